Background: an optimization exercise with open tools, aiming at small area and a short achievable clock period. Do not read the settings as production practice. RTL that was checked went through simulation tests only; none was proved equivalent to the original. Order is by start time. A run may have started before the one above it ended, and the first run may already hold edits. Some runs may be left out. An edit can pass the tests and still lose a function that they never use. Only the layout flow was run in runs 2 to 7 and 12; the RTL was not checked for function there. The flow treats the clock pin as an ideal source, which a real chip does not have.

==> design/flow/design.v <==
`timescale 1ns / 1ps
 `timescale 1ns / 1ps
module request_update (
	input	[31:0] di,
	input	re,	
	input	we,
	input	clk,
	input   rst,
	output	we_n,
	output	re_n,
	output	[8'd5-1:0]	r_adr,
	output	[8'd5-1:0]	w_adr,
	output  r_err,
	output  w_err,
	output  [31:0] data_out
);  
	wire full,empty;
	assign  we_n  = (we & (~full) & (~rst)) | (we & re & full);
	assign  re_n  = re & (~empty)& (~rst);
	assign  w_err  = we & (full);
	assign  r_err  = re & (empty);
	address_update  lut1(
	.clk	(clk),
	.rst	(rst),
	.re		(re),	
	.we		(we),
	.empty	(empty),
	.full	(full),
	.r_adr	(r_adr),
	.w_adr	(w_adr)
	);
	assign data_out  = di;
endmodule
module address_update (
	input   clk,
	input   rst,
	input	re,	
	input	we,
	output  empty,
	output	full,
	output	[8'd5-1:0] r_adr,
	output	[8'd5-1:0] w_adr
);
	reg  [8'd5:0] rd_addr;
	reg  [8'd5:0] wr_addr;
	reg  [3:0] count;
	assign  full  = (rd_addr[8'd5] ^ wr_addr[8'd5]) & (rd_addr[8'd5-1:0]==wr_addr[8'd5-1:0]);
	assign	empty = (rd_addr == wr_addr);
	always @(posedge clk ) begin
		if(rst) begin
			rd_addr <= 4'b0;
		end
		else if(re & ~empty ) begin
			rd_addr <= rd_addr +1'b1;
		end
	end
	always @(posedge clk ) begin
		if(rst) begin
			wr_addr <= 4'b0;
		end
		else if((we & ~full)|(we & re & full)) begin
			wr_addr <= wr_addr +1'b1;
		end
	end
	assign r_adr = rd_addr[8'd5-1:0];
	assign w_adr = wr_addr[8'd5-1:0];
endmodule
 `timescale 1ns / 1ps
module mem_ctr    (
	input	clk,
	input	rst,
	input	WE_N,
	input	RE_N,
	input	[8'd5-1:0] R_ADR,
	input	[8'd5-1:0] W_ADR,
	input	[31:0] DI,
 	output 	ENABLE_0,
	output	WE_0,
	output	[8'd5-2:0] A_0,
	output	[31:0] DI_0,
 	output 	ENABLE_1,
	output	WE_1,
	output	[8'd5-2:0] A_1,
	output	[31:0] DI_1
);
	wire	R_bit, W_bit;
	wire	[8'd5-2:0] R_A;
	wire	[8'd5-2:0] W_A;
	wire	CONFLICT;
	reg		W_bit_D;
	reg		[8'd5-2:0] W_A_D;
	reg		[31:0] DI_D; 	
	reg		flag;
	assign  {R_A,R_bit} = R_ADR;
	assign  {W_A,W_bit} = W_ADR;
	assign	CONFLICT = (RE_N & WE_N )&&(R_bit ^~ W_bit ) ? 1'b1 : 1'b0;
	always @(posedge clk ) begin
		if(rst) begin
			W_bit_D <= 1'b0 ;
			W_A_D	<= 31'b0 ;
			DI_D	<= 31'b0	;
			flag	<= 1'b0 ;
		end
		else if (CONFLICT) begin
			W_bit_D <= W_bit ;
			W_A_D	<= W_A   ;
			DI_D	<= DI	 ;
			flag	<= 1'b1 ;
		end
		else begin
			flag <= 1'b0;
		end
	end
	assign  ENABLE_0 = (RE_N & ~R_bit) | (WE_N & ~W_bit) | (flag & ~W_bit_D) ;
	assign  ENABLE_1 = (RE_N &  R_bit) | (WE_N &  W_bit) | (flag &  W_bit_D) ;
	assign	WE_0 = (~ (RE_N & ~R_bit) ) & ( WE_N & ~W_bit) | (flag & ~W_bit_D) ;
	assign	WE_1 = (~ (RE_N &  R_bit) ) & ( WE_N &  W_bit) | (flag &  W_bit_D) ;
	assign	A_0  = (RE_N & ~R_bit)   ? R_A   :
				   (flag & ~W_bit_D) ? W_A_D :
				   (WE_N & ~W_bit) 	 ? W_A   :
				   					   R_A   ;
	assign	A_1  = (RE_N & R_bit)   ? R_A   :
				   (flag & W_bit_D) ? W_A_D :
				   (WE_N & W_bit)   ? W_A   :
				   					  R_A   ;
	assign  DI_0 = (flag & ~W_bit_D ) ? DI_D:
				   (WE_N & ~W_bit)    ? DI  : 
									    DI_D;
	assign  DI_1 = (flag & W_bit_D )  ? DI_D:
				   (WE_N & W_bit)     ? DI  :
									    DI_D;
endmodule
 `timescale 1ns / 1ps
module single_port_ram (
	input clk,
	input rst,
	input ena,
	input wea,
	input	[31:0]	din,
	input	[8'd5-2:0] addr,
	output reg [31:0]	dout,
	output reg read_valid
);
	parameter  num = 32'b1<<8'd5;
	reg [31:0] ram[num-1:0];
	integer i;
	always @(posedge clk ) begin
		if(rst) begin
			for (i = 0;i<num ;i=i+1 ) begin
				ram[i] <= 32'b0;
			end
			dout <= 32'b0;			
			read_valid <=1'b0;
		end
		else if (ena && wea) begin
			ram[addr] <= din;
			read_valid <= 1'b0;
		end 
		else if (ena && ~wea) begin
			dout <= ram[addr];
			read_valid <=1'b1;
		end
		else
			read_valid <=1'b0;
	end
endmodule
 `timescale 1ns / 1ps
module fifo (
	input [31:0] DI,
	input	RE,
	input	WE,
	input   clk,
	input	rst,
	output	[31:0] res,
	output	read_valid,
	output	r_err,
	output	w_err
);
	wire	we_n;
	wire	re_n;
	wire	[8'd5-1:0]  r_adr;
	wire	[8'd5-1:0]  w_adr;	
	wire	[31:0] d_out;
	wire	read_valid_0,read_valid_1;
	request_update update_addr (
		.di		(DI),
		.re		(RE),	
		.we		(WE),
		.clk	(clk),
		.rst	(rst),
		.we_n	(we_n),
		.re_n	(re_n),
		.r_adr	(r_adr),
		.w_adr	(w_adr),
		.r_err	(r_err),
		.w_err	(w_err),
		.data_out (d_out)
	);
	wire	ENABLE_0,ENABLE_1;
	wire	WE_0,WE_1;
	wire	[8'd5-2:0] A_0;
	wire    [31:0] DI_0;
	wire	[8'd5-2:0] A_1;
	wire    [31:0] DI_1;
	wire    [31:0] RAM_0_out,RAM_1_out;
	mem_ctr mem_ctr_1(
		.clk	(clk),
		.rst	(rst),
		.WE_N	(we_n),
		.RE_N	(re_n),
		.R_ADR	(r_adr),
		.W_ADR	(w_adr),
		.DI		(d_out),
 		.ENABLE_0 (ENABLE_0),
		.WE_0	  (WE_0),
		.A_0	  (A_0)	,
		.DI_0	  (DI_0),
 		.ENABLE_1 (ENABLE_1),
		.WE_1	  (WE_1),
		.A_1	  (A_1),
		.DI_1	  (DI_1)
	);
	single_port_ram RAM_0(
		.clk	(clk),
		.rst	(rst),
		.ena	(ENABLE_0),
		.wea	(WE_0),
		.din	(DI_0),
		.addr	(A_0),
		.dout	(RAM_0_out),
		.read_valid (read_valid_0)
	);
	single_port_ram RAM_1(
		.clk	(clk),
		.rst	(rst),
		.ena	(ENABLE_1),
		.wea	(WE_1),
		.din	(DI_1),
		.addr	(A_1),
		.dout	(RAM_1_out),
		.read_valid (read_valid_1)
	);
	res_mux r(
		.clk	(clk),
		.rd_en	(RE),
		.en0	(read_valid_0),
		.en1	(read_valid_1),
		.data0	(RAM_0_out),
		.data1	(RAM_1_out),
		.out	(res),
		.read_valid (read_valid)
	);
endmodule
module res_mux (
	input	clk,
	input	rd_en,
	input 	en0,
	input 	en1,
	input [31:0] data0,
	input [31:0] data1,
	output [31:0] out,
	output read_valid
);
	reg en0_r;
	reg en1_r;
	assign out = (en0 ) ? data0 :
				 (en1 ) ? data1 :
				 	      32'hffffffff;
	assign read_valid = (en0 | en1);
endmodule
==> design/flow/run.sh <==
#!/bin/bash
# synth_recipe.tcl (not shown) runs the flow's synth.tcl, then flattens the netlist and writes it again
# the make line also repeats each setting of config.mk as NAME=value (left out here)
make -C /OpenROAD-flow-scripts/flow DESIGN_CONFIG=/design/flow/config.mk WORK_HOME=/design/flow/orfs CLKGATE_MAP_FILE= SYNTH_SCRIPT=/design/flow/synth_recipe.tcl finish
==> design/flow/config.mk <==
export PLATFORM = sky130hd
export DESIGN_NAME = fifo
export DESIGN_NICKNAME = fifo
export VERILOG_FILES = /design/flow/design.v
export SDC_FILE = /design/flow/constraint.sdc
export NUM_CORES = 4
export LEC_CHECK = 0
export CAP_MARGIN = 20
export CORE_MARGIN = 2
export CORE_UTILIZATION = 40
export SLEW_MARGIN = 20
==> design/flow/constraint.sdc <==
create_clock -name core_clock -period 5.0 [get_ports {clk}]
set_input_delay 1.0000 -clock core_clock [delete_from_list [all_inputs] [get_ports {clk}]]
set_output_delay 1.0000 -clock core_clock [all_outputs]
set_load 0.01 [all_outputs]
==> flow_results.org, run 1 <==
** Logic synthesis
- Counting flops with a built-in enable in the synthesized netlist gives 1024.
- After Yosys synthesis, and, or, nand and nor cells account for 12.1% of the synthesized area.
- Synth Area in Compound Gates :: 13.4%
- After synthesis, the mean cell area works out to 11.9 um2.
- After synthesis the netlist holds a flip-flop and latch count of 1140.
- Library cells used by synthesis :: 75
- Post-Synth Adder-Cell Area :: 0.0514%
- Largest family of logic cells by synthesized area :: compound AO/OA/AOI/OAI gates
- Summing the sequential cell areas from Yosys gives about 68% of the chip area.
- The cell area that synthesis handed to floorplanning was 48700 um2.
- Ys Warns :: 3
- The number of nets handed over by synthesis was 4120.
- In the synthesized netlist the dominant register cell turns out to be edfxtp_1.
- After technology mapping, the gate count stands at about 4100.
- Fraction of synthesized cell area in xor and xnor cells :: 0.306%
- After synthesis, the share of cell area in mux cells is under 10%.
- Async set-or-reset flop fraction in the synthesized netlist :: 0%

** Routing
- The detail route stage leaves a number of antenna-violating nets equal to 0.
- Total wirelength of the detailed-routed design :: 150000 um
- The routed layout has 34400 vias.
- The first TritonRoute pass finished after 6 iterations.
- Post-route DRC :: 0
- The first routing iteration left 4395 violations.
- Using the TritonRoute via totals, the vias-per-cell ratio works out to roughly 6.
- Dividing the detail-routed wire length by the instance count gives 25.5 um.

** Timing
- Worst clock skew :: 34.1 ps
- Setup repair after global routing missed its margin :: no
- At the pin with the least slew margin, the transition time is 934 ps.
- Once routing completed, OpenROAD measured the worst setup slack at 557 ps.
- Derived from the worst setup path, the maximum achievable clock frequency is 225 MHz.
- Setup Viol. Count Final :: 0
- Final Critical Period :: 4440 ps
- The hold violation total from the final report is 0.
- Worst slew slack as a fraction of its limit :: between 30% and 40%
- Period utilisation layout :: 88.9%
- Setup tns final :: 0 ps
- The number of pins with negative max-slew slack in the final report was 0.

** Global routing
- Total global routing track utilization :: 23.6%
- The number of global-route vias before repair came to ~33000.
- The first global-routing pass estimated 221000 um of wire.
- The number of antenna violations at the first check in global routing is 0.
- Overflow left after global routing :: 0
- Maximum number of pins on one net before global-route repair :: 67

** Setup path
- For the worst flop-to-flop path, the logic depth is 11.
- Classification of the worst setup path :: in2reg
- CP arrival :: 4990 ps
- Across all register-to-register paths, the minimum setup slack is 570 ps.
- Sort of element at the end of the critical path :: flip-flop
- Startpoint of the worst register-to-register path :: update_addr.lut1.rd_addr[3]
- Critical path endpoint :: RAM_0.dout[26]
- Capture point of the worst reg-to-reg path :: RAM_0.dout[26]
- Along the worst path, the maximum fanout reaches 30.
- Element type at the critical path start :: input pin
- STA puts the critical path data required time at 5550 ps.
- Launching instance or port of the critical path :: rst

** Min path
- The path class of the tightest hold or removal check is reg2reg.
- Worst Hold Path Cells :: 2

** CTS
- After clock tree synthesis, the clock-pin slew on the worst setup and hold paths is 60 ps.
- At the later pin of the worst-skew pair, clock insertion delay measures 720 ps.
- In this run, post-CTS hold repair placed 0 buffers.
- Post-cts resize count :: 0
- CTS built an H-tree with a depth of 3.
- TritonCTS built the clock tree.
- CTS placed an instance of clkbuf_16 at the clock tree root.
- Bufs on Longest Clock Path :: 3
- Post-CTS setup buffers :: 0
- For this design, the sink count on the clock tree is 1140.
- Buffers inserted during clock tree synthesis total 117.

** Placed design
- Post-detailed-placement half-perimeter wirelength :: 94300 um
- OpenSTA, run right after detailed placement, puts the worst setup slack at -177 ps.
- Gp weighted congestion :: 0.892
- Buffers placed on the I/O ports in this run total 70.

** Die
- The initialized floorplan defines 128 standard-cell rows.
- The die covers 125000 um2.
- I/O Pins :: 71
- The initial utilization of the core area, before any placement, comes to 40.2%.
- X dimension of the die :: 353 um
- Chip height :: between 300 and 400 um
- In this run the standard cell core region covers roughly 120000 um2.

** Layout
- Final nets :: around 4200
- Relative area change from synthesis to final layout :: 15.0%
- Fill cell count :: 10900
- The number of antenna diodes in the final layout is 0.
- Cells with a size suffix above 1 make up 11.6% of the layout.

** Outcome
- The flow ran to the end and the layout has no timing, DRC or antenna violations.

** Run
- Max capacitance violation total :: 0
[state kept, by name, indices dropped and copies added (netlist names)]
signal                    cells
mem_ctr_1.flag                1
RAM_0.read_valid              1
update_addr.lut1.rd_addr      6
RAM_0.ram                   512
RAM_0.dout                   32
update_addr.lut1.wr_addr      6
mem_ctr_1.DI_D               32
mem_ctr_1.W_bit_D             1
mem_ctr_1.W_A_D               4
RAM_1.ram                   512
RAM_1.dout                   32
RAM_1.read_valid              1
[metal layers]
layer / up-vias / track usage [%] / share of wire, %
met5: - / 0 / 0
met4: 0 / 6.68 / 2.5
met3: 227 / 3.66 / 9.4
met2: 1778 / 36.7 / 46
met1: 17300 / 34.2 / 42
li1: 15200 / - / -
[layout make-up]
cell class | count | area [um2] | share of cell area, %
clock inverters | 43 | 319 | 0.570
flip-flops and latches | 1140 | 33100 | 59.1
repair buffers | 318 | 2890 | 5.16
inverters | 49 | 189 | 0.337
multi-input cells | 2519 | 14100 | 25.2
clock buffers | 170 | 3350 | 5.98
well taps | 1625 | 2030 | 3.63
[layout by cell type, fill, tap and decap left out, drive strengths merged, types with 16 or more instances in the layout]
master | netlist | layout
nor4 | 20 | 20
buf | 89 | 248
clkbuf | 285 | 170
clkinv | 0 | 35
dfxtp | 116 | 116
edfxtp | 1024 | 1024
a211oi | 22 | 22
a2111oi | 33 | 33
a22o | 39 | 39
nand2 | 256 | 256
or2 | 16 | 16
o22a | 31 | 31
nor2 | 1059 | 1059
inv | 49 | 52
a31oi | 52 | 52
a222oi | 33 | 33
mux2i | 128 | 128
a21oi | 159 | 159
a22oi | 306 | 306
o22ai | 64 | 64
o21ai | 73 | 73
clkdlybuf4s50 | 0 | 70
nor3b | 41 | 41
[synthesized netlist by cell type, drive strengths merged (16+ instances only)]
master      n  area, um2
a2111oi    33        297
a211oi     22        178
a21oi     159        807
a222oi     33        330
a22o       39        342
a22oi     306       2300
a31oi      52        340
buf        89        463
clkbuf    285       1070
dfxtp     116       2320
edfxtp   1024      30700
inv        49        184
mux2i     128       1280
nand2     256        961
nor2     1059       3980
nor3b      41        313
nor4       20        125
o21ai      73        380
o22a       31        272
o22ai      64        400
or2        16        100
[per-stage QoR]
| stage | hold slack, ps | util, % | std cells | cell area (um2) |
|---|---|---|---|---|
| 3_5_place_dp | 464 | 43.2 | 5651 | 52300 |
| 5_1_grt | 491 | 46.2 | 5864 | 56000 |
| 3_3_place_gp | 457 | 43.2 | 5651 | 52300 |
| 2_1_floorplan | 448 | - | 4082 | 48700 |
| 4_1_cts | 475 | 46.2 | 5864 | 56000 |
| 6_report | 472 | 46.2 | 5864 | 56000 |
[logic make-up after synthesis]
kind of cell | Yosys count
AO/OA/AOI/OAI | 909
XOR/XNOR | 17
adder cells (fa/ha/maj) | 2
buffers and inverters | 423
flip-flops | 1140
multiplexers | 133
AND/OR/NAND/NOR | 1458
[worst max-delay path: stages]
cell             delay (ps)
clkdlybuf4s50_1         660
nor3_1                  310
a21boi_0                560
o31ai_2                 340
a221o_4                 620
nand2_1                 150
buf_12                  210
o22ai_1                 150
a2111oi_0               820
a31oi_1                 140
[worst min path at each step]
stage / startpoint / to / slack [ps]
2_1_floorplan: mem_ctr_1.DI_D[0] / mem_ctr_1.DI_D[0] / 450
3_3_place_gp: mem_ctr_1.DI_D[12] / mem_ctr_1.DI_D[12] / 460
3_5_place_dp: mem_ctr_1.DI_D[5] / mem_ctr_1.DI_D[5] / 460
4_1_cts: mem_ctr_1.DI_D[5] / mem_ctr_1.DI_D[5] / 480
5_1_grt: mem_ctr_1.DI_D[3] / mem_ctr_1.DI_D[3] / 490
6_report: mem_ctr_1.DI_D[11] / mem_ctr_1.DI_D[11] / 470
Power of run 1 is not shown: the default activity estimate is doubtful for this run.
==> run 2: changes to the inputs <==
==> design/flow/design.v (replaced) <==
`timescale 1ns / 1ps
module fifo (
	input  [31:0] DI,
	input         RE,
	input         WE,
	input         clk,
	input         rst,
	output [31:0] res,
	output        read_valid,
	output        r_err,
	output        w_err
);
	reg  [4:0]  rd_ptr, wr_ptr;
	reg         empty, full;
	reg         rv;
	reg  [31:0] dout;
	wire rd = RE & ~empty;
	wire wr = WE & (~full | RE);
	assign r_err      = RE & empty;
	assign w_err      = WE & full;
	assign read_valid = rv;
	assign res        = dout;
	wire [31:0] wsel = 32'd1 << wr_ptr;
	wire [31:0] rsel = 32'd1 << rd_ptr;
	wire [31:0] mem_q [0:31];
	genvar k;
	generate
		for (k = 0; k < 32; k = k + 1) begin : g_word
			reg  [31:0] q;
			wire        en = wr & wsel[k];
			always @(posedge clk)
				q <= ({32{en}} & DI) | ({32{~en}} & q);
			assign mem_q[k] = q;
		end
	endgenerate
	reg [31:0] rdata;
	integer j;
	always @(*) begin
		rdata = 32'd0;
		for (j = 0; j < 32; j = j + 1)
			rdata = rdata | ({32{rsel[j]}} & mem_q[j]);
	end
	wire [4:0] rd_inc = rd_ptr + 5'd1;
	wire [4:0] wr_inc = wr_ptr + 5'd1;
	always @(posedge clk) begin
		dout <= rdata;
		if (rst) begin
			rd_ptr <= 5'd0;
			wr_ptr <= 5'd0;
			empty  <= 1'b1;
			full   <= 1'b0;
			rv     <= 1'b0;
		end else begin
			rv <= rd;
			if (rd) rd_ptr <= rd_inc;
			if (wr) wr_ptr <= wr_inc;
			empty <= ~wr & (empty | (rd & (rd_inc == wr_ptr)));
			full  <= (full & ~(rd & ~wr)) | (wr & ~rd & (wr_inc == rd_ptr));
		end
	end
endmodule
==> run 2 against run 1 <==
Net effect: synthesized area shrank 19%; sequential cell count shrank 71; non-clock buffer count shrank 123; final cell count shrank 37%; sequential share of layout area grew 9.6 points; synthesized cell count shrank 47%; fmax grew 26%; die area shrank 19%; hold slack gained 67 ps; critical path depth shrank 5; clock skew shrank 4.9 ps; critical path type is now reg2reg.
==> flow_results.org, run 2 <==
** Global routing
- Number of global-route vias before repair :: 23300 (-29%)
- The global-route wire length before repair came to 180000 um (-19%).
- Overflow left after global routing :: 0 (unchanged)
- The maximum number of pins on one net before global-route repair was 46 (-31%).
- Total global routing track utilization :: 25.1% (+1.6 points)
- Antenna violations before repair :: 5 (+5)

** Logic synthesis
- The number of synthesized register bits was 1069 (-6.2%).
- The net count after synthesis was 2218 (-46%).
- The number of distinct library cell variants in the gate-level netlist after synthesis was 64 (-15%).
- Portion of synthesized cell area occupied by the leading cell type :: 77.9% (+15 points)
- Synth Cell Area :: 39500 um2 (-19%)
- The synthesized design spends more area on one cell type than any other, namely edfxtp_1.
- Sorting the synthesized cells by how often they occur yields edfxtp_1 (1024), a22oi_1 (214), a22o_1 (71).
- Sequential element share of the synthesized area :: 80.2% (+12 points)
- Leading register cell type out of synthesis :: edfxtp_1
- The share of async-settable or async-resettable flops after synthesis came to 0% (unchanged).
- Post-synthesis average cell area :: 18.2 um2 (+52%)
- The number of standard cells after synthesis is 2170 (-47%).
- The number of warnings printed during yosys synthesis was 1 (-2).
- Most common cell in the synthesized netlist :: edfxtp_1
- Number of enable flip-flop cells after synthesis :: 1024 (unchanged)
- Yosys attributes the largest share of cell area to edfxtp_1 (78%), a22oi_1 (4.1%), dfxtp_1 (2.3%), a22o_1 (1.6%), a221oi_1 (1.4%).

** Placed design
- Post-detailed-placement half-perimeter wirelength :: 75800 um (-20%)
- The final estimated routing congestion in global placement was 0.885 (-0.76%).
- Number of buffer cells added on primary ports :: 70 (unchanged)
- Placed cell areas :: 42600 um2 (-19%)

** Setup path
- In this run the critical register-to-register path is launched from rd_ptr[3].
- The worst register-to-register path ends at dout[20].
- The worst setup path is captured at a flip-flop.
- Classification of the worst setup path :: reg2reg
- CP arrival :: 4090 ps (-900 ps)
- The top fanout value on the critical path came to 45 (+50%).
- Worst-case register-to-register setup slack :: 1460 ps (+890 ps)
- The worst setup path is launched from a flip-flop.
- Cell depth of the worst flop-to-flop path :: 5 (-6)
- The required time of the critical path came to 5550 ps (about the same).

** Die
- Number of core rows :: 115 (-10%)
- Effective utilization at floorplan :: 40.2% (+0.062 points)
- X dimension of the die :: 318 um (-9.8%)
- Area of the die :: 101000 um2 (-19%)
- The number of top-level pins came to 71 (unchanged).
- The die boundary height came to 318 um (-9.8%).
- The core region area came to 98100 um2 (-19%).

** Layout
- The total of fill cells in the finished design is 8203 (-25%).
- In the layout the commonest cells are edfxtp_1 (1024), a22oi_1 (214), buf_4 (113).
- Combined flip-flop and latch cell area :: 31700 um2 (-4.3%)
- The area used by multi-input combinational logic is 7520 um2 (-47%).
- Fraction of final layout cells sized beyond drive strength 1 :: 16.6% (+5.0 points)
- The post-route cell area is 46100 um2 (-18%).
- Final nets :: 2388 (-43%)
- Antenna Cells :: 0 (unchanged)
- Relative area change from synthesis to final layout :: 16.8%
- Most common cell after layout, fill and taps aside :: edfxtp_1

** Routing
- Post-route DRC :: 0 (unchanged)
- The mean routed wirelength per cell came to 34.8 um (+36%).
- After detailed routing, no signal wire sits above met5.
- The met1 layer wirelength in the final routing is 48400 um (-24%).
- The remaining number of nets flagged by the antenna check after routing was 0 (unchanged).
- The mean number of vias per cell is 6.36 (+8.3%).
- The final routed wirelength across all metal layers is 129000 um (-14%).
- Vias after detailed routing :: 23700 (-31%)
- The detailed route wirelength on metal2 came to 59700 um (-13%).
- The violation count after the first detailed-route iteration came to 3428 (-22%).
- First drt pass iteration count :: 6 (unchanged)
- Wire length on met3 :: 15100 um (+7.0%)

** CTS
- The clock edge transition at the registers on the reported setup and hold paths came to 70 ps (about the same).
- The clock sink count was 1069 (-6.2%).
- Worst-skew pair later-pin latency :: 700 ps (-20 ps)
- The H-tree depth is 3 (unchanged).
- Post-cts resize count :: 0 (unchanged)
- The post-CTS setup buffer count is 0 (unchanged).
- Clock tree synthesis selected as its root buffer the cell clkbuf_16.
- The number of hold buffers added after CTS came to 0 (unchanged).
- Bufs on Longest Clock Path :: 3 (unchanged)
- The TritonCTS buffer count was 108 (-7.7%).
- TritonCTS built the clock tree.

** Run
- Max capacitance violation total :: 0 (unchanged)

** Timing
- Worst clock skew :: 29.3 ps (-4.85 ps)
- The highest achievable clock rate is 283 MHz (+26%).
- The number of pins with negative max-slew slack in the final report is 0 (unchanged).
- Setup repair after global routing left no endpoint under its margin.
- Worst hold slack :: 539 ps (+67.5 ps)
- Setup tns final :: 0 ps (unchanged)
- Transition time at the pin with the least slew margin :: 1270 ps (+338 ps)
- The minimum period implied by the final worst setup slack was 3540 ps (-908 ps).
- The relative max-transition margin was 15.2% (-21 points).
- Setup Viol. Count Final :: 0 (unchanged)
- Final Hold Vio Count :: 0 (unchanged)
- The portion of the clock cycle consumed by the worst path in the final layout is 70.7% (-18 points).

** Min path
- For hold timing, the worst endpoint is dout[10].
- The depth of the worst hold-timing path came to 2 (unchanged).
- In this run the worst hold path is classified as reg2reg.

** Outcome
- Outcome :: complete, no violations
## run 2: kinds of logic after synthesis
kind of cell / synth area share, %
AOI/OAI and AO/OA: 10.5
xor gates and xnor gates: 0.333
and+or+nand+nor: 4.37
adders and majority gates: 0.380
muxes: 2.48
buffers and inverters: 1.74
DFF: 80.2
## run 2: how the worst max path moves through the flow
| stage | endpoint | slack [ps] | cells after the start | startpoint |
|---|---|---|---|---|
| 6_report | dout[20] | 1460 | 5 | rd_ptr[3] |
| 2_1_floorplan | flip-flop | 990 | 3 | RE |
| 3_5_place_dp | flip-flop | 1200 | 7 | RE |
| 5_1_grt | dout[5] | 1470 | 5 | rd_ptr[3] |
| 4_1_cts | dout[20] | 1590 | 5 | rd_ptr[3] |
| 3_3_place_gp | flip-flop | 1210 | 7 | RE |
## run 2: critical path, cell delays in order (launching register included)
cell and delay [ps]:
dfxtp_4 900, and4b_1 630, buf_4 410, a222oi_1 480, o221ai_1 360, or4_1 560
## run 2: area by class of cell
class	count	share of cell area, %
flip-flops and latches	1069	68.6
clock inverters	67	1.45
clock buffers	138	6.23
multi-input cells	953	16.3
inverters	13	0.106
well taps	1287	3.49
repair buffers	195	3.77
## run 2: metal layers
layer  GRT usage (%)  vias to the layer above
met3            5.70                      349
li1                -                     9426
met4            10.6                        8
met5               0                        -
met2            39.7                     1737
met1            33.7                    12100
## run 2: per-stage QoR
stage | util (%) | std cells | setup WS (ps)
after detailed placement | 43.4 | 3517 | 1200
after global routing | 47.0 | 3722 | 1470
after CTS | 47.0 | 3722 | 1590
final | 47.0 | 3722 | 1460
after floorplan | - | 2170 | 993
after global placement | 43.4 | 3517 | 1210
Power of run 2 is not shown: the default activity estimate is doubtful for this run.
==> run 3: changes to the inputs <==
--- a/design/flow/design.v
+++ b/design/flow/design.v
@@ -23,3 +23,3 @@
 	wire [31:0] wsel = 32'd1 << wr_ptr;
-	wire [31:0] rsel = 32'd1 << rd_ptr;
+	reg  [31:0] rsel;	 
 	wire [31:0] mem_q [0:31];
@@ -44,4 +44,6 @@
 	wire [4:0] wr_inc = wr_ptr + 5'd1;
+	wire [4:0] rd_next = rst ? 5'd0 : rd ? rd_inc : rd_ptr;
 	always @(posedge clk) begin
 		dout <= rdata;
+		rsel <= 32'd1 << rd_next;
 		if (rst) begin
--- a/design/flow/config.mk
+++ b/design/flow/config.mk
@@ -10,2 +10,3 @@
 export CORE_UTILIZATION = 40
+export SETUP_SLACK_MARGIN = 2.5
 export SLEW_MARGIN = 20
==> run 3 against run 2 <==
Net effect: sequential share of layout area grew 2.4 points; synthesized area shrank 1.6%; first-iteration DRC count grew 17%; utilization grew 0.20 points; cell area shrank 1.3%; count of clock-buffer cells in the layout shrank 5; register-to-register slack gained 1100 ps; setup slack gained 1100 ps; critical path depth shrank 1; global-route usage shrank 0.44 points; still clean on timing, DRC and antenna; fmax grew 43%; final cell count shrank 2.8%; critical path type unchanged.
==> flow_results.org, run 3 <==
** Outcome
- The run finished with no timing, DRC or antenna violations.

** Logic synthesis
- For this run, the leading register cell type out of synthesis is edfxtp_1.
- After synthesis, the most frequently instantiated cells are edfxtp_1 (1024), a22oi_1 (512), nand4_1 (130).
- Number of enable flip-flop cells after synthesis :: 1024 (unchanged)
- Mux contribution to synthesized area :: 0% (-2.5 points)
- Of all cell types, the one taking the most synthesized area is edfxtp_1.
- The number of distinct library cell variants in the gate-level netlist after synthesis was 50 (-22%).
- The share of async-settable or async-resettable flops after synthesis came to 0% (unchanged).
- Post-Syn Instances :: 2071 (-4.6%)
- The xor and xnor fraction of the mapped netlist area is 0.428% (+0.096 points).
- Synth Cell Area :: 38800 um2 (-1.6%)
- The proportion of netlist area held by the largest area contributor was 79.2% (+1.3 points).
- The part of the Yosys area used for sequential elements came to 83.1% (+3.0 points).
- Area share of and/or/nand/nor cells after synthesis :: 4.72% (+0.35 points)
- Post-Synth Adder-Cell Area :: 0.225% (-0.15 points)
- After synthesis, the largest family of logic cells by area is compound AO/OA/AOI/OAI gates.
- The net count after synthesis is 2114 (-4.7%).
- The number of synthesized register bits was 1101 (+3.0%).
- The post-synthesis compound-gate area fraction is 10.2% (-0.34 points).
- The number of warnings printed during yosys synthesis was 1 (unchanged).
- Yosys instantiated no cell more often than edfxtp_1.
- Main area contributors after synthesis :: edfxtp_1 (79%), a22oi_1 (9.9%), dfxtp_1 (4.0%), nand4_1 (2.1%), clkbuf_1 (1.0%)
- Post-synthesis average cell area :: 18.8 um2 (+3.1%)

** Layout
- The footprint of the flip-flops and latches came to 32300 um2 (+2.1%).
- Fill cell count :: 7989 (-2.6%)
- Highest-count cells in the layout ignoring fill and taps :: edfxtp_1 (1024), a22oi_1 (512), nand4_1 (130)
- The post-route core utilization was 47.2% (+0.20 points).
- From synthesis to final layout, the design area changed by 17.2%.
- The total number of nets in the final design came to 2288 (-4.2%).
- The library cell used most frequently in the layout, excluding fill and tap cells, is edfxtp_1.
- The post-route cell area is 45500 um2 (-1.3%).
- The area used by multi-input combinational logic is 6380 um2 (-15%).
- The ratio of cells with drive above 1 in the final layout came to 16.5% (-0.12 points).

** Timing
- The relative max-transition margin was 14.2% (-0.97 points).
- The setup TNS after final layout is 0 ps (unchanged).
- Period utilisation layout :: 49.3% (-21 points)
- Setup repair after global routing left no endpoint under its margin.
- The hold violation total from the final report was 0 (unchanged).
- Worst hold slack :: 558 ps (+18.7 ps)
- The transition time of the tightest slew-check pin is 1290 ps (+15.4 ps).
- The total setup violations reported at the end of the flow is 0 (unchanged).
- The highest achievable clock rate is 406 MHz (+43%).
- The minimum period implied by the final worst setup slack was 2460 ps (-1070 ps).
- Max Slew Vio Count :: 0 (unchanged)
- Worst clock skew :: 29.1 ps (-0.144 ps)

** Die
- Core area :: 96400 um2 (-1.7%)
- Effective utilization at floorplan :: 40.3% (+0.055 points)
- The die boundary height came to 316 um (-0.80%).
- The site row count was 114 (-0.87%).
- The die footprint came to 99600 um2 (-1.6%).
- X dimension of the die :: 316 um (-0.80%)
- The number of top-level pins was 71 (unchanged).

** Placed design
- Post-detailed-placement half-perimeter wirelength :: 68100 um (-10%)
- Number of buffer cells added on primary ports :: 70 (unchanged)
- The area of placed instances is 41700 um2 (-2.0%).
- Gp weighted congestion :: 0.845 (-4.5%)

** Routing
- Via density per instance :: 6.32 (-0.52%)
- The final routed DRC violation total was 0 (unchanged).
- Wire per inst :: 34.3 um (-1.4%)
- Number of DRC violations after detailed-routing iteration 0 :: 4008 (+17%)
- The remaining number of nets flagged by the antenna check after routing was 0 (unchanged).
- The total via count after detailed routing was 22900 (-3.4%).
- The final routed wirelength across all metal layers was 124000 um (-4.2%).
- First drt pass iteration count :: 6 (unchanged)

** CTS
- The number of hold buffers added after CTS is 0 (unchanged).
- Htree depth :: 3 (unchanged)
- The clock sink count came to 1101 (+3.0%).
- The clock edge transition at the registers on the reported setup and hold paths came to 60 ps (about the same).
- The TritonCTS buffer count was 107 (-0.93%).
- The worst-case clock buffer depth came to 3 (unchanged).
- The tree is rooted in a clkbuf_16.
- Worst-skew pair later-pin latency :: 700 ps (about the same)
- Clock tree from TritonCTS :: built

** Global routing
- The global-route congestion overflow total came to 0 (unchanged).
- The global-route wire length before repair came to 173000 um (-3.9%).
- Antenna violations before repair :: 7 (+2)
- Maximum number of pins on one net before global-route repair :: 33 (-28%)
- The number of global-route vias before repair is 22200 (-4.5%).
- The global router's overall resource usage came to 24.7% (-0.44 points).

** Setup path
- The arrival time of data at the critical path endpoint was 2940 ps (-1150 ps).
- Capture point of the worst reg-to-reg path :: dout[5]
- Stages on worst setup path :: 4 (-1)
- The top fanout value on the critical path is 32 (-29%).
- Required @ worst endpoint :: 5470 ps (-80 ps)
- The stage delay of the slowest cell on the critical path is 780 ps (-120 ps).
- The critical path starts at rsel[7].
- The worst setup path is launched from a flip-flop.
- The worst-case reg-to-reg path depth is 4 (-1).
- Startpoint of the worst register-to-register path :: rsel[7]
- Sort of element at the end of the critical path :: flip-flop
- The critical path is of the reg2reg type.
- For this design, the slowest cell found on the critical path is or4_1.
- Worst-case register-to-register setup slack :: 2540 ps (+1070 ps)
- The critical path goes through buf_4, a22oi_1, nand4_1, or4_1.
- Critical path endpoint :: dout[5]
- On the critical path the largest part of the delay comes from simple AND/OR/NAND/NOR gates.
- The number of buffers and inverters on the critical path was 1 (unchanged).

** Min path
- Path category of the worst min-delay check :: reg2reg

** Run
- Max capacitance violation total :: 0 (unchanged)
## run 3: how the worst min path moves through the flow
stage | depth (start not counted) | slack, ps | startpoint | endpoint
after global routing | 2 | 570 | wr_ptr[1] | wr_ptr[1]
after global placement | 2 | 540 | wr_ptr[1] | wr_ptr[1]
after detailed placement | 2 | 550 | wr_ptr[1] | wr_ptr[1]
after CTS | 2 | 540 | full | full
final | 2 | 560 | full | full
after floorplan | 2 | 500 | full | full
## run 3: worst min-delay path: stages (launching register included)
cell and delay (ps):
dfxtp_2 340, nand2b_1 100, o32ai_1 70
## run 3: stage by stage
step	cells	worst slack, ps
2_1_floorplan	2071	2490
3_3_place_gp	3387	1240
3_5_place_dp	3389	1180
4_1_cts	3611	2270
5_1_grt	3613	2500
6_report	3616	2540
## run 3: cells by family after synthesis
logic type               count (synthesis)
XOR/XNOR                                16
buffers and inverters                  124
adder cells (fa/ha/maj)                  7
flip-flops                            1101
AND/OR/NAND/NOR                        293
AO/OA/AOI/OAI                          530
## run 3: routing by layer
layer,routed length (um),share of wire (%),GRT usage [%]
met5,0,0,0
met2,55800,45,37.6
met4,3820,3.1,7.72
met1,48400,39,36.1
met3,15800,13,4.75
## run 3: timing repair
action                     CTS  global route
gates cloned                 1             0
setup endpoints to repair  896           178
buffers inserted            20             2
pin swaps                   13             1
resized for setup           49             6
## run 3: cell type report
cell class                 instances  share of cell area [%]
inverter                           7                  0.0577
multi-input combinational        847                    14.0
clock buffer                     133                    6.19
timing repair buffer             181                    3.43
antenna                            3                  0.0165
sequential                      1101                    71.0
clock inverter                    68                    1.73
tap                             1276                    3.51
Power of run 3 is not shown: the default activity estimate is doubtful for this run.
==> run 4: changes to the inputs <==
--- a/design/flow/config.mk
+++ b/design/flow/config.mk
@@ -10,3 +10,6 @@
 export CORE_UTILIZATION = 40
-export SETUP_SLACK_MARGIN = 2.5
+export CTS_BUF_LIST = sky130_fd_sc_hd__clkbuf_16
+export CTS_CLUSTER_DIAMETER = 100
+export CTS_CLUSTER_SIZE = 25
+export SETUP_SLACK_MARGIN = 2.7
 export SLEW_MARGIN = 20
==> run 4 against run 3 <==
Net effect: count of clock-buffer cells in the layout shrank 82; cell area shrank 3.7%; via count shrank 0.39%; global-route usage grew 0.27 points.
==> flow_results.org, run 4 <==
** Timing
- Maximum operating frequency :: 420 MHz (+3.4%)
- Transition time at the pin with the least slew margin :: 1050 ps (-234 ps)
- Final Hold Vio Count :: 0 (unchanged)
- Max Slew Vio Count :: 0 (unchanged)
- Period utilisation layout :: 47.7% (-1.6 points)
- The setup TNS after final layout came to 0 ps (unchanged).
- The minimum period implied by the final worst setup slack is 2380 ps (-80.9 ps).
- The final worst hold slack came to 547 ps (-10.8 ps).
- The total setup violations reported at the end of the flow was 0 (unchanged).
- The clock tree skew after final layout came to 22.1 ps (-7.00 ps).
- Setup repair after global routing missed its margin :: yes
- Worst slew slack as a fraction of its limit :: 29.8% (+16 points)

** Routing
- Wire per inst :: 35.4 um (+3.4%)
- Via density per instance :: 6.43 (+1.6%)
- The remaining number of nets flagged by the antenna check after routing came to 0 (unchanged).
- First drt pass iteration count :: 5 (-1)
- Number of DRC violations after detailed-routing iteration 0 :: 3971 (-0.92%)
- The final routed wirelength across all metal layers was 126000 um (+1.3%).
- Post-route DRC :: 0 (unchanged)
- The total via count after detailed routing was 22800 (-0.39%).

** Logic synthesis
- In the post-synthesis netlist, the cell with the most instances is edfxtp_1.
- The part of the Yosys area used for sequential elements came to 83.1% (unchanged).
- The number of enable-type register cells in the synthesized netlist came to 1024 (unchanged).
- Library cells used by synthesis :: 50 (unchanged)
- Portion of synthesized cell area occupied by the leading cell type :: 79.2% (unchanged)
- The net count after synthesis came to 2114 (unchanged).
- Synth top cells by count :: edfxtp_1 (1024), a22oi_1 (512), nand4_1 (130)
- Leading register cell type out of synthesis :: edfxtp_1
- Flip-flop and latch count after synthesis :: 1101 (unchanged)
- The number of warnings printed during yosys synthesis came to 1 (unchanged).
- edfxtp_1 takes more of the synthesized area than any other cell.
- Synth Cell Area :: 38800 um2 (unchanged)
- Post-synthesis average cell area :: 18.8 um2 (unchanged)
- Async set-or-reset flop fraction in the synthesized netlist :: 0% (unchanged)
- The number of standard cells after synthesis was 2071 (unchanged).
- Main area contributors after synthesis :: edfxtp_1 (79%), a22oi_1 (9.9%), dfxtp_1 (4.0%), nand4_1 (2.1%), clkbuf_1 (1.0%)

** Setup path
- Total buffers and inverters traversed by the critical path :: 2 (+1)
- Sort of element at the end of the critical path :: primary output
- The required time of the critical path came to 4000 ps (-1470 ps).
- The cell that appears most often on the critical path is buf_6.
- Walking the worst path, the cells encountered are buf_6, and2_4, buf_6.
- Classification of the worst setup path :: in2out
- The worst setup path is launched from an input pin.
- The stage delay of the slowest cell on the critical path was 150 ps (-630 ps).
- Slowest library cell on the worst path :: and2_4
- Broken down by cell family, the worst path's largest delay share belongs to buffers and inverters.
- The top fanout value on the critical path was 9 (-72%).
- The arrival time of data at the critical path endpoint came to 1380 ps (-1560 ps).

** Global routing
- Total global routing track utilization :: 25.0% (+0.27 points)
- Wire length of the first global-routing pass :: 174000 um (+0.82%)
- Maximum number of pins on one net before global-route repair :: 33 (unchanged)
- The global-route congestion overflow total was 0 (unchanged).
- The number of antenna violations at the first check in global routing is 6 (-1).
- The number of global-route vias before repair is 21900 (-1.4%).

** CTS
- Number of buffers created by CTS :: 50 (-53%)
- Worst-skew pair later-pin latency :: 650 ps (-50 ps)
- The cell sitting at the root of the clock tree is a clkbuf_16.
- TritonCTS built the clock tree.
- The clock edge transition at the registers on the reported setup and hold paths came to 100 ps (+40 ps).
- The worst-case clock buffer depth was 3 (unchanged).
- Hold buffer count at CTS :: 0 (unchanged)
- The H-tree depth is 2 (-1).
- Number of sinks driven by the clock tree :: 1101 (unchanged)

** Placed design
- Count of placed standard cells including taps :: 3395 (+0.18%)
- The total of buffers placed on input and output ports is 70 (unchanged).
- The sum of net half-perimeters after detailed placement came to 69100 um (+1.4%).
- Placed cell areas :: 41800 um2 (+0.12%)
- Gp weighted congestion :: 0.885 (+4.7%)

** Layout
- Fraction of final layout cells sized beyond drive strength 1 :: 14.6% (-1.9 points)
- The area growth from synthesis to layout is 12.9%.
- Final nets :: 2269 (-0.83%)
- Non-Filler Cell Area, Final :: 43800 um2 (-3.7%)
- Number of standard cells in the layout, taps in and fillers out :: 3544 (-2.0%)
- Highest-count cells in the layout ignoring fill and taps :: edfxtp_1 (1024), a22oi_1 (510), nand4_1 (130)
- Most common cell after layout, fill and taps aside :: edfxtp_1

** Die
- The site row count is 114 (unchanged).
- Core area :: 96400 um2 (unchanged)
- The chip width is 316 um (unchanged).
- The starting utilization of the core area is 40.3% (unchanged).
- Area of the die :: 99600 um2 (unchanged)
- The number of top-level pins was 71 (unchanged).
- Chip height :: 316 um (unchanged)

** Outcome
- Outcome :: complete, no violations

** Min path
- Path category of the worst min-delay check :: reg2reg

** Run
- The max-capacitance violation count was 0 (unchanged).
## run 4: tightest hold or removal path: stages (launching register included)
cell and delay [ps]:
dfxtp_2 370, nand2b_1 70, o32ai_1 70
## run 4: area by class of cell
| type | instances | area (um2) |
|---|---|---|
| fill | 8174 | 52600 |
| sequential | 1101 | 32300 |
| multi-input combinational | 848 | 6410 |
| timing repair buffer | 218 | 2010 |
| tap | 1276 | 1600 |
| clock buffer | 51 | 1280 |
| clock inverter | 41 | 175 |
| inverter | 7 | 26.3 |
| antenna | 2 | 5.00 |
## run 4: kinds of logic (layout without fill, tap and decap cells)
logic type | Yosys count | in the layout | synth area share (%)
xor gates and xnor gates | 16 | 16 | 0.428
buffers and inverters | 124 | 317 | 1.30
and+or+nand+nor | 293 | 295 | 4.72
adders and majority gates | 7 | 7 | 0.225
other | 0 | 2 | 0
DFF | 1101 | 1101 | 83.1
AOI/OAI and AO/OA | 530 | 530 | 10.2
## run 4: final timing paths
check / startpoint / slack (ps) / endpoint / cells after the start
setup / recovery: RE / 2620 / r_err / 3
hold / removal: full / 550 / full / 2
setup reg to reg: rsel[15] / 2740 / dout[22] / 4
hold reg to reg: full / 550 / full / 2
## run 4: layer usage
metal | vias up | wire, um | global-route usage (%)
met5 | - | 13 | 0
met4 | 2 | 4050 | 7.24
met3 | 231 | 16600 | 5.58
met2 | 1852 | 56100 | 37.6
met1 | 11700 | 48700 | 36.5
li1 | 8977 | - | -
## run 4: repair_timing
item,CTS,global route
setup endpoints to repair,1072,186
cloned,2,0
setup buffers,47,6
gates resized for setup,65,16
pin swaps,25,4
## run 4: stage by stage
step	worst slack (ps)	utilization (%)
CTS	2260	45.4
finish	2620	45.5
detailed placement	1080	43.3
floorplan	2490	-
global route	2600	45.5
global placement	1090	43.4
Power of run 4 is not shown: the default activity estimate is doubtful for this run.
==> run 5: changes to the inputs <==
--- a/design/flow/config.mk
+++ b/design/flow/config.mk
@@ -9,3 +9,3 @@
 export CORE_MARGIN = 2
-export CORE_UTILIZATION = 40
+export CORE_UTILIZATION = 60
 export CTS_BUF_LIST = sky130_fd_sc_hd__clkbuf_16
@@ -13,3 +13,3 @@
 export CTS_CLUSTER_SIZE = 25
-export SETUP_SLACK_MARGIN = 2.7
+export SETUP_SLACK_MARGIN = 2.5
 export SLEW_MARGIN = 20
==> run 5 against run 4 <==
Net effect: hold slack improved by 29 ps; setup slack got worse by 140 ps; first-iteration DRC count grew 0.58%; non-clock buffer count decreased by 18; critical path depth rose by 1; still clean on timing, DRC and antenna; final cell count down 12%; sequential cell count stayed put; die area decreased by 33%.
==> flow_results.org, run 5 <==
** Outcome
- Outcome :: complete, no violations

** CTS
- Number of sinks driven by the clock tree :: 1101 (unchanged)
- Htree depth :: 2 (unchanged)
- The clock latency of the later-clocked register in the worst-skew pair was 660 ps (about the same).
- The worst-case clock buffer depth is 3 (unchanged).
- The TritonCTS buffer count is 50 (unchanged).
- CTS clk-pin slew, worst paths :: 100 ps (about the same)
- The tree is rooted in a clkbuf_16.
- TritonCTS built the clock tree.

** Layout
- Number of standard cells in the layout, taps in and fillers out :: 3106 (-12%)
- Most common cell after layout, fill and taps aside :: edfxtp_1
- Combined flip-flop and latch cell area :: 32300 um2 (about the same)
- Highest-count cells in the layout ignoring fill and taps :: edfxtp_1 (1024), a22oi_1 (512), nand4_1 (130)
- The area used by multi-input combinational logic came to 6380 um2 (-0.41%).
- Relative area change from synthesis to final layout :: 10.9%
- The post-route cell area came to 43100 um2 (-1.7%).
- The ratio of cells with drive above 1 in the final layout was 13.3% (-1.3 points).
- The total of fill cells in the finished design is 4358 (-47%).
- The total number of nets in the final design was 2250 (-0.84%).

** Logic synthesis
- Synth top cells by count :: edfxtp_1 (1024), a22oi_1 (512), nand4_1 (130)
- Yosys instantiated no cell more often than edfxtp_1.
- Post-synthesis average cell area :: 18.8 um2 (unchanged)
- The number of distinct library cell variants in the gate-level netlist after synthesis was 50 (unchanged).
- The biggest area contributor in the post-synthesis netlist is edfxtp_1.
- Async set-or-reset flop fraction in the synthesized netlist :: 0% (unchanged)
- The proportion of netlist area held by the largest area contributor is 79.2% (unchanged).
- Syn_nets :: 2114 (unchanged)
- The number of warnings printed during yosys synthesis came to 1 (unchanged).
- The total standard cell area after synthesis is 38800 um2 (unchanged).
- By area the synthesized netlist is led by edfxtp_1 (79%), a22oi_1 (9.9%), dfxtp_1 (4.0%), nand4_1 (2.1%), clkbuf_1 (1.0%).
- Post-Syn Instances :: 2071 (unchanged)
- The number of enable-type register cells in the synthesized netlist came to 1024 (unchanged).
- The part of the Yosys area used for sequential elements is 83.1% (unchanged).
- Flip-flop and latch count after synthesis :: 1101 (unchanged)
- Leading register cell type out of synthesis :: edfxtp_1

** Die
- The chip width is 258 um (-18%).
- The die footprint is 66800 um2 (-33%).
- Chip height :: 258 um (-18%)
- Effective utilization at floorplan :: 60.5% (+20 points)
- Number of core rows :: 93 (-18%)
- The number of top-level pins is 71 (unchanged).
- The core region area came to 64200 um2 (-33%).

** Timing
- Worst slew slack as a fraction of its limit :: 27.0% (-2.7 points)
- Transition time at the pin with the least slew margin :: 1090 ps (+37.8 ps)
- The minimum period implied by the final worst setup slack came to 2520 ps (+138 ps).
- Setup repair after global routing left no endpoint under its margin.
- Maximum operating frequency :: 397 MHz (-5.5%)
- Worst hold slack :: 576 ps (+28.6 ps)
- The total setup violations reported at the end of the flow was 0 (unchanged).
- The setup TNS after final layout came to 0 ps (unchanged).
- Worst clock skew :: 27.2 ps (+5.04 ps)
- The hold violation total from the final report is 0 (unchanged).
- Period utilisation layout :: 50.4% (+2.8 points)
- The number of pins with negative max-slew slack in the final report is 0 (unchanged).

** Min path
- WHS Endpoint :: dout[7]
- Worst Hold Path Cells :: 3 (+1)
- The tightest min-delay check is of the reg2reg type.

** Run
- The max-capacitance violation count came to 0 (unchanged).

** Setup path
- The endpoint identified for the worst register-to-register timing path is dout[20].
- Worst-case register-to-register setup slack :: 2480 ps (-260 ps)
- The stage delay of the slowest cell on the critical path is 740 ps (+590 ps).
- Cell depth of the worst flop-to-flop path :: 4 (unchanged)
- The required time of the critical path came to 5470 ps (+1470 ps).
- The number of buffers and inverters on the critical path came to 1 (-1).
- The arrival time of data at the critical path endpoint came to 2990 ps (+1610 ps).
- STA classifies the critical path endpoint as a flip-flop.
- Largest delay contributor family on the critical path :: simple AND/OR/NAND/NOR gates
- Startpoint of the worst register-to-register path :: rsel[8]
- STA classifies the critical path startpoint as a flip-flop.
- The largest individual stage delay along the critical path comes from the cell or4_1.
- The most critical setup path has its startpoint at rsel[8].
- Stages on worst setup path :: 4 (+1)
- The critical path is of the reg2reg type.
- The top fanout value on the critical path came to 20 (+11).
- CP Cell Sequence :: buf_4, a22oi_1, nand4_1, or4_1

** Routing
- Number of DRC violations after detailed-routing iteration 0 :: 3994 (+0.58%)
- Via density per instance :: 7.31 (+14%)
- The remaining number of nets flagged by the antenna check after routing came to 0 (unchanged).
- The mean routed wirelength per cell was 39.7 um (+12%).
- The final routed wirelength across all metal layers came to 123000 um (-1.7%).
- First drt pass iteration count :: 6 (+1)
- The total via count after detailed routing was 22700 (-0.36%).
- Post-route DRC :: 0 (unchanged)

** Placed design
- The area of placed instances came to 41400 um2 (-0.95%).
- Post-detailed-placement half-perimeter wirelength :: 67200 um (-2.7%)
- Count of placed standard cells including taps :: 2984 (-12%)
- Number of buffer cells added on primary ports :: 70 (unchanged)
- Gp weighted congestion :: 0.865 (-2.3%)

** Global routing
- Total global routing track utilization :: 37.1% (+12 points)
- Wire length of the first global-routing pass :: 170000 um (-2.3%)
- The number of antenna violations at the first check in global routing was 0 (-6).
- Number of global-route vias before repair :: 21800 (-0.61%)
- Maximum number of pins on one net before global-route repair :: 33 (unchanged)
- The global-route congestion overflow total was 0 (unchanged).
-- run 5: worst max-delay path by stage --
| stage | to | slack (ps) |
|---|---|---|
| 6_report | dout[20] | 2480 |
| 5_1_grt | flip-flop | 2510 |
| 4_1_cts | r_err | 2400 |
| 3_5_place_dp | flip-flop | 1080 |
| 3_3_place_gp | flip-flop | 1080 |
| 2_1_floorplan | flip-flop | 2490 |
-- run 5: logic make-up after synthesis --
kind of cell | count (synthesis) | synth area share, %
DFF | 1101 | 83.1
AOI/OAI and AO/OA | 530 | 10.2
and+or+nand+nor | 293 | 4.72
buffers and inverters | 124 | 1.30
xor gates and xnor gates | 16 | 0.428
adders and majority gates | 7 | 0.225
-- run 5: per-stage QoR --
| stage | setup WS [ps] | util, % |
|---|---|---|
| 3_5_place_dp | 1080 | 64.5 |
| 2_1_floorplan | 2490 | - |
| 3_3_place_gp | 1080 | 64.5 |
| 4_1_cts | 2400 | 67.0 |
| 6_report | 2480 | 67.1 |
| 5_1_grt | 2510 | 67.1 |
-- run 5: area by class of cell --
cell class,instances,area share (%)
tap,855,2.48
timing repair buffer,200,4.20
inverter,7,0.0610
clock buffer,50,2.90
sequential,1101,75.0
clock inverter,44,0.496
multi-input combinational,847,14.8
antenna,2,0.0116
-- run 5: worst reg2reg max path, cell delays in order, from the launching register on --
cell and delay (ps):
dfxtp_2 640, buf_4 400, a22oi_1 240, nand4_1 310, or4_1 740
-- run 5: routing by layer --
metal,share of wire (%),GRT usage (%),wire length [um],up-vias
met5,0,0,0,-
met4,4.1,13.6,5110,0
met3,12,6.69,14500,254
met2,47,57.4,57700,1754
met1,37,53.9,46100,11800
li1,-,-,-,8937
-- run 5: timing repair --
| action | 4_1_cts | 5_1_grt |
|---|---|---|
| setup endpoints to repair | 1008 | 146 |
| buffers inserted | 18 | 7 |
| gates cloned | 1 | 0 |
| pin swaps | 8 | 4 |
| gates resized for setup | 52 | 6 |
| hold buffers | 0 | 0 |
Power of run 5 is not shown: the default activity estimate is doubtful for this run.
==> run 6: changes to the inputs <==
--- a/design/flow/config.mk
+++ b/design/flow/config.mk
@@ -13,3 +13,3 @@
 export CTS_CLUSTER_SIZE = 25
-export SETUP_SLACK_MARGIN = 2.5
+export SETUP_SLACK_MARGIN = 2.9
 export SLEW_MARGIN = 20
==> run 6 against run 5 <==
Net effect: hold slack worse by 34 ps; global-route usage down 1.0 points; via count down 1.6%; still clean; utilization up 0.52 points.
==> flow_results.org, run 6 <==
** Setup path
- Critical Path Fanout Max :: 3 (-85%)
- Sort of element at the end of the critical path :: primary output
- The arrival time of data at the critical path endpoint was 1350 ps (-1640 ps).
- The required time of the critical path is 4000 ps (-1470 ps).
- The stage delay of the slowest cell on the critical path came to 140 ps (-600 ps).
- Element type at the critical path start :: input pin
- CP Cell Sequence :: buf_12, and2_4, buf_6
- Classification of the worst setup path :: in2out
- Slowest library cell on the worst path :: and2_4

** Layout
- Relative area change from synthesis to final layout :: 11.8%
- Most common cell after layout, fill and taps aside :: edfxtp_1
- Number of standard cells in the layout, taps in and fillers out :: 3104 (-0.064%)
- The total number of nets in the final design was 2251 (+0.044%).
- The footprint of the flip-flops and latches is 32400 um2 (+0.13%).
- Area used by multi-input combinational logic :: 6450 um2 (+0.98%)
- In the layout the commonest cells are edfxtp_1 (1024), a22oi_1 (506), nand4_1 (130).
- Fill cell count :: 4320 (-0.87%)
- The ratio of cells with drive above 1 in the final layout came to 16.7% (+3.4 points).

** CTS
- Root Driver :: clkbuf_16
- Htree depth :: 2 (unchanged)
- The worst-case clock buffer depth is 3 (unchanged).
- The TritonCTS buffer count came to 50 (unchanged).
- Worst-skew pair later-pin latency :: 650 ps (about the same)
- Clock tree from TritonCTS :: built
- The clock edge transition at the registers on the reported setup and hold paths is 90 ps (about the same).
- Number of sinks driven by the clock tree :: 1101 (unchanged)
- The number of hold buffers added after CTS is 0 (unchanged).

** Timing
- Worst clock skew :: 25.6 ps (-1.55 ps)
- Setup repair after global routing missed its margin :: yes
- The setup TNS after final layout came to 0 ps (unchanged).
- The hold violation total from the final report came to 0 (unchanged).
- Period utilisation layout :: 47.0% (-3.4 points)
- Final Critical Period :: 2350 ps (-169 ps)
- Maximum operating frequency :: 425 MHz (+7.2%)
- The worst-case setup margin in the final layout is 2650 ps (+169 ps).
- The total setup violations reported at the end of the flow came to 0 (unchanged).
- Max Slew Vio Count :: 0 (unchanged)
- Transition time at the pin with the least slew margin :: 1100 ps (+9.65 ps)
- Worst slew slack as a fraction of its limit :: 26.4% (-0.65 points)

** Logic synthesis
- Post-Syn Instances :: 2071 (unchanged)
- Main area contributors after synthesis :: edfxtp_1 (79%), a22oi_1 (9.9%), dfxtp_1 (4.0%), nand4_1 (2.1%), clkbuf_1 (1.0%)
- Syn_nets :: 2114 (unchanged)
- Most common cell in the synthesized netlist :: edfxtp_1
- Library cells used by synthesis :: 50 (unchanged)
- The post-synthesis average cell area is 18.8 um2 (unchanged).
- The commonest cells after synthesis are edfxtp_1 (1024), a22oi_1 (512), nand4_1 (130).
- The largest total area in the synthesized netlist belongs to edfxtp_1.
- For this run, the leading register cell type out of synthesis is edfxtp_1.
- The part of the Yosys area used for sequential elements is 83.1% (unchanged).
- Synth Cell Area :: 38800 um2 (unchanged)
- Number of enable flip-flop cells after synthesis :: 1024 (unchanged)
- The proportion of netlist area held by the largest area contributor is 79.2% (unchanged).
- Async set-or-reset flop fraction in the synthesized netlist :: 0% (unchanged)
- Flip-flop and latch count after synthesis :: 1101 (unchanged)
- The number of warnings printed during yosys synthesis is 1 (unchanged).

** Routing
- Via density per instance :: 7.20 (-1.5%)
- First drt pass iteration count :: 8 (+2)
- The final routed DRC violation total is 0 (unchanged).
- Antenna Violating Nets Remaining :: 0 (unchanged)
- The total via count after detailed routing came to 22300 (-1.6%).
- Number of DRC violations after detailed-routing iteration 0 :: 3649 (-8.6%)
- Wire per inst :: 38.6 um (-2.9%)
- Total wirelength of the detailed-routed design :: 120000 um (-2.9%)

** Die
- X dimension of the die :: 258 um (unchanged)
- The site row count came to 93 (unchanged).
- The core region area was 64200 um2 (unchanged).
- The starting utilization of the core area is 60.5% (unchanged).
- The number of top-level pins was 71 (unchanged).
- Area of the die :: 66800 um2 (unchanged)
- The die boundary height came to 258 um (unchanged).

** Placed design
- Count of placed standard cells including taps :: 2961 (-0.77%)
- Worst setup slack before clock tree synthesis :: 1110 ps (+25.1 ps)
- Post-detailed-placement half-perimeter wirelength :: 62200 um (-7.4%)
- The total of buffers placed on input and output ports is 70 (unchanged).
- Gp weighted congestion :: 0.842 (-2.6%)

** Run
- The max-capacitance violation count came to 0 (unchanged).

** Global routing
- The number of global-route vias before repair is 21600 (-0.97%).
- Antenna violations before repair :: 4 (+4)
- The global-route congestion overflow total was 0 (unchanged).
- Total global routing track utilization :: 36.1% (-1.0 points)
- The maximum number of pins on one net before global-route repair was 33 (unchanged).
- Wire length of the first global-routing pass :: 165000 um (-3.0%)

** Min path
- Path category of the worst min-delay check :: reg2reg

** Outcome
- The flow ran to the end and the layout has no timing, DRC or antenna violations.
==> run 6: cell counts after synthesis <==
No cell type changed its count.
==> run 6: path summary, 6_finish.rpt <==
check                  from   endpoint  slack [ps]  depth (start not counted)
hold / removal    rd_ptr[1]  rd_ptr[1]         540                          2
setup reg to reg    rsel[2]   dout[10]        2880                          4
setup / recovery         RE      r_err        2650                          3
hold reg to reg   rd_ptr[1]  rd_ptr[1]         540                          2
==> run 6: cell type report <==
| class | count | area share (%) |
|---|---|---|
| multi-input cells | 846 | 14.8 |
| clock inverters | 41 | 0.464 |
| flip-flops and latches | 1101 | 74.5 |
| well taps | 855 | 2.46 |
| repair buffers | 202 | 4.68 |
| clock buffers | 51 | 2.94 |
| diodes | 1 | 0.00576 |
| inverters | 7 | 0.0605 |
==> run 6: timing repair <==
action | CTS | global route
endpoints found under the setup margin | 1101 | 472
gates cloned | 1 | 0
pin swaps | 21 | 3
resized for setup | 203 | 63
setup buffers | 44 | 5
==> run 6: layer usage <==
metal	vias to the layer above	GRT usage (%)	wire length (um)
li1	8948	-	-
met1	11500	51.6	44400
met2	1642	56.0	55900
met3	252	7.94	14900
met4	6	12.4	4550
met5	-	0	40
==> run 6: cells by family (layout without fill, tap and decap cells) <==
family / Yosys count / count (layout) / share of synthesized area [%]
xor gates and xnor gates: 16 / 16 / 0.428
buffers and inverters: 124 / 301 / 1.30
AOI/OAI and AO/OA: 530 / 530 / 10.2
adders and majority gates: 7 / 7 / 0.225
and+or+nand+nor: 293 / 293 / 4.72
other: 0 / 1 / 0
DFF: 1101 / 1101 / 83.1
==> run 6: metrics by stage <==
| stage | hold WS, ps | util, % | cell area, um2 |
|---|---|---|---|
| after detailed placement | 554 | 64.2 | 41200 |
| after CTS | 543 | 67.3 | 43200 |
| after floorplan | 496 | - | 39200 |
| final | 542 | 67.6 | 43400 |
| after global placement | 565 | 64.2 | 41300 |
| after global routing | 566 | 67.6 | 43400 |
==> run 6: worst max-delay path, delay by kind of cell <==
kind | cells | cell delay [ps]
buffers and inverters | 2 | 210
and+or+nand+nor | 1 | 140
Power of run 6 is not shown: the default activity estimate is doubtful for this run.
==> run 7: changes to the inputs <==
==> design/flow/design.v (replaced) <==
`timescale 1ns / 1ps
module fifo (
	input  [31:0] DI,
	input         RE,
	input         WE,
	input         clk,
	input         rst,
	output [31:0] res,
	output        read_valid,
	output        r_err,
	output        w_err
);
	reg  [5:0]  count;
	reg         empty, full;
	reg  [31:0] rsel;	 
	reg         rv;
	reg  [31:0] dout;
	wire rd = RE & ~empty;
	wire wr = WE & (~full | RE);
	assign r_err      = RE & empty;
	assign w_err      = WE & full;
	assign read_valid = rv;
	assign res        = dout;
	reg [31:0] stage [0:31];
	integer k;
	always @(posedge clk)
		if (wr) begin
			stage[0] <= DI;
			for (k = 1; k < 32; k = k + 1)
				stage[k] <= stage[k-1];
		end
	reg [31:0] rdata;
	integer j;
	always @(*) begin
		rdata = 32'd0;
		for (j = 0; j < 32; j = j + 1)
			rdata = rdata | ({32{rsel[j]}} & stage[j]);
	end
	wire [5:0] count_next = rst ? 6'd0 : count + {5'd0, wr & ~rd} - {5'd0, rd & ~wr};
	wire [4:0] head_next  = count_next[4:0] - 5'd1;
	always @(posedge clk) begin
		dout  <= rdata;
		rv    <= ~rst & rd;
		count <= count_next;
		empty <= count_next == 6'd0;
		full  <= count_next[5];
		rsel  <= 32'd1 << head_next;
	end
endmodule
==> run 7 against run 6 <==
Net effect: sequential share of layout area increased by 2.2 points; hold slack got worse by 91 ps; first-iteration DRC count decreased by 13%; critical path type is now in2reg; utilization decreased by 0.84 points; routed wire length decreased by 16%; cell area decreased by 3.2%; synthesized area decreased by 1.9%; still clean; global-route usage decreased by 5.7 points; sequential cell count decreased by 5; critical endpoint is now rsel[16]; setup slack got worse by 130 ps; via count decreased by 6.5%; clock skew decreased by 4.0 ps.
==> flow_results.org, run 7 <==
** Layout
- The post-layout instance count excluding filler cells was 2934 (-5.5%).
- In the final layout, the registers with the most flip-flops are stage x1024, dout x32, rsel x32.
- The total number of nets in the final design came to 2091 (-7.1%).
- In the layout the commonest cells are edfxtp_1 (1024), a22oi_1 (512), nand4_1 (128).
- The ratio of cells with drive above 1 in the final layout came to 12.5% (-4.2 points).
- Number of flip-flops under the largest register name :: around 1000
- Relative area change from synthesis to final layout :: 10.4%
- Fill cell count :: 4249 (-1.6%)
- The number of antenna repair diodes is 0 (-1).
- Leaving out fill and tap cells, the most frequent cell in the layout is edfxtp_1.
- More flip-flops sit in one register than any other, and that register is stage.

** Logic synthesis
- The number of enable-type register cells in the synthesized netlist was 1024 (unchanged).
- Ys Warns :: 2 (+1)
- Among all cell types in the netlist, the one instantiated most often is edfxtp_1.
- Area share of and/or/nand/nor cells after synthesis :: 3.44% (-1.3 points)
- Largest family of logic cells by synthesized area :: compound AO/OA/AOI/OAI gates
- After synthesis, the cell types taking the most area are edfxtp_1 (81%), a22oi_1 (10%), dfxtp_1 (3.8%), nand4_1 (2.1%), clkbuf_1 (0.97%).
- The net count after synthesis came to 2002 (-5.3%).
- Post-Synth Adder-Cell Area :: 0.250% (+0.024 points)
- The proportion of netlist area held by the largest area contributor came to 80.7% (+1.6 points).
- Flip-flop and latch count after synthesis :: 1096 (-0.45%)
- Leading register cell type out of synthesis :: edfxtp_1
- The number of distinct library cell variants in the gate-level netlist after synthesis was 34 (-32%).
- The post-synthesis compound-gate area fraction is 10.4% (+0.18 points).
- edfxtp_1 takes more of the synthesized area than any other cell.
- Fraction of synthesized cell area in xor and xnor cells :: 0.282% (-0.15 points)
- The number of standard cells after synthesis came to 1959 (-5.4%).
- The portion of netlist area occupied by mux cells was 0.0591% (+0.059 points).
- The post-synthesis average cell area was 19.4 um2 (+3.7%).
- Sequential element share of the synthesized area :: 84.5% (+1.4 points)
- Synth Cell Area :: 38100 um2 (-1.9%)
- Async set-or-reset flop fraction in the synthesized netlist :: 0% (unchanged)
- Ranked by instance count, the synthesized netlist is headed by edfxtp_1 (1024), a22oi_1 (512), nand4_1 (128).

** Setup path
- The required time of the critical path is 5550 ps (+1550 ps).
- Classification of the worst setup path :: in2reg
- The register-to-register path setup slack is 2580 ps (-300 ps).
- Element type at the critical path start :: input pin
- CP arrival :: 3030 ps (+1680 ps)
- The worst register-to-register path begins at count[5].
- STA classifies the critical path endpoint as a flip-flop.
- Critical Path Fanout Max :: 5 (+2)
- Capture point of the worst reg-to-reg path :: rsel[16]
- The worst-case reg-to-reg path depth came to 13 (+9).

** CTS
- The clock sink count came to 1096 (-0.45%).
- Htree depth :: 2 (unchanged)
- The clock latency of the later-clocked register in the worst-skew pair is 640 ps (about the same).
- Root Driver :: clkbuf_16
- TritonCTS built the clock tree.
- The worst-case clock buffer depth was 3 (unchanged).
- The TritonCTS buffer count was 49 (-2.0%).
- The clock edge transition at the registers on the reported setup and hold paths was 100 ps (about the same).
- Hold buffer count at CTS :: 0 (unchanged)

** Timing
- The highest achievable clock rate was 404 MHz (-5.1%).
- Max Slew Vio Count :: 0 (unchanged)
- The portion of the clock cycle consumed by the worst path in the final layout was 49.5% (+2.5 points).
- Transition time at the pin with the least slew margin :: 897 ps (-203 ps)
- Setup Viol. Count Final :: 0 (unchanged)
- Final Hold Vio Count :: 0 (unchanged)
- The clock tree skew after final layout was 21.6 ps (-4.04 ps).
- Final Critical Period :: 2480 ps (+125 ps)
- The relative max-transition margin was 40.2% (+14 points).
- Setup repair after global routing could not meet its margin everywhere.
- PnR worst setup slack :: 2520 ps (-125 ps)
- The setup TNS after final layout came to 0 ps (unchanged).

** Routing
- Post-route DRC :: 0 (unchanged)
- The met1 layer wirelength in the final routing was 40700 um (-8.4%).
- The remaining number of nets flagged by the antenna check after routing came to 0 (unchanged).
- Met2 Routed Length :: 47100 um (-16%)
- The final routed wirelength across all metal layers was 101000 um (-16%).
- First drt pass iteration count :: 5 (-3)
- Number of DRC violations after detailed-routing iteration 0 :: 3168 (-13%)
- Vias after detailed routing :: 20900 (-6.5%)
- Wire per inst :: 34.4 um (-11%)
- The highest metal layer carrying signal wires in the routed design is met4.
- The routed length on met3 came to 10300 um (-31%).
- The mean number of vias per cell was 7.12 (-1.1%).

** Die
- The core region area is 63000 um2 (-2.0%).
- Number of core rows :: 92 (-1.1%)
- Area of the die :: 65500 um2 (-1.9%)
- The chip width is 256 um (-0.96%).
- The starting utilization of the core area was 60.5% (about the same).
- Chip height :: 256 um (-0.96%)
- The number of top-level pins came to 71 (unchanged).

** Placed design
- The final estimated routing congestion in global placement came to 0.812 (-3.6%).
- Count of placed standard cells including taps :: 2817 (-4.9%)
- Number of buffer cells added on primary ports :: 70 (unchanged)
- Post-detailed-placement half-perimeter wirelength :: 51000 um (-18%)
- Worst setup slack before clock tree synthesis :: 838 ps (-270 ps)

** Global routing
- Overflow left after global routing :: 0 (unchanged)
- The global-route wire length before repair was 142000 um (-14%).
- The global router's overall resource usage was 30.4% (-5.7 points).
- Number of global-route vias before repair :: 20200 (-6.5%)
- The maximum number of pins on one net before global-route repair came to 107 (+220%).
- The number of antenna violations at the first check in global routing was 0 (-4).

** Min path
- The worst hold path begins at stage[17][9].
- Path category of the worst min-delay check :: reg2reg
- WHS Endpoint :: stage[18][9]
- The depth of the worst hold-timing path was 0 (-2).

** Run
- The max-capacitance violation count is 0 (unchanged).

** Outcome
- The run finished with no timing, DRC or antenna violations.
## run 7: cell count changes in the layout (fill, tap and decap cells not counted), moves of 8 or more
cell,before,now
buf_2,31,17
buf_4,86,34
xnor2_1,10,2
buf_16,0,8
nor2_4,28,1
clkdlybuf4s50_1,18,33
buf_12,30,4
## run 7: cell families after synthesis
logic type	after synthesis
AO/OA/AOI/OAI	525
buffers and inverters	110
multiplexers	1
flip-flops	1096
adder cells (fa/ha/maj)	7
XOR/XNOR	8
AND/OR/NAND/NOR	212
## run 7: routing by layer
layer	GRT usage (%)	vias up
met5	0	-
met4	8.72	0
met3	4.59	165
met2	47.1	1284
met1	45.8	11000
li1	-	8458
## run 7: how the worst max path moves through the flow
stage               from       endpoint  slack (ps)  cells after the start
floorplan             RE    stage[0][0]      -11940                      2
global placement      RE  stage[28][18]         910                      5
detailed placement    RE  stage[18][18]         840                      5
CTS                   RE       rsel[12]        2510                     14
global route          RE       rsel[16]        2490                     14
finish                RE       rsel[16]        2520                     14
## run 7: per-stage QoR
stage                     hold slack (ps)  utilization [%]  cell area, um2
after floorplan                       427                -           38200
after global placement                429             63.5           40000
after detailed placement              433             63.5           40000
after CTS                             451             66.5           41900
after global routing                  458             66.8           42000
final                                 451             66.8           42000
## run 7: final cells by class
class                      count  area [um2]  area share [%]
timing repair buffer         137        1520            3.61
clock buffer                  52        1300            3.09
multi-input combinational    753        5700            13.6
tap                          846        1060            2.52
inverter                      11        60.1           0.143
sequential                  1096       32300            76.7
clock inverter                39         151           0.360
## run 7: what timing repair did
action | 4_1_cts | 5_1_grt
endpoints found under the setup margin | 1100 | 572
pin swaps | 10 | 13
resized for setup | 233 | 26
gates cloned | 6 | 1
buffers inserted | 13 | 6
## run 7: critical path: stages
cell	delay, ps
buf_12	120
inv_12	40
nor2_4	30
ha_4	260
inv_2	40
ha_4	150
fa_2	350
a21o_1	190
a21oi_4	150
buf_6	130
xor2_4	170
buf_6	140
nand2b_4	80
a211oi_2	170
Power of run 7 is not shown: the default activity estimate is doubtful for this run.
==> run 8: changes to the inputs <==
--- a/design/flow/design.v
+++ b/design/flow/design.v
@@ -12,3 +12,3 @@
 );
-	reg  [5:0]  count;
+	reg  [4:0]  head;	 
 	reg         empty, full;
@@ -38,4 +38,7 @@
 	end
-	wire [5:0] count_next = rst ? 6'd0 : count + {5'd0, wr & ~rd} - {5'd0, rd & ~wr};
-	wire [4:0] head_next  = count_next[4:0] - 5'd1;
+	wire up = wr & ~rd;
+	wire dn = rd & ~wr;
+	wire [4:0] head_p1 = head + 5'd1;
+	wire [4:0] head_m1 = head - 5'd1;
+	wire [4:0] head_next = rst ? 5'd31 : up ? head_p1 : dn ? head_m1 : head;
 	always @(posedge clk) begin
@@ -43,5 +46,5 @@
 		rv    <= ~rst & rd;
-		count <= count_next;
-		empty <= count_next == 6'd0;
-		full  <= count_next[5];
+		head  <= head_next;
+		empty <= rst | (empty & ~up) | (dn & (head == 5'd0));
+		full  <= ~rst & ((full & ~dn) | (up & (head == 5'd30)));
 		rsel  <= 32'd1 << head_next;
==> design/flow/flow/run.sh (new file) <==
#!/bin/bash
# The standard layout with two changes: small port buffers (the flow's
# timing repair upsizes those on critical paths) and a clock tree without
# dummy loads.  Each tool's output goes to the ORFS logs under orfs/logs;
# make's own output goes to standard.log here.
set -euo pipefail
bash standard.sh \
  "BUFFER_PORTS_ARGS=-buffer_cell sky130_fd_sc_hd__buf_2" \
  "CTS_ARGS=-sink_clustering_enable -repair_clock_nets -sink_clustering_size 25 -sink_clustering_max_diameter 100 -buf_list sky130_fd_sc_hd__clkbuf_16 -dont_use_dummy_load" \
  finish > standard.log 2>&1
==> design/flow/standard.sh (new file) <==
#!/bin/bash
# synth_recipe.tcl (not shown) runs the flow's synth.tcl, then flattens the netlist and writes it again
# the make line also repeats each setting of config.mk as NAME=value (left out here)
make -C /OpenROAD-flow-scripts/flow DESIGN_CONFIG=/design/flow/config.mk WORK_HOME=/design/flow/orfs CLKGATE_MAP_FILE= SYNTH_SCRIPT=/design/flow/synth_recipe.tcl "${@:-finish}"
removed: design/flow/run.sh
==> run 8 against run 7 <==
Net effect: first-iteration DRC count rose by 4.0%; setup slack better by 140 ps; clock skew grew 17 ps; utilization is 0.24 points lower; largest cell class unchanged; routed wire length barely moved; still clean on timing, DRC and antenna.
==> flow_results.org, run 8 <==
** Layout
- Core occupancy in the finished layout :: 66.5% (-0.24 points)
- The total number of nets in the final design was 2125 (+1.6%).
- Top flop regs :: stage x1024, dout x32, rsel x32
- Highest-count cells in the layout ignoring fill and taps :: edfxtp_1 (1024), a22oi_1 (512), nand4_1 (129)
- The post-layout instance count excluding filler cells is 2931 (-0.10%).
- Non-Filler Cell Area, Final :: 41900 um2 (-0.36%)
- Leaving out fill and tap cells, the most frequent cell in the layout is edfxtp_1.
- Compared with the post-synthesis result, the final layout area differs by 9.64%.
- Fraction of final layout cells sized beyond drive strength 1 :: 15.7% (+3.2 points)
- Number of flip-flops under the largest register name :: 1024 (unchanged)
- Largest reg by FF count :: stage

** Routing
- The violation count after the first detailed-route iteration was 3295 (+4.0%).
- First drt pass iteration count :: 6 (+1)
- The mean number of vias per cell was 7.26 (+2.0%).
- Vias after detailed routing :: 21300 (+1.9%)
- The mean routed wirelength per cell is 34.4 um (about the same).
- Antenna Violating Nets Remaining :: 0 (unchanged)
- Total wirelength of the detailed-routed design :: 101000 um (about the same)
- The final routed DRC violation total was 0 (unchanged).

** Logic synthesis
- The number of standard cells after synthesis was 1975 (+0.82%).
- The share of async-settable or async-resettable flops after synthesis came to 0% (unchanged).
- The total standard cell area after synthesis came to 38200 um2 (+0.33%).
- Flip-flop and latch count after synthesis :: 1096 (unchanged)
- Sequential element share of the synthesized area :: 84.2% (-0.28 points)
- The proportion of netlist area held by the largest area contributor was 80.5% (-0.27 points).
- Leading register cell type out of synthesis :: edfxtp_1
- The number of warnings printed during yosys synthesis was 2 (unchanged).
- Cell type with the highest aggregate area in the netlist :: edfxtp_1
- The number of distinct library cell variants in the gate-level netlist after synthesis came to 44 (+29%).
- In the post-synthesis netlist, the biggest area contributors are edfxtp_1 (80%), a22oi_1 (10%), dfxtp_1 (3.8%), nand4_1 (2.1%), clkbuf_1 (0.96%).
- Syn_nets :: 2015 (+0.65%)
- The post-synthesis average cell area is 19.4 um2 (-0.48%).
- Number of enable flip-flop cells after synthesis :: 1024 (unchanged)
- Most common cell in the synthesized netlist :: edfxtp_1
- Synth top cells by count :: edfxtp_1 (1024), a22oi_1 (512), nand4_1 (129)

** Setup path
- Sort of element at the end of the critical path :: primary output
- Highest cell delay on the worst timing path :: 130 ps (-220 ps)
- Startpoint of the worst register-to-register path :: rsel[13]
- Element type at the critical path start :: input pin
- In this design, the largest share of critical-path delay is due to buffers and inverters.
- The critical path goes through buf_8, and2_4, buf_6.
- CP arrival :: 1330 ps (-1700 ps)
- Slowest library cell on the worst path :: and2_4
- Required @ worst endpoint :: 4000 ps (-1550 ps)
- The worst setup path is of the in2out kind.
- The top fanout value on the critical path is 2 (-3).
- The number of buffers and inverters on the critical path came to 2 (-3).
- Launching instance or port of the critical path :: RE

** Global routing
- Overflow left after global routing :: 0 (unchanged)
- Maximum number of pins on one net before global-route repair :: 92 (-14%)
- The number of global-route vias before repair came to 20500 (+1.7%).
- Wire length of the first global-routing pass :: 143000 um (+0.37%)
- The global router's overall resource usage came to 30.2% (-0.18 points).
- Antenna violations before repair :: 1 (+1)

** Timing
- Transition time at the pin with the least slew margin :: 913 ps (+15.8 ps)
- Setup repair after global routing could not meet its margin everywhere.
- Max Slew Vio Count :: 0 (unchanged)
- Worst slew slack as a fraction of its limit :: 39.1% (-1.1 points)
- Maximum operating frequency :: 428 MHz (+6.1%)
- Setup tns final :: 0 ps (unchanged)
- Final Hold Vio Count :: 0 (unchanged)
- Worst clock skew :: 38.6 ps (+17.0 ps)
- The portion of the clock cycle consumed by the worst path in the final layout came to 46.7% (-2.9 points).
- The minimum period implied by the final worst setup slack is 2330 ps (-143 ps).
- Setup Viol. Count Final :: 0 (unchanged)

** Die
- Core area :: 63000 um2 (unchanged)
- I/O Pins :: 71 (unchanged)
- The die boundary height is 256 um (+0.16%).
- The die footprint was 65700 um2 (+0.32%).
- The site row count was 92 (unchanged).
- Effective utilization at floorplan :: 60.7% (+0.20 points)
- The chip width was 256 um (+0.16%).

** Min path
- Path category of the worst min-delay check :: reg2reg
- The startpoint identified for the worst hold timing path is stage[25][9].

** CTS
- TritonCTS built the clock tree.
- Root Driver :: clkbuf_16
- The clock latency of the later-clocked register in the worst-skew pair was 650 ps (about the same).
- The number of hold buffers added after CTS is 0 (unchanged).
- The H-tree depth was 2 (unchanged).
- The clock sink count came to 1096 (unchanged).
- The worst-case clock buffer depth is 3 (unchanged).
- The clock edge transition at the registers on the reported setup and hold paths is 90 ps (about the same).
- The TritonCTS buffer count came to 49 (unchanged).

** Placed design
- Post-detailed-placement half-perimeter wirelength :: 51700 um (+1.3%)
- Number of buffer cells added on primary ports :: 70 (unchanged)
- The final estimated routing congestion in global placement was 0.810 (-0.25%).
- Placed cell areas :: 40000 um2 (+0.20%)
- The total placed cells including tap cells is 2855 (+1.3%).

** Run
- The max-capacitance violation count was 0 (unchanged).

** Outcome
- Outcome :: complete, no violations
==> run 8: cell type report <==
cell class	count	area, um2
fillers	4261	21100
inverters	8	46.3
clock buffers	49	1230
flip-flops and latches	1096	32300
multi-input cells	767	5840
repair buffers	163	1460
well taps	846	1060
diodes	2	5.00
==> run 8: what timing repair did <==
action	in CTS	in global routing
pin swaps	9	10
buffers inserted	13	12
endpoints found under the setup margin	324	62
resized for setup	58	36
==> run 8: worst paths after layout <==
check	endpoint	slack [ps]	cells past startpoint
setup / recovery	r_err	2670	3
hold / removal	stage[26][9]	450	0
setup reg to reg	dout[17]	2890	4
hold reg to reg	stage[26][9]	450	0
==> run 8: cell families after synthesis <==
family / count (synthesis) / share of synthesized area, %
DFF: 1096 / 84.2
muxes: 2 / 0.0786
buffers and inverters: 112 / 1.21
adders and majority gates: 4 / 0.131
AOI/OAI and AO/OA: 537 / 10.5
and+or+nand+nor: 224 / 3.80
==> run 8: metal layers <==
| layer | global-route usage, % | share of wire (%) |
|---|---|---|
| met1 | 43.8 | 39 |
| met2 | 46.7 | 47 |
| met3 | 5.96 | 11 |
| met4 | 10.4 | 3.5 |
| met5 | 0 | 0 |
==> run 8: per-stage QoR <==
step	worst slack, ps	hold slack, ps
after floorplan	-13430	427
after global placement	1830	429
after detailed placement	2100	433
after CTS	2670	433
after global routing	2660	436
final	2670	445
Power of run 8 is not shown: the default activity estimate is doubtful for this run.
==> run 9: changes to the inputs <==
==> design/flow/run.sh (new file) <==
#!/bin/bash
# synth_recipe.tcl (not shown) runs the flow's synth.tcl, then flattens the netlist and writes it again
# the make line also repeats each setting of config.mk as NAME=value (left out here)
make -C /OpenROAD-flow-scripts/flow DESIGN_CONFIG=/design/flow/config.mk WORK_HOME=/design/flow/orfs CLKGATE_MAP_FILE= SYNTH_SCRIPT=/design/flow/synth_recipe.tcl finish
removed: design/flow/flow/run.sh
removed: design/flow/standard.sh
==> run 9 against run 8 <==
Net effect: still clean on timing, DRC and antenna; hold slack better by 3.1 ps; register-to-register slack about the same; die area unchanged; sequential share of layout area down 0.81 points; routed wire length up 0.74%; sequential cell count unchanged; final cell count up 1.2%; cell area up 1.1%; fmax down 0.65%; critical path depth unchanged; highest routed layer unchanged.
==> flow_results.org, run 9 <==
** Timing
- The highest achievable clock rate came to 426 MHz (-0.65%).
- Final Hold Vio Count :: 0 (unchanged)
- The transition time of the tightest slew-check pin was 928 ps (+15.1 ps).
- The minimum period implied by the final worst setup slack is 2350 ps (+15.2 ps).
- Setup tns final :: 0 ps (unchanged)
- The portion of the clock cycle consumed by the worst path in the final layout was 47.0% (+0.30 points).
- Worst clock skew :: 23.8 ps (-14.8 ps)
- Worst slew slack as a fraction of its limit :: 38.1% (-1.0 points)
- The number of pins with negative max-slew slack in the final report was 0 (unchanged).
- Setup repair after global routing could not meet its margin everywhere.
- The total setup violations reported at the end of the flow came to 0 (unchanged).

** Logic synthesis
- The number of distinct library cell variants in the gate-level netlist after synthesis was 44 (unchanged).
- Flip-flop and latch count after synthesis :: 1096 (unchanged)
- Ys Warns :: 2 (unchanged)
- Number of enable flip-flop cells after synthesis :: 1024 (unchanged)
- Post-synthesis average cell area :: 19.4 um2 (unchanged)
- The share of async-settable or async-resettable flops after synthesis is 0% (unchanged).
- By count the netlist is led by edfxtp_1 (1024), a22oi_1 (512), nand4_1 (129).
- Cell type with the highest aggregate area in the netlist :: edfxtp_1
- Post-Syn Instances :: 1975 (unchanged)
- The net count after synthesis is 2015 (unchanged).
- Sequential element share of the synthesized area :: 84.2% (unchanged)
- The most used flip-flop cell after synthesis is edfxtp_1.
- Main area contributors after synthesis :: edfxtp_1 (80%), a22oi_1 (10%), dfxtp_1 (3.8%), nand4_1 (2.1%), clkbuf_1 (0.96%)
- Most common cell in the synthesized netlist :: edfxtp_1
- Synth Cell Area :: 38200 um2 (unchanged)
- The proportion of netlist area held by the largest area contributor is 80.5% (unchanged).

** Global routing
- Global-route track usage on met1 :: 45.4% (+1.6 points)
- Antenna violations before repair :: 1 (unchanged)
- Met2 routing resource usage after global routing :: 47.6% (+0.84 points)
- Most heavily used metal layer in global routing :: met2
- The global router's overall resource usage came to 30.3% (+0.060 points).
- The global-route congestion overflow total was 0 (unchanged).
- The maximum number of pins on one net before global-route repair is 99 (+7.6%).
- Wire length of the first global-routing pass :: 144000 um (+0.45%)
- The number of global-route vias before repair is 20300 (-0.99%).
- GR Layer Usage met3 :: 4.40% (-1.6 points)

** Layout
- The post-layout instance count excluding filler cells was 2967 (+1.2%).
- Antenna Cells :: 0 (-2)
- Number of flip-flops under the largest register name :: 1024 (unchanged)
- Fraction of final layout cells sized beyond drive strength 1 :: 13.9% (-1.8 points)
- Relative to the synthesized area, the layout overhead comes to 10.8%.
- Top flop regs :: stage x1024, dout x32, rsel x32
- The register with the most flip-flops in the final layout is stage.
- In the layout the commonest cells are edfxtp_1 (1024), a22oi_1 (512), nand4_1 (129).
- Core occupancy in the finished layout :: 67.3% (+0.73 points)
- The library cell used most frequently in the layout, excluding fill and tap cells, is edfxtp_1.
- Final nets :: 2123 (-0.094%)

** CTS
- The TritonCTS buffer count is 49 (unchanged).
- Hold buffer count at CTS :: 0 (unchanged)
- The clock sink count came to 1096 (unchanged).
- The clock latency of the later-clocked register in the worst-skew pair came to 630 ps (-20 ps).
- Clock tree from TritonCTS :: built
- CTS clk-pin slew, worst paths :: 100 ps (about the same)
- The root buffer cell chosen for the clock tree is clkbuf_16.
- The H-tree depth was 2 (unchanged).
- Bufs on Longest Clock Path :: 3 (unchanged)

** Routing
- The violation count after the first detailed-route iteration was 3229 (-2.0%).
- Vias after detailed routing :: 21400 (+0.30%)
- The remaining number of nets flagged by the antenna check after routing was 0 (unchanged).
- The mean routed wirelength per cell is 34.2 um (-0.48%).
- Post-route DRC :: 0 (unchanged)
- Total wirelength of the detailed-routed design :: 102000 um (+0.74%)
- First drt pass iteration count :: 6 (unchanged)
- Via density per instance :: 7.20 (-0.92%)

** Setup path
- Sort of element at the end of the critical path :: primary output
- Element type at the critical path start :: input pin
- The required time of the critical path was 4000 ps (about the same).
- Classification of the worst setup path :: in2out
- The top fanout value on the critical path was 2 (unchanged).
- The arrival time of data at the critical path endpoint was 1350 ps (+20 ps).

** Die
- Number of core rows :: 92 (unchanged)
- Area of the die :: 65700 um2 (unchanged)
- The number of top-level pins came to 71 (unchanged).
- The chip width was 256 um (unchanged).
- Chip height :: 256 um (unchanged)
- The core region area came to 63000 um2 (unchanged).
- The starting utilization of the core area was 60.7% (unchanged).

** Min path
- Path category of the worst min-delay check :: reg2reg

** Placed design
- The final estimated routing congestion in global placement is 0.835 (+3.1%).
- The total placed cells including tap cells is 2854 (-0.035%).
- The sum of net half-perimeters after detailed placement was 52400 um (+1.4%).
- Number of buffer cells added on primary ports :: 70 (unchanged)

** Run
- Max capacitance violation total :: 0 (unchanged)

** Outcome
- The flow ran to the end and the layout has no timing, DRC or antenna violations.
run 9: cell type report:
type                       instances  area, um2
clock buffer                      50       1250
tap                              846       1060
timing repair buffer             160       1710
fill                            4208      20600
clock inverter                    39        146
sequential                      1096      32300
multi-input combinational        767       5860
inverter                           8       45.0
timing repair inverter             1       8.76
run 9: worst paths after layout:
path / from / endpoint / slack (ps) / depth (start not counted)
setup reg to reg: rsel[27] / dout[0] / 2880 / 4
hold reg to reg: stage[22][7] / stage[23][7] / 450 / 0
hold / removal: stage[22][7] / stage[23][7] / 450 / 0
setup / recovery: WE / w_err / 2650 / 3
run 9: kinds of logic after synthesis:
family	count (synthesis)	synth area share [%]
AND/OR/NAND/NOR	224	3.80
buffers and inverters	112	1.21
multiplexers	2	0.0786
AO/OA/AOI/OAI	537	10.5
flip-flops	1096	84.2
adder cells (fa/ha/maj)	4	0.131
run 9: critical path, cell delays in order:
cell and delay [ps]:
buf_8 90, and2_4 140, buf_6 110
run 9: routing by layer:
metal / wire, um / vias up / share of wire [%]
li1: - / 8602 / -
met2: 47800 / 1418 / 47
met5: 0 / - / 0
met4: 2820 / 0 / 2.8
met3: 10400 / 178 / 10
met1: 40600 / 11200 / 40
run 9: timing repair:
item                                    in CTS  in global routing
endpoints found under the setup margin    1099                 55
endpoints found under the hold margin        0                  0
cloned                                       0                  2
buffers inserted                             9                 13
pin swaps                                    3                 12
gates resized for setup                    200                 59
run 9: per-stage QoR:
step / setup slack [ps] / hold WS (ps) / cell area, um2
after global routing: 2640 / 463 / 42400
after global placement: 1410 / 428 / 40400
after detailed placement: 1600 / 433 / 40400
after floorplan: -13430 / 427 / 38300
final: 2650 / 448 / 42400
after CTS: 2640 / 452 / 41900
Power of run 9 is not shown: the default activity estimate is doubtful for this run.
==> run 10: changes to the inputs <==
==> design/flow/flow/run.sh (new file) <==
#!/bin/bash
# The standard layout with two changes: small port buffers (the flow's
# timing repair upsizes those on critical paths) and a clock tree without
# dummy loads.  Each tool's output goes to the ORFS logs under orfs/logs;
# make's own output goes to standard.log here.
set -euo pipefail
bash standard.sh \
  "BUFFER_PORTS_ARGS=-buffer_cell sky130_fd_sc_hd__buf_1" \
  "CTS_ARGS=-sink_clustering_enable -repair_clock_nets -sink_clustering_size 25 -sink_clustering_max_diameter 100 -buf_list sky130_fd_sc_hd__clkbuf_16 -dont_use_dummy_load" \
  finish > standard.log 2>&1
==> design/flow/standard.sh (new file) <==
#!/bin/bash
# synth_recipe.tcl (not shown) runs the flow's synth.tcl, then flattens the netlist and writes it again
# the make line also repeats each setting of config.mk as NAME=value (left out here)
make -C /OpenROAD-flow-scripts/flow DESIGN_CONFIG=/design/flow/config.mk WORK_HOME=/design/flow/orfs CLKGATE_MAP_FILE= SYNTH_SCRIPT=/design/flow/synth_recipe.tcl "${@:-finish}"
--- a/design/flow/config.mk
+++ b/design/flow/config.mk
@@ -13,3 +13,3 @@
 export CTS_CLUSTER_SIZE = 25
-export SETUP_SLACK_MARGIN = 2.9
+export SETUP_SLACK_MARGIN = 2.7
 export SLEW_MARGIN = 20
removed: design/flow/run.sh
==> run 10 against run 9 <==
Net effect: sequential cell count stayed put; hold slack got worse by 2.8 ps; critical path depth unchanged; cell area decreased by 2.4%; die area is the same; final cell count fell by 1.8%; fmax rose by 0.42%.
==> flow_results.org, run 10 <==
** CTS
- TritonCTS built the clock tree.
- The clock edge transition at the registers on the reported setup and hold paths is 90 ps (about the same).
- The number of hold buffers added after CTS came to 0 (unchanged).
- Htree depth :: 2 (unchanged)
- Worst-skew pair later-pin latency :: 640 ps (about the same)
- The clock sink count came to 1096 (unchanged).
- Number of buffers created by CTS :: 49 (unchanged)
- Root Driver :: clkbuf_16
- The worst-case clock buffer depth came to 3 (unchanged).

** Routing
- Number of DRC violations after detailed-routing iteration 0 :: 3190 (-1.2%)
- The number of search-and-repair iterations in the first detailed-routing pass was 6 (unchanged).
- The final routed DRC violation total was 0 (unchanged).
- Wire per inst :: 34.8 um (+1.6%)
- The final routed wirelength across all metal layers is 101000 um (-0.15%).
- Via density per instance :: 7.23 (+0.47%)
- The total via count after detailed routing came to 21100 (-1.3%).
- Antenna Violating Nets Remaining :: 0 (unchanged)

** Logic synthesis
- Synth Cell Area :: 38200 um2 (unchanged)
- Mux contribution to synthesized area :: 0.0786% (unchanged)
- Syn_nets :: 2015 (unchanged)
- By instance count, the leading cell after synthesis is edfxtp_1.
- The number of enable-type register cells in the synthesized netlist came to 1024 (unchanged).
- Post-Syn Instances :: 1975 (unchanged)
- Cell type with the highest aggregate area in the netlist :: edfxtp_1
- Fraction of synthesized cell area in xor and xnor cells :: 0% (unchanged)
- By count the netlist is led by edfxtp_1 (1024), a22oi_1 (512), nand4_1 (129).
- The post-synthesis compound-gate area fraction was 10.5% (unchanged).
- The post-synthesis average cell area was 19.4 um2 (unchanged).
- The share of async-settable or async-resettable flops after synthesis is 0% (unchanged).
- Largest family of logic cells by synthesized area :: compound AO/OA/AOI/OAI gates
- Ys Warns :: 2 (unchanged)
- Area share of and/or/nand/nor cells after synthesis :: 3.80% (unchanged)
- The number of distinct library cell variants in the gate-level netlist after synthesis was 44 (unchanged).
- The post-synthesis share of cell area spent on full adders, half adders and majority gates was 0.131% (unchanged).
- Main area contributors after synthesis :: edfxtp_1 (80%), a22oi_1 (10%), dfxtp_1 (3.8%), nand4_1 (2.1%), clkbuf_1 (0.96%)
- The number of synthesized register bits came to 1096 (unchanged).
- Sequential element share of the synthesized area :: 84.2% (unchanged)
- Leading register cell type out of synthesis :: edfxtp_1
- The proportion of netlist area held by the largest area contributor was 80.5% (unchanged).

** Die
- Chip height :: 256 um (unchanged)
- I/O Pins :: 71 (unchanged)
- The core region area is 63000 um2 (unchanged).
- X dimension of the die :: 256 um (unchanged)
- Area of the die :: 65700 um2 (unchanged)
- Effective utilization at floorplan :: 60.7% (unchanged)
- Number of core rows :: 92 (unchanged)

** Setup path
- The worst setup path is launched from an input pin.
- Following the worst setup path forward leads to its endpoint at w_err.
- Sort of element at the end of the critical path :: primary output
- Launching instance or port of the critical path :: WE
- The worst register-to-register path begins at rsel[9].
- The critical path is of the in2out type.
- The register-to-register path setup slack was 2850 ps (-30 ps).
- The stage delay of the slowest cell on the critical path came to 130 ps (about the same).
- For this design, the slowest cell found on the critical path is and2_4.
- CP Cell Sequence :: buf_12, and2_4, buf_6
- Capture point of the worst reg-to-reg path :: dout[30]
- Cell depth of the worst flop-to-flop path :: 4 (unchanged)
- Critical Path Fanout Max :: 4 (+2)
- The arrival time of data at the critical path endpoint is 1340 ps (about the same).
- Required @ worst endpoint :: 4000 ps (about the same)

** Global routing
- The global-route wire length before repair came to 145000 um (+0.68%).
- The number of antenna violations at the first check in global routing was 0 (-1).
- Overflow left after global routing :: 0 (unchanged)
- Number of global-route vias before repair :: 20500 (+1.2%)
- The global router's overall resource usage is 30.6% (+0.32 points).
- Maximum number of pins on one net before global-route repair :: 89 (-10%)

** Min path
- Path category of the worst min-delay check :: reg2reg
- The startpoint identified for the worst hold timing path is stage[6][11].

** Run
- Max capacitance violation total :: 0 (unchanged)

** Timing
- Setup Viol. Count Final :: 0 (unchanged)
- The portion of the clock cycle consumed by the worst path in the final layout is 46.8% (-0.20 points).
- The minimum period implied by the final worst setup slack is 2340 ps (-9.80 ps).
- The setup TNS after final layout was 0 ps (unchanged).
- The highest achievable clock rate is 427 MHz (+0.42%).
- Worst clock skew :: 25.2 ps (+1.37 ps)
- Setup repair after global routing could not meet its margin everywhere.
- The number of pins with negative max-slew slack in the final report was 0 (unchanged).
- The relative max-transition margin came to 39.5% (+1.4 points).
- The hold violation total from the final report is 0 (unchanged).
- The transition time of the tightest slew-check pin was 907 ps (-20.7 ps).

** Layout
- The flip-flop count of the largest register, all copies and words added came to 1024 (unchanged).
- Leaving out fill and tap cells, the most frequent cell in the layout is edfxtp_1.
- Largest reg by FF count :: stage
- Antenna Cells :: 0 (unchanged)
- Highest-count cells in the layout ignoring fill and taps :: edfxtp_1 (1024), a22oi_1 (512), nand4_1 (129)
- Fraction of final layout cells sized beyond drive strength 1 :: 9.91% (-4.0 points)
- Relative area change from synthesis to final layout :: 8.18%
- The largest registers in the layout are stage x1024, dout x32, rsel x32.
- The total number of nets in the final design was 2111 (-0.57%).

** Outcome
- Outcome :: complete, no violations

** Placed design
- Post-detailed-placement half-perimeter wirelength :: 51500 um (-1.7%)
- The total of buffers placed on input and output ports was 70 (unchanged).
- The final estimated routing congestion in global placement was 0.819 (-1.8%).
-- run 10: cell counts after synthesis --
No cell type changed its count.
-- run 10: cell type report --
cell class                 count  area [um2]
clock buffer                  49        1230
fill                        4240       21600
inverter                       8        35.0
multi-input combinational    767        5660
sequential                  1096       32200
tap                          846        1060
timing repair buffer         149        1120
-- run 10: metal layers --
metal	wire, um	vias up	track usage (%)	share of wire, %
met3	11700	169	6.90	12
met1	40400	11000	45.5	40
li1	-	8520	-	-
met2	46300	1375	46.3	46
met4	3030	0	8.72	3.0
met5	0	-	0	0
-- run 10: repair_timing --
action | 4_1_cts | 5_1_grt
buffers inserted | 5 | 6
pin swaps | 1 | 0
endpoints found under the setup margin | 922 | 33
hold endpoints to repair | 0 | 0
gates resized for setup | 9 | 11
-- run 10: critical path: cells and delay by family --
family,cells,cell delay [ps]
and+or+nand+nor,1,130
buffers and inverters,2,210
-- run 10: cell families (layout without fill, tap and decap cells) --
group,Yosys count,after routing
compound gates,537,537
fa+ha+maj,4,4
buf+inv,112,206
flops,1096,1096
mux,2,2
simple gates,224,224
-- run 10: how the worst min path moves through the flow --
stage	slack, ps	end	cells past startpoint
after floorplan	430	stage[10][30]	0
after global placement	430	stage[29][21]	0
after detailed placement	430	stage[1][4]	0
after CTS	440	stage[7][11]	0
after global routing	460	stage[26][11]	0
final	450	stage[7][11]	0
-- run 10: metrics by stage --
stage | cell area, um2 | setup slack (ps) | hold WS [ps] | instances | util (%)
after floorplan | 38300 | -13430 | 427 | 1975 | -
after global placement | 40000 | 1810 | 429 | 2855 | 63.5
after detailed placement | 40000 | 1720 | 433 | 2855 | 63.5
after CTS | 41300 | 2540 | 440 | 2909 | 65.5
after global routing | 41300 | 2650 | 455 | 2915 | 65.7
final | 41300 | 2660 | 446 | 2915 | 65.7
Power of run 10 is not shown: the default activity estimate is doubtful for this run.
==> run 11: changes to the inputs <==
==> design/flow/flow/run.sh (replaced) <==
#!/bin/bash
# The standard layout with three changes:
#  - the read multiplexer of the standard synthesis is re-mapped with larger
#    AND-OR cells (flow/remap_readmux.py; registers are untouched),
#  - small port buffers (timing repair upsizes those on critical paths),
#  - a clock tree without dummy loads.
# make's output goes to standard_synth.log and standard.log here, each
# tool's own log to orfs/logs/.
set -euo pipefail
ARGS=(
  "BUFFER_PORTS_ARGS=-buffer_cell sky130_fd_sc_hd__buf_1"
  "CTS_ARGS=-sink_clustering_enable -repair_clock_nets -sink_clustering_size 25 -sink_clustering_max_diameter 100 -buf_list sky130_fd_sc_hd__clkbuf_16 -dont_use_dummy_load"
)
bash standard.sh "${ARGS[@]}" synth > standard_synth.log 2>&1
R=orfs/results/sky130hd/fifo/base
cp $R/1_2_yosys.v $R/1_2_yosys_standard.v
python3 flow/remap_readmux.py $R/1_2_yosys_standard.v $R/1_2_yosys.v > remap.log 2>&1
# rebuild the synthesis database from the re-mapped netlist
rm -f $R/1_synth.odb $R/1_synth.sdc
bash standard.sh "${ARGS[@]}" finish > standard.log 2>&1
==> design/flow/flow/remap_readmux.py (new file) <==
#!/usr/bin/env python3
"""Re-map the read multiplexer of a Yosys netlist with fewer, larger cells.

Finds every or4 whose four inputs come from nand4 cells whose inputs all come
from a22oi cells (an AND-OR of 32 two-input terms), and rebuilds it as ten
a222oi plus one a22oi, two nand4 and a nand3, and an or3.  The function is
unchanged; only combinational cells are touched.

usage: remap_readmux.py IN.v OUT.v
"""
import re
import sys
from collections import Counter

P = 'sky130_fd_sc_hd__'
src = open(sys.argv[1]).read()

inst_re = re.compile(r'^\s*(' + P + r'\w+)\s+(\S+)\s*\((.*?)\);\n', re.M | re.S)
pin_re = re.compile(r'\.(\w+)\(([^()]*)\)')
cells = {}
for m in inst_re.finditer(src):
    pins = {k: v.strip() for k, v in pin_re.findall(m.group(3))}
    cells[m.group(2)] = dict(type=m.group(1), pins=pins, span=m.span())

use = Counter()
drv = {}
for n, c in cells.items():
    for k, v in c['pins'].items():
        if k in ('X', 'Y'):
            drv[v] = n
        else:
            use[v] += 1
# nets also used by assign statements or ports count as extra uses
for v in re.findall(r'assign\s+\S+\s*=\s*(\S+?)\s*;', src):
    use[v] += 1


def is_type(n, base):
    return n is not None and re.fullmatch(P + base + r'_\d+', cells[n]['type'])


def net_name(s):
    return s if s.startswith('\\') else s


remove = set()
groups = []
for n, c in cells.items():
    if not is_type(n, 'or4'):
        continue
    terms = []
    inner = []
    ok = True
    for k in ('A', 'B', 'C', 'D'):
        nd = drv.get(c['pins'][k])
        if not is_type(nd, 'nand4') or use[c['pins'][k]] != 1:
            ok = False
            break
        inner.append(nd)
        for kk in ('A', 'B', 'C', 'D'):
            net = cells[nd]['pins'][kk]
            a = drv.get(net)
            if not is_type(a, 'a22oi') or use[net] != 1:
                ok = False
                break
            inner.append(a)
            p = cells[a]['pins']
            terms.append((p['A1'], p['A2']))
            terms.append((p['B1'], p['B2']))
        if not ok:
            break
    if not ok or len(terms) != 32:
        continue
    remove.add(n)
    remove.update(inner)
    groups.append((c['pins']['X'], terms))

# drop the old cells
spans = sorted(cells[n]['span'] for n in remove)
out = []
pos = 0
for a, b in spans:
    out.append(src[pos:a])
    pos = b
out.append(src[pos:])
body = ''.join(out)

wires = []
new = []
k = 0


def cell(t, pins):
    global k
    k += 1
    conn = ',\n'.join('    .%s(%s)' % (p, v if not v.startswith('\\') else v + ' ') for p, v in pins)
    new.append('  %s%s rmx_c%d (\n%s\n  );\n' % (P, t, k, conn))


def wire():
    global k
    k += 1
    w = 'rmx_n%d' % k
    wires.append('  wire %s;\n' % w)
    return w


for out_net, terms in groups:
    g = []
    for i in range(0, 30, 3):
        w = wire()
        t = terms[i:i + 3]
        cell('a222oi_1', [('A1', t[0][0]), ('A2', t[0][1]), ('B1', t[1][0]), ('B2', t[1][1]),
                          ('C1', t[2][0]), ('C2', t[2][1]), ('Y', w)])
        g.append(w)
    w = wire()
    t = terms[30:32]
    cell('a22oi_1', [('A1', t[0][0]), ('A2', t[0][1]), ('B1', t[1][0]), ('B2', t[1][1]), ('Y', w)])
    g.append(w)
    h = [wire(), wire(), wire()]
    cell('nand4_1', [('A', g[0]), ('B', g[1]), ('C', g[2]), ('D', g[3]), ('Y', h[0])])
    cell('nand4_1', [('A', g[4]), ('B', g[5]), ('C', g[6]), ('D', g[7]), ('Y', h[1])])
    cell('nand3_1', [('A', g[8]), ('B', g[9]), ('C', g[10]), ('Y', h[2])])
    cell('or3_1', [('A', h[0]), ('B', h[1]), ('C', h[2]), ('X', out_net)])

i = body.rindex('endmodule')
body = body[:i] + ''.join(wires) + ''.join(new) + body[i:]
open(sys.argv[2], 'w').write(body)
sys.stderr.write('remap_readmux: rebuilt %d multiplexer bits, removed %d cells, added %d\n'
                 % (len(groups), len(remove), len(new)))
==> run 11 against run 10 <==
Net effect: still clean; cell area fell by 2.0%; synthesized area is 1.8% lower; register-to-register slack hardly changed; setup slack worse by 8.2 ps; routed wire length decreased by 3.5%; die area is 1.8% lower; fmax is 0.35% lower; synthesized cell count fell by 9.7%; non-clock buffer count fell by 14; final cell count fell by 7.3%; critical endpoint unchanged.
==> flow_results.org, run 11 <==
** CTS
- Number of buffers created by CTS :: 49 (unchanged)
- Root Driver :: clkbuf_16
- The clock sink count came to 1096 (unchanged).
- The H-tree depth was 2 (unchanged).
- The worst-case clock buffer depth is 3 (unchanged).
- The clock edge transition at the registers on the reported setup and hold paths was 100 ps (about the same).
- Worst-skew pair later-pin latency :: 640 ps (about the same)
- The number of hold buffers added after CTS came to 0 (unchanged).
- TritonCTS built the clock tree.

** Layout
- More flip-flops sit in one register than any other, and that register is stage.
- The post-route core utilization is 65.5% (-0.15 points).
- The total number of nets in the final design is 1905 (-9.8%).
- Fraction of final layout cells sized beyond drive strength 1 :: 10.2% (+0.29 points)
- Non-Filler Cell Area, Final :: 40500 um2 (-2.0%)
- Most common cell after layout, fill and taps aside :: edfxtp_1
- In the layout the commonest cells are edfxtp_1 (1024), a222oi_1 (320), buf_1 (66).
- Top flop regs :: stage x1024, dout x32, rsel x32
- From synthesis to final layout, the design area changed by 7.91%.
- Number of flip-flops under the largest register name :: 1024 (unchanged)

** Die
- The core region area came to 61800 um2 (-1.8%).
- Effective utilization at floorplan :: 60.7% (about the same)
- The die footprint came to 64600 um2 (-1.8%).
- The chip width is 254 um (-0.88%).
- The site row count was 91 (-1.1%).
- Chip height :: 254 um (-0.88%)
- I/O Pins :: 71 (unchanged)

** Logic synthesis
- Syn_nets :: 1823 (-9.5%)
- The number of standard cells after synthesis was 1783 (-9.7%).
- The post-synthesis average cell area is 21.1 um2 (+8.8%).
- Ys Warns :: 2 (unchanged)
- Synth Cell Area :: 37500 um2 (-1.8%)

** Timing
- The highest achievable clock rate came to 426 MHz (-0.35%).
- Setup repair after global routing could not meet its margin everywhere.
- PnR worst setup slack :: 2650 ps (-8.20 ps)
- The setup TNS after final layout is 0 ps (unchanged).
- Final Hold Vio Count :: 0 (unchanged)
- The minimum period implied by the final worst setup slack is 2350 ps (+8.20 ps).
- Max Slew Vio Count :: 0 (unchanged)
- Period utilisation layout :: 47.0% (+0.16 points)
- Setup Viol. Count Final :: 0 (unchanged)
- Transition time at the pin with the least slew margin :: 903 ps (-4.07 ps)
- The clock tree skew after final layout is 31.6 ps (+6.39 ps).
- Worst slew slack as a fraction of its limit :: 39.8% (+0.27 points)

** Setup path
- STA classifies the critical path startpoint as an input pin.
- Startpoint of the worst register-to-register path :: head[0]
- Required @ worst endpoint :: 4000 ps (about the same)
- The critical path is of the in2out type.
- STA classifies the critical path endpoint as a primary output.
- The top fanout value on the critical path was 4 (unchanged).
- Tracing the worst setup path back leads to its startpoint at WE.
- CP arrival :: 1350 ps (about the same)

** Min path
- In this run the worst hold path is classified as reg2reg.
- Startpoint of the lowest-slack hold path :: stage[16][6]

** Routing
- Wire per inst :: 36.2 um (+4.1%)
- Via density per instance :: 7.49 (+3.6%)
- The total via count after detailed routing came to 20200 (-4.0%).
- Number of DRC violations after detailed-routing iteration 0 :: 4965 (+56%)
- Post-route DRC :: 0 (unchanged)
- The final routed wirelength across all metal layers was 97800 um (-3.5%).
- The remaining number of nets flagged by the antenna check after routing was 0 (unchanged).
- First drt pass iteration count :: 10 (+4)

** Global routing
- The number of global-route vias before repair came to 19400 (-5.7%).
- Maximum number of pins on one net before global-route repair :: 118 (+33%)
- The number of antenna violations at the first check in global routing is 2 (+2).
- The global-route wire length before repair is 137000 um (-5.5%).
- The global router's overall resource usage came to 30.1% (-0.48 points).
- The global-route congestion overflow total was 0 (unchanged).

** Placed design
- Post-detailed-placement half-perimeter wirelength :: 48700 um (-5.4%)
- Gp weighted congestion :: 0.812 (-0.94%)
- Number of buffer cells added on primary ports :: 70 (unchanged)
- Worst setup slack before clock tree synthesis :: 1810 ps (+91.9 ps)
- The area of placed instances came to 39100 um2 (-2.1%).

** Run
- The max-capacitance violation count was 0 (unchanged).

** Outcome
- Outcome :: complete, no violations
run 11: through the flow:
step | hold slack, ps | std cells
2_1_floorplan | 425 | 1783
3_3_place_gp | 427 | 2641
3_5_place_dp | 433 | 2641
4_1_cts | 447 | 2695
5_1_grt | 449 | 2701
6_report | 451 | 2702
run 11: path summary, 6_finish.rpt:
check	slack [ps]	cells after the start	endpoint
min	450	0	stage[17][6]
min reg2reg	450	0	stage[17][6]
max reg2reg	2860	6	rsel[19]
max	2650	3	w_err
run 11: repair_timing:
item | 4_1_cts | 5_1_grt
setup buffers | 5 | 5
setup endpoints to repair | 746 | 398
pin swaps | 0 | 1
gates resized for setup | 15 | 2
run 11: routing by layer:
layer / vias to the layer above / routed length, um / GRT usage (%)
met3: 202 / 13200 / 6.87
li1: 8111 / - / -
met5: - / 0 / 0
met2: 1545 / 44800 / 45.6
met1: 10400 / 36300 / 43.9
met4: 0 / 3580 / 10.3
run 11: final cells by class:
type	count	area, um2
Antenna cell	2	5.00
Multi-Input combinational cell	575	4980
Clock buffer	49	1230
Inverter	8	35.0
Fill cell	4143	21300
Sequential cell	1096	32200
Timing Repair Buffer	135	980
Tap cell	837	1050
run 11: critical path, cell delays in order:
cell	delay [ps]
buf_8	100
and2_4	130
buf_6	110
Power of run 11 is not shown: the default activity estimate is doubtful for this run.
==> run 12: changes to the inputs <==
--- a/design/flow/design.v
+++ b/design/flow/design.v
@@ -14,3 +14,2 @@
 	reg         empty, full;
-	reg  [31:0] rsel;	 
 	reg         rv;
@@ -31,9 +30,3 @@
 		end
-	reg [31:0] rdata;
-	integer j;
-	always @(*) begin
-		rdata = 32'd0;
-		for (j = 0; j < 32; j = j + 1)
-			rdata = rdata | ({32{rsel[j]}} & stage[j]);
-	end
+	wire [31:0] rdata = stage[head];
 	wire up = wr & ~rd;
@@ -49,3 +42,2 @@
 		full  <= ~rst & ((full & ~dn) | (up & (head == 5'd30)));
-		rsel  <= 32'd1 << head_next;
 	end
==> design/flow/flow/run.sh (replaced) <==
#!/bin/bash
# The standard layout with three changes:
#  - the read multiplexer of the standard synthesis is rebuilt as a one-hot
#    decoder of head feeding AND-OR cells (flow/remap_readcone.py;
#    registers are untouched),
#  - small port buffers (timing repair upsizes those on critical paths),
#  - a clock tree without dummy loads.
# make's output goes to standard_synth.log and standard.log here, each
# tool's own log to orfs/logs/.
set -euo pipefail
ARGS=(
  "BUFFER_PORTS_ARGS=-buffer_cell sky130_fd_sc_hd__buf_1"
  "CTS_ARGS=-sink_clustering_enable -repair_clock_nets -sink_clustering_size 30 -sink_clustering_max_diameter 100 -buf_list sky130_fd_sc_hd__clkbuf_16 -dont_use_dummy_load"
)
bash standard.sh "${ARGS[@]}" synth > standard_synth.log 2>&1
R=orfs/results/sky130hd/fifo/base
cp $R/1_2_yosys.v $R/1_2_yosys_standard.v
python3 flow/remap_readcone.py $R/1_2_yosys_standard.v $R/1_2_yosys.v > remap.log 2>&1
# rebuild the synthesis database from the re-mapped netlist
rm -f $R/1_synth.odb $R/1_synth.sdc
bash standard.sh "${ARGS[@]}" finish > standard.log 2>&1
==> design/flow/flow/remap_readcone.py (new file) <==
#!/usr/bin/env python3
"""Rebuild the read multiplexer of the synthesized netlist.

The read port of the FIFO is dout[b] <= stage[head][b].  This script removes
the combinational cells that Yosys/ABC made for that multiplexer (the cells
whose outputs reach only the D pins of the dout registers) and builds it
again as a one-hot decoder of head (predecoded, 32 select lines) followed by
an AND-OR per bit made of a222oi/a22oi, nand4/nand3 and or3 cells.
Registers are untouched; the function is unchanged.

usage: remap_readcone.py IN.v OUT.v
"""
import re
import sys
from collections import defaultdict

P = 'sky130_fd_sc_hd__'
src = open(sys.argv[1]).read()

inst_re = re.compile(r'^\s*(' + P + r'\w+)\s+(\S+)\s*\((.*?)\);\n', re.M | re.S)
pin_re = re.compile(r'\.(\w+)\(([^()]*)\)')
OUTS = {'X', 'Y', 'Q', 'Q_N', 'SUM', 'COUT', 'HI', 'LO'}
cells = {}
for m in inst_re.finditer(src):
    pins = {k: v.strip() for k, v in pin_re.findall(m.group(3))}
    cells[m.group(2)] = dict(type=m.group(1), pins=pins, span=m.span())


def is_seq(n):
    return re.search(r'__(s?e?df|dl)', cells[n]['type']) is not None


drv = {}
loads = defaultdict(list)
for n, c in cells.items():
    for k, v in c['pins'].items():
        if k in OUTS:
            drv[v] = n
        else:
            loads[v].append((n, k))
# nets read by assign statements (e.g. ports) count as outside loads
for a, b in re.findall(r'assign\s+(\S+)\s*=\s*(\S+?)\s*;', src):
    loads[b].append(('<assign>', a))


def flop(name_re):
    r = {}
    for n in cells:
        m = re.fullmatch(name_re, n)
        if m and is_seq(n):
            r[tuple(int(g) for g in m.groups())] = n
    return r


dout = flop(r'\\dout\[(\d+)\]\$\S*')
head = flop(r'\\head\[(\d+)\]\$\S*')
stage = flop(r'\\stage\[(\d+)\]\[(\d+)\]\$\S*')
assert len(dout) == 32 and len(head) == 5 and len(stage) == 1024, (len(dout), len(head), len(stage))
head_q = [cells[head[(i,)]]['pins']['Q'] for i in range(5)]
stage_q = {k: cells[n]['pins']['Q'] for k, n in stage.items()}
d_nets = {cells[dout[(b,)]]['pins']['D']: b for b in range(32)}

# the fan-in cone of the dout D pins, up to registers and ports
cone = set()
stack = list(d_nets)
while stack:
    net = stack.pop()
    n = drv.get(net)
    if n is None or n in cone or is_seq(n):
        continue
    cone.add(n)
    for k, v in cells[n]['pins'].items():
        if k not in OUTS:
            stack.append(v)

# cells of the cone whose outputs feed only the cone or the dout D pins
dpins = set((dout[(b,)], 'D') for b in range(32))
removable = set(cone)
changed = True
while changed:
    changed = False
    for n in list(removable):
        for k, v in cells[n]['pins'].items():
            if k in OUTS:
                for ld in loads[v]:
                    if ld[0] not in removable and ld not in dpins:
                        removable.discard(n)
                        changed = True
                        break
            if n not in removable:
                break
# every D net must now be driven by a removable cell
for net in d_nets:
    assert drv.get(net) in removable, net

spans = sorted(cells[n]['span'] for n in removable)
out = []
pos = 0
for a, b in spans:
    out.append(src[pos:a])
    pos = b
out.append(src[pos:])
body = ''.join(out)

wires = []
new = []
cnt = [0]


def ref(v):
    return v + ' ' if v.startswith('\\') else v


def cell(t, pins):
    cnt[0] += 1
    conn = ',\n'.join('    .%s(%s)' % (p, ref(v)) for p, v in pins)
    new.append('  %s%s rdm_c%d (\n%s\n  );\n' % (P, t, cnt[0], conn))


def wire():
    cnt[0] += 1
    w = 'rdm_n%d' % cnt[0]
    wires.append('  wire %s;\n' % w)
    return w


# head decoder: inverted bits, active-low predecodes, one-hot selects
hn = []
for i in range(5):
    w = wire()
    cell('inv_1', [('A', head_q[i]), ('Y', w)])
    hn.append(w)


def lit(i, v):
    return head_q[i] if v else hn[i]


lo_n = []
for j in range(4):
    w = wire()
    cell('nand2_1', [('A', lit(0, j & 1)), ('B', lit(1, (j >> 1) & 1)), ('Y', w)])
    lo_n.append(w)
hi_n = []
for j in range(8):
    w = wire()
    cell('nand3_1', [('A', lit(2, j & 1)), ('B', lit(3, (j >> 1) & 1)), ('C', lit(4, (j >> 2) & 1)), ('Y', w)])
    hi_n.append(w)
sel = []
for j in range(32):
    w = wire()
    cell('nor2_1', [('A', lo_n[j & 3]), ('B', hi_n[j >> 2]), ('Y', w)])
    sel.append(w)

d_of = {b: cells[dout[(b,)]]['pins']['D'] for b in range(32)}
for b in range(32):
    terms = [(sel[j], stage_q[(j, b)]) for j in range(32)]
    g = []
    for i in range(0, 30, 3):
        w = wire()
        t = terms[i:i + 3]
        cell('a222oi_1', [('A1', t[0][0]), ('A2', t[0][1]), ('B1', t[1][0]), ('B2', t[1][1]),
                          ('C1', t[2][0]), ('C2', t[2][1]), ('Y', w)])
        g.append(w)
    w = wire()
    t = terms[30:32]
    cell('a22oi_1', [('A1', t[0][0]), ('A2', t[0][1]), ('B1', t[1][0]), ('B2', t[1][1]), ('Y', w)])
    g.append(w)
    h = [wire(), wire(), wire()]
    cell('nand4_1', [('A', g[0]), ('B', g[1]), ('C', g[2]), ('D', g[3]), ('Y', h[0])])
    cell('nand4_1', [('A', g[4]), ('B', g[5]), ('C', g[6]), ('D', g[7]), ('Y', h[1])])
    cell('nand3_1', [('A', g[8]), ('B', g[9]), ('C', g[10]), ('Y', h[2])])
    cell('or3_1', [('A', h[0]), ('B', h[1]), ('C', h[2]), ('X', d_of[b])])

i = body.rindex('endmodule')
body = body[:i] + ''.join(wires) + ''.join(new) + body[i:]
open(sys.argv[2], 'w').write(body)
sys.stderr.write('remap_readcone: cone %d cells, removed %d, added %d\n'
                 % (len(cone), len(removable), len(new)))
--- a/design/flow/config.mk
+++ b/design/flow/config.mk
@@ -9,6 +9,6 @@
 export CORE_MARGIN = 2
-export CORE_UTILIZATION = 60
+export CORE_UTILIZATION = 70
 export CTS_BUF_LIST = sky130_fd_sc_hd__clkbuf_16
 export CTS_CLUSTER_DIAMETER = 100
-export CTS_CLUSTER_SIZE = 25
+export CTS_CLUSTER_SIZE = 30
 export SETUP_SLACK_MARGIN = 2.7
removed: design/flow/flow/remap_readmux.py
==> run 12 against run 11 <==
Net effect: hold slack lost 41 ps; fmax shrank 7.7%; non-clock buffer count grew 63; final cell count shrank 4.4%; die area shrank 17%; utilization grew 13 points; setup slack lost 190 ps; critical path depth grew 7; first-iteration DRC count shrank 11%; synthesized area shrank 3.0%; sequential cell count shrank 32; count of clock-buffer cells in the layout shrank 8; critical endpoint is now dout[15]; highest routed layer is now met5.
==> flow_results.org, run 12 <==
** Outcome
- The flow ran to the end and the layout has no timing, DRC or antenna violations.

** CTS
- The clock edge transition at the registers on the reported setup and hold paths came to 120 ps (+20 ps).
- The H-tree depth was 2 (unchanged).
- Root Driver :: clkbuf_16
- Bufs on Longest Clock Path :: 3 (unchanged)
- Clock tree from TritonCTS :: built
- Number of sinks driven by the clock tree :: 1064 (-2.9%)
- Worst-skew pair later-pin latency :: 610 ps (-30 ps)
- Number of buffers created by CTS :: 41 (-16%)

** Setup path
- Critical path endpoint :: dout[15]
- Capture point of the worst reg-to-reg path :: dout[15]
- Cell depth of the worst flop-to-flop path :: 10 (+4)
- STA classifies the critical path endpoint as a flip-flop.
- The setup path with the least slack is of type reg2reg.
- Worst-case register-to-register setup slack :: 2460 ps (-400 ps)
- Slowest library cell on the worst path :: or3_1
- The critical path starts at head[2].
- CP arrival :: 3040 ps (+1690 ps)
- The top fanout value on the critical path was 8 (+4).
- Startpoint of the worst register-to-register path :: head[2]
- CP Cell Sequence :: clkinvlp_4, buf_6, buf_6, nand3_4, buf_12, buf_12, nor2_4, a222oi_1, nand4_1, or3_1
- Element type at the critical path start :: flip-flop
- The required time of the critical path came to 5490 ps (+1490 ps).
- The stage delay of the slowest cell on the critical path came to 420 ps (+290 ps).

** Layout
- Most common cell after layout, fill and taps aside :: edfxtp_1
- Fraction of final layout cells sized beyond drive strength 1 :: 13.3% (+3.1 points)
- Highest-count cells in the layout ignoring fill and taps :: edfxtp_1 (1024), a222oi_1 (320), buf_4 (68)
- Relative to the synthesized area, the layout overhead comes to 11.4%.
- Number of flip-flops under the largest register name :: 1024 (unchanged)
- Top flop regs :: stage x1024, dout x32, head x5
- Largest reg by FF count :: stage
- The number of antenna repair diodes is 0 (-2).
- Fill cell count :: 2564 (-38%)
- Final nets :: 1949 (+2.3%)

** Timing
- The minimum period implied by the final worst setup slack is 2540 ps (+195 ps).
- The setup TNS after final layout is 0 ps (unchanged).
- Setup Viol. Count Final :: 0 (unchanged)
- The relative max-transition margin is 20.8% (-19 points).
- Transition time at the pin with the least slew margin :: 1190 ps (+285 ps)
- Maximum operating frequency :: 393 MHz (-7.7%)
- Worst hold slack :: 410 ps (-41.3 ps)
- Worst clock skew :: 46.9 ps (+15.3 ps)
- The worst-case setup margin in the final layout is 2460 ps (-195 ps).
- Setup repair after global routing missed its margin :: yes
- The portion of the clock cycle consumed by the worst path in the final layout was 50.9% (+3.9 points).
- The hold violation total from the final report came to 0 (unchanged).
- The number of pins with negative max-slew slack in the final report is 0 (unchanged).

** Global routing
- The maximum number of pins on one net before global-route repair is 212 (+80%).
- Wire length of the first global-routing pass :: 122000 um (-11%)
- Overflow left after global routing :: 0 (unchanged)
- Total global routing track utilization :: 31.3% (+1.2 points)
- The number of antenna violations at the first check in global routing is 6 (+4).
- The number of global-route vias before repair came to 18500 (-4.4%).

** Placed design
- The sum of net half-perimeters after detailed placement is 40500 um (-17%).
- The total of buffers placed on input and output ports was 70 (unchanged).
- The final estimated routing congestion in global placement is 0.772 (-4.9%).
- Worst setup slack before clock tree synthesis :: 1650 ps (-161 ps)

** Routing
- The remaining number of nets flagged by the antenna check after routing came to 0 (unchanged).
- First drt pass iteration count :: 10 (unchanged)
- The total via count after detailed routing is 20000 (-1.0%).
- The final routed wirelength across all metal layers is 86200 um (-12%).
- Via density per instance :: 7.75 (+3.5%)
- Post-route DRC :: 0 (unchanged)
- Wire per inst :: 33.4 um (-7.9%)
- Number of DRC violations after detailed-routing iteration 0 :: 4417 (-11%)

** Die
- The chip width was 232 um (-8.7%).
- The die boundary height was 232 um (-8.7%).
- Core area :: 51400 um2 (-17%)
- I/O Pins :: 71 (unchanged)
- The starting utilization of the core area was 70.9% (+10 points).
- The site row count came to 83 (-8.8%).
- Area of the die :: 53900 um2 (-17%)

** Logic synthesis
- The net count after synthesis came to 1711 (-6.1%).
- The number of warnings printed during yosys synthesis is 2 (unchanged).
- Post-Syn Instances :: 1668 (-6.4%)
- The post-synthesis average cell area is 21.8 um2 (+3.7%).
- The total standard cell area after synthesis came to 36400 um2 (-3.0%).

** Min path
- Path category of the worst min-delay check :: reg2reg
- The startpoint identified for the worst hold timing path is stage[10][29].

** Run
- The max-capacitance violation count came to 0 (unchanged).
## run 12: area by class of cell
class | count | area [um2] | share of cell area, %
multi-input cells | 586 | 5240 | 12.9
clock buffers | 41 | 1030 | 2.53
repair inverters | 1 | 5.00 | 0.0123
inverters | 14 | 75.1 | 0.185
well taps | 680 | 851 | 2.10
flip-flops and latches | 1064 | 31600 | 77.8
repair buffers | 198 | 1820 | 4.49
## run 12: critical path: cells and delay by family, from the launching register on
family | cells | cell delay [ps]
simple gates | 4 | 930
buf+inv | 5 | 670
compound gates | 1 | 410
flops | 1 | 390
## run 12: how the worst min path moves through the flow
stage,to,slack [ps],cells past startpoint
6_report,stage[11][29],410,0
5_1_grt,stage[6][4],420,0
4_1_cts,stage[11][29],410,0
3_5_place_dp,stage[10][25],430,0
3_3_place_gp,stage[10][15],430,0
2_1_floorplan,stage[10][0],430,0
## run 12: through the flow
stage	util, %	std cells	cell area (um2)
final	79.0	2584	40600
after global routing	79.0	2584	40600
after CTS	78.0	2550	40100
after detailed placement	73.7	2424	37900
after global placement	73.7	2423	37900
after floorplan	-	1668	36400
## run 12: per-layer routing
metal / share of wire [%] / track usage [%]
met1: 38 / 46.7
met4: 2.4 / 8.59
met2: 48 / 49.2
met5: 0.010 / 0
met3: 11 / 5.35
## run 12: what timing repair did
item                                    4_1_cts  5_1_grt
setup buffers                                64       32
hold buffers                                  0        0
resized for setup                            91       37
endpoints found under the setup margin      747       36
pin swaps                                    74       91
cloned                                       21        2
Power of run 12 is not shown: the default activity estimate is doubtful for this run.
==> run 13: changes to the inputs <==
--- a/design/flow/design.v
+++ b/design/flow/design.v
@@ -14,2 +14,3 @@
 	reg         empty, full;
+	reg  [31:0] rsel;	 
 	reg         rv;
@@ -30,3 +31,9 @@
 		end
-	wire [31:0] rdata = stage[head];
+	reg [31:0] rdata;
+	integer j;
+	always @(*) begin
+		rdata = 32'd0;
+		for (j = 0; j < 32; j = j + 1)
+			rdata = rdata | ({32{rsel[j]}} & stage[j]);
+	end
 	wire up = wr & ~rd;
@@ -42,2 +49,3 @@
 		full  <= ~rst & ((full & ~dn) | (up & (head == 5'd30)));
+		rsel  <= 32'd1 << head_next;
 	end
--- a/design/flow/flow/run.sh
+++ b/design/flow/flow/run.sh
@@ -2,5 +2,4 @@
 # The standard layout with three changes:
-#  - the read multiplexer of the standard synthesis is rebuilt as a one-hot
-#    decoder of head feeding AND-OR cells (flow/remap_readcone.py;
-#    registers are untouched),
+#  - the read multiplexer of the standard synthesis is re-mapped with larger
+#    AND-OR cells (flow/remap_readmux.py; registers are untouched),
 #  - small port buffers (timing repair upsizes those on critical paths),
@@ -17,3 +16,3 @@
 cp $R/1_2_yosys.v $R/1_2_yosys_standard.v
-python3 flow/remap_readcone.py $R/1_2_yosys_standard.v $R/1_2_yosys.v > remap.log 2>&1
+python3 flow/remap_readmux.py $R/1_2_yosys_standard.v $R/1_2_yosys.v > remap.log 2>&1
 # rebuild the synthesis database from the re-mapped netlist
==> design/flow/flow/remap_readmux.py: back to that of run 11 <==
removed: design/flow/flow/remap_readcone.py
==> run 13 against run 12 <==
Net effect: critical path depth shrank 7; synthesized cell count grew 6.9%; still clean on timing, DRC and antenna; sequential cell count grew 32; synthesized area grew 3.1%.
==> flow_results.org, run 13 <==
** CTS
- Number of buffers created by CTS :: 42 (+2.4%)
- The number of hold buffers added after CTS came to 0 (unchanged).
- The worst-case clock buffer depth was 3 (unchanged).
- The clock sink count was 1096 (+3.0%).
- The clock latency of the later-clocked register in the worst-skew pair was 630 ps (+20 ps).
- Root Driver :: clkbuf_16
- Clock tree from TritonCTS :: built
- Htree depth :: 2 (unchanged)
- The clock edge transition at the registers on the reported setup and hold paths came to 110 ps (about the same).

** Setup path
- CP Cell Sequence :: buf_6, and2_4, buf_6
- Crit-path most repeated cell :: buf_6
- The arrival time of data at the critical path endpoint was 1350 ps (-1690 ps).
- Broken down by cell family, the worst path's largest delay share belongs to buffers and inverters.
- Stages on worst setup path :: 3 (-7)
- Critical Path Fanout Max :: 5 (-3)
- Required @ worst endpoint :: 4000 ps (-1490 ps)
- The worst-case reg-to-reg path depth came to 4 (-6).
- Element type at the critical path start :: input pin
- The largest individual stage delay along the critical path comes from the cell and2_4.
- The number of buffers and inverters on the critical path was 2 (-3).
- The stage delay of the slowest cell on the critical path was 130 ps (-290 ps).
- By startpoint and endpoint, the worst setup path is classified as in2out.
- STA classifies the critical path endpoint as a primary output.

** Placed design
- The total of buffers placed on input and output ports was 70 (unchanged).
- The sum of net half-perimeters after detailed placement is 46700 um (+15%).
- Gp weighted congestion :: 0.827 (+7.2%)

** Outcome
- The flow ran to the end and the layout has no timing, DRC or antenna violations.

** Layout
- Largest reg by FF count :: stage
- The flip-flop count of the largest register, all copies and words added came to 1024 (unchanged).
- In the layout the commonest cells are edfxtp_1 (1024), a222oi_1 (320), buf_1 (66).
- The largest registers in the layout are stage x1024, dout x32, rsel x32.
- Most common cell after layout, fill and taps aside :: edfxtp_1
- Relative area change from synthesis to final layout :: 6.75%
- Fraction of final layout cells sized beyond drive strength 1 :: 9.62% (-3.7 points)
- Final nets :: 1892 (-2.9%)

** Routing
- The violation count after the first detailed-route iteration came to 5038 (+14%).
- The remaining number of nets flagged by the antenna check after routing came to 0 (unchanged).
- Vias after detailed routing :: 20600 (+2.7%)
- Post-route DRC :: 0 (unchanged)
- Wire per inst :: 37.3 um (+12%)
- Via density per instance :: 8.10 (+4.4%)
- Total wirelength of the detailed-routed design :: 94800 um (+10%)
- First drt pass iteration count :: 7 (-3)

** Timing
- The number of pins with negative max-slew slack in the final report came to 0 (unchanged).
- The minimum period implied by the final worst setup slack came to 2350 ps (-193 ps).
- Setup Viol. Count Final :: 0 (unchanged)
- Worst clock skew :: 36.8 ps (-10.1 ps)
- The highest achievable clock rate was 425 MHz (+8.2%).
- The portion of the clock cycle consumed by the worst path in the final layout is 47.0% (-3.9 points).
- The final worst hold slack was 443 ps (+33.0 ps).
- Setup repair after global routing could not meet its margin everywhere.
- The hold violation total from the final report was 0 (unchanged).
- The transition time of the tightest slew-check pin was 898 ps (-290 ps).
- The setup TNS after final layout came to 0 ps (unchanged).
- The relative max-transition margin was 40.1% (+19 points).

** Die
- The die boundary height was 236 um (+1.5%).
- The starting utilization of the core area was 71.1% (+0.29 points).
- The chip width is 236 um (+1.5%).
- Core area :: 52800 um2 (+2.6%)
- The site row count is 84 (+1.2%).
- Area of the die :: 55500 um2 (+3.0%)
- I/O Pins :: 71 (unchanged)

** Global routing
- Maximum number of pins on one net before global-route repair :: 171 (-19%)
- Number of global-route vias before repair :: 19600 (+6.1%)
- The global router's overall resource usage came to 33.7% (+2.4 points).
- The global-route congestion overflow total was 0 (unchanged).
- Antenna violations before repair :: 1 (-5)
- The global-route wire length before repair is 134000 um (+9.7%).

** Min path
- The depth of the worst hold-timing path came to 0 (unchanged).
- The path class of the tightest hold or removal check is reg2reg.

** Logic synthesis
- Ys Warns :: 2 (unchanged)
- The number of standard cells after synthesis came to 1783 (+6.9%).
- The total standard cell area after synthesis came to 37500 um2 (+3.1%).
- Post-synthesis average cell area :: 21.1 um2 (-3.6%)
- Syn_nets :: 1823 (+6.5%)

** Run
- Max capacitance violation total :: 0 (unchanged)
[run 13: worst register-to-register path, delay by kind of cell (launching register included)]
family | cells | cell delay [ps]
AOI/OAI and AO/OA | 1 | 500
and+or+nand+nor | 2 | 530
DFF | 1 | 590
buffers and inverters | 1 | 430
[run 13: path summary, 6_finish.rpt]
path,start,to,slack [ps]
setup / recovery,RE,r_err,2650
hold / removal,stage[5][0],stage[6][0],440
setup reg to reg,rsel[16],dout[31],2840
hold reg to reg,stage[5][0],stage[6][0],440
[run 13: stage by stage]
stage | util (%) | instances | setup slack (ps) | instance area [um2]
3_5_place_dp | 73.7 | 2488 | 1790 | 38900
6_report | 75.9 | 2540 | 2650 | 40100
4_1_cts | 75.8 | 2533 | 2660 | 40000
3_3_place_gp | 73.7 | 2488 | 1830 | 38900
2_1_floorplan | - | 1783 | -13430 | 37600
5_1_grt | 75.9 | 2538 | 2640 | 40100
[run 13: layout make-up]
class | instances | area (um2)
sequential | 1096 | 32200
fill | 2926 | 12700
multi-input combinational | 575 | 4980
clock buffer | 42 | 1050
timing repair buffer | 129 | 902
tap | 688 | 861
inverter | 8 | 35.0
antenna | 2 | 5.00
[run 13: layer usage]
metal	vias up	global-route usage (%)	wire, um	part of all wire [%]
met5	-	0	0	0
met4	0	13.4	3760	4.0
met3	224	6.64	13700	14
met2	1891	51.8	44400	47
met1	10400	49.1	33000	35
li1	8094	-	-	-
[run 13: repair_timing]
action	CTS	global route
resized for setup	14	6
buffers inserted	3	4
pin swaps	0	1
gates cloned	0	1
endpoints found under the setup margin	749	638
Power of run 13 is not shown: the default activity estimate is doubtful for this run.
==> run 14: changes to the inputs <==
--- a/design/flow/design.v
+++ b/design/flow/design.v
@@ -14,3 +14,4 @@
 	reg         empty, full;
-	reg  [31:0] rsel;	 
+	reg  [3:0]  lo_n;	 
+	reg  [7:0]  hi_n;	 
 	reg         rv;
@@ -36,3 +37,3 @@
 		for (j = 0; j < 32; j = j + 1)
-			rdata = rdata | ({32{rsel[j]}} & stage[j]);
+			rdata = rdata | ({32{~lo_n[j%4] & ~hi_n[j/4]}} & stage[j]);
 	end
@@ -49,3 +50,4 @@
 		full  <= ~rst & ((full & ~dn) | (up & (head == 5'd30)));
-		rsel  <= 32'd1 << head_next;
+		lo_n  <= ~(4'd1 << head_next[1:0]);
+		hi_n  <= ~(8'd1 << head_next[4:2]);
 	end
--- a/design/flow/flow/run.sh
+++ b/design/flow/flow/run.sh
@@ -3,3 +3,3 @@
 #  - the read multiplexer of the standard synthesis is re-mapped with larger
-#    AND-OR cells (flow/remap_readmux.py; registers are untouched),
+#    AND-OR cells (flow/remap_readsel.py; registers are untouched),
 #  - small port buffers (timing repair upsizes those on critical paths),
@@ -16,3 +16,3 @@
 cp $R/1_2_yosys.v $R/1_2_yosys_standard.v
-python3 flow/remap_readmux.py $R/1_2_yosys_standard.v $R/1_2_yosys.v > remap.log 2>&1
+python3 flow/remap_readsel.py $R/1_2_yosys_standard.v $R/1_2_yosys.v > remap.log 2>&1
 # rebuild the synthesis database from the re-mapped netlist
==> design/flow/flow/remap_readsel.py (new file) <==
#!/usr/bin/env python3
"""Rebuild the read multiplexer of the synthesized netlist.

The read port of the FIFO is dout[b] <= stage[j][b] for the one j whose
active-low predecode registers lo_n[j%4] and hi_n[j/4] are both low.  This
script removes the combinational cells that Yosys/ABC made for that
multiplexer (the cells whose outputs reach only the D pins of the dout
registers) and builds it again as 32 select lines, nor2(lo_n, hi_n), feeding
an AND-OR per bit made of a222oi/a22oi, nand4/nand3 and or3 cells.
Registers are untouched; the function is unchanged.

usage: remap_readcone.py IN.v OUT.v
"""
import re
import sys
from collections import defaultdict

P = 'sky130_fd_sc_hd__'
src = open(sys.argv[1]).read()

inst_re = re.compile(r'^\s*(' + P + r'\w+)\s+(\S+)\s*\((.*?)\);\n', re.M | re.S)
pin_re = re.compile(r'\.(\w+)\(([^()]*)\)')
OUTS = {'X', 'Y', 'Q', 'Q_N', 'SUM', 'COUT', 'HI', 'LO'}
cells = {}
for m in inst_re.finditer(src):
    pins = {k: v.strip() for k, v in pin_re.findall(m.group(3))}
    cells[m.group(2)] = dict(type=m.group(1), pins=pins, span=m.span())


def is_seq(n):
    return re.search(r'__(s?e?df|dl)', cells[n]['type']) is not None


drv = {}
loads = defaultdict(list)
for n, c in cells.items():
    for k, v in c['pins'].items():
        if k in OUTS:
            drv[v] = n
        else:
            loads[v].append((n, k))
# nets read by assign statements (e.g. ports) count as outside loads
for a, b in re.findall(r'assign\s+(\S+)\s*=\s*(\S+?)\s*;', src):
    loads[b].append(('<assign>', a))


def flop(name_re):
    r = {}
    for n in cells:
        m = re.fullmatch(name_re, n)
        if m and is_seq(n):
            r[tuple(int(g) for g in m.groups())] = n
    return r


dout = flop(r'\\dout\[(\d+)\]\$\S*')
lo_n = flop(r'\\lo_n\[(\d+)\]\$\S*')
hi_n = flop(r'\\hi_n\[(\d+)\]\$\S*')
stage = flop(r'\\stage\[(\d+)\]\[(\d+)\]\$\S*')
assert len(dout) == 32 and len(lo_n) == 4 and len(hi_n) == 8 and len(stage) == 1024
lo_q = [cells[lo_n[(i,)]]['pins']['Q'] for i in range(4)]
hi_q = [cells[hi_n[(i,)]]['pins']['Q'] for i in range(8)]
stage_q = {k: cells[n]['pins']['Q'] for k, n in stage.items()}
d_nets = {cells[dout[(b,)]]['pins']['D']: b for b in range(32)}

# the fan-in cone of the dout D pins, up to registers and ports
cone = set()
stack = list(d_nets)
while stack:
    net = stack.pop()
    n = drv.get(net)
    if n is None or n in cone or is_seq(n):
        continue
    cone.add(n)
    for k, v in cells[n]['pins'].items():
        if k not in OUTS:
            stack.append(v)

# cells of the cone whose outputs feed only the cone or the dout D pins
dpins = set((dout[(b,)], 'D') for b in range(32))
removable = set(cone)
changed = True
while changed:
    changed = False
    for n in list(removable):
        for k, v in cells[n]['pins'].items():
            if k in OUTS:
                for ld in loads[v]:
                    if ld[0] not in removable and ld not in dpins:
                        removable.discard(n)
                        changed = True
                        break
            if n not in removable:
                break
# every D net must now be driven by a removable cell
for net in d_nets:
    assert drv.get(net) in removable, net

spans = sorted(cells[n]['span'] for n in removable)
out = []
pos = 0
for a, b in spans:
    out.append(src[pos:a])
    pos = b
out.append(src[pos:])
body = ''.join(out)

wires = []
new = []
cnt = [0]


def ref(v):
    return v + ' ' if v.startswith('\\') else v


def cell(t, pins):
    cnt[0] += 1
    conn = ',\n'.join('    .%s(%s)' % (p, ref(v)) for p, v in pins)
    new.append('  %s%s rdm_c%d (\n%s\n  );\n' % (P, t, cnt[0], conn))


def wire():
    cnt[0] += 1
    w = 'rdm_n%d' % cnt[0]
    wires.append('  wire %s;\n' % w)
    return w


# one-hot select lines from the predecode registers
sel = []
for j in range(32):
    w = wire()
    cell('nor2_1', [('A', lo_q[j & 3]), ('B', hi_q[j >> 2]), ('Y', w)])
    sel.append(w)

d_of = {b: cells[dout[(b,)]]['pins']['D'] for b in range(32)}
for b in range(32):
    terms = [(sel[j], stage_q[(j, b)]) for j in range(32)]
    g = []
    for i in range(0, 30, 3):
        w = wire()
        t = terms[i:i + 3]
        cell('a222oi_1', [('A1', t[0][0]), ('A2', t[0][1]), ('B1', t[1][0]), ('B2', t[1][1]),
                          ('C1', t[2][0]), ('C2', t[2][1]), ('Y', w)])
        g.append(w)
    w = wire()
    t = terms[30:32]
    cell('a22oi_1', [('A1', t[0][0]), ('A2', t[0][1]), ('B1', t[1][0]), ('B2', t[1][1]), ('Y', w)])
    g.append(w)
    h = [wire(), wire(), wire()]
    cell('nand4_1', [('A', g[0]), ('B', g[1]), ('C', g[2]), ('D', g[3]), ('Y', h[0])])
    cell('nand4_1', [('A', g[4]), ('B', g[5]), ('C', g[6]), ('D', g[7]), ('Y', h[1])])
    cell('nand3_1', [('A', g[8]), ('B', g[9]), ('C', g[10]), ('Y', h[2])])
    cell('or3_1', [('A', h[0]), ('B', h[1]), ('C', h[2]), ('X', d_of[b])])

i = body.rindex('endmodule')
body = body[:i] + ''.join(wires) + ''.join(new) + body[i:]
open(sys.argv[2], 'w').write(body)
sys.stderr.write('remap_readsel: cone %d cells, removed %d, added %d\n'
                 % (len(cone), len(removable), len(new)))
removed: design/flow/flow/remap_readmux.py
==> run 14 against run 13 <==
Net effect: still clean; utilization up 1.0 points; cell area down 1.2%; critical path depth unchanged; final cell count down 1.3%; sequential cell count down 20; highest routed layer is now met5.
==> flow_results.org, run 14 <==
** Placed design
- Number of buffer cells added on primary ports :: 70 (unchanged)
- Worst setup slack before clock tree synthesis :: 2010 ps (+221 ps)
- Gp weighted congestion :: 0.771 (-6.8%)
- Post-detailed-placement half-perimeter wirelength :: 44000 um (-5.8%)

** Setup path
- Required @ worst endpoint :: 4000 ps (about the same)
- The setup path with the least slack is of type in2out.
- Element type at the critical path start :: input pin
- CP arrival :: 1340 ps (about the same)
- Cell depth of the worst flop-to-flop path :: 5 (+1)
- Worst-case register-to-register setup slack :: 2760 ps (-80 ps)
- In this design, the largest share of critical-path delay is due to buffers and inverters.
- STA classifies the critical path endpoint as a primary output.
- The slowest stage of the critical path belongs to the cell and2_4.
- Startpoint of the worst register-to-register path :: lo_n[2]
- Critical Path Fanout Max :: 3 (-2)
- The critical path goes through buf_8, and2_4, buf_6.
- Total buffers and inverters traversed by the critical path :: 2 (unchanged)
- In this run the critical register-to-register path is captured at dout[8].
- The stage delay of the slowest cell on the critical path is 130 ps (about the same).

** Timing
- Setup tns final :: 0 ps (unchanged)
- The transition time of the tightest slew-check pin came to 1160 ps (+261 ps).
- The minimum period implied by the final worst setup slack was 2340 ps (-9.94 ps).
- The highest achievable clock rate is 427 MHz (+0.42%).
- Setup repair after global routing could not meet its margin everywhere.
- Setup Viol. Count Final :: 0 (unchanged)
- Worst slew slack as a fraction of its limit :: 22.5% (-18 points)
- The clock tree skew after final layout was 37.3 ps (+0.503 ps).
- The number of pins with negative max-slew slack in the final report was 0 (unchanged).
- Worst hold slack :: 439 ps (-4.08 ps)
- The hold violation total from the final report was 0 (unchanged).
- PnR worst setup slack :: 2660 ps (+9.94 ps)
- Period utilisation layout :: 46.8% (-0.20 points)

** CTS
- Number of buffers created by CTS :: 41 (-2.4%)
- Worst-skew pair later-pin latency :: 620 ps (about the same)
- TritonCTS built the clock tree.
- The number of hold buffers added after CTS was 0 (unchanged).
- Root Driver :: clkbuf_16
- CTS clk-pin slew, worst paths :: 110 ps (about the same)
- Bufs on Longest Clock Path :: 3 (unchanged)
- The clock sink count came to 1076 (-1.8%).
- Htree depth :: 2 (unchanged)

** Die
- The number of top-level pins was 71 (unchanged).
- X dimension of the die :: 232 um (-1.3%)
- Area of the die :: 54000 um2 (-2.6%)
- Chip height :: 232 um (-1.3%)
- The core region area came to 51400 um2 (-2.6%).
- The site row count came to 83 (-1.2%).
- Effective utilization at floorplan :: 71.1% (-0.091 points)

** Run
- Max capacitance violation total :: 0 (unchanged)

** Layout
- Final nets :: 1870 (-1.2%)
- The area growth from synthesis to layout is 8.37%.
- Largest reg by FF count :: stage
- Most common cell after layout, fill and taps aside :: edfxtp_1
- Core occupancy in the finished layout :: 77.0% (+1.0 points)
- Fraction of final layout cells sized beyond drive strength 1 :: 8.97% (-0.65 points)
- Highest-count cells in the layout ignoring fill and taps :: edfxtp_1 (1024), a222oi_1 (320), buf_1 (66)
- Antenna Cells :: 0 (-2)
- Number of flip-flops under the largest register name :: 1024 (unchanged)
- Top flop regs :: stage x1024, dout x32, hi_n x8

** Min path
- Startpoint of the lowest-slack hold path :: stage[22][2]
- Worst Hold Path Cells :: 0 (unchanged)
- WHS Endpoint :: stage[23][2]
- The path class of the tightest hold or removal check is reg2reg.

** Routing
- Post-route DRC :: 0 (unchanged)
- Vias after detailed routing :: 19100 (-6.9%)
- Via density per instance :: 7.63 (-5.7%)
- The remaining number of nets flagged by the antenna check after routing came to 0 (unchanged).
- Number of DRC violations after detailed-routing iteration 0 :: 4118 (-18%)
- First drt pass iteration count :: 14 (+7)
- The mean routed wirelength per cell was 30.2 um (-19%).
- Total wirelength of the detailed-routed design :: 75800 um (-20%)

** Global routing
- Number of global-route vias before repair :: 18300 (-6.8%)
- Total global routing track utilization :: 28.1% (-5.6 points)
- The global-route congestion overflow total is 0 (unchanged).
- The number of antenna violations at the first check in global routing is 8 (+7).
- The maximum number of pins on one net before global-route repair came to 70 (-59%).
- Wire length of the first global-routing pass :: 113000 um (-16%)

** Logic synthesis
- The net count after synthesis came to 1691 (-7.2%).
- The total standard cell area after synthesis came to 36500 um2 (-2.7%).
- The post-synthesis average cell area is 22.1 um2 (+5.1%).
- The number of warnings printed during yosys synthesis is 2 (unchanged).
- Post-Syn Instances :: 1651 (-7.4%)

** Outcome
- Outcome :: complete, no violations
run 14: how the worst max path moves through the flow:
stage	from	endpoint	cells past startpoint
after floorplan	full	empty	2
after global placement	RE	stage[23][20]	5
after detailed placement	RE	stage[23][20]	6
after CTS	WE	w_err	3
after global routing	WE	w_err	3
final	WE	w_err	3
run 14: final cells by class:
| cell class | instances | area [um2] |
|---|---|---|
| fill | 2760 | 11800 |
| tap | 680 | 851 |
| sequential | 1076 | 31800 |
| clock buffer | 41 | 1030 |
| inverter | 6 | 22.5 |
| timing repair buffer | 138 | 996 |
| multi-input combinational | 567 | 4870 |
run 14: worst register-to-register path, cell delays in order (launching register included):
cell,delay [ps]
dfxtp_4,470
nor2_2,70
buf_4,270
a222oi_1,420
nand4_1,390
or3_1,490
run 14: per-layer routing:
| layer | global-route usage (%) | vias up | wire length, um |
|---|---|---|---|
| met1 | 43.3 | 9863 | 30800 |
| li1 | - | 7961 | - |
| met3 | 6.38 | 98 | 8720 |
| met5 | 0 | - | 13 |
| met2 | 42.2 | 1220 | 34900 |
| met4 | 6.67 | 2 | 1340 |
run 14: timing repair:
| action | in CTS | in global routing |
|---|---|---|
| pin swaps | 4 | 11 |
| resized for setup | 23 | 3 |
| buffers inserted | 1 | 7 |
| endpoints found under the hold margin | 0 | 0 |
| setup endpoints to repair | 98 | 78 |
run 14: per-stage QoR:
| stage | instance area, um2 | std cells |
|---|---|---|
| global route | 39600 | 2508 |
| global placement | 38400 | 2457 |
| CTS | 39500 | 2501 |
| floorplan | 36600 | 1651 |
| finish | 39600 | 2508 |
| detailed placement | 38400 | 2459 |
Power of run 14 is not shown: the default activity estimate is doubtful for this run.
==> run 15: changes to the inputs <==
--- a/design/flow/flow/run.sh
+++ b/design/flow/flow/run.sh
@@ -2,4 +2,5 @@
 # The standard layout with three changes:
-#  - the read multiplexer of the standard synthesis is re-mapped with larger
-#    AND-OR cells (flow/remap_readsel.py; registers are untouched),
+#  - the read multiplexer of the standard synthesis is rebuilt as 32 select
+#    lines, nor2 of the predecode registers lo_n/hi_n, feeding AND-OR cells
+#    (flow/remap_readsel.py; registers are untouched),
 #  - small port buffers (timing repair upsizes those on critical paths),
==> run 15 against run 14 <==
Net effect: still clean; final cell count unchanged; clock skew unchanged; synthesized cell count unchanged; global-route usage unchanged; cell area unchanged; setup slack unchanged; non-clock buffer count unchanged; utilization unchanged; hold slack unchanged; die area unchanged; fmax unchanged; register-to-register slack about the same; largest cell class unchanged.
==> flow_results.org, run 15 <==
** Outcome
- The run finished with no timing, DRC or antenna violations.

** Setup path
- The stage delay of the slowest cell on the critical path came to 130 ps (about the same).
- The arrival time of data at the critical path endpoint is 1340 ps (about the same).
- Total buffers and inverters traversed by the critical path :: 2 (unchanged)
- Classification of the worst setup path :: in2out
- Cell depth of the worst flop-to-flop path :: 5 (unchanged)
- STA classifies the critical path startpoint as an input pin.
- In this run the critical register-to-register path is launched from lo_n[2].
- Traced cell by cell, the critical path runs through buf_8, and2_4, buf_6.
- The register-to-register path setup slack is 2760 ps (about the same).
- Tracing the worst setup path back leads to its startpoint at WE.
- Sort of element at the end of the critical path :: primary output
- The endpoint identified for the worst register-to-register timing path is dout[8].
- The required time of the critical path was 4000 ps (about the same).
- Slowest library cell on the worst path :: and2_4
- Largest delay contributor family on the critical path :: buffers and inverters
- Critical Path Fanout Max :: 3 (unchanged)

** Global routing
- The global router's overall resource usage is 28.1% (unchanged).
- The global-route congestion overflow total is 0 (unchanged).
- Number of global-route vias before repair :: 18300 (unchanged)
- The global-route wire length before repair came to 113000 um (unchanged).
- The number of antenna violations at the first check in global routing came to 8 (unchanged).
- The maximum number of pins on one net before global-route repair is 70 (unchanged).

** Timing
- Maximum operating frequency :: 427 MHz (unchanged)
- Worst slew slack as a fraction of its limit :: 22.5% (unchanged)
- The clock tree skew after final layout is 37.3 ps (unchanged).
- The total setup violations reported at the end of the flow is 0 (unchanged).
- Setup repair after global routing missed its margin :: yes
- Worst hold slack :: 439 ps (unchanged)
- Max Slew Vio Count :: 0 (unchanged)
- The transition time of the tightest slew-check pin came to 1160 ps (unchanged).
- The minimum period implied by the final worst setup slack is 2340 ps (unchanged).
- Final Hold Vio Count :: 0 (unchanged)
- The portion of the clock cycle consumed by the worst path in the final layout is 46.8% (unchanged).
- Setup tns final :: 0 ps (unchanged)

** Routing
- Total wirelength of the detailed-routed design :: 75800 um (unchanged)
- Top routing layer used :: met5
- Wire length on met3 :: 8720 um (unchanged)
- Met2 Routed Length :: 34900 um (unchanged)
- The number of search-and-repair iterations in the first detailed-routing pass is 14 (unchanged).
- Post-route DRC :: 0 (unchanged)
- Number of DRC violations after detailed-routing iteration 0 :: 4118 (unchanged)
- The met1 layer wirelength in the final routing was 30800 um (unchanged).
- The mean number of vias per cell was 7.63 (unchanged).
- The remaining number of nets flagged by the antenna check after routing came to 0 (unchanged).
- Wire per inst :: 30.2 um (unchanged)
- Vias after detailed routing :: 19100 (unchanged)

** Layout
- Number of standard cells in the layout, taps in and fillers out :: 2508 (unchanged)
- Highest-count cells in the layout ignoring fill and taps :: edfxtp_1 (1024), a222oi_1 (320), buf_1 (66)
- The post-route core utilization came to 77.0% (unchanged).
- Fraction of final layout cells sized beyond drive strength 1 :: 8.97% (unchanged)
- The library cell used most frequently in the layout, excluding fill and tap cells, is edfxtp_1.
- Antenna Cells :: 0 (unchanged)
- The growth of design area from synthesis to finish was 8.37% (unchanged).
- Top flop regs :: stage x1024, dout x32, hi_n x8
- The total number of nets in the final design is 1870 (unchanged).
- The flip-flop count of the largest register, all copies and words added was 1024 (unchanged).
- Counting flops per register, the top entry is stage.

** Die
- Effective utilization at floorplan :: 71.1% (unchanged)
- The die footprint is 54000 um2 (unchanged).
- The number of top-level pins is 71 (unchanged).
- The die boundary height is 232 um (unchanged).
- X dimension of the die :: 232 um (unchanged)
- Number of core rows :: 83 (unchanged)
- Core area :: 51400 um2 (unchanged)

** Logic synthesis
- The number of standard cells after synthesis is 1651 (unchanged).
- The post-synthesis average cell area was 22.1 um2 (unchanged).
- The total standard cell area after synthesis was 36500 um2 (unchanged).
- The number of warnings printed during yosys synthesis is 2 (unchanged).
- Syn_nets :: 1691 (unchanged)

** CTS
- The clock sink count is 1076 (unchanged).
- The clock latency of the later-clocked register in the worst-skew pair was 620 ps (about the same).
- The clock edge transition at the registers on the reported setup and hold paths was 110 ps (about the same).
- Number of buffers created by CTS :: 41 (unchanged)
- The worst-case clock buffer depth was 3 (unchanged).
- The root buffer cell chosen for the clock tree is clkbuf_16.
- TritonCTS built the clock tree.
- The H-tree depth was 2 (unchanged).
- Hold buffer count at CTS :: 0 (unchanged)

** Placed design
- The sum of net half-perimeters after detailed placement was 44000 um (unchanged).
- Gp weighted congestion :: 0.771 (unchanged)
- Count of placed standard cells including taps :: 2459 (unchanged)
- The total of buffers placed on input and output ports was 70 (unchanged).

** Min path
- Worst Hold Path Cells :: 0 (unchanged)
- For hold timing, the worst endpoint is stage[23][2].
- The tightest min-delay check is of the reg2reg type.
- Startpoint of the lowest-slack hold path :: stage[22][2]

** Run
- Max capacitance violation total :: 0 (unchanged)
==> run 15: cell counts in the layout (fill, tap and decap cells not counted) <==
Identical to the previous run, type by type.
==> run 15: worst max-delay path by stage <==
stage | to | slack (ps) | cells past startpoint
after floorplan | empty | -13430 | 2
after global placement | stage[23][20] | 1750 | 5
after detailed placement | stage[23][20] | 2010 | 6
after CTS | w_err | 2660 | 3
after global routing | w_err | 2650 | 3
final | w_err | 2660 | 3
==> run 15: stage by stage <==
step | instance area, um2 | worst slack [ps]
final | 39600 | 2660
after global routing | 39600 | 2650
after CTS | 39500 | 2660
after detailed placement | 38400 | 2010
after global placement | 38400 | 1750
after floorplan | 36600 | -13430
==> run 15: metal layers <==
layer | up-vias | track usage (%)
met3 | 98 | 6.38
li1 | 7961 | -
met4 | 2 | 6.67
met5 | - | 0
met2 | 1220 | 42.2
met1 | 9863 | 43.3
==> run 15: what timing repair did <==
action	in CTS	in global routing
resized for setup	23	3
setup endpoints to repair	98	78
pin swaps	4	11
buffers inserted	1	7
hold endpoints to repair	0	0
==> run 15: worst register-to-register path, stage by stage (launching register included) <==
cell      delay [ps]
dfxtp_4          470
nor2_2            70
buf_4            270
a222oi_1         420
nand4_1          390
or3_1            490
==> run 15: layout make-up <==
type | instances | area [um2]
multi-input cells | 567 | 4870
fillers | 2760 | 11800
inverters | 6 | 22.5
clock buffers | 41 | 1030
flip-flops and latches | 1076 | 31800
repair buffers | 138 | 996
well taps | 680 | 851
Power of run 15 is not shown: the default activity estimate is doubtful for this run.
==> run 16: changes to the inputs <==
--- a/design/flow/config.mk
+++ b/design/flow/config.mk
@@ -7,3 +7,3 @@
 export LEC_CHECK = 0
-export CAP_MARGIN = 20
+export CAP_MARGIN = 10
 export CORE_MARGIN = 2
@@ -13,3 +13,3 @@
 export CTS_CLUSTER_SIZE = 30
-export SETUP_SLACK_MARGIN = 2.7
-export SLEW_MARGIN = 20
+export SETUP_SLACK_MARGIN = 2.68
+export SLEW_MARGIN = 10
==> run 16 against run 15 <==
Net effect: still clean; count of clock-buffer cells in the layout stayed put; hold slack improved by 4.5 ps; routed wire length shrank 1.1%; synthesized area did not move; fmax is 0.28% lower; sequential share of layout area up 0.51 points; clock skew shrank 10 ps; synthesized cell count is the same; die area unchanged; final cell count is 1.0% lower; non-clock buffer count shrank 26; cell area is 0.63% lower; critical path type unchanged; critical endpoint is now r_err.
==> flow_results.org, run 16 <==
** Outcome
- Outcome :: complete, no violations

** Die
- Area of the die :: 54000 um2 (unchanged)
- Chip height :: 232 um (unchanged)
- The chip width is 232 um (unchanged).
- Core area :: 51400 um2 (unchanged)
- The number of top-level pins is 71 (unchanged).
- Effective utilization at floorplan :: 71.1% (unchanged)
- Number of core rows :: 83 (unchanged)

** Min path
- The min-delay analysis places its worst path in the category reg2reg.
- WHS Endpoint :: stage[9][16]
- The depth of the worst hold-timing path is 0 (unchanged).
- The startpoint identified for the worst hold timing path is stage[8][16].

** Timing
- Setup repair after global routing could not meet its margin everywhere.
- Maximum operating frequency :: 426 MHz (-0.28%)
- The clock tree skew after final layout was 26.9 ps (-10.4 ps).
- Final Hold Vio Count :: 0 (unchanged)
- The final worst hold slack came to 443 ps (+4.45 ps).
- Worst slew slack as a fraction of its limit :: 26.1% (+3.6 points)
- The total setup violations reported at the end of the flow is 0 (unchanged).
- Transition time at the pin with the least slew margin :: 1110 ps (-53.4 ps)
- The number of pins with negative max-slew slack in the final report is 0 (unchanged).
- The portion of the clock cycle consumed by the worst path in the final layout is 46.9% (+0.13 points).
- Setup tns final :: 0 ps (unchanged)
- The minimum period implied by the final worst setup slack was 2350 ps (+6.67 ps).

** Layout
- Non-Filler Cell Area, Final :: 39300 um2 (-0.63%)
- The ratio of cells with drive above 1 in the final layout is 7.66% (-1.3 points).
- The total of fill cells in the finished design is 2756 (-0.14%).
- Highest-count cells in the layout ignoring fill and taps :: edfxtp_1 (1024), a222oi_1 (320), buf_1 (66)
- The flip-flop count of the largest register, all copies and words added came to 1024 (unchanged).
- Largest reg by FF count :: stage
- The total number of nets in the final design was 1844 (-1.4%).
- The post-route core utilization came to 76.5% (-0.48 points).
- The largest registers in the layout are stage x1024, dout x32, hi_n x8.
- Most common cell after layout, fill and taps aside :: edfxtp_1
- Relative area change from synthesis to final layout :: 7.68%

** Placed design
- Gp weighted congestion :: 0.793 (+2.9%)
- The area of placed instances was 38200 um2 (-0.66%).
- Post-detailed-placement half-perimeter wirelength :: 41900 um (-4.8%)
- The total of buffers placed on input and output ports is 70 (unchanged).

** Setup path
- The worst-case reg-to-reg path depth was 5 (unchanged).
- STA classifies the critical path endpoint as a primary output.
- The worst register-to-register path begins at lo_n[1].
- The endpoint identified for the worst register-to-register timing path is dout[20].
- The arrival time of data at the critical path endpoint came to 1350 ps (about the same).
- Worst-case register-to-register setup slack :: 2740 ps (-20 ps)
- Classification of the worst setup path :: in2out
- Critical Path Fanout Max :: 2 (-1)
- The worst setup path is launched from an input pin.
- Required @ worst endpoint :: 4000 ps (about the same)

** Global routing
- The global-route congestion overflow total was 0 (unchanged).
- Total global routing track utilization :: 27.6% (-0.52 points)
- Maximum number of pins on one net before global-route repair :: 147 (+110%)
- Antenna violations before repair :: 4 (-4)
- The global-route wire length before repair came to 110000 um (-2.2%).
- The number of global-route vias before repair came to 17700 (-3.1%).

** Run
- Max capacitance violation total :: 0 (unchanged)

** Routing
- The final routed DRC violation total came to 0 (unchanged).
- Antenna Violating Nets Remaining :: 0 (unchanged)
- Vias after detailed routing :: 18900 (-1.1%)
- Met2 Routed Length :: 33700 um (-3.4%)
- Wire per inst :: 30.2 um (-0.15%)
- First drt pass iteration count :: 11 (-3)
- The routed length on met3 is 9640 um (+11%).
- Top routing layer used :: met4
- Number of DRC violations after detailed-routing iteration 0 :: 4233 (+2.8%)
- The met1 layer wirelength in the final routing came to 30500 um (-0.99%).
- Total wirelength of the detailed-routed design :: 74900 um (-1.1%)
- Via density per instance :: 7.63 (about the same)

** CTS
- Number of buffers created by CTS :: 41 (unchanged)
- The clock sink count was 1076 (unchanged).
- The H-tree depth is 2 (unchanged).
- Clock tree from TritonCTS :: built
- Hold buffer count at CTS :: 0 (unchanged)
- The tree is rooted in a clkbuf_16.
- The worst-case clock buffer depth was 3 (unchanged).
- Worst-skew pair later-pin latency :: 610 ps (about the same)
- The clock edge transition at the registers on the reported setup and hold paths came to 100 ps (about the same).

** Logic synthesis
- Ys Warns :: 2 (unchanged)
- Synth Cell Area :: 36500 um2 (unchanged)
- Post-synthesis average cell area :: 22.1 um2 (unchanged)
- The net count after synthesis came to 1691 (unchanged).
- Post-Syn Instances :: 1651 (unchanged)
-- run 16: changes by cell type in the layout (fill, tap and decap cells not counted) --
cell	change
buf_6	-1
buf_12	-2
diode_2	+1
nor2_4	-1
dfxtp_2	+1
o21ai_2	-1
buf_4	-22
o21ai_1	+1
nor2_2	+1
dfxtp_1	-1
buf_16	-1
-- run 16: layout make-up --
type	count	area, um2	share of cell area [%]
Clock buffer	41	1030	2.61
Timing Repair Buffer	112	752	1.91
Sequential cell	1076	31800	80.9
Inverter	6	22.5	0.0573
Antenna cell	1	2.50	0.00636
Tap cell	680	851	2.16
Multi-Input combinational cell	567	4870	12.4
-- run 16: what timing repair did --
action | in CTS | in global routing
pin swaps | 2 | 6
cloned | 0 | 0
resized for setup | 14 | 13
buffers inserted | 3 | 3
hold endpoints to repair | 0 | 0
endpoints found under the setup margin | 33 | 378
-- run 16: stage by stage --
stage          std cells  setup slack, ps
2_1_floorplan       1651           -13430
3_3_place_gp        2435             2070
3_5_place_dp        2435             2030
4_1_cts             2479             2660
5_1_grt             2482             2650
6_report            2483             2650
-- run 16: metal layers --
| layer | vias to the layer above | GRT usage [%] |
|---|---|---|
| li1 | 7896 | - |
| met1 | 9701 | 44.1 |
| met2 | 1265 | 40.1 |
| met3 | 79 | 6.81 |
| met4 | 0 | 5.33 |
| met5 | - | 0 |
-- run 16: worst max path at each step --
stage,start,endpoint,slack [ps],cells past startpoint
detailed placement,RE,stage[4][28],2030,5
CTS,WE,w_err,2660,3
floorplan,full,empty,-13430,2
finish,RE,r_err,2650,3
global placement,RE,stage[0][8],2070,5
global route,RE,r_err,2650,3
-- run 16: worst max-delay path, cell delays in order --
cell	delay, ps
buf_6	100
and2_4	140
buf_6	110
Power of run 16 is not shown: the default activity estimate is doubtful for this run.
==> run 17: changes to the inputs <==
--- a/design/flow/config.mk
+++ b/design/flow/config.mk
@@ -13,3 +13,3 @@
 export CTS_CLUSTER_SIZE = 30
-export SETUP_SLACK_MARGIN = 2.68
+export SETUP_SLACK_MARGIN = 2.7
 export SLEW_MARGIN = 10
==> run 17 against run 16 <==
Net effect: still clean on timing, DRC and antenna; count of clock-buffer cells in the layout unchanged; routed wire length is 2.2% higher; die area did not move; global-route usage is 0.74 points higher; cell area is 0.73% higher; utilization is 0.56 points higher; sequential cell count stayed put; setup slack better by 4.0 ps; clock skew rose by 3.2 ps; critical path depth unchanged; largest cell class unchanged.
==> flow_results.org, run 17 <==
** Outcome
- The flow ran to the end and the layout has no timing, DRC or antenna violations.

** Logic synthesis
- The total standard cell area after synthesis came to 36500 um2 (unchanged).
- The number of standard cells after synthesis was 1651 (unchanged).
- The post-synthesis average cell area came to 22.1 um2 (unchanged).
- Ys Warns :: 2 (unchanged)
- The net count after synthesis is 1691 (unchanged).

** Setup path
- Largest delay contributor family on the critical path :: buffers and inverters
- Element type at the critical path start :: input pin
- The arrival time of data at the critical path endpoint is 1340 ps (about the same).
- Highest cell delay on the worst timing path :: 130 ps (about the same)
- Total buffers and inverters traversed by the critical path :: 2 (unchanged)
- CP Cell Sequence :: buf_12, and2_4, buf_6
- For this design, the slowest cell found on the critical path is and2_4.
- Sort of element at the end of the critical path :: primary output
- The required time of the critical path came to 4000 ps (about the same).
- The critical path in this run is classified as in2out.
- Critical Path Fanout Max :: 2 (unchanged)

** Timing
- Final Critical Period :: 2340 ps (-3.96 ps)
- Maximum operating frequency :: 427 MHz (+0.17%)
- Setup repair after global routing could not meet its margin everywhere.
- The relative max-transition margin was 21.0% (-5.0 points).
- Worst hold slack :: 442 ps (-0.815 ps)
- PnR worst setup slack :: 2660 ps (+3.96 ps)
- The hold violation total from the final report was 0 (unchanged).
- Setup Viol. Count Final :: 0 (unchanged)
- Period utilisation layout :: 46.9% (-0.079 points)
- Worst clock skew :: 30.0 ps (+3.15 ps)
- Setup tns final :: 0 ps (unchanged)
- The transition time of the tightest slew-check pin came to 1180 ps (+75.5 ps).
- The number of pins with negative max-slew slack in the final report came to 0 (unchanged).

** Die
- The core region area is 51400 um2 (unchanged).
- Chip height :: 232 um (unchanged)
- The die footprint is 54000 um2 (unchanged).
- The number of top-level pins came to 71 (unchanged).
- The starting utilization of the core area is 71.1% (unchanged).
- The chip width is 232 um (unchanged).
- Number of core rows :: 83 (unchanged)

** Routing
- The number of search-and-repair iterations in the first detailed-routing pass came to 13 (+2).
- Via density per instance :: 7.62 (-0.12%)
- The violation count after the first detailed-route iteration was 3934 (-7.1%).
- The final routed DRC violation total is 0 (unchanged).
- The mean routed wirelength per cell was 30.5 um (+0.92%).
- The final routed wirelength across all metal layers was 76600 um (+2.2%).
- The total via count after detailed routing was 19200 (+1.1%).
- The remaining number of nets flagged by the antenna check after routing is 0 (unchanged).

** Layout
- The ratio of cells with drive above 1 in the final layout was 9.28% (+1.6 points).
- Fill cell count :: 2741 (-0.54%)
- stage holds more flip-flops than any other register.
- The largest registers in the layout are stage x1024, dout x32, hi_n x8.
- Highest-count cells in the layout ignoring fill and taps :: edfxtp_1 (1024), a222oi_1 (320), buf_1 (66)
- Final nets :: 1874 (+1.6%)
- The area growth from synthesis to layout is 8.47%.
- The flip-flop count of the largest register, all copies and words added came to 1024 (unchanged).
- The library cell used most frequently in the layout, excluding fill and tap cells, is edfxtp_1.

** CTS
- Number of buffers created by CTS :: 41 (unchanged)
- The worst-case clock buffer depth came to 3 (unchanged).
- The H-tree depth was 2 (unchanged).
- Clock tree from TritonCTS :: built
- Hold buffer count at CTS :: 0 (unchanged)
- The clock edge transition at the registers on the reported setup and hold paths came to 110 ps (about the same).
- Worst-skew pair later-pin latency :: 620 ps (about the same)
- Number of sinks driven by the clock tree :: 1076 (unchanged)
- The tree is rooted in a clkbuf_16.

** Placed design
- Post-detailed-placement half-perimeter wirelength :: 43900 um (+4.6%)
- The total of buffers placed on input and output ports is 70 (unchanged).
- Worst setup slack before clock tree synthesis :: 1710 ps (-324 ps)
- The final estimated routing congestion in global placement was 0.771 (-2.8%).

** Global routing
- Number of global-route vias before repair :: 18300 (+3.1%)
- Overflow left after global routing :: 0 (unchanged)
- Total global routing track utilization :: 28.4% (+0.74 points)
- Antenna violations before repair :: 8 (+4)
- The maximum number of pins on one net before global-route repair came to 70 (-52%).
- Wire length of the first global-routing pass :: 114000 um (+2.9%)

** Run
- Max capacitance violation total :: 0 (unchanged)

** Min path
- The min-delay analysis places its worst path in the category reg2reg.
-- run 17: per-layer routing --
| layer | part of all wire (%) | track usage [%] | vias to the layer above |
|---|---|---|---|
| met3 | 12 | 7.99 | 89 |
| met1 | 40 | 42.5 | 9845 |
| met2 | 46 | 42.5 | 1243 |
| li1 | - | - | 7973 |
| met4 | 1.7 | 6.75 | 4 |
| met5 | 0.031 | 0 | - |
-- run 17: area by class of cell --
| type | count | area [um2] | area share, % |
|---|---|---|---|
| flip-flops and latches | 1076 | 31800 | 80.3 |
| multi-input cells | 568 | 4900 | 12.4 |
| clock buffers | 41 | 1030 | 2.59 |
| repair buffers | 141 | 996 | 2.51 |
| well taps | 680 | 851 | 2.15 |
| inverters | 6 | 22.5 | 0.0568 |
| diodes | 2 | 5.00 | 0.0126 |
-- run 17: worst register-to-register path, delay by kind of cell (launching register included) --
family / cells / cell delay [ps]
AO/OA/AOI/OAI: 1 / 160
flip-flops: 1 / 430
AND/OR/NAND/NOR: 3 / 1120
buffers and inverters: 1 / 460
-- run 17: timing repair --
action                     in CTS  in global routing
hold endpoints to repair        0                  0
gates resized for setup        23                 11
pin swaps                       2                  6
buffers inserted                5                  8
gates cloned                    1                  0
setup endpoints to repair     985                222
-- run 17: per-stage QoR --
stage	util, %	std cells	area (um2)
floorplan	-	1651	36600
global placement	74.6	2457	38400
detailed placement	74.6	2457	38400
CTS	76.9	2504	39500
global route	77.1	2512	39600
finish	77.1	2514	39600
-- run 17: final timing paths --
path	startpoint	to	slack, ps	cells past startpoint
min reg2reg	stage[7][9]	stage[8][9]	440	0
max reg2reg	lo_n[3]	dout[26]	2770	5
max	WE	w_err	2660	3
min	stage[7][9]	stage[8][9]	440	0
Power of run 17 is not shown: the default activity estimate is doubtful for this run.

-- re-timing with driven ports --
The flow's constraints put no driver on any port. The routed layouts listed below were extracted and timed again, unchanged, in two steps.
Step 1 (the two cells are an assumption about what drives the block):
set clk [get_ports {clk}]
set_driving_cell -lib_cell sky130_fd_sc_hd__clkbuf_16 $clk
set_driving_cell -lib_cell sky130_fd_sc_hd__buf_2 [delete_from_list [all_inputs] $clk]
Step 2 also shifts input and output timing later by t, the mid clock arrival at the registers, as if the neighbouring blocks saw the same clock.
a / b / c = ideal ports / drivers / drivers and shift; a / b = the first two.
run	shift t [ns]	setup WS [ns]	clock arrival spread, ns	slew at the worst register clock pin (ns)	pins driven straight from the clock port
run 1	0.780	0.557 / 0.567 / -0.178	0.037 / 0.037	0.07 / 0.07	1
run 2	0.764	1.465 / 1.465 / 1.128	0.034 / 0.034	0.07 / 0.07	1
run 3	0.756	2.536 / 2.534 / 1.858	0.035 / 0.035	0.07 / 0.07	1
run 4	0.701	2.617 / 2.585 / 2.127	0.026 / 0.026	0.11 / 0.11	1
run 5	0.716	2.478 / 2.478 / 1.883	0.030 / 0.030	0.10 / 0.10	1
run 6	0.705	2.648 / 2.600 / 2.152	0.030 / 0.030	0.10 / 0.10	1
run 7	0.695	2.523 / 2.540 / 1.845	0.035 / 0.036	0.11 / 0.11	1
run 8	0.691	2.665 / 2.627 / 2.224	0.042 / 0.043	0.10 / 0.10	1
run 9	0.682	2.650 / 2.608 / 2.065	0.030 / 0.030	0.10 / 0.10	1
run 10	0.691	2.660 / 2.614 / 2.119	0.026 / 0.027	0.10 / 0.10	1
run 11	0.685	2.652 / 2.614 / 2.067	0.034 / 0.035	0.10 / 0.10	1
run 12	0.652	2.457 / 2.457 / 2.117	0.050 / 0.050	0.12 / 0.12	1
run 13	0.670	2.650 / 2.614 / 2.183	0.041 / 0.042	0.11 / 0.11	1
run 14	0.657	2.660 / 2.620 / 2.145	0.044 / 0.045	0.11 / 0.11	1
run 15	0.657	2.660 / 2.620 / 2.145	0.044 / 0.045	0.11 / 0.11	1
run 16	0.651	2.653 / 2.612 / 2.062	0.040 / 0.040	0.11 / 0.11	1
run 17	0.661	2.657 / 2.610 / 2.076	0.036 / 0.035	0.11 / 0.11	1
Met with ideal ports but missed after step 2: setup timing in run 1. For run 1, which loses most, drivers alone change the setup slack by +0.010 ns; drivers and shift together by -0.735 ns.
